What follows belongs to an exercise in optimizing a design on an open flow for small area; a production flow would make more cautious choices. Only simulation tests tie the RTL to the original design; equivalence was not proved. Order is by start time. A run may have started before the one above it ended, and the first run may already hold edits. Some runs may be left out. An edit can pass the tests and still lose a function that they never use. Power is estimated from default activity; no workload was simulated.

File: flow/run.sh
#!/bin/bash
# synth_recipe.tcl (not shown) runs the flow's synth.tcl, then flattens the netlist and writes it again
# the make line also repeats each setting of config.mk as NAME=value (left out here)
make -C /OpenROAD-flow-scripts/flow DESIGN_CONFIG=/design/flow/config.mk WORK_HOME=/design/flow/orfs CLKGATE_MAP_FILE= SYNTH_SCRIPT=/design/flow/synth_recipe.tcl finish
File: flow/config.mk
export PLATFORM = sky130hd
export DESIGN_NAME = Main
export DESIGN_NICKNAME = Main
export VERILOG_FILES = /design/flow/design.v
export SDC_FILE = /design/flow/constraint.sdc
export NUM_CORES = 4
export LEC_CHECK = 0
export CAP_MARGIN = 20
export CORE_MARGIN = 2
export CORE_UTILIZATION = 40
export SLEW_MARGIN = 20
File: flow/constraint.sdc
create_clock -name core_clock -period 10.0 [get_ports {CLOCK_SIGNAL_IN}]
set_input_delay 2.0000 -clock core_clock [delete_from_list [all_inputs] [get_ports {CLOCK_SIGNAL_IN}]]
set_output_delay 2.0000 -clock core_clock [all_outputs]
set_load 0.01 [all_outputs]
File: flow/design.v
`timescale 1ns / 1ps
module CRC(
  input [63:0] data_in,
  input crc_en,
  output [14:0] crc_out,
  input rst,
  input clk);
  reg [14:0] lfsr_q ,lfsr_c ;
  assign crc_out[14:0] = lfsr_q[14:0];
  always @(*) begin
     lfsr_c[0] = lfsr_q[0] ^ lfsr_q[2] ^ lfsr_q[3] ^ lfsr_q[8] ^ lfsr_q[9] ^ lfsr_q[12] ^ lfsr_q[13] ^ lfsr_q[14] ^ data_in[0] ^ data_in[1] ^ data_in[2] ^ data_in[3] ^ data_in[4] ^ data_in[6] ^ data_in[7] ^ data_in[9] ^ data_in[10] ^ data_in[11] ^ data_in[12] ^ data_in[14] ^ data_in[17] ^ data_in[19] ^ data_in[20] ^ data_in[21] ^ data_in[27] ^ data_in[29] ^ data_in[33] ^ data_in[37] ^ data_in[38] ^ data_in[43] ^ data_in[45] ^ data_in[48] ^ data_in[49] ^ data_in[51] ^ data_in[52] ^ data_in[57] ^ data_in[58] ^ data_in[61] ^ data_in[62] ^ data_in[63];
    lfsr_c[1] = lfsr_q[0] ^ lfsr_q[1] ^ lfsr_q[3] ^ lfsr_q[4] ^ lfsr_q[9] ^ lfsr_q[10] ^ lfsr_q[13] ^ lfsr_q[14] ^ data_in[1] ^ data_in[2] ^ data_in[3] ^ data_in[4] ^ data_in[5] ^ data_in[7] ^ data_in[8] ^ data_in[10] ^ data_in[11] ^ data_in[12] ^ data_in[13] ^ data_in[15] ^ data_in[18] ^ data_in[20] ^ data_in[21] ^ data_in[22] ^ data_in[28] ^ data_in[30] ^ data_in[34] ^ data_in[38] ^ data_in[39] ^ data_in[44] ^ data_in[46] ^ data_in[49] ^ data_in[50] ^ data_in[52] ^ data_in[53] ^ data_in[58] ^ data_in[59] ^ data_in[62] ^ data_in[63];
    lfsr_c[2] = lfsr_q[1] ^ lfsr_q[2] ^ lfsr_q[4] ^ lfsr_q[5] ^ lfsr_q[10] ^ lfsr_q[11] ^ lfsr_q[14] ^ data_in[2] ^ data_in[3] ^ data_in[4] ^ data_in[5] ^ data_in[6] ^ data_in[8] ^ data_in[9] ^ data_in[11] ^ data_in[12] ^ data_in[13] ^ data_in[14] ^ data_in[16] ^ data_in[19] ^ data_in[21] ^ data_in[22] ^ data_in[23] ^ data_in[29] ^ data_in[31] ^ data_in[35] ^ data_in[39] ^ data_in[40] ^ data_in[45] ^ data_in[47] ^ data_in[50] ^ data_in[51] ^ data_in[53] ^ data_in[54] ^ data_in[59] ^ data_in[60] ^ data_in[63];
    lfsr_c[3] = lfsr_q[0] ^ lfsr_q[5] ^ lfsr_q[6] ^ lfsr_q[8] ^ lfsr_q[9] ^ lfsr_q[11] ^ lfsr_q[13] ^ lfsr_q[14] ^ data_in[0] ^ data_in[1] ^ data_in[2] ^ data_in[5] ^ data_in[11] ^ data_in[13] ^ data_in[15] ^ data_in[19] ^ data_in[21] ^ data_in[22] ^ data_in[23] ^ data_in[24] ^ data_in[27] ^ data_in[29] ^ data_in[30] ^ data_in[32] ^ data_in[33] ^ data_in[36] ^ data_in[37] ^ data_in[38] ^ data_in[40] ^ data_in[41] ^ data_in[43] ^ data_in[45] ^ data_in[46] ^ data_in[49] ^ data_in[54] ^ data_in[55] ^ data_in[57] ^ data_in[58] ^ data_in[60] ^ data_in[62] ^ data_in[63];
    lfsr_c[4] = lfsr_q[0] ^ lfsr_q[1] ^ lfsr_q[2] ^ lfsr_q[3] ^ lfsr_q[6] ^ lfsr_q[7] ^ lfsr_q[8] ^ lfsr_q[10] ^ lfsr_q[13] ^ data_in[0] ^ data_in[4] ^ data_in[7] ^ data_in[9] ^ data_in[10] ^ data_in[11] ^ data_in[16] ^ data_in[17] ^ data_in[19] ^ data_in[21] ^ data_in[22] ^ data_in[23] ^ data_in[24] ^ data_in[25] ^ data_in[27] ^ data_in[28] ^ data_in[29] ^ data_in[30] ^ data_in[31] ^ data_in[34] ^ data_in[39] ^ data_in[41] ^ data_in[42] ^ data_in[43] ^ data_in[44] ^ data_in[45] ^ data_in[46] ^ data_in[47] ^ data_in[48] ^ data_in[49] ^ data_in[50] ^ data_in[51] ^ data_in[52] ^ data_in[55] ^ data_in[56] ^ data_in[57] ^ data_in[59] ^ data_in[62];
    lfsr_c[5] = lfsr_q[0] ^ lfsr_q[1] ^ lfsr_q[2] ^ lfsr_q[3] ^ lfsr_q[4] ^ lfsr_q[7] ^ lfsr_q[8] ^ lfsr_q[9] ^ lfsr_q[11] ^ lfsr_q[14] ^ data_in[1] ^ data_in[5] ^ data_in[8] ^ data_in[10] ^ data_in[11] ^ data_in[12] ^ data_in[17] ^ data_in[18] ^ data_in[20] ^ data_in[22] ^ data_in[23] ^ data_in[24] ^ data_in[25] ^ data_in[26] ^ data_in[28] ^ data_in[29] ^ data_in[30] ^ data_in[31] ^ data_in[32] ^ data_in[35] ^ data_in[40] ^ data_in[42] ^ data_in[43] ^ data_in[44] ^ data_in[45] ^ data_in[46] ^ data_in[47] ^ data_in[48] ^ data_in[49] ^ data_in[50] ^ data_in[51] ^ data_in[52] ^ data_in[53] ^ data_in[56] ^ data_in[57] ^ data_in[58] ^ data_in[60] ^ data_in[63];
    lfsr_c[6] = lfsr_q[0] ^ lfsr_q[1] ^ lfsr_q[2] ^ lfsr_q[3] ^ lfsr_q[4] ^ lfsr_q[5] ^ lfsr_q[8] ^ lfsr_q[9] ^ lfsr_q[10] ^ lfsr_q[12] ^ data_in[2] ^ data_in[6] ^ data_in[9] ^ data_in[11] ^ data_in[12] ^ data_in[13] ^ data_in[18] ^ data_in[19] ^ data_in[21] ^ data_in[23] ^ data_in[24] ^ data_in[25] ^ data_in[26] ^ data_in[27] ^ data_in[29] ^ data_in[30] ^ data_in[31] ^ data_in[32] ^ data_in[33] ^ data_in[36] ^ data_in[41] ^ data_in[43] ^ data_in[44] ^ data_in[45] ^ data_in[46] ^ data_in[47] ^ data_in[48] ^ data_in[49] ^ data_in[50] ^ data_in[51] ^ data_in[52] ^ data_in[53] ^ data_in[54] ^ data_in[57] ^ data_in[58] ^ data_in[59] ^ data_in[61];
    lfsr_c[7] = lfsr_q[1] ^ lfsr_q[4] ^ lfsr_q[5] ^ lfsr_q[6] ^ lfsr_q[8] ^ lfsr_q[10] ^ lfsr_q[11] ^ lfsr_q[12] ^ lfsr_q[14] ^ data_in[0] ^ data_in[1] ^ data_in[2] ^ data_in[4] ^ data_in[6] ^ data_in[9] ^ data_in[11] ^ data_in[13] ^ data_in[17] ^ data_in[21] ^ data_in[22] ^ data_in[24] ^ data_in[25] ^ data_in[26] ^ data_in[28] ^ data_in[29] ^ data_in[30] ^ data_in[31] ^ data_in[32] ^ data_in[34] ^ data_in[38] ^ data_in[42] ^ data_in[43] ^ data_in[44] ^ data_in[46] ^ data_in[47] ^ data_in[50] ^ data_in[53] ^ data_in[54] ^ data_in[55] ^ data_in[57] ^ data_in[59] ^ data_in[60] ^ data_in[61] ^ data_in[63];
    lfsr_c[8] = lfsr_q[0] ^ lfsr_q[3] ^ lfsr_q[5] ^ lfsr_q[6] ^ lfsr_q[7] ^ lfsr_q[8] ^ lfsr_q[11] ^ lfsr_q[14] ^ data_in[0] ^ data_in[4] ^ data_in[5] ^ data_in[6] ^ data_in[9] ^ data_in[11] ^ data_in[17] ^ data_in[18] ^ data_in[19] ^ data_in[20] ^ data_in[21] ^ data_in[22] ^ data_in[23] ^ data_in[25] ^ data_in[26] ^ data_in[30] ^ data_in[31] ^ data_in[32] ^ data_in[35] ^ data_in[37] ^ data_in[38] ^ data_in[39] ^ data_in[44] ^ data_in[47] ^ data_in[49] ^ data_in[52] ^ data_in[54] ^ data_in[55] ^ data_in[56] ^ data_in[57] ^ data_in[60] ^ data_in[63];
    lfsr_c[9] = lfsr_q[1] ^ lfsr_q[4] ^ lfsr_q[6] ^ lfsr_q[7] ^ lfsr_q[8] ^ lfsr_q[9] ^ lfsr_q[12] ^ data_in[1] ^ data_in[5] ^ data_in[6] ^ data_in[7] ^ data_in[10] ^ data_in[12] ^ data_in[18] ^ data_in[19] ^ data_in[20] ^ data_in[21] ^ data_in[22] ^ data_in[23] ^ data_in[24] ^ data_in[26] ^ data_in[27] ^ data_in[31] ^ data_in[32] ^ data_in[33] ^ data_in[36] ^ data_in[38] ^ data_in[39] ^ data_in[40] ^ data_in[45] ^ data_in[48] ^ data_in[50] ^ data_in[53] ^ data_in[55] ^ data_in[56] ^ data_in[57] ^ data_in[58] ^ data_in[61];
    lfsr_c[10] = lfsr_q[3] ^ lfsr_q[5] ^ lfsr_q[7] ^ lfsr_q[10] ^ lfsr_q[12] ^ lfsr_q[14] ^ data_in[0] ^ data_in[1] ^ data_in[3] ^ data_in[4] ^ data_in[8] ^ data_in[9] ^ data_in[10] ^ data_in[12] ^ data_in[13] ^ data_in[14] ^ data_in[17] ^ data_in[22] ^ data_in[23] ^ data_in[24] ^ data_in[25] ^ data_in[28] ^ data_in[29] ^ data_in[32] ^ data_in[34] ^ data_in[38] ^ data_in[39] ^ data_in[40] ^ data_in[41] ^ data_in[43] ^ data_in[45] ^ data_in[46] ^ data_in[48] ^ data_in[52] ^ data_in[54] ^ data_in[56] ^ data_in[59] ^ data_in[61] ^ data_in[63];
    lfsr_c[11] = lfsr_q[0] ^ lfsr_q[4] ^ lfsr_q[6] ^ lfsr_q[8] ^ lfsr_q[11] ^ lfsr_q[13] ^ data_in[1] ^ data_in[2] ^ data_in[4] ^ data_in[5] ^ data_in[9] ^ data_in[10] ^ data_in[11] ^ data_in[13] ^ data_in[14] ^ data_in[15] ^ data_in[18] ^ data_in[23] ^ data_in[24] ^ data_in[25] ^ data_in[26] ^ data_in[29] ^ data_in[30] ^ data_in[33] ^ data_in[35] ^ data_in[39] ^ data_in[40] ^ data_in[41] ^ data_in[42] ^ data_in[44] ^ data_in[46] ^ data_in[47] ^ data_in[49] ^ data_in[53] ^ data_in[55] ^ data_in[57] ^ data_in[60] ^ data_in[62];
    lfsr_c[12] = lfsr_q[1] ^ lfsr_q[5] ^ lfsr_q[7] ^ lfsr_q[9] ^ lfsr_q[12] ^ lfsr_q[14] ^ data_in[2] ^ data_in[3] ^ data_in[5] ^ data_in[6] ^ data_in[10] ^ data_in[11] ^ data_in[12] ^ data_in[14] ^ data_in[15] ^ data_in[16] ^ data_in[19] ^ data_in[24] ^ data_in[25] ^ data_in[26] ^ data_in[27] ^ data_in[30] ^ data_in[31] ^ data_in[34] ^ data_in[36] ^ data_in[40] ^ data_in[41] ^ data_in[42] ^ data_in[43] ^ data_in[45] ^ data_in[47] ^ data_in[48] ^ data_in[50] ^ data_in[54] ^ data_in[56] ^ data_in[58] ^ data_in[61] ^ data_in[63];
    lfsr_c[13] = lfsr_q[0] ^ lfsr_q[2] ^ lfsr_q[6] ^ lfsr_q[8] ^ lfsr_q[10] ^ lfsr_q[13] ^ data_in[3] ^ data_in[4] ^ data_in[6] ^ data_in[7] ^ data_in[11] ^ data_in[12] ^ data_in[13] ^ data_in[15] ^ data_in[16] ^ data_in[17] ^ data_in[20] ^ data_in[25] ^ data_in[26] ^ data_in[27] ^ data_in[28] ^ data_in[31] ^ data_in[32] ^ data_in[35] ^ data_in[37] ^ data_in[41] ^ data_in[42] ^ data_in[43] ^ data_in[44] ^ data_in[46] ^ data_in[48] ^ data_in[49] ^ data_in[51] ^ data_in[55] ^ data_in[57] ^ data_in[59] ^ data_in[62];
    lfsr_c[14] = lfsr_q[1] ^ lfsr_q[2] ^ lfsr_q[7] ^ lfsr_q[8] ^ lfsr_q[11] ^ lfsr_q[12] ^ lfsr_q[13] ^ data_in[0] ^ data_in[1] ^ data_in[2] ^ data_in[3] ^ data_in[5] ^ data_in[6] ^ data_in[8] ^ data_in[9] ^ data_in[10] ^ data_in[11] ^ data_in[13] ^ data_in[16] ^ data_in[18] ^ data_in[19] ^ data_in[20] ^ data_in[26] ^ data_in[28] ^ data_in[32] ^ data_in[36] ^ data_in[37] ^ data_in[42] ^ data_in[44] ^ data_in[47] ^ data_in[48] ^ data_in[50] ^ data_in[51] ^ data_in[56] ^ data_in[57] ^ data_in[60] ^ data_in[61] ^ data_in[62];
  end  
  always @(posedge clk or posedge rst) begin
    if(rst) begin
      lfsr_q <= {15{1'b1}};
    end
    else begin
       lfsr_q[14:0] <= crc_en ? lfsr_c[14:0] : lfsr_q[14:0];
    end
  end  
endmodule  
`timescale 1ns / 1ps
module OneShot(
    input pulse,
    input clk,
    input rst,
    output reg out
    );
parameter waiting_l = 2'b00, on = 2'b01, waiting_h = 2'b10;
reg[1:0] next_state, current_state;
always @ (posedge clk or posedge rst) begin
	if(rst) begin
		current_state <= waiting_l;
	end
	else begin
		current_state <= next_state;
	end
end
always @ (current_state or pulse) begin
	if(current_state == on) begin
		next_state <= waiting_h;
	end
	else if(current_state == waiting_h) begin
		if(pulse) begin
			next_state <= waiting_h;
		end
		else begin
			next_state <= waiting_l;
		end
	end
	else if(pulse) begin
		next_state<= on;
	end
	else begin
		next_state<= waiting_l;
	end
end
always @(current_state or rst) begin
	if(rst)
		out <= 1'b0;
	else if(current_state == on)
		out <= 1'b1;
	else 
		out <= 1'b0;
end
endmodule
`timescale 1ns / 1ps
module can_tx(
	output reg tx,
	output reg can_bitstuff,
	output reg txing,
	input rx,
	input[10:0] address,
	input clk,
	input baud_tick,
	input rst,
	input [63:0] data,
	input send_data,
	input bitstuffed_output,
	input clear_to_tx
	);
	wire rx_buf;
	assign rx_buf = rx;
	parameter all_ones = 15'b111111111111111;
	parameter idle = 8'h0,  start_of_frame = 8'h1, addressing =8'h2 ,rtr = 8'h3 ,ide = 8'h4, reserve_bit = 8'h5, num_of_bytes = 8'h6,
			data_out = 8'h7, crc_out = 8'h8, crc_delimiter = 8'h9 , ack = 8'hA, ack_delimiter =  8'hB, end_of_frame = 8'hC, waiting = 8'hD;
	parameter bytes = 5'd8;
	reg[10:0] address_count, crc_count, eof_count, data_bit_count, data_byte_count;
	reg[7:0] c_state, n_state;
	reg[14:0] crc_output, crc_holder;
	wire one_shotted_send;
	wire[14:0] crc_buff;
	CRC cyclic_red_check(data, one_shotted_send, crc_buff,rst,clk);
	OneShot os(send_data, clk, rst, one_shotted_send);
	always @(crc_buff or crc_holder) begin
		if(crc_buff != all_ones) 
			crc_output <= crc_buff;
		else
			crc_output <= crc_holder;
	end
	always @ (posedge clk or posedge rst) begin
		if(rst == 1) begin
			crc_holder <= 15'd0;
		end
		else begin
			crc_holder <= crc_output;
		end
	end
	always @ (posedge clk or posedge rst) begin
		if(rst == 1) begin
			c_state <= 32'd0;
		end
		else if(baud_tick) begin
			c_state <= n_state;
		end
	end
	always @ (posedge clk) begin
		if(baud_tick)
		case(c_state) 
			idle: begin
				address_count <= 11'd0;
				data_bit_count<= 11'd0;
				data_byte_count<= 11'd0;
				crc_count <= 11'd0; 
				eof_count <= 11'd0;
			end
			waiting: begin
				address_count <= 11'd0;
				data_bit_count<= 11'd0;
				data_byte_count<= 11'd0;
				crc_count <= 11'd0; 
				eof_count <= 11'd0;
			end
			start_of_frame:begin
				address_count <= 11'd0;
				data_bit_count<= 11'd0;
				data_byte_count<= 11'd0;
				crc_count <= 11'd0; 
				eof_count <= 11'd0;
			end
			addressing: begin
				address_count <= address_count + 1'b1;
				data_bit_count<= 11'd0;
				data_byte_count<= 11'd0;
				crc_count <= 11'd0; 
				eof_count <= 11'd0;
			end
			rtr: begin
				address_count <= 11'd0;
				data_bit_count<= 11'd0;
				data_byte_count<= 11'd0;
				crc_count <= 11'd0; 
				eof_count <= 11'd0;
			end
			ide: begin
				address_count <= 11'd0;
				data_bit_count<= 11'd0;
				data_byte_count<= 11'd0;
				crc_count <= 11'd0; 
				eof_count <= 11'd0;
			end
			reserve_bit: begin
				address_count <= 11'd0;
				data_bit_count<= 11'd0;
				data_byte_count<= 11'd0;
				crc_count <= 11'd0; 
				eof_count <= 11'd0;
			end
			num_of_bytes: begin
				address_count <= 11'd0;
				data_bit_count<= 11'd0;
				data_byte_count<= data_byte_count +1'b1;
				crc_count <= 11'd0; 
				eof_count <= 11'd0;
			end
			data_out: begin
				address_count <= 11'd0;
				data_bit_count<= data_bit_count +1'b1;
				data_byte_count<= 11'd0;
				crc_count <= 11'd0; 
				eof_count <= 11'd0;
			end
			crc_out: begin
				address_count <= 11'd0;
				data_bit_count<= 11'd0;
				data_byte_count<= 11'd0;
				crc_count <= crc_count + 1'b1; 
				eof_count <= 11'd0;
			end
			crc_delimiter: begin
				address_count <= 11'd0;
				data_bit_count<= 11'd0;
				data_byte_count<= 11'd0;
				crc_count <= 11'd0; 
				eof_count <= 11'd0;
			end
			ack: begin
				address_count <= 11'd0;
				data_bit_count<= 11'd0;
				data_byte_count<= 11'd0;
				crc_count <= 11'd0; 
				eof_count <= 11'd0;
			end
			ack_delimiter:begin
				address_count <= 11'd0;
				data_bit_count<= 11'd0;
				data_byte_count<= 11'd0;
				crc_count <= 11'd0; 
				eof_count <= 11'd0;
			end
			end_of_frame: begin
				address_count <= 11'd0;
				data_bit_count<= 11'd0;
				data_byte_count<= 11'd0;
				crc_count <= 11'd0; 
				eof_count <= eof_count +1'b1;
			end
			default: begin
				address_count <= 11'd0;
				data_bit_count<= 11'd0;
				data_byte_count<= 11'd0;
				crc_count <= 11'd0; 
				eof_count <= 11'd0;
			end
		endcase
	end
	always @ (c_state or rx_buf or data or send_data or address_count or bitstuffed_output or data_byte_count
		or data_bit_count or crc_count or eof_count or clear_to_tx or crc_output) begin
		case(c_state)
			idle: begin
				if(send_data && clear_to_tx) begin
					n_state <= start_of_frame;
				end
				else begin
					n_state <= idle;
				end
			end
			start_of_frame: begin
				if(!rx_buf) begin
					n_state <= addressing;
				end
				else begin
					n_state <= waiting;
				end
			end
			waiting: begin
				if(send_data && clear_to_tx) begin
					n_state <= start_of_frame;
				end
				else begin
					n_state <= waiting;
				end
			end
			addressing: begin
				if(rx_buf != bitstuffed_output) begin
					n_state <= waiting;  
				end
				else if(address_count == 11'd10) begin
					n_state <= rtr;
				end
				else begin
					n_state <= addressing;
				end
			end
			rtr: begin
				n_state <= ide;
			end
			ide: begin
				n_state <= reserve_bit;
			end
			reserve_bit: begin
				n_state <= num_of_bytes;
			end
			num_of_bytes: begin
				if(data_byte_count == 11'd3) begin
					n_state <= data_out;
				end
				else begin
					n_state <= num_of_bytes;
				end
			end
			data_out: begin
				if(data_bit_count == 11'd63) begin
					n_state <= crc_out;
				end
				else begin
					n_state <= data_out;
				end
			end
			crc_out: begin
				if(crc_count == 11'd14) begin
					n_state <= crc_delimiter;
				end
				else begin
					n_state <= crc_out;
				end
			end
			crc_delimiter: begin
				n_state <= ack;
			end
			ack: begin
				n_state <= ack_delimiter;
			end
			ack_delimiter: begin
				n_state <= end_of_frame;
			end
			end_of_frame: begin
				if(eof_count == 11'd6) begin
					n_state <= idle;
				end
				else begin
					n_state <= end_of_frame;
				end
			end
			default:
			begin
				n_state <= idle;
			end
		endcase
	end
	always @(c_state or address or data or crc_output or crc_count or data_byte_count or data_bit_count or address_count) begin
		case(c_state) 
			idle: begin
				tx <= 1;
				can_bitstuff <= 0;
				txing <= 1'b0;
			end
			addressing: begin
				tx <= address[11'd10-address_count];
				can_bitstuff <= 1;
				txing <= 1'b1;
			end
			start_of_frame: begin
				tx<= 0;
				can_bitstuff <= 1'b0;
				txing <= 1'b1;
			end
			rtr: begin
				tx <= 0;
				can_bitstuff <= 1;
				txing <= 1'b1;
			end
			ide: begin
				tx <= 0;
				can_bitstuff <= 1;
				txing <= 1'b1;
			end
			reserve_bit: begin
				tx <= 0;
				can_bitstuff <= 1;
				txing <= 1'b1;
			end
			num_of_bytes: begin
				tx <= bytes[11'd3-data_byte_count];
				can_bitstuff <= 1;
				txing <= 1'b1;
			end
			data_out: begin
				tx <= data[11'd63-data_bit_count];
				can_bitstuff <= 1;
				txing <= 1'b1;
			end
			crc_out: begin
				tx <= crc_output[11'd14-crc_count];
				can_bitstuff <= 1;
				txing <= 1'b1;
			end
			crc_delimiter: begin
				tx <= 1;
				can_bitstuff <= 0;
				txing <= 1'b1;
			end
			ack: begin
				tx <= 1;
				can_bitstuff <= 0;
				txing <= 1'b1;
			end
			ack_delimiter:begin
				tx <= 1;
				can_bitstuff <= 0;
				txing <= 1'b1;
			end
			end_of_frame: begin
				tx <= 1;
				can_bitstuff <= 0;
				txing <= 1'b1;
			end
			waiting: begin
				tx <= 1;
				can_bitstuff <= 0;
				txing <= 1'b0;
			end
			default: begin
				tx <= 1;
				can_bitstuff <= 0;
				txing <= 1'b1;
			end
		endcase
	end
endmodule
`timescale 1ns / 1ps
module tx_container(
	output reg tx,
	output txing,
	input rx,
	input rxing,
	input[10:0] address,
	input clk,
	input baud_tick,
	input rst,
	input [63:0] data,
	input send_data
    );
	parameter  init = 2'h0,  ones = 2'h1, zeros = 2'h2;
	wire clear_to_tx;
	wire tx_buf;
	assign clear_to_tx =1;
	reg bit_stuffing;
	reg[1:0] c_state, n_state;
	reg[31:0] bit_stuffing_count;
	wire can_bitstuff;
	can_tx tx_block(tx_buf,can_bitstuff,txing,rx,address,clk,baud_tick,rst,data,send_data,tx,clear_to_tx);
	always @ (posedge clk or posedge rst) begin
		if(rst) begin
			bit_stuffing_count<= 0;
			bit_stuffing <= 0;
		end
		else begin
			if(n_state != c_state) begin
				bit_stuffing_count<= 0;
				bit_stuffing <= 0;
			end
			else if(!can_bitstuff) begin
				bit_stuffing_count <= 0;
				bit_stuffing <= 0;
			end 
			else if(bit_stuffing_count >= 5000)begin
				bit_stuffing_count <= 0;
				bit_stuffing <= 0;
			end
			else if(bit_stuffing_count >= 4000)begin
				bit_stuffing_count <= bit_stuffing_count + 1;
				bit_stuffing <= 1;
			end
			else begin
				bit_stuffing_count <= bit_stuffing_count +1;
				bit_stuffing <= 0;
			end
		end
	end
	always @ (posedge clk) begin
		c_state <= n_state;
	end
	always @ (tx_buf) begin
		if(tx_buf == 1) begin
			n_state<= ones;
		end
		else begin
			n_state <= zeros;
		end
	end
	always @ (bit_stuffing or tx_buf) begin
		if(bit_stuffing) begin
			tx <= ~tx_buf;
		end
		else begin
			tx <= tx_buf;
		end
	end
endmodule
`timescale 1ns / 1ps
module BaudGen(clk,rst,baud_clk,baud_tick);
input clk,rst;
output reg baud_clk;
output baud_tick;
parameter EndCount = 10'd800;
reg[9:0] count;
assign baud_tick = !rst && (count == EndCount) && !baud_clk;
always@(posedge clk)begin
	if(rst == 1) begin
		count <=10'd0;
		baud_clk <= 10'd0;
	end
	else if(count == EndCount) begin
		count <= 10'd0; 
		baud_clk <= ~baud_clk;
		end
	else begin
		count <= count + 10'd1;
		baud_clk <= baud_clk;
		end
	end
endmodule
`timescale 1ns / 1ps
module Main(
	output CAN_TX,
	output txing,
	input CAN_RX,
	input RESET,
	input CLOCK_SIGNAL_IN,
	input send_data,
	input[10:0] address,
	input[63:0] transmit_data
	);
	wire[63:0] tx_data;
	wire clk;
	wire baud_clk, baud_tick;
	assign tx_data = transmit_data;
	parameter rxing = 1'b1;
	assign clk = CLOCK_SIGNAL_IN;
	BaudGen baud_calc(clk,RESET,baud_clk,baud_tick);
	tx_container tx_can(CAN_TX,txing,CAN_RX,rxing,address,clk,baud_tick,RESET,tx_data,send_data);
endmodule
==> results.ini, run 1 <==
[sta]
relSlewSlack = 0.3939
tightest_slew_ps = 909.1
fin_hold_ws_ps = 471.9
finalCriticalPeriod_ps = 7331
rsz0062_at_grt = false
fin_setup_tns_ps = 0
finalCritPeriodShare = 0.7331
max_freq_mhz = 136.4
layout_setup_ws_ps = 2669
finalClockSkew_ps = 6.588
hold_violations = 0
drv_slew = 0
setup-violations-final = 0

[clocking]
numCtsBuffers = 17
clk_path_buf_depth = 2
clkTransAtPathRegs_ps = 50
htree_levels = 4
cts_sinks = 137
clk_latency_ps = 410
cts-root-buf = clkbuf_16
ctsResizeCount = 0
post_cts_buffers = 0
cts_tree = done
holdBufCountCts = 0

[worst_setup_path]
arrival_ps = 5330
start_kind = primary input
critical_path_class = primary input to output pin
crit_path_end_kind = output pin
cp_data_required_time_ps = 8000
cp_max_fo = 5

[synth]
avgSynthCellArea_um2 = 9.961
synthCells = 977
synth_ff_type = edfxtp_1
synth.most_common_cell = xnor2_1
synthTopCellsByArea = xnor2_1 (23%), edfxtp_1 (17%), dfrtp_1 (14%)
synth-seq-cells = 137
synth_edf_count = 55
async_reset_ff_frac = 0.5036
post-synth-top-area-cell = xnor2_1
yosys.cell_types.count = 64
yosysSeqAreaShare = 0.3758
synth_area_mm2 = 0.009732
synth_common_cells = xnor2_1 (254), nor2_1 (98), xor2_1 (83)
synth_top_cell_area_share = 0.2286
ys_warn_count = 5

[job]
maxCapViolCount = 0

[run_status]
status = timing/DRC/antenna clean

[power_and_ir_drop]
power.leakage_nw = 3.988
p_per_area_mw_per_mm2 = 256.7
ir_worst_vdd_mv = 0.3761
p_clk_frac = 0.229
comb_power_share = 0.521
p_switching_mw = 1.065
internal_power_mw = 1.883
total_power_mw = 2.947
pwr-share-seq = 0.250
switching_share = 0.3612

[floorplan]
die_h_um = 160.0
rows = 57
start_util = 0.4037
die_area_mm2 = 0.02559
die_w_um = 160.0
coreArea_mm2 = 0.02411
ios = 81

[route]
via_count = 7109
final_antenna_net_count = 0
routed_wl_um = 23790
via_per_inst = 5.103
drt_iter0_drc = 500
wl_per_cell_um = 17.07
dr.pass1.iters = 5
drc = 0

[global_routing]
overflow = 0
antenna_found_initial = 0
grt_max_degree = 71
grtUsageTotal = 0.1906
grt_pass1_vias = 7155
grt_pass1_wl_um = 38520

[finish]
multi_input_area_mm2 = 0.005873
drive_above_1_share = 0.06922
fillers = 2352
area_growth_pct = 18.00
final_nets = 1150
final_core_util = 0.4764
antennaDiodeCount = 0
final-seq-area_mm2 = 0.003657

[worst_hold_path]
hold_path.class = register to register

[placed_design]
port_buffers = 80
dp_hpwl_um = 18110
gp_congestion = 0.9480
dpl_worst_slack_ps = 2670

-- path summary, 6_finish.rpt --
| kind | from | to | slack [ps] | cells past startpoint |
|---|---|---|---|---|
| worst min-delay path | baud_calc.count[0] | baud_calc.count[0] | 470 | 1 |
| min in group asynchronous | RESET | tx_can.bit_stuffing_count[16] | 2340 | 3 |
| worst max register to register | tx_can.tx_block.cyclic_red_check.lfsr_q[1] | tx_can.bit_stuffing_count[12] | 6160 | 10 |
| max in group asynchronous | RESET | tx_can.tx_block.crc_holder[7] | 7080 | 3 |
| worst min register to register | baud_calc.count[0] | baud_calc.count[0] | 470 | 1 |
| worst max-delay path | transmit_data[27] | CAN_TX | 2670 | 10 |
-- cell families after synthesis --
group | share of synthesized area
compound gates | 0.05683
xor+xnor | 0.3057
fa+ha+maj | 0.01929
buf+inv | 0.02816
flops | 0.3758
mux | 0.06210
other cells | 0.0003853
simple gates | 0.1517
-- layout make-up --
type,count,area share
multi-input combinational,793,0.5114
sequential,137,0.3185
tap,324,0.03530
clock inverter,13,0.01754
clock buffer,19,0.03770
timing repair buffer,83,0.07169
inverter,24,0.007845
-- metal layers --
metal	vias up	global-route usage	share of wire
met5	-	0	0
met3	31	0.04338	0.053
met4	0	0.05979	0.022
li1	3465	-	-
met2	179	0.3013	0.46
met1	3434	0.2605	0.47
-- worst max-delay path, stage by stage --
cell and delay, ps:
clkdlybuf4s50_1 530, mux4_1 590, mux4_2 500, nand3_1 100
o21ai_1 70, a311o_1 420, or2_2 310, inv_1 80
xnor2_1 150, clkdlybuf4s50_1 580
-- power groups by stage --
stage / Sequential, mW / Clock, mW / Combinational (mW)
floorplan: 0.714 / 0 / 1.23
global placement: 0.746 / 0 / 1.53
detailed placement: 0.747 / 0 / 1.53
CTS: 0.737 / 0.687 / 1.54
global route: 0.745 / 0.711 / 1.66
finish: 0.736 / 0.675 / 1.54
-- stage by stage --
step / instance area [um2] / std cells
detailed placement: 10850 / 1361
floorplan: 9799 / 995
CTS: 11480 / 1393
global route: 11480 / 1393
global placement: 10850 / 1361
finish: 11480 / 1393
-- sequential cells by signal, indices dropped and copies added (netlist names), 10 cells and up --
name                                     cells
tx_can.tx_block.crc_count                   11
tx_can.tx_block.data_bit_count              11
tx_can.tx_block.data_byte_count             11
tx_can.tx_block.cyclic_red_check.lfsr_q     15
tx_can.tx_block.eof_count                   11
tx_can.tx_block.address_count               11
baud_calc.count                             10
tx_can.bit_stuffing_count                   32
tx_can.tx_block.crc_holder                  15
-- layout by cell type (no fill, tap or decap), types with 10 or more instances in the layout --
master	netlist	final
a21oi_1	12	12
and3_1	16	16
clkbuf_16	0	17
clkdlybuf4s50_1	0	80
conb_1	1	19
dfrtp_1	54	54
dfstp_2	15	15
dfxtp_1	13	13
edfxtp_1	55	55
ha_1	15	15
inv_1	23	22
mux2_2	10	10
mux2i_1	12	12
nand2_1	59	59
nand3_1	44	44
nor2_1	98	98
nor3_1	13	13
nor4_1	13	13
o21ai_0	29	29
xnor2_1	254	254
xor2_1	83	83
==> run 2: changes to the inputs <==
==> flow/design.v (replaced) <==
module CRC(input [14:0] q, input [63:0] d, output [14:0] c);
  wire x0 = q[8] ^ d[57];
  wire x1 = d[11] ^ x0;
  wire x2 = q[1] ^ d[50];
  wire x3 = q[0] ^ d[49];
  wire x4 = q[14] ^ d[63];
  wire x5 = x1 ^ x3;
  wire x6 = d[30] ^ d[47];
  wire x7 = d[29] ^ d[43];
  wire x8 = d[6] ^ d[26];
  wire x9 = d[19] ^ d[45];
  wire x10 = q[13] ^ d[62];
  wire x11 = q[9] ^ d[58];
  wire x12 = d[31] ^ x2;
  wire x13 = d[12] ^ d[48];
  wire x14 = d[21] ^ d[22];
  wire x15 = q[2] ^ d[51];
  wire x16 = d[24] ^ d[46];
  wire x17 = d[1] ^ d[10];
  wire x18 = d[25] ^ d[44];
  wire x19 = q[7] ^ d[56];
  wire x20 = q[3] ^ d[52];
  wire x21 = d[2] ^ d[13];
  wire x22 = q[6] ^ d[55];
  wire x23 = d[4] ^ d[9];
  wire x24 = q[12] ^ d[61];
  wire x25 = q[5] ^ d[54];
  wire x26 = q[10] ^ d[59];
  wire x27 = q[11] ^ d[60];
  wire x28 = q[4] ^ d[53];
  wire x29 = d[23] ^ d[40];
  wire x30 = x4 ^ x25;
  wire x31 = d[32] ^ x8;
  wire x32 = d[5] ^ d[18];
  wire x33 = x6 ^ x18;
  wire x34 = x7 ^ x16;
  wire x35 = d[27] ^ x9;
  wire x36 = d[20] ^ x32;
  wire x37 = x5 ^ x22;
  wire x38 = d[39] ^ x14;
  wire x39 = x12 ^ x28;
  wire x40 = d[0] ^ d[38];
  wire x41 = d[28] ^ x26;
  wire x42 = x13 ^ x24;
  wire x43 = x11 ^ x35;
  wire x44 = x21 ^ x27;
  wire x45 = d[17] ^ x23;
  wire x46 = x20 ^ x33;
  wire x47 = x10 ^ x17;
  wire x48 = d[16] ^ d[42];
  wire x49 = d[41] ^ x37;
  wire x50 = d[36] ^ x43;
  wire x51 = d[34] ^ x41;
  wire x52 = d[3] ^ x15;
  wire x53 = x30 ^ x40;
  wire x54 = x19 ^ x36;
  wire x55 = d[32] ^ x34;
  wire x56 = x45 ^ x51;
  wire x57 = d[33] ^ x50;
  wire x58 = d[15] ^ x49;
  wire x59 = x17 ^ x29;
  wire x60 = x31 ^ x39;
  wire x61 = d[23] ^ x46;
  wire x62 = d[41] ^ x42;
  wire x63 = x29 ^ x44;
  wire x64 = d[7] ^ x38;
  wire x65 = d[37] ^ x52;
  wire x66 = d[14] ^ x19;
  wire x67 = x34 ^ x61;
  wire x68 = d[44] ^ x47;
  wire x69 = d[26] ^ d[35];
  wire x70 = d[8] ^ d[47];
  wire x71 = d[5] ^ x30;
  wire x72 = d[8] ^ d[22];
  wire x73 = d[38] ^ x64;
  wire x74 = x4 ^ x20;
  wire x75 = x53 ^ x56;
  wire x76 = d[3] ^ x62;
  wire x77 = d[0] ^ d[48];
  wire x78 = d[6] ^ d[14];
  wire x79 = d[35] ^ x31;
  wire x80 = d[45] ^ x59;
  wire x81 = d[20] ^ x65;
  wire x82 = x58 ^ x63;
  wire x83 = d[1] ^ x14;
  wire x84 = d[31] ^ x79;
  wire x85 = x22 ^ x60;
  wire x86 = d[17] ^ x13;
  wire x87 = d[10] ^ x12;
  wire x88 = x1 ^ x44;
  wire x89 = x48 ^ x87;
  wire x90 = x66 ^ x76;
  wire x91 = d[29] ^ x23;
  wire x92 = d[42] ^ x69;
  wire x93 = x2 ^ x68;
  wire x94 = x27 ^ x54;
  wire x95 = x15 ^ x67;
  wire x96 = x24 ^ x88;
  wire x97 = x72 ^ x80;
  wire x98 = d[33] ^ x47;
  wire x99 = d[11] ^ d[12];
  wire x100 = d[25] ^ x90;
  wire x101 = d[37] ^ x53;
  wire x102 = d[21] ^ x5;
  wire x103 = x55 ^ x97;
  wire x104 = d[7] ^ x81;
  wire x105 = d[4] ^ d[46];
  wire x106 = d[18] ^ x25;
  wire x107 = x6 ^ x100;
  wire x108 = d[43] ^ x71;
  wire x109 = x46 ^ x94;
  wire x110 = x9 ^ x52;
  wire x111 = x4 ^ x39;
  wire x112 = x38 ^ x110;
  wire x113 = d[16] ^ x99;
  wire x114 = x10 ^ x86;
  wire x115 = x3 ^ x105;
  wire x116 = x19 ^ x64;
  wire x117 = x63 ^ x71;
  wire x118 = d[8] ^ x11;
  wire x119 = d[2] ^ x8;
  wire x120 = d[36] ^ x77;
  wire x121 = d[28] ^ x65;
  wire x122 = x43 ^ x104;
  wire x123 = d[34] ^ x89;
  wire x124 = x42 ^ x59;
  wire x125 = x28 ^ x118;
  wire x126 = x96 ^ x121;
  wire x127 = d[2] ^ x45;
  wire x128 = x78 ^ x112;
  wire x129 = x54 ^ x57;
  wire x130 = d[30] ^ x93;
  wire x131 = x103 ^ x109;
  wire x132 = x35 ^ x49;
  wire x133 = x31 ^ x70;
  wire x134 = x55 ^ x57;
  wire x135 = d[13] ^ d[39];
  wire x136 = d[14] ^ x91;
  wire x137 = d[40] ^ x107;
  wire x138 = d[3] ^ x51;
  wire x139 = d[19] ^ x84;
  wire x140 = x73 ^ x124;
  wire x141 = x21 ^ x26;
  wire x142 = x42 ^ x102;
  wire x143 = x7 ^ x78;
  wire x144 = x111 ^ x131;
  wire x145 = x60 ^ x95;
  wire x146 = x39 ^ x70;
  wire x147 = x32 ^ x33;
  wire x148 = x119 ^ x123;
  wire x149 = d[24] ^ x50;
  wire x150 = d[11] ^ x148;
  wire x151 = x16 ^ x92;
  wire x152 = x56 ^ x77;
  wire x153 = x83 ^ x134;
  wire x154 = x62 ^ x141;
  wire x155 = x122 ^ x142;
  wire x156 = d[24] ^ x140;
  wire x157 = d[43] ^ x41;
  wire x158 = x128 ^ x146;
  wire x159 = x117 ^ x158;
  wire x160 = x102 ^ x154;
  wire x161 = x137 ^ x149;
  wire x162 = x5 ^ x144;
  wire x163 = x33 ^ x75;
  wire x164 = d[27] ^ x104;
  wire x165 = x57 ^ x145;
  wire x166 = x28 ^ x147;
  wire x167 = d[42] ^ x163;
  wire x168 = x101 ^ x139;
  wire x169 = d[5] ^ x101;
  wire x170 = x92 ^ x162;
  wire x171 = x99 ^ x130;
  wire x172 = d[13] ^ x18;
  wire x173 = d[28] ^ x170;
  wire x174 = x37 ^ x38;
  wire x175 = x98 ^ x127;
  wire x176 = x11 ^ x15;
  wire x177 = x45 ^ x94;
  wire x178 = x75 ^ x103;
  wire x179 = x21 ^ x125;
  wire x180 = x36 ^ x73;
  wire x181 = d[15] ^ x115;
  wire x182 = d[19] ^ x48;
  wire x183 = x40 ^ x143;
  wire x184 = x168 ^ x174;
  wire x185 = x89 ^ x132;
  wire x186 = x58 ^ x114;
  wire x187 = x157 ^ x186;
  wire x188 = x133 ^ x182;
  wire x189 = x151 ^ x166;
  wire x190 = d[39] ^ x82;
  wire x191 = x74 ^ x171;
  wire x192 = x10 ^ x116;
  wire x193 = x85 ^ x129;
  wire x194 = x83 ^ x85;
  wire x195 = d[35] ^ x91;
  wire x196 = x26 ^ x195;
  wire x197 = x138 ^ x179;
  wire x198 = x159 ^ x196;
  wire x199 = x0 ^ x156;
  wire x200 = x82 ^ x153;
  wire x201 = x173 ^ x176;
  wire x202 = x61 ^ x184;
  wire x203 = x177 ^ x202;
  wire x204 = x54 ^ x93;
  wire x205 = x136 ^ x190;
  wire x206 = x167 ^ x194;
  wire x207 = x155 ^ x183;
  wire x208 = d[15] ^ x161;
  wire x209 = x95 ^ x152;
  wire x210 = d[30] ^ x200;
  wire x211 = x84 ^ x172;
  wire x212 = x100 ^ x178;
  wire x213 = x20 ^ x212;
  wire x214 = x48 ^ x211;
  wire x215 = x164 ^ x187;
  wire x216 = x135 ^ x213;
  wire x217 = x175 ^ x207;
  wire x218 = x34 ^ x206;
  wire x219 = d[9] ^ x188;
  wire x220 = x106 ^ x160;
  wire x221 = x10 ^ x169;
  wire x222 = x180 ^ x197;
  wire x223 = d[9] ^ x165;
  wire x224 = x210 ^ x221;
  wire x225 = x150 ^ x208;
  wire x226 = x126 ^ x219;
  wire x227 = x113 ^ x198;
  wire x228 = x74 ^ x217;
  wire x229 = x220 ^ x223;
  wire x230 = x185 ^ x209;
  wire x231 = x191 ^ x222;
  wire x232 = x189 ^ x205;
  wire x233 = x98 ^ x232;
  wire x234 = x192 ^ x230;
  wire x235 = x105 ^ x214;
  wire x236 = x108 ^ x225;
  wire x237 = x193 ^ x199;
  wire x238 = x181 ^ x231;
  wire x239 = x204 ^ x226;
  wire x240 = x96 ^ x218;
  wire x241 = x120 ^ x239;
  wire x242 = x86 ^ x201;
  wire x243 = x215 ^ x235;
  assign c[0] = x228;
  assign c[1] = x238;
  assign c[2] = x227;
  assign c[3] = x224;
  assign c[4] = x234;
  assign c[5] = x242;
  assign c[6] = x229;
  assign c[7] = x240;
  assign c[8] = x203;
  assign c[9] = x237;
  assign c[10] = x216;
  assign c[11] = x233;
  assign c[12] = x236;
  assign c[13] = x243;
  assign c[14] = x241;
endmodule
module OneShot(input pulse, input clk, input rst, output out);
	reg on, hi;
	always @(posedge clk or posedge rst) begin
		if (rst) begin
			on <= 1'b0;
			hi <= 1'b0;
		end else begin
			on <= pulse & ~on & ~hi;
			hi <= on | (hi & pulse);
		end
	end
	assign out = on;
endmodule
module can_tx(
	output tx_buf,
	output can_bitstuff,
	output txing,
	input rx,
	input tx,
	input [10:0] address,
	input [63:0] data,
	input send_data,
	input baud_tick,
	input clk,
	input rst
	);
	localparam IDLE = 7'd44;
	reg [6:0] p;
	reg f;
	reg [14:0] d;
	wire upd;
	wire [14:0] n;
	OneShot os(send_data, clk, rst, upd);
	CRC crc(d | {15{f}}, data, n);
	wire ones = &n;
	always @(posedge clk or posedge rst) begin
		if (rst) begin
			f <= 1'b1;
			d <= 15'd0;
		end else if (upd) begin
			f <= ones;
			if (!ones) d <= n;
		end
	end
	wire idle = ~p[6] & p[5] & ~p[4] & ~p[1] & ~p[0];
	wire sof_addr = ~p[6] & p[5] & ((~p[4] & (p[1] | p[0])) | (p[4] & (~p[3] | ~(p[2] | p[1] | p[0]))));
	wire eof_last = ~p[6] & ~p[5] & p[4] & p[3];
	assign txing = ~idle;
	assign can_bitstuff = p[6] | (~p[5] & ~p[4] & ~(&p[3:0])) | (p[5] & (p[4] | p[1]));
	reg amux, cmux;
	always @(*) begin
		case (p[3:0])
			4'd0: amux = address[8];
			4'd1: amux = address[7];
			4'd2: amux = address[6];
			4'd3: amux = address[5];
			4'd4: amux = address[4];
			4'd5: amux = address[3];
			4'd6: amux = address[2];
			4'd7: amux = address[1];
			4'd8: amux = address[0];
			4'd12: amux = 1'b1;
			4'd14: amux = address[10] & ~p[4];
			4'd15: amux = address[9] & ~p[4];
			default: amux = 1'b0;
		endcase
		case (p[3:0])
			4'd15: cmux = 1'b1;
			default: cmux = d[4'd14 - p[3:0]];
		endcase
	end
	wire dmux = data[6'd63 - p[5:0]];
	assign tx_buf = p[6] ? dmux : p[5] ? amux : p[4] | cmux;
	wire load = (sof_addr & (rx ^ tx)) | eof_last;
	always @(posedge clk or posedge rst) begin
		if (rst) p <= IDLE;
		else if (baud_tick) begin
			if (load) p <= IDLE;
			else if (~idle | send_data) p <= p + 7'd1;
		end
	end
endmodule
module tx_container(output tx, input tx_buf, input can_bitstuff, input clk);
	reg prev;
	reg [12:0] t;
	reg w;
	wire keep = can_bitstuff & (tx_buf == prev);
	wire m4000 = t[0] & t[1] & t[2] & ~t[3] & ~t[4] & t[5] & ~t[7] & ~t[9] & ~t[11] & ~t[12];
	wire m5000 = t[2] & t[3] & t[4] & t[5] & t[6] & t[7];
	wire clr = ~keep | (w & m5000);
	always @(posedge clk) begin
		prev <= tx_buf;
		if (clr) begin
			t <= 13'd34;
			w <= 1'b0;
		end else begin
			t <= {t[11:0], ~(t[12] ^ t[0])};
			w <= w | m4000;
		end
	end
	assign tx = tx_buf ^ w;
endmodule
module BaudGen(input clk, input rst, output baud_tick);
	reg [9:0] s;
	reg half;
	wire last = s[0] & ~s[1] & ~s[3] & s[4] & ~s[5] & ~s[7] & s[8];
	assign baud_tick = last & ~half;
	always @(posedge clk) begin
		if (rst | last) s <= 10'd95;
		else s <= {s[8:0], ~(s[9] ^ s[2])};
		if (rst) half <= 1'b0;
		else if (last) half <= ~half;
	end
endmodule
module Main(
	output CAN_TX,
	output txing,
	input CAN_RX,
	input RESET,
	input CLOCK_SIGNAL_IN,
	input send_data,
	input [10:0] address,
	input [63:0] transmit_data
	);
	wire baud_tick, tx_buf, can_bitstuff;
	BaudGen baud_calc(CLOCK_SIGNAL_IN, RESET, baud_tick);
	can_tx tx_block(tx_buf, can_bitstuff, txing, CAN_RX, CAN_TX, address,
		transmit_data, send_data, baud_tick, CLOCK_SIGNAL_IN, RESET);
	tx_container stuffer(CAN_TX, tx_buf, can_bitstuff, CLOCK_SIGNAL_IN);
endmodule
==> results.ini, run 2 <==
[run_status]
status = timing/DRC/antenna clean

[finish]
antennaDiodeCount = 0  ; unchanged
fillers = 1232  ; -48%
final_cell_mix = xnor2_1 (126), clkdlybuf4s50_1 (80), xnor3_1 (54)
final_nets = 659  ; -43%
final_cells = 757  ; -46%
largest-register = tx_block.d
top_regs = tx_block.d: 15 flops, stuffer.t: 13 flops, baud_calc.s: 10 flops
drive_above_1_share = 0.07799  ; +0.008766
largest_reg_flops = 15  ; -53%
final_common_cell = xnor2_1
area_growth_pct = 20.34

[global_routing]
overflow = 0  ; unchanged
grt_pass1_vias = 4222  ; -41%
grt_max_degree = 26  ; -63%
antenna_found_initial = 0  ; unchanged
grtUsageTotal = 0.2331  ; +0.04254
grt_pass1_wl_um = 25590  ; -34%

[worst_setup_path]
critPathTopFamily = buffers and inverters
cp_slowest_cell = clkdlybuf4s50_1
cp_data_required_time_ps = 8000  ; about the same
crit_path_max_incr_delay_ps = 570  ; -20 ps
start_kind = primary input
cp_num_buf_inv = 2  ; -1
critical_path_class = primary input to output pin
crit_path_end_kind = output pin
critPathMostFrequentCell = clkdlybuf4s50_1
path_cells = clkdlybuf4s50_1 -> mux4_2 -> a22o_1 -> o21ai_0 -> a21oi_1 -> o311ai_2 -> xnor2_1 -> clkdlybuf4s50_1
arrival_ps = 4850  ; -480 ps
cp_max_fo = 4  ; -1

[job]
maxCapViolCount = 0  ; unchanged

[synth]
synth_ff_type = dfxtp_1
synth_xor_area_frac = 0.5003  ; +0.1946
synth_common_cells = xnor2_1 (126), xnor3_1 (54), nor2_1 (36)
synth-simple-area-share = 0.09218  ; -0.05953
synth-seq-cells = 51  ; -63%
synth_edf_count = 0  ; -100%
post-synth-top-area-cell = xnor3_1
avgSynthCellArea_um2 = 11.23  ; +13%
yosysSeqAreaShare = 0.2039  ; -0.1719
synth_compound_area_frac = 0.07091  ; +0.01408
synth_top_cell_area_share = 0.2154  ; -0.01322
synth_area_mm2 = 0.005647  ; -42%
synth_top_family_by_area = XOR/XNOR gates
yosys.cell_types.count = 58  ; -9.4%
synth-adder-area-share = 0.008863  ; -0.01042
synth.most_common_cell = xnor2_1
synthTopCellsByArea = xnor3_1 (22%), xnor2_1 (20%), dfrtp_1 (9.3%)
synthCells = 503  ; -49%
ys_warn_count = 4  ; -1
async_reset_ff_frac = 0.4902  ; -0.01345
synth_mux_area_frac = 0.09683  ; +0.03473

[floorplan]
die_w_um = 122.8  ; -23%
die_h_um = 122.8  ; -23%
start_util = 0.4084  ; +0.004663
die_area_mm2 = 0.01508  ; -41%
ios = 81  ; unchanged
coreArea_mm2 = 0.01383  ; -43%
rows = 43  ; -25%

[sta]
fin_setup_tns_ps = 0  ; unchanged
max_freq_mhz = 146.1  ; +7.1%
fin_hold_ws_ps = 427.6  ; -44.33 ps
hold_violations = 0  ; unchanged
rsz0062_at_grt = false
drv_slew = 0  ; unchanged
finalClockSkew_ps = 8.881  ; +2.293 ps
tightest_slew_ps = 963.0  ; +53.90 ps
finalCritPeriodShare = 0.6846  ; -0.04853
relSlewSlack = 0.3573  ; -0.03664
setup-violations-final = 0  ; unchanged
finalCriticalPeriod_ps = 6846  ; -485.3 ps

[route]
via_count = 4154  ; -42%
top_layer = met4
met3WireLength_um = 1725  ; +36%
wl_met1_um = 7039  ; -37%
final_antenna_net_count = 0  ; unchanged
drt_iter0_drc = 430  ; -14%
met2RoutedLength_um = 8003  ; -26%
via_per_inst = 5.487  ; +7.5%
wl_per_cell_um = 22.39  ; +31%
routed_wl_um = 16950  ; -29%
dr.pass1.iters = 5  ; unchanged
drc = 0  ; unchanged

[worst_hold_path]
hold_path.class = register to register

[placed_design]
dp_hpwl_um = 14100  ; -22%
gp_congestion = 0.9490  ; +0.11%
place_inst = 749  ; -45%
port_buffers = 80  ; unchanged

[clocking]
htree_levels = 2  ; -2
cts_tree = done
cts-root-buf = clkbuf_16
holdBufCountCts = 0  ; unchanged
numCtsBuffers = 5  ; -12
cts_sinks = 51  ; -63%
post_cts_buffers = 0  ; unchanged
ctsResizeCount = 0  ; unchanged
clkTransAtPathRegs_ps = 70  ; +20 ps
clk_latency_ps = 290  ; -120 ps
clk_path_buf_depth = 2  ; unchanged

[power_and_ir_drop]
ir_worst_vdd_mv = 0.2757  ; -27%
p_per_area_mw_per_mm2 = 367.6  ; +43%
power.leakage_nw = 2.962  ; -26%

[run 2: cell types whose count changed after synthesis, moves of 41 or more]
cell,change
nor2_1,-62
xnor2_1,-128
xnor3_1,+54
xor2_1,-48
nand2_1,-49
nand3_1,-41
edfxtp_1,-55
[run 2: path summary, 6_finish.rpt]
kind,from,to,slack [ps],cells after the start
max,transmit_data[51],CAN_TX,3150,8
min,tx_block.os.hi,tx_block.os.on,430,1
max reg2reg,tx_block.f,tx_block.d[9],5960,9
min reg2reg,tx_block.os.hi,tx_block.os.on,430,1
max in group asynchronous,RESET,tx_block.os.on,7050,2
min in group asynchronous,RESET,tx_block.p[0],2360,2
[run 2: area by class of cell]
| type | count | area (um2) | area share |
|---|---|---|---|
| clock inverter | 1 | 6.256 | 0.0009206 |
| sequential | 51 | 1151 | 0.1694 |
| tap | 180 | 225.2 | 0.03314 |
| inverter | 21 | 78.83 | 0.01160 |
| multi-input combinational | 415 | 4343 | 0.6391 |
| timing repair buffer | 82 | 815.8 | 0.1201 |
| clock buffer | 7 | 175.2 | 0.02578 |
[run 2: cell families (layout without fill, tap and decap cells)]
| kind of cell | Yosys count | in the layout |
|---|---|---|
| xor gates and xnor gates | 224 | 224 |
| muxes | 30 | 30 |
| AOI/OAI and AO/OA | 57 | 57 |
| DFF | 51 | 51 |
| adders and majority gates | 4 | 4 |
| and+or+nand+nor | 100 | 100 |
| buffers and inverters | 37 | 111 |
[run 2: routing by layer]
layer,vias up,GRT usage
met5,-,0
met4,0,0.03233
met3,17,0.09201
met2,169,0.3788
met1,2066,0.3008
li1,1902,-
[run 2: metrics by stage]
stage	worst slack [ps]	util	cell area [um2]	total power, mW
after detailed placement	3161	0.4783	6614	2.288
final	3154	0.4914	6795	2.498
after CTS	3149	0.4914	6795	2.503
after floorplan	4399	-	5647	1.868
after global placement	3149	0.4783	6614	2.279
after global routing	3033	0.4914	6795	2.655
[run 2: where the power goes]
| group | leakage (nW) | switching (mW) | internal [mW] |
|---|---|---|---|
| Clock | 0.0907 | 0.0758 | 0.123 |
| Combinational | 2.37 | 0.876 | 1.08 |
| Sequential | 0.496 | 0.0726 | 0.271 |
==> run 3: changes to the inputs <==
==> flow/design.v (replaced) <==
module CRC(input [14:0] q, input [63:0] d, output [14:0] c);
  wire [243:0] x;
  XOR2 g0(q[8], d[57], x[0]);
  XOR2 g1(d[11], x[0], x[1]);
  XOR2 g2(q[1], d[50], x[2]);
  XOR2 g3(q[0], d[49], x[3]);
  XOR2 g4(q[14], d[63], x[4]);
  XOR2 g5(x[1], x[3], x[5]);
  XOR2 g6(d[30], d[47], x[6]);
  XOR2 g7(d[29], d[43], x[7]);
  XOR2 g8(d[6], d[26], x[8]);
  XOR2 g9(d[19], d[45], x[9]);
  XOR2 g10(q[13], d[62], x[10]);
  XOR2 g11(q[9], d[58], x[11]);
  XOR2 g12(d[31], x[2], x[12]);
  XOR2 g13(d[12], d[48], x[13]);
  XOR2 g14(d[21], d[22], x[14]);
  XOR2 g15(q[2], d[51], x[15]);
  XOR2 g16(d[24], d[46], x[16]);
  XOR2 g17(d[1], d[10], x[17]);
  XOR2 g18(d[25], d[44], x[18]);
  XOR2 g19(q[7], d[56], x[19]);
  XOR2 g20(q[3], d[52], x[20]);
  XOR2 g21(d[2], d[13], x[21]);
  XOR2 g22(q[6], d[55], x[22]);
  XOR2 g23(d[4], d[9], x[23]);
  XOR2 g24(q[12], d[61], x[24]);
  XOR2 g25(q[5], d[54], x[25]);
  XOR2 g26(q[10], d[59], x[26]);
  XOR2 g27(q[11], d[60], x[27]);
  XOR2 g28(q[4], d[53], x[28]);
  XOR2 g29(d[23], d[40], x[29]);
  XOR2 g30(x[4], x[25], x[30]);
  XOR2 g31(d[32], x[8], x[31]);
  XOR2 g32(d[5], d[18], x[32]);
  XOR2 g33(x[6], x[18], x[33]);
  XOR2 g34(x[7], x[16], x[34]);
  XOR2 g35(d[27], x[9], x[35]);
  XOR2 g36(d[20], x[32], x[36]);
  XOR2 g37(x[5], x[22], x[37]);
  XOR2 g38(d[39], x[14], x[38]);
  XOR2 g39(x[12], x[28], x[39]);
  XOR2 g40(d[0], d[38], x[40]);
  XOR2 g41(d[28], x[26], x[41]);
  XOR2 g42(x[13], x[24], x[42]);
  XOR2 g43(x[11], x[35], x[43]);
  XOR2 g44(x[21], x[27], x[44]);
  XOR2 g45(d[17], x[23], x[45]);
  XOR2 g46(x[20], x[33], x[46]);
  XOR2 g47(x[10], x[17], x[47]);
  XOR2 g48(d[16], d[42], x[48]);
  XOR2 g49(d[41], x[37], x[49]);
  XOR2 g50(d[36], x[43], x[50]);
  XOR2 g51(d[34], x[41], x[51]);
  XOR2 g52(d[3], x[15], x[52]);
  XOR2 g53(x[30], x[40], x[53]);
  XOR2 g54(x[19], x[36], x[54]);
  XOR2 g55(d[32], x[34], x[55]);
  XOR2 g56(x[45], x[51], x[56]);
  XOR2 g57(d[33], x[50], x[57]);
  XOR2 g58(d[15], x[49], x[58]);
  XOR2 g59(x[17], x[29], x[59]);
  XOR2 g60(x[31], x[39], x[60]);
  XOR2 g61(d[23], x[46], x[61]);
  XOR2 g62(d[41], x[42], x[62]);
  XOR2 g63(x[29], x[44], x[63]);
  XOR2 g64(d[7], x[38], x[64]);
  XOR2 g65(d[37], x[52], x[65]);
  XOR2 g66(d[14], x[19], x[66]);
  XOR2 g67(x[34], x[61], x[67]);
  XOR2 g68(d[44], x[47], x[68]);
  XOR2 g69(d[26], d[35], x[69]);
  XOR2 g70(d[8], d[47], x[70]);
  XOR2 g71(d[5], x[30], x[71]);
  XOR2 g72(d[8], d[22], x[72]);
  XOR2 g73(d[38], x[64], x[73]);
  XOR2 g74(x[4], x[20], x[74]);
  XOR2 g75(x[53], x[56], x[75]);
  XOR2 g76(d[3], x[62], x[76]);
  XOR2 g77(d[0], d[48], x[77]);
  XOR2 g78(d[6], d[14], x[78]);
  XOR2 g79(d[35], x[31], x[79]);
  XOR2 g80(d[45], x[59], x[80]);
  XOR2 g81(d[20], x[65], x[81]);
  XOR2 g82(x[58], x[63], x[82]);
  XOR2 g83(d[1], x[14], x[83]);
  XOR2 g84(d[31], x[79], x[84]);
  XOR2 g85(x[22], x[60], x[85]);
  XOR2 g86(d[17], x[13], x[86]);
  XOR2 g87(d[10], x[12], x[87]);
  XOR2 g88(x[1], x[44], x[88]);
  XOR2 g89(x[48], x[87], x[89]);
  XOR2 g90(x[66], x[76], x[90]);
  XOR2 g91(d[29], x[23], x[91]);
  XOR2 g92(d[42], x[69], x[92]);
  XOR2 g93(x[2], x[68], x[93]);
  XOR2 g94(x[27], x[54], x[94]);
  XOR2 g95(x[15], x[67], x[95]);
  XOR2 g96(x[24], x[88], x[96]);
  XOR2 g97(x[72], x[80], x[97]);
  XOR2 g98(d[33], x[47], x[98]);
  XOR2 g99(d[11], d[12], x[99]);
  XOR2 g100(d[25], x[90], x[100]);
  XOR2 g101(d[37], x[53], x[101]);
  XOR2 g102(d[21], x[5], x[102]);
  XOR2 g103(x[55], x[97], x[103]);
  XOR2 g104(d[7], x[81], x[104]);
  XOR2 g105(d[4], d[46], x[105]);
  XOR2 g106(d[18], x[25], x[106]);
  XOR2 g107(x[6], x[100], x[107]);
  XOR2 g108(d[43], x[71], x[108]);
  XOR2 g109(x[46], x[94], x[109]);
  XOR2 g110(x[9], x[52], x[110]);
  XOR2 g111(x[4], x[39], x[111]);
  XOR2 g112(x[38], x[110], x[112]);
  XOR2 g113(d[16], x[99], x[113]);
  XOR2 g114(x[10], x[86], x[114]);
  XOR2 g115(x[3], x[105], x[115]);
  XOR2 g116(x[19], x[64], x[116]);
  XOR2 g117(x[63], x[71], x[117]);
  XOR2 g118(d[8], x[11], x[118]);
  XOR2 g119(d[2], x[8], x[119]);
  XOR2 g120(d[36], x[77], x[120]);
  XOR2 g121(d[28], x[65], x[121]);
  XOR2 g122(x[43], x[104], x[122]);
  XOR2 g123(d[34], x[89], x[123]);
  XOR2 g124(x[42], x[59], x[124]);
  XOR2 g125(x[28], x[118], x[125]);
  XOR2 g126(x[96], x[121], x[126]);
  XOR2 g127(d[2], x[45], x[127]);
  XOR2 g128(x[78], x[112], x[128]);
  XOR2 g129(x[54], x[57], x[129]);
  XOR2 g130(d[30], x[93], x[130]);
  XOR2 g131(x[103], x[109], x[131]);
  XOR2 g132(x[35], x[49], x[132]);
  XOR2 g133(x[31], x[70], x[133]);
  XOR2 g134(x[55], x[57], x[134]);
  XOR2 g135(d[13], d[39], x[135]);
  XOR2 g136(d[14], x[91], x[136]);
  XOR2 g137(d[40], x[107], x[137]);
  XOR2 g138(d[3], x[51], x[138]);
  XOR2 g139(d[19], x[84], x[139]);
  XOR2 g140(x[73], x[124], x[140]);
  XOR2 g141(x[21], x[26], x[141]);
  XOR2 g142(x[42], x[102], x[142]);
  XOR2 g143(x[7], x[78], x[143]);
  XOR2 g144(x[111], x[131], x[144]);
  XOR2 g145(x[60], x[95], x[145]);
  XOR2 g146(x[39], x[70], x[146]);
  XOR2 g147(x[32], x[33], x[147]);
  XOR2 g148(x[119], x[123], x[148]);
  XOR2 g149(d[24], x[50], x[149]);
  XOR2 g150(d[11], x[148], x[150]);
  XOR2 g151(x[16], x[92], x[151]);
  XOR2 g152(x[56], x[77], x[152]);
  XOR2 g153(x[83], x[134], x[153]);
  XOR2 g154(x[62], x[141], x[154]);
  XOR2 g155(x[122], x[142], x[155]);
  XOR2 g156(d[24], x[140], x[156]);
  XOR2 g157(d[43], x[41], x[157]);
  XOR2 g158(x[128], x[146], x[158]);
  XOR2 g159(x[117], x[158], x[159]);
  XOR2 g160(x[102], x[154], x[160]);
  XOR2 g161(x[137], x[149], x[161]);
  XOR2 g162(x[5], x[144], x[162]);
  XOR2 g163(x[33], x[75], x[163]);
  XOR2 g164(d[27], x[104], x[164]);
  XOR2 g165(x[57], x[145], x[165]);
  XOR2 g166(x[28], x[147], x[166]);
  XOR2 g167(d[42], x[163], x[167]);
  XOR2 g168(x[101], x[139], x[168]);
  XOR2 g169(d[5], x[101], x[169]);
  XOR2 g170(x[92], x[162], x[170]);
  XOR2 g171(x[99], x[130], x[171]);
  XOR2 g172(d[13], x[18], x[172]);
  XOR2 g173(d[28], x[170], x[173]);
  XOR2 g174(x[37], x[38], x[174]);
  XOR2 g175(x[98], x[127], x[175]);
  XOR2 g176(x[11], x[15], x[176]);
  XOR2 g177(x[45], x[94], x[177]);
  XOR2 g178(x[75], x[103], x[178]);
  XOR2 g179(x[21], x[125], x[179]);
  XOR2 g180(x[36], x[73], x[180]);
  XOR2 g181(d[15], x[115], x[181]);
  XOR2 g182(d[19], x[48], x[182]);
  XOR2 g183(x[40], x[143], x[183]);
  XOR2 g184(x[168], x[174], x[184]);
  XOR2 g185(x[89], x[132], x[185]);
  XOR2 g186(x[58], x[114], x[186]);
  XOR2 g187(x[157], x[186], x[187]);
  XOR2 g188(x[133], x[182], x[188]);
  XOR2 g189(x[151], x[166], x[189]);
  XOR2 g190(d[39], x[82], x[190]);
  XOR2 g191(x[74], x[171], x[191]);
  XOR2 g192(x[10], x[116], x[192]);
  XOR2 g193(x[85], x[129], x[193]);
  XOR2 g194(x[83], x[85], x[194]);
  XOR2 g195(d[35], x[91], x[195]);
  XOR2 g196(x[26], x[195], x[196]);
  XOR2 g197(x[138], x[179], x[197]);
  XOR2 g198(x[159], x[196], x[198]);
  XOR2 g199(x[0], x[156], x[199]);
  XOR2 g200(x[82], x[153], x[200]);
  XOR2 g201(x[173], x[176], x[201]);
  XOR2 g202(x[61], x[184], x[202]);
  XOR2 g203(x[177], x[202], x[203]);
  XOR2 g204(x[54], x[93], x[204]);
  XOR2 g205(x[136], x[190], x[205]);
  XOR2 g206(x[167], x[194], x[206]);
  XOR2 g207(x[155], x[183], x[207]);
  XOR2 g208(d[15], x[161], x[208]);
  XOR2 g209(x[95], x[152], x[209]);
  XOR2 g210(d[30], x[200], x[210]);
  XOR2 g211(x[84], x[172], x[211]);
  XOR2 g212(x[100], x[178], x[212]);
  XOR2 g213(x[20], x[212], x[213]);
  XOR2 g214(x[48], x[211], x[214]);
  XOR2 g215(x[164], x[187], x[215]);
  XOR2 g216(x[135], x[213], x[216]);
  XOR2 g217(x[175], x[207], x[217]);
  XOR2 g218(x[34], x[206], x[218]);
  XOR2 g219(d[9], x[188], x[219]);
  XOR2 g220(x[106], x[160], x[220]);
  XOR2 g221(x[10], x[169], x[221]);
  XOR2 g222(x[180], x[197], x[222]);
  XOR2 g223(d[9], x[165], x[223]);
  XOR2 g224(x[210], x[221], x[224]);
  XOR2 g225(x[150], x[208], x[225]);
  XOR2 g226(x[126], x[219], x[226]);
  XOR2 g227(x[113], x[198], x[227]);
  XOR2 g228(x[74], x[217], x[228]);
  XOR2 g229(x[220], x[223], x[229]);
  XOR2 g230(x[185], x[209], x[230]);
  XOR2 g231(x[191], x[222], x[231]);
  XOR2 g232(x[189], x[205], x[232]);
  XOR2 g233(x[98], x[232], x[233]);
  XOR2 g234(x[192], x[230], x[234]);
  XOR2 g235(x[105], x[214], x[235]);
  XOR2 g236(x[108], x[225], x[236]);
  XOR2 g237(x[193], x[199], x[237]);
  XOR2 g238(x[181], x[231], x[238]);
  XOR2 g239(x[204], x[226], x[239]);
  XOR2 g240(x[96], x[218], x[240]);
  XOR2 g241(x[120], x[239], x[241]);
  XOR2 g242(x[86], x[201], x[242]);
  XOR2 g243(x[215], x[235], x[243]);
  assign c[0] = x[228];
  assign c[1] = x[238];
  assign c[2] = x[227];
  assign c[3] = x[224];
  assign c[4] = x[234];
  assign c[5] = x[242];
  assign c[6] = x[229];
  assign c[7] = x[240];
  assign c[8] = x[203];
  assign c[9] = x[237];
  assign c[10] = x[216];
  assign c[11] = x[233];
  assign c[12] = x[236];
  assign c[13] = x[243];
  assign c[14] = x[241];
endmodule
module XOR2(input a, input b, output y);
  assign y = a ^ b;
endmodule
module OneShot(input pulse, input clk, input rst, output out);
	reg on, hi;
	always @(posedge clk or posedge rst) begin
		if (rst) begin
			on <= 1'b0;
			hi <= 1'b0;
		end else begin
			on <= pulse & ~on & ~hi;
			hi <= on | (hi & pulse);
		end
	end
	assign out = on;
endmodule
module can_tx(
	output tx_buf,
	output can_bitstuff,
	output txing,
	input rx,
	input tx,
	input [10:0] address,
	input [63:0] data,
	input send_data,
	input baud_tick,
	input clk,
	input rst
	);
	localparam IDLE = 7'd44;
	reg [6:0] p;
	reg f;
	reg [14:0] d;
	wire upd;
	wire [14:0] n;
	OneShot os(send_data, clk, rst, upd);
	CRC crc(d | {15{f}}, data, n);
	wire ones = &n;
	always @(posedge clk or posedge rst) begin
		if (rst) begin
			f <= 1'b1;
			d <= 15'd0;
		end else if (upd) begin
			f <= ones;
			if (!ones) d <= n;
		end
	end
	wire idle = ~p[6] & p[5] & ~p[4] & ~p[1] & ~p[0];
	wire sof_addr = ~p[6] & p[5] & ((~p[4] & (p[1] | p[0])) | (p[4] & (~p[3] | ~(p[2] | p[1] | p[0]))));
	wire eof_last = ~p[6] & ~p[5] & p[4] & p[3];
	assign txing = ~idle;
	assign can_bitstuff = p[6] | (~p[5] & ~p[4] & ~(&p[3:0])) | (p[5] & (p[4] | p[1]));
	reg amux, cmux;
	always @(*) begin
		case (p[3:0])
			4'd0: amux = address[8];
			4'd1: amux = address[7];
			4'd2: amux = address[6];
			4'd3: amux = address[5];
			4'd4: amux = address[4];
			4'd5: amux = address[3];
			4'd6: amux = address[2];
			4'd7: amux = address[1];
			4'd8: amux = address[0];
			4'd12: amux = 1'b1;
			4'd14: amux = address[10] & ~p[4];
			4'd15: amux = address[9] & ~p[4];
			default: amux = 1'b0;
		endcase
		case (p[3:0])
			4'd15: cmux = 1'b1;
			default: cmux = d[4'd14 - p[3:0]];
		endcase
	end
	wire dmux = data[6'd63 - p[5:0]];
	assign tx_buf = p[6] ? dmux : p[5] ? amux : p[4] | cmux;
	wire load = (sof_addr & (rx ^ tx)) | eof_last;
	always @(posedge clk or posedge rst) begin
		if (rst) p <= IDLE;
		else if (baud_tick) begin
			if (load) p <= IDLE;
			else if (~idle | send_data) p <= p + 7'd1;
		end
	end
endmodule
module tx_container(output tx, input tx_buf, input can_bitstuff, input clk);
	reg prev;
	reg [12:0] t;
	reg w;
	wire keep = can_bitstuff & (tx_buf == prev);
	wire m4000 = t[0] & t[1] & t[2] & ~t[3] & ~t[4] & t[5] & ~t[7] & ~t[9] & ~t[11] & ~t[12];
	wire m5000 = t[2] & t[3] & t[4] & t[5] & t[6] & t[7];
	wire clr = ~keep | (w & m5000);
	always @(posedge clk) begin
		prev <= tx_buf;
		if (clr) begin
			t <= 13'd34;
			w <= 1'b0;
		end else begin
			t <= {t[11:0], ~(t[12] ^ t[0])};
			w <= w | m4000;
		end
	end
	assign tx = tx_buf ^ w;
endmodule
module BaudGen(input clk, input rst, output baud_tick);
	reg [9:0] s;
	reg half;
	wire last = s[0] & ~s[1] & ~s[3] & s[4] & ~s[5] & ~s[7] & s[8];
	assign baud_tick = last & ~half;
	always @(posedge clk) begin
		if (rst | last) s <= 10'd95;
		else s <= {s[8:0], ~(s[9] ^ s[2])};
		if (rst) half <= 1'b0;
		else if (last) half <= ~half;
	end
endmodule
module Main(
	output CAN_TX,
	output txing,
	input CAN_RX,
	input RESET,
	input CLOCK_SIGNAL_IN,
	input send_data,
	input [10:0] address,
	input [63:0] transmit_data
	);
	wire baud_tick, tx_buf, can_bitstuff;
	BaudGen baud_calc(CLOCK_SIGNAL_IN, RESET, baud_tick);
	can_tx tx_block(tx_buf, can_bitstuff, txing, CAN_RX, CAN_TX, address,
		transmit_data, send_data, baud_tick, CLOCK_SIGNAL_IN, RESET);
	tx_container stuffer(CAN_TX, tx_buf, can_bitstuff, CLOCK_SIGNAL_IN);
endmodule
--- a/flow/config.mk
+++ b/flow/config.mk
@@ -10,2 +10,4 @@
 export CORE_UTILIZATION = 40
 export SLEW_MARGIN = 20
+export SYNTH_HIERARCHICAL = 1
+export SYNTH_MINIMUM_KEEP_SIZE = 0
==> results.ini, run 3 <==
[run_status]
status = timing/DRC/antenna clean

[synth]
synth.most_common_cell = xor2_1
async_reset_ff_frac = 0.4902  ; unchanged
synth_top_cell_area_share = 0.4043  ; +0.1889
post-synth-top-area-cell = xor2_1
avgSynthCellArea_um2 = 10.21  ; -9.0%
synthTopCellsByArea = xor2_1 (40%), dfrtp_1 (9.8%), dfxtp_1 (9.7%)
yosysSeqAreaShare = 0.2151  ; +0.01125
synth-seq-cells = 51  ; unchanged
synth_edf_count = 0  ; unchanged
synth_ff_type = dfxtp_1
synth_common_cells = xor2_1 (247), dfxtp_1 (26), dfrtp_1 (21)
synth_area_mm2 = 0.005351  ; -5.2%
ys_warn_count = 10  ; +6
synthCells = 524  ; +4.2%
yosys.cell_types.count = 65  ; +12%

[clocking]
cts-root-buf = clkbuf_16
cts_tree = done
clkTransAtPathRegs_ps = 70  ; about the same
cts_sinks = 51  ; unchanged
clk_path_buf_depth = 2  ; unchanged
post_cts_buffers = 0  ; unchanged
numCtsBuffers = 5  ; unchanged
clk_latency_ps = 290  ; about the same
htree_levels = 2  ; unchanged
ctsResizeCount = 0  ; unchanged
holdBufCountCts = 0  ; unchanged

[placed_design]
place_area_mm2 = 0.006166  ; -6.8%
dp_hpwl_um = 13800  ; -2.1%
port_buffers = 80  ; unchanged
gp_congestion = 0.9725  ; +2.5%

[sta]
finalClockSkew_ps = 12.50  ; +3.621 ps
hold_violations = 0  ; unchanged
finalCritPeriodShare = 0.7287  ; +0.04411
finalCriticalPeriod_ps = 7287  ; +441.1 ps
tightest_slew_ps = 1019  ; +55.95 ps
relSlewSlack = 0.3184  ; -0.03891
rsz0062_at_grt = false
max_freq_mhz = 137.2  ; -6.1%
drv_slew = 0  ; unchanged
fin_setup_tns_ps = 0  ; unchanged
setup-violations-final = 0  ; unchanged

[worst_setup_path]
critPathMostFrequentCell = xor2_1
cp_slowest_cell = o41ai_4
cp_data_required_time_ps = 10170  ; +2170 ps
cp_max_fo = 16  ; +12
path_cells = clkdlybuf4s50_1 -> xor2_1 -> xor2_1 -> xor2_1 -> xor2_1 -> xor2_1 -> xor2_1 -> xor2_1 -> xor2_1 -> xor2_1 -> xor2_1 -> xor2_1 -> xor2_1 -> nand4_1 -> o41ai_4 -> mux2_2
arrival_ps = 7450  ; +2600 ps
crit_path_max_incr_delay_ps = 970  ; +400 ps
start_kind = primary input
critical_path_class = primary input to register
reg2reg_depth = 15  ; +6
crit_path_end_kind = register

[global_routing]
grt_pass1_wl_um = 25900  ; +1.2%
antenna_found_initial = 0  ; unchanged
overflow = 0  ; unchanged
grt_pass1_vias = 4278  ; +1.3%
grt_max_degree = 25  ; -3.8%
grtUsageTotal = 0.2423  ; +0.009143

[finish]
drive_above_1_share = 0.1492  ; +0.07124
fillers = 1270  ; +3.1%
final_common_cell = xor2_1
largest-register = tx_block.d
antennaDiodeCount = 0  ; unchanged
design_area_mm2 = 0.006330  ; -6.8%
final_nets = 666  ; +1.1%
top_regs = tx_block.d: 15 flops, stuffer.t: 13 flops, baud_calc.s: 10 flops
area_growth_pct = 18.28
largest_reg_flops = 15  ; unchanged
final_cell_mix = xor2_1 (247), clkdlybuf4s50_1 (80), dfxtp_1 (26)

[floorplan]
rows = 42  ; -2.3%
start_util = 0.4073  ; -0.001046
die_area_mm2 = 0.01432  ; -5.1%
die_w_um = 119.7  ; -2.6%
coreArea_mm2 = 0.01314  ; -5.0%
die_h_um = 119.7  ; -2.6%
ios = 81  ; unchanged

[route]
final_antenna_net_count = 0  ; unchanged
drt_iter0_drc = 292  ; -32%
drc = 0  ; unchanged
via_per_inst = 5.350  ; -2.5%
dr.pass1.iters = 5  ; unchanged
wl_per_cell_um = 22.50  ; +0.46%
routed_wl_um = 17080  ; +0.73%
via_count = 4061  ; -2.2%

[worst_hold_path]
hold_path_depth = 1  ; unchanged
hold_path.class = register to register

[job]
maxCapViolCount = 0  ; unchanged

[run 3: cell types whose count changed in the layout (fill, tap and decap cells not counted), sizes merged, moves of 9 or more]
cell,before,now
xor2,36,248
xnor3,56,0
inv,22,7
mux2,4,16
nor3b,2,12
a21oi,15,6
a22oi,12,1
nor2,36,7
and2,15,4
or2,2,18
xnor2,127,4
[run 3: logic make-up (layout without fill, tap and decap cells)]
group                      after synthesis  in the layout  synth area share
DFF                                     51             51            0.2151
muxes                                   46             46            0.1316
adders and majority gates                5              5           0.01169
AOI/OAI and AO/OA                       37             37           0.05542
and+or+nand+nor                         93             93            0.1211
buffers and inverters                   40             99           0.04770
xor gates and xnor gates               252            252            0.4174
[run 3: worst paths after layout]
| path | startpoint | end | slack (ps) |
|---|---|---|---|
| hold / removal | baud_calc.s[0] | baud_calc.s[1] | 440 |
| hold reg to reg | baud_calc.s[0] | baud_calc.s[1] | 440 |
| setup reg to reg | tx_block.f | tx_block.d[10] | 4140 |
| min in group asynchronous | RESET | tx_block.os.on | 2020 |
| setup / recovery | transmit_data[12] | tx_block.d[10] | 2710 |
| max in group asynchronous | RESET | tx_block.d[10] | 7000 |
[run 3: routing by layer]
layer | vias up | part of all wire | track usage
li1 | 1873 | - | -
met1 | 2029 | 0.44 | 0.3286
met2 | 135 | 0.48 | 0.4011
met3 | 24 | 0.050 | 0.02567
met4 | 0 | 0.029 | 0.08603
met5 | - | 0 | 0
[run 3: modules after synthesis (local to each module, per instance), excerpt]
module | cells inside | copies in the design | cell area, um2 | flops+latches
CRC | 15 | 1 | 112.6 | 0
OneShot | 5 | 1 | 73.82 | 2
can_tx | 189 | 1 | 2115 | 23
tx_container | 41 | 1 | 566.8 | 15
XOR2 | 1 | 244 | 8.758 | 0
BaudGen | 30 | 1 | 346.6 | 11
[run 3: through the flow]
| step | instances | hold slack, ps | utilization | setup slack (ps) |
|---|---|---|---|---|
| floorplan | 524 | 402.7 | - | 4119 |
| global placement | 751 | 414.5 | 0.4693 | 2548 |
| detailed placement | 751 | 424.3 | 0.4693 | 2559 |
| CTS | 759 | 442.6 | 0.4818 | 2828 |
| global route | 759 | 461.6 | 0.4818 | 2512 |
| finish | 759 | 436.9 | 0.4818 | 2713 |
[run 3: cell type report]
class / count / area [um2] / share of cell area
inverter: 9 / 33.78 / 0.005337
clock inverter: 2 / 13.76 / 0.002174
clock buffer: 6 / 150.1 / 0.02372
tap: 176 / 220.2 / 0.03479
sequential: 51 / 1151 / 0.1819
timing repair buffer: 82 / 815.8 / 0.1289
multi-input combinational: 433 / 3945 / 0.6232
[run 3: critical path: cells and delay by family]
family	cells	cell delay (ps)
xor gates and xnor gates	12	3210
AOI/OAI and AO/OA	1	970
muxes	1	430
buffers and inverters	1	630
and+or+nand+nor	1	210
Power of run 3 is not shown: the default activity estimate is doubtful for this run.
==> run 4: changes to the inputs <==
==> flow/design.v (replaced) <==
module CRC(input [14:0] q, input f, input [63:0] d, output [14:0] c);
  wire [14:0] m = ~(q | {15{f}});
  wire [237:0] x;
  XOR2 g0(m[8], d[57], x[0]);
  XOR2 g1(d[11], x[0], x[1]);
  XOR2 g2(m[0], d[49], x[2]);
  XOR2 g3(m[14], d[63], x[3]);
  XOR2 g4(m[1], d[50], x[4]);
  XOR2 g5(d[44], x[1], x[5]);
  XOR2 g6(d[30], d[47], x[6]);
  XOR2 g7(d[25], x[5], x[7]);
  XOR2 g8(d[12], d[48], x[8]);
  XOR2 g9(m[11], d[60], x[9]);
  XOR2 g10(m[6], d[55], x[10]);
  XOR2 g11(d[24], d[29], x[11]);
  XOR2 g12(m[3], d[52], x[12]);
  XOR2 g13(d[21], d[22], x[13]);
  XOR2 g14(d[6], d[26], x[14]);
  XOR2 g15(d[31], x[4], x[15]);
  XOR2 g16(m[5], d[54], x[16]);
  XOR2 g17(m[2], d[51], x[17]);
  XOR2 g18(d[43], d[46], x[18]);
  XOR2 g19(d[4], d[9], x[19]);
  XOR2 g20(m[9], d[58], x[20]);
  XOR2 g21(d[2], d[13], x[21]);
  XOR2 g22(m[13], d[62], x[22]);
  XOR2 g23(m[10], d[59], x[23]);
  XOR2 g24(m[12], d[61], x[24]);
  XOR2 g25(d[1], d[10], x[25]);
  XOR2 g26(m[4], d[53], x[26]);
  XOR2 g27(d[19], d[45], x[27]);
  XOR2 g28(m[7], d[56], x[28]);
  XOR2 g29(d[23], x[2], x[29]);
  XOR2 g30(d[5], d[18], x[30]);
  XOR2 g31(d[32], x[14], x[31]);
  XOR2 g32(x[3], x[16], x[32]);
  XOR2 g33(d[27], x[27], x[33]);
  XOR2 g34(x[11], x[18], x[34]);
  XOR2 g35(x[6], x[7], x[35]);
  XOR2 g36(x[8], x[24], x[36]);
  XOR2 g37(x[20], x[33], x[37]);
  XOR2 g38(d[38], x[13], x[38]);
  XOR2 g39(x[29], x[35], x[39]);
  XOR2 g40(d[28], d[42], x[40]);
  XOR2 g41(x[25], x[30], x[41]);
  XOR2 g42(x[15], x[26], x[42]);
  XOR2 g43(x[9], x[21], x[43]);
  XOR2 g44(d[0], d[17], x[44]);
  XOR2 g45(x[19], x[44], x[45]);
  XOR2 g46(x[12], x[45], x[46]);
  XOR2 g47(d[3], d[14], x[47]);
  XOR2 g48(d[41], x[34], x[48]);
  XOR2 g49(d[20], x[31], x[49]);
  XOR2 g50(d[7], x[22], x[50]);
  XOR2 g51(d[40], x[28], x[51]);
  XOR2 g52(x[17], x[23], x[52]);
  XOR2 g53(d[33], x[37], x[53]);
  XOR2 g54(x[10], x[38], x[54]);
  XOR2 g55(d[39], x[39], x[55]);
  XOR2 g56(d[36], x[36], x[56]);
  XOR2 g57(d[8], d[39], x[57]);
  XOR2 g58(d[40], x[43], x[58]);
  XOR2 g59(x[32], x[47], x[59]);
  XOR2 g60(d[37], x[49], x[60]);
  XOR2 g61(x[32], x[54], x[61]);
  XOR2 g62(d[16], x[52], x[62]);
  XOR2 g63(x[2], x[50], x[63]);
  XOR2 g64(d[20], x[3], x[64]);
  XOR2 g65(d[34], x[23], x[65]);
  XOR2 g66(d[15], d[41], x[66]);
  XOR2 g67(d[32], d[45], x[67]);
  XOR2 g68(x[34], x[40], x[68]);
  XOR2 g69(x[42], x[53], x[69]);
  XOR2 g70(x[25], x[36], x[70]);
  XOR2 g71(x[51], x[67], x[71]);
  XOR2 g72(d[0], d[36], x[72]);
  XOR2 g73(d[46], x[41], x[73]);
  XOR2 g74(d[35], x[19], x[74]);
  XOR2 g75(x[24], x[43], x[75]);
  XOR2 g76(x[10], x[40], x[76]);
  XOR2 g77(x[28], x[46], x[77]);
  XOR2 g78(d[6], d[29], x[78]);
  XOR2 g79(d[5], d[11], x[79]);
  XOR2 g80(d[35], x[60], x[80]);
  XOR2 g81(d[42], x[66], x[81]);
  XOR2 g82(x[1], x[53], x[82]);
  XOR2 g83(d[2], d[43], x[83]);
  XOR2 g84(x[12], x[21], x[84]);
  XOR2 g85(x[51], x[56], x[85]);
  XOR2 g86(d[23], x[57], x[86]);
  XOR2 g87(x[22], x[72], x[87]);
  XOR2 g88(x[42], x[68], x[88]);
  XOR2 g89(x[62], x[76], x[89]);
  XOR2 g90(d[10], d[34], x[90]);
  XOR2 g91(x[55], x[77], x[91]);
  XOR2 g92(x[20], x[64], x[92]);
  XOR2 g93(d[3], x[63], x[93]);
  XOR2 g94(x[46], x[70], x[94]);
  XOR2 g95(d[37], x[82], x[95]);
  XOR2 g96(d[25], x[59], x[96]);
  XOR2 g97(x[26], x[73], x[97]);
  XOR2 g98(d[38], x[94], x[98]);
  XOR2 g99(d[17], x[8], x[99]);
  XOR2 g100(d[15], d[30], x[100]);
  XOR2 g101(d[1], x[61], x[101]);
  XOR2 g102(x[17], x[41], x[102]);
  XOR2 g103(d[24], x[85], x[103]);
  XOR2 g104(x[15], x[90], x[104]);
  XOR2 g105(d[28], x[65], x[105]);
  XOR2 g106(d[31], x[80], x[106]);
  XOR2 g107(d[8], x[102], x[107]);
  XOR2 g108(x[58], x[74], x[108]);
  XOR2 g109(d[22], x[71], x[109]);
  XOR2 g110(d[4], x[93], x[110]);
  XOR2 g111(d[19], x[106], x[111]);
  XOR2 g112(d[19], x[60], x[112]);
  XOR2 g113(x[47], x[83], x[113]);
  XOR2 g114(x[4], x[75], x[114]);
  XOR2 g115(d[26], x[39], x[115]);
  XOR2 g116(d[9], x[28], x[116]);
  XOR2 g117(d[44], x[92], x[117]);
  XOR2 g118(d[11], x[117], x[118]);
  XOR2 g119(x[39], x[56], x[119]);
  XOR2 g120(x[5], x[114], x[120]);
  XOR2 g121(d[14], x[108], x[121]);
  XOR2 g122(d[3], x[120], x[122]);
  XOR2 g123(x[22], x[97], x[123]);
  XOR2 g124(x[27], x[62], x[124]);
  XOR2 g125(x[38], x[118], x[125]);
  XOR2 g126(x[66], x[106], x[126]);
  XOR2 g127(x[57], x[125], x[127]);
  XOR2 g128(x[6], x[83], x[128]);
  XOR2 g129(d[21], x[98], x[129]);
  XOR2 g130(d[27], x[18], x[130]);
  XOR2 g131(x[99], x[115], x[131]);
  XOR2 g132(x[63], x[64], x[132]);
  XOR2 g133(d[47], x[42], x[133]);
  XOR2 g134(x[103], x[104], x[134]);
  XOR2 g135(x[78], x[133], x[135]);
  XOR2 g136(x[45], x[88], x[136]);
  XOR2 g137(x[31], x[84], x[137]);
  XOR2 g138(x[108], x[135], x[138]);
  XOR2 g139(x[16], x[119], x[139]);
  XOR2 g140(d[18], x[52], x[140]);
  XOR2 g141(d[16], x[40], x[141]);
  XOR2 g142(x[48], x[58], x[142]);
  XOR2 g143(x[89], x[130], x[143]);
  XOR2 g144(x[88], x[131], x[144]);
  XOR2 g145(d[48], x[122], x[145]);
  XOR2 g146(x[9], x[111], x[146]);
  XOR2 g147(x[89], x[104], x[147]);
  XOR2 g148(x[79], x[86], x[148]);
  XOR2 g149(d[47], x[87], x[149]);
  XOR2 g150(x[107], x[144], x[150]);
  XOR2 g151(x[84], x[127], x[151]);
  XOR2 g152(d[48], x[33], x[152]);
  XOR2 g153(x[145], x[149], x[153]);
  XOR2 g154(d[35], x[109], x[154]);
  XOR2 g155(x[13], x[152], x[155]);
  XOR2 g156(x[95], x[142], x[156]);
  XOR2 g157(d[12], x[59], x[157]);
  XOR2 g158(x[65], x[101], x[158]);
  XOR2 g159(d[13], x[99], x[159]);
  XOR2 g160(x[96], x[105], x[160]);
  XOR2 g161(x[12], x[92], x[161]);
  XOR2 g162(x[37], x[81], x[162]);
  XOR2 g163(x[48], x[109], x[163]);
  XOR2 g164(x[61], x[146], x[164]);
  XOR2 g165(x[112], x[116], x[165]);
  XOR2 g166(x[29], x[156], x[166]);
  XOR2 g167(x[98], x[160], x[167]);
  XOR2 g168(x[107], x[141], x[168]);
  XOR2 g169(x[14], x[134], x[169]);
  XOR2 g170(d[16], x[79], x[170]);
  XOR2 g171(x[163], x[167], x[171]);
  XOR2 g172(x[113], x[129], x[172]);
  XOR2 g173(x[0], x[103], x[173]);
  XOR2 g174(x[10], x[55], x[174]);
  XOR2 g175(d[32], x[100], x[175]);
  XOR2 g176(d[12], x[151], x[176]);
  XOR2 g177(x[137], x[140], x[177]);
  XOR2 g178(x[4], x[97], x[178]);
  XOR2 g179(x[169], x[170], x[179]);
  XOR2 g180(d[9], x[69], x[180]);
  XOR2 g181(x[35], x[75], x[181]);
  XOR2 g182(x[139], x[177], x[182]);
  XOR2 g183(d[21], x[182], x[183]);
  XOR2 g184(d[33], x[174], x[184]);
  XOR2 g185(x[143], x[159], x[185]);
  XOR2 g186(x[110], x[126], x[186]);
  XOR2 g187(x[100], x[176], x[187]);
  XOR2 g188(x[96], x[179], x[188]);
  XOR2 g189(x[78], x[172], x[189]);
  XOR2 g190(x[158], x[181], x[190]);
  XOR2 g191(x[147], x[155], x[191]);
  XOR2 g192(x[81], x[184], x[192]);
  XOR2 g193(x[50], x[91], x[193]);
  XOR2 g194(d[7], x[49], x[194]);
  XOR2 g195(x[150], x[161], x[195]);
  XOR2 g196(x[95], x[189], x[196]);
  XOR2 g197(d[39], x[69], x[197]);
  XOR2 g198(x[87], x[175], x[198]);
  XOR2 g199(x[178], x[187], x[199]);
  XOR2 g200(x[162], x[188], x[200]);
  XOR2 g201(x[30], x[164], x[201]);
  XOR2 g202(x[48], x[193], x[202]);
  XOR2 g203(x[180], x[183], x[203]);
  XOR2 g204(x[54], x[173], x[204]);
  XOR2 g205(x[31], x[136], x[205]);
  XOR2 g206(x[13], x[138], x[206]);
  XOR2 g207(x[148], x[157], x[207]);
  XOR2 g208(x[9], x[195], x[208]);
  XOR2 g209(x[41], x[204], x[209]);
  XOR2 g210(x[124], x[207], x[210]);
  XOR2 g211(x[101], x[198], x[211]);
  XOR2 g212(x[194], x[209], x[212]);
  XOR2 g213(d[5], x[166], x[213]);
  XOR2 g214(d[26], x[11], x[214]);
  XNOR2 g215(x[191], x[202], x[215]);
  XOR2 g216(x[192], x[214], x[216]);
  XOR2 g217(x[211], x[213], x[217]);
  XOR2 g218(x[86], x[171], x[218]);
  XNOR2 g219(x[190], x[205], x[219]);
  XOR2 g220(x[153], x[168], x[220]);
  XOR2 g221(x[185], x[186], x[221]);
  XOR2 g222(x[17], x[132], x[222]);
  XOR2 g223(x[128], x[200], x[223]);
  XNOR2 g224(x[206], x[210], x[224]);
  XOR2 g225(x[110], x[199], x[225]);
  XOR2 g226(x[121], x[216], x[226]);
  XOR2 g227(x[105], x[225], x[227]);
  XOR2 g228(d[23], x[197], x[228]);
  XOR2 g229(x[154], x[208], x[229]);
  XOR2 g230(d[13], x[218], x[230]);
  XOR2 g231(x[7], x[221], x[231]);
  XOR2 g232(x[196], x[222], x[232]);
  XOR2 g233(x[91], x[201], x[233]);
  XOR2 g234(x[48], x[203], x[234]);
  XNOR2 g235(x[165], x[220], x[235]);
  XNOR2 g236(x[212], x[228], x[236]);
  XOR2 g237(x[123], x[226], x[237]);
  assign c[0] = x[232];
  assign c[1] = x[227];
  assign c[2] = x[224];
  assign c[3] = x[217];
  assign c[4] = x[215];
  assign c[5] = x[229];
  assign c[6] = x[234];
  assign c[7] = x[219];
  assign c[8] = x[233];
  assign c[9] = x[236];
  assign c[10] = x[230];
  assign c[11] = x[237];
  assign c[12] = x[223];
  assign c[13] = x[231];
  assign c[14] = x[235];
endmodule
module XOR2(input a, input b, output y);
  assign y = a ^ b;
endmodule
module XNOR2(input a, input b, output y);
  assign y = ~(a ^ b);
endmodule
module OneShot(input pulse, input clk, input rst, output out);
	reg on, hi;
	always @(posedge clk or posedge rst) begin
		if (rst) begin
			on <= 1'b0;
			hi <= 1'b0;
		end else begin
			on <= pulse & ~on & ~hi;
			hi <= on | (hi & pulse);
		end
	end
	assign out = on;
endmodule
module can_tx(
	output tx_buf,
	output can_bitstuff,
	output txing,
	input rx,
	input tx,
	input [10:0] address,
	input [63:0] data,
	input send_data,
	input baud_tick,
	input clk,
	input rst
	);
	localparam IDLE = 7'd44;
	reg [6:0] p;
	reg f;
	reg [14:0] d;
	wire upd;
	wire [14:0] n;
	OneShot os(send_data, clk, rst, upd);
	CRC crc(d, f, data, n);
	wire ones = &n;
	always @(posedge clk or posedge rst) begin
		if (rst) begin
			f <= 1'b1;
			d <= 15'd0;
		end else if (upd) begin
			f <= ones;
			if (!ones) d <= n;
		end
	end
	wire idle = ~p[6] & p[5] & ~p[4] & ~p[1] & ~p[0];
	wire sof_addr = ~p[6] & p[5] & ((~p[4] & (p[1] | p[0])) | (p[4] & (~p[3] | ~(p[2] | p[1] | p[0]))));
	wire eof_last = ~p[6] & ~p[5] & p[4] & p[3];
	assign txing = ~idle;
	assign can_bitstuff = p[6] | (~p[5] & ~p[4] & ~(&p[3:0])) | (p[5] & (p[4] | p[1]));
	wire [7:0] s;
	DEC8 dec(p[2:0], s);
	wire [7:0] dg;
	genvar g, k;
	generate
		for (g = 0; g < 8; g = g + 1) begin : dgrp
			wire [7:0] din;
			for (k = 0; k < 8; k = k + 1) begin : bit_
				assign din[k] = data[63 - 8*g - k];
			end
			SEL8 sel(din, s, dg[g]);
		end
	endgenerate
	wire g0, g1, g6;
	SEL8 sel_c0({d[7], d[8], d[9], d[10], d[11], d[12], d[13], d[14]}, s, g0);
	SEL8 sel_c1({1'b1, d[0], d[1], d[2], d[3], d[4], d[5], d[6]}, s, g1);
	SEL8 sel_a1({address[1], address[2], address[3], address[4],
		address[5], address[6], address[7], address[8]}, s, g6);
	wire g5 = s[4] | (address[10] & s[6]) | (address[9] & s[7]);
	wire g7 = (address[0] & s[0]) | s[4];
	wire nd = p[5] ? (p[4] ? (p[3] ? g7 : g6) : g5) : (p[4] | (p[3] ? g1 : g0));
	assign tx_buf = p[6] ? dg[p[5:3]] : nd;
	wire inc = baud_tick & (~idle | send_data);
	wire load = baud_tick & ((sof_addr & (rx ^ tx)) | eof_last);
	always @(posedge clk or posedge rst) begin
		if (rst) p <= IDLE;
		else p <= load ? IDLE : p + {6'd0, inc};
	end
endmodule
module DEC8(input [2:0] a, output [7:0] s);
	assign s[0] = a == 3'd0;
	assign s[1] = a == 3'd1;
	assign s[2] = a == 3'd2;
	assign s[3] = a == 3'd3;
	assign s[4] = a == 3'd4;
	assign s[5] = a == 3'd5;
	assign s[6] = a == 3'd6;
	assign s[7] = a == 3'd7;
endmodule
module SEL8(input [7:0] a, input [7:0] s, output y);
	assign y = |(a & s);
endmodule
module tx_container(output tx, input tx_buf, input can_bitstuff, input clk);
	reg prev;
	reg [12:0] t;
	reg w;
	wire keep = can_bitstuff & (tx_buf == prev);
	wire m4000 = t[0] & t[1] & t[2] & ~t[3] & ~t[4] & t[5] & ~t[7] & ~t[9] & ~t[11] & ~t[12];
	wire m5000 = t[2] & t[3] & t[4] & t[5] & t[6] & t[7];
	wire clr = ~keep | (w & m5000);
	always @(posedge clk) begin
		prev <= tx_buf;
		if (clr) begin
			t <= 13'd34;
			w <= 1'b0;
		end else begin
			t <= {t[11:0], ~(t[12] ^ t[0])};
			w <= w | m4000;
		end
	end
	assign tx = tx_buf ^ w;
endmodule
module BaudGen(input clk, input rst, output baud_tick);
	reg [9:0] s;
	reg half;
	wire last = s[0] & ~s[1] & ~s[3] & s[4] & ~s[5] & ~s[7] & s[8];
	assign baud_tick = last & ~half;
	always @(posedge clk) begin
		if (rst | last) s <= 10'd95;
		else s <= {s[8:0], ~(s[9] ^ s[2])};
		if (rst) half <= 1'b0;
		else if (last) half <= ~half;
	end
endmodule
module Main(
	output CAN_TX,
	output txing,
	input CAN_RX,
	input RESET,
	input CLOCK_SIGNAL_IN,
	input send_data,
	input [10:0] address,
	input [63:0] transmit_data
	);
	wire baud_tick, tx_buf, can_bitstuff;
	BaudGen baud_calc(CLOCK_SIGNAL_IN, RESET, baud_tick);
	can_tx tx_block(tx_buf, can_bitstuff, txing, CAN_RX, CAN_TX, address,
		transmit_data, send_data, baud_tick, CLOCK_SIGNAL_IN, RESET);
	tx_container stuffer(CAN_TX, tx_buf, can_bitstuff, CLOCK_SIGNAL_IN);
endmodule
--- a/flow/config.mk
+++ b/flow/config.mk
@@ -9,4 +9,5 @@
 export CORE_MARGIN = 2
 export CORE_UTILIZATION = 40
+export CTS_BUF_LIST = sky130_fd_sc_hd__clkbuf_8
 export SLEW_MARGIN = 20
 export SYNTH_HIERARCHICAL = 1
==> results.ini, run 4 <==
[placed_design]
gp_congestion = 1.007  ; +3.5%
place_area_mm2 = 0.005761  ; -6.6%
port_buffers = 80  ; unchanged
dp_hpwl_um = 13650  ; -1.1%

[route]
final_antenna_net_count = 0  ; unchanged
wl_per_cell_um = 23.61  ; +4.9%
drc = 0  ; unchanged
routed_wl_um = 17050  ; -0.17%
via_count = 4052  ; -0.22%
drt_iter0_drc = 329  ; +13%
via_per_inst = 5.612  ; +4.9%
dr.pass1.iters = 6  ; +1

[sta]
finalCriticalPeriod_ps = 7435  ; +147.6 ps
rsz0062_at_grt = false
drv_slew = 0  ; unchanged
fin_setup_tns_ps = 0  ; unchanged
max_freq_mhz = 134.5  ; -2.0%
hold_violations = 0  ; unchanged
tightest_slew_ps = 1033  ; +14.03 ps
finalClockSkew_ps = 15.10  ; +2.594 ps
setup-violations-final = 0  ; unchanged
finalCritPeriodShare = 0.7435  ; +0.01476
relSlewSlack = 0.3090  ; -0.009382

[worst_setup_path]
ff2ff_setup_slack_ps = 3940  ; -200 ps
start_kind = primary input
critical_path_class = primary input to register
cp_max_fo = 16  ; unchanged
timing.rr.start = tx_block.f
cp_data_required_time_ps = 10180  ; about the same
arrival_ps = 7610  ; +160 ps
crit_path_end_kind = register
reg2reg_depth = 17  ; +2
r2r-end = tx_block.d[4]

[worst_hold_path]
hold_path.class = register to register
min_from = baud_calc.s[6]
holdPathEnd = baud_calc.s[7]
hold_path_depth = 1  ; unchanged

[finish]
largest_reg_flops = 15  ; unchanged
design_area_mm2 = 0.005862  ; -7.4%
drive_above_1_share = 0.1043  ; -0.04488
largest-register = tx_block.d
top_regs = tx_block.d: 15 flops, stuffer.t: 13 flops, baud_calc.s: 10 flops
final_common_cell = xor2_1
final_nets = 654  ; -1.8%
area_growth_pct = 19.09
final_cell_mix = xor2_1 (240), clkdlybuf4s50_1 (80), a22oi_1 (44)
antennaDiodeCount = 0  ; unchanged

[synth]
post-synth-top-area-cell = xor2_1
synthTopCellsByArea = xor2_1 (43%), dfrtp_1 (11%), dfxtp_1 (11%)
synth.most_common_cell = xor2_1
synth-seq-cells = 51  ; unchanged
synth_common_cells = xor2_1 (240), a22oi_1 (44), dfxtp_1 (26)
synth-simple-area-share = 0.1324  ; +0.01132
synth_edf_count = 0  ; unchanged
synth_ff_type = dfxtp_1
synth_area_mm2 = 0.004922  ; -8.0%
synth_xor_area_frac = 0.4428  ; +0.02546
synth-adder-area-share = 0.002542  ; -0.009148
synthCells = 507  ; -3.2%
ys_warn_count = 10  ; unchanged
yosys.cell_types.count = 53  ; -18%
synth_top_cell_area_share = 0.4270  ; +0.02279
synth_top_family_by_area = XOR/XNOR gates
synth_mux_area_frac = 0.05008  ; -0.08156
synth_compound_area_frac = 0.09990  ; +0.04449
avgSynthCellArea_um2 = 9.709  ; -4.9%
async_reset_ff_frac = 0.4902  ; unchanged
yosysSeqAreaShare = 0.2339  ; +0.01875

[global_routing]
antenna_found_initial = 0  ; unchanged
overflow = 0  ; unchanged
grt_max_degree = 24  ; -4.0%
grt_pass1_vias = 4208  ; -1.6%
grtUsageTotal = 0.2528  ; +0.01053
grt_pass1_wl_um = 24590  ; -5.0%

[clocking]
cts_sinks = 51  ; unchanged
clk_path_buf_depth = 2  ; unchanged
numCtsBuffers = 5  ; unchanged
cts_tree = done
htree_levels = 2  ; unchanged
ctsResizeCount = 0  ; unchanged
clkTransAtPathRegs_ps = 80  ; about the same
cts-root-buf = clkbuf_8
clk_latency_ps = 300  ; about the same
holdBufCountCts = 0  ; unchanged
post_cts_buffers = 0  ; unchanged

[run_status]
status = timing/DRC/antenna clean

[floorplan]
die_area_mm2 = 0.01321  ; -7.8%
rows = 40  ; -4.8%
die_w_um = 114.9  ; -4.0%
start_util = 0.4098  ; +0.002458
ios = 81  ; unchanged
die_h_um = 114.9  ; -4.0%
coreArea_mm2 = 0.01201  ; -8.6%

[job]
maxCapViolCount = 0  ; unchanged

[run 4: cell count changes after synthesis, sizes merged, moves of 5 or more]
cell,change
mux2i,-12
buf,-5
nor2,+15
xor2,-8
mux4,-15
a22oi,+43
or2,-15
nand4,+9
[run 4: kinds of logic after synthesis]
kind of cell,count (synthesis)
AOI/OAI and AO/OA,64
xor gates and xnor gates,248
adders and majority gates,1
buffers and inverters,26
DFF,51
muxes,20
other,1
and+or+nand+nor,96
[run 4: cell type report]
class,count,area (um2)
Inverter,3,11.26
Clock inverter,2,12.51
Sequential cell,51,1151
Multi-Input combinational cell,430,3597
Fill cell,1177,6150
Clock buffer,6,82.58
Timing Repair Buffer,83,823.3
Tap cell,147,183.9
[run 4: per-layer routing]
layer,vias up,GRT usage,part of all wire
met2,190,0.4424,0.48
li1,1858,-,-
met4,0,0.1414,0.058
met1,1948,0.2987,0.40
met5,-,0,0
met3,56,0.03268,0.061
[run 4: worst max-delay path, stage by stage]
cell and delay, ps:
clkdlybuf4s50_1 500, xor2_1 250, xor2_1 280, xor2_1 280
xor2_1 280, xor2_1 260, xor2_1 370, xor2_1 240
xor2_1 200, xor2_1 370, xor2_1 230, xor2_1 200
xor2_1 210, xor2_1 350, nand4_1 220, o41ai_4 950
mux2_2 420
[run 4: per-module statistics from Yosys, one instance, submodules excluded, a selection]
module | times used | area (um2)
BaudGen | 1 | 346.6
tx_container | 1 | 566.8
XOR2 | 233 | 8.758
SEL8 | 11 | 36.28
OneShot | 1 | 73.82
DEC8 | 1 | 65.06
can_tx | 1 | 1206
CRC | 1 | 180.2
XNOR2 | 5 | 8.758
[run 4: worst max path at each step]
stage	slack [ps]	end	depth (start not counted)	from
after floorplan	3750	tx_block.d[0]	18	transmit_data[57]
after global placement	2430	tx_block.d[4]	17	transmit_data[57]
after detailed placement	2350	tx_block.d[14]	17	transmit_data[57]
after CTS	2650	tx_block.d[4]	17	transmit_data[57]
after global routing	2240	tx_block.d[4]	17	transmit_data[57]
final	2570	tx_block.d[4]	17	transmit_data[57]
[run 4: metrics by stage]
stage / util / cells / worst slack (ps) / hold slack [ps]
after floorplan: - / 507 / 3748 / 402.7
after global placement: 0.4796 / 714 / 2426 / 408.7
after detailed placement: 0.4796 / 714 / 2346 / 420.1
after CTS: 0.4875 / 722 / 2648 / 438.6
after global routing: 0.4880 / 722 / 2240 / 478.1
final: 0.4880 / 722 / 2565 / 436.5
Power of run 4 is not shown: the default activity estimate is doubtful for this run.
==> run 5: changes to the inputs <==
==> flow/flow/run.sh (new file) <==
#!/bin/bash
# Layout: the standard flow (standard.sh, standard synthesis unchanged) with
#  - buf_1 as the cell that buffers each input and output port,
#  - power recovery (downsizing of cells with slack) after global routing,
#  - CTS without dummy loads.
# make's full output goes to flow_make.log in the work folder; ORFS's per-step
# logs are under orfs/logs/.
set -euo pipefail
bash standard.sh \
  BUFFER_PORTS_ARGS="-buffer_cell sky130_fd_sc_hd__buf_1" \
  RECOVER_POWER=100 \
  CTS_ARGS="-sink_clustering_enable -repair_clock_nets -buf_list sky130_fd_sc_hd__clkbuf_8 -dont_use_dummy_load" \
  finish > flow_make.log 2>&1
==> flow/standard.sh (new file) <==
#!/bin/bash
# synth_recipe.tcl (not shown) runs the flow's synth.tcl, then flattens the netlist and writes it again
# the make line also repeats each setting of config.mk as NAME=value (left out here)
make -C /OpenROAD-flow-scripts/flow DESIGN_CONFIG=/design/flow/config.mk WORK_HOME=/design/flow/orfs CLKGATE_MAP_FILE= SYNTH_SCRIPT=/design/flow/synth_recipe.tcl "${@:-finish}"
removed: flow/run.sh
==> results.ini, run 5 <==
[worst_setup_path]
critical_path_class = primary input to register
ff2ff_setup_slack_ps = 3970  ; +30 ps
cp_data_required_time_ps = 10170  ; about the same
cp_max_fo = 16  ; unchanged
crit_path_max_incr_delay_ps = 920  ; -30 ps
cp_num_buf_inv = 1  ; unchanged
cp_slowest_cell = o41ai_4
critPathMostFrequentCell = xor2_1
crit_path_end_kind = register
arrival_ps = 7220  ; -390 ps
start_kind = primary input
path_cells = buf_1 -> xor2_1 -> xor2_1 -> xor2_1 -> xor2_1 -> xor2_1 -> xor2_1 -> xor2_1 -> xor2_1 -> xor2_1 -> xor2_1 -> xor2_1 -> xor2_1 -> xor2_1 -> nand4_1 -> o41ai_4 -> mux2_2
critPathTopFamily = XOR/XNOR gates

[synth]
synth-seq-cells = 51  ; unchanged
ys_warn_count = 10  ; unchanged
avgSynthCellArea_um2 = 9.709  ; unchanged
synth_common_cells = xor2_1 (240), a22oi_1 (44), dfxtp_1 (26)
async_reset_ff_frac = 0.4902  ; unchanged
yosysSeqAreaShare = 0.2339  ; unchanged
synthCells = 507  ; unchanged
synthTopCellsByArea = xor2_1 (43%), dfrtp_1 (11%), dfxtp_1 (11%)
synth_edf_count = 0  ; unchanged
post-synth-top-area-cell = xor2_1
synth.most_common_cell = xor2_1
synth_area_mm2 = 0.004922  ; unchanged
yosys.cell_types.count = 53  ; unchanged
synth_top_cell_area_share = 0.4270  ; unchanged
synth_ff_type = dfxtp_1

[global_routing]
antenna_found_initial = 0  ; unchanged
grt_max_degree = 24  ; unchanged
overflow = 0  ; unchanged
grt_pass1_vias = 4132  ; -1.8%
grt_pass1_wl_um = 24270  ; -1.3%
grtUsageTotal = 0.2468  ; -0.006000

[route]
dr.pass1.iters = 5  ; -1
via_count = 4070  ; +0.44%
wl_per_cell_um = 22.49  ; -4.7%
routed_wl_um = 16170  ; -5.1%
final_antenna_net_count = 0  ; unchanged
via_per_inst = 5.661  ; +0.86%
drt_iter0_drc = 282  ; -14%
drc = 0  ; unchanged

[floorplan]
die_area_mm2 = 0.01321  ; unchanged
die_w_um = 114.9  ; unchanged
start_util = 0.4098  ; unchanged
coreArea_mm2 = 0.01201  ; unchanged
rows = 40  ; unchanged
die_h_um = 114.9  ; unchanged
ios = 81  ; unchanged

[placed_design]
gp_congestion = 1.017  ; +1.0%
dp_hpwl_um = 12990  ; -4.8%
dpl_worst_slack_ps = 2716  ; +370.1 ps
port_buffers = 80  ; unchanged
place_inst = 714  ; unchanged

[finish]
area_growth_pct = 7.422
final_cell_mix = xor2_1 (240), buf_1 (78), a22oi_1 (44)
final_nets = 654  ; unchanged
drive_above_1_share = 0.08217  ; -0.02218
final_common_cell = xor2_1
antennaDiodeCount = 0  ; unchanged
largest-register = tx_block.d
final_cells = 719  ; -0.42%
fillers = 1242  ; +5.5%
final_core_util = 0.4402  ; -0.04781
largest_reg_flops = 15  ; unchanged
top_regs = tx_block.d: 15 flops, stuffer.t: 13 flops, baud_calc.s: 10 flops

[sta]
layout_setup_ws_ps = 2948  ; +382.3 ps
setup-violations-final = 0  ; unchanged
relSlewSlack = 0.2706  ; -0.03838
drv_slew = 0  ; unchanged
finalCriticalPeriod_ps = 7052  ; -382.3 ps
finalClockSkew_ps = 23.26  ; +8.161 ps
fin_setup_tns_ps = 0  ; unchanged
hold_violations = 0  ; unchanged
max_freq_mhz = 141.8  ; +5.4%
tightest_slew_ps = 1092  ; +58.74 ps
finalCritPeriodShare = 0.7052  ; -0.03823
rsz0062_at_grt = false

[clocking]
numCtsBuffers = 5  ; unchanged
ctsResizeCount = 0  ; unchanged
cts-root-buf = clkbuf_8
cts_tree = done
cts_sinks = 51  ; unchanged
clkTransAtPathRegs_ps = 90  ; about the same
holdBufCountCts = 0  ; unchanged
clk_path_buf_depth = 2  ; unchanged
htree_levels = 2  ; unchanged
clk_latency_ps = 300  ; about the same
post_cts_buffers = 0  ; unchanged

[run_status]
status = timing/DRC/antenna clean

[worst_hold_path]
hold_path.class = register to register

[job]
maxCapViolCount = 0  ; unchanged

==> run 5: changes by cell type in the layout (fill, tap and decap cells not counted), moves of 2 or more <==
cell	change
clkdlybuf4s50_1	-80
and2_0	+5
clkbuf_1	+2
nor3b_1	+9
nor3b_2	-9
buf_1	+78
and2_1	-5
==> run 5: cell type report <==
cell class / count / area (um2) / area share
Clock buffer: 5 / 68.82 / 0.01301
Inverter: 3 / 11.26 / 0.002130
Multi-Input combinational cell: 430 / 3550 / 0.6713
Sequential cell: 51 / 1151 / 0.2177
Tap cell: 147 / 183.9 / 0.03478
Timing Repair Buffer: 83 / 322.8 / 0.06105
==> run 5: layer usage <==
metal | routed length, um | part of all wire | up-vias | global-route usage
met1 | 6925 | 0.43 | 1948 | 0.3235
met2 | 7424 | 0.46 | 219 | 0.4059
met5 | 0 | 0 | - | 0
li1 | - | - | 1856 | -
met3 | 1060 | 0.066 | 47 | 0.02794
met4 | 760 | 0.047 | 0 | 0.1181
==> run 5: worst register-to-register path, delay by kind of cell, from the launching register on <==
kind | cells | cell delay (ps)
DFF | 1 | 710
and+or+nand+nor | 2 | 330
AOI/OAI and AO/OA | 1 | 920
muxes | 1 | 420
xor gates and xnor gates | 13 | 3520
==> run 5: modules after synthesis, one instance, submodules excluded, excerpt <==
module        flip-flops and latches  copies in the design
can_tx                            23                     1
tx_container                      15                     1
BaudGen                           11                     1
CRC                                0                     1
OneShot                            2                     1
DEC8                               0                     1
SEL8                               0                    11
XNOR2                              0                     5
XOR2                               0                   233
==> run 5: cells by family (layout without fill, tap and decap cells) <==
kind of cell             count (synthesis)  in the layout  share of synthesized area
AO/OA/AOI/OAI                           64             64                    0.09990
XOR/XNOR                               248            248                     0.4428
adder cells (fa/ha/maj)                  1              1                   0.002542
buffers and inverters                   26             91                    0.03762
flip-flops                              51             51                     0.2339
multiplexers                            20             20                    0.05007
other                                    1              1                  0.0007619
AND/OR/NAND/NOR                         96             96                     0.1324
==> run 5: stage by stage <==
| step | area, um2 | hold WS [ps] |
|---|---|---|
| finish | 5288 | 407.7 |
| global route | 5288 | 456.0 |
| CTS | 5329 | 418.9 |
| detailed placement | 5260 | 428.6 |
| global placement | 5260 | 417.6 |
| floorplan | 4922 | 402.7 |
==> run 5: path summary, 6_finish.rpt <==
check,start,endpoint,cells past startpoint
min in group asynchronous,RESET,tx_block.os.on,2
setup / recovery,transmit_data[57],tx_block.d[0],17
hold reg to reg,baud_calc.s[6],baud_calc.s[7],1
setup reg to reg,tx_block.f,tx_block.d[0],17
max in group asynchronous,RESET,tx_block.d[0],2
hold / removal,baud_calc.s[6],baud_calc.s[7],1
Power of run 5 is not shown: the default activity estimate is doubtful for this run.
==> run 6: changes to the inputs <==
--- a/flow/design.v
+++ b/flow/design.v
@@ -264,12 +264,7 @@
 module OneShot(input pulse, input clk, input rst, output out);
 	reg on, hi;
-	always @(posedge clk or posedge rst) begin
-		if (rst) begin
-			on <= 1'b0;
-			hi <= 1'b0;
-		end else begin
-			on <= pulse & ~on & ~hi;
-			hi <= on | (hi & pulse);
-		end
+	always @(posedge clk) begin
+		on <= ~rst & pulse & ~on & ~hi;
+		hi <= ~rst & (on | (hi & pulse));
 	end
 	assign out = on;
@@ -335,7 +330,6 @@
 	wire inc = baud_tick & (~idle | send_data);
 	wire load = baud_tick & ((sof_addr & (rx ^ tx)) | eof_last);
-	always @(posedge clk or posedge rst) begin
-		if (rst) p <= IDLE;
-		else p <= load ? IDLE : p + {6'd0, inc};
+	always @(posedge clk) begin
+		p <= (load | rst) ? IDLE : p + {6'd0, inc};
 	end
 endmodule
@@ -351,5 +345,18 @@
 endmodule
 module SEL8(input [7:0] a, input [7:0] s, output y);
-	assign y = |(a & s);
+	wire n0, n1, n2;
+	AOI222 u0(a[0], s[0], a[1], s[1], a[2], s[2], n0);
+	AOI222 u1(a[3], s[3], a[4], s[4], a[5], s[5], n1);
+	AOI22 u2(a[6], s[6], a[7], s[7], n2);
+	NAND3 u3(n0, n1, n2, y);
+endmodule
+module AOI222(input a0, input b0, input a1, input b1, input a2, input b2, output y);
+	assign y = ~((a0 & b0) | (a1 & b1) | (a2 & b2));
+endmodule
+module AOI22(input a0, input b0, input a1, input b1, output y);
+	assign y = ~((a0 & b0) | (a1 & b1));
+endmodule
+module NAND3(input a, input b, input c, output y);
+	assign y = ~(a & b & c);
 endmodule
 module tx_container(output tx, input tx_buf, input can_bitstuff, input clk);
==> results.ini, run 6 <==
[worst_setup_path]
crit_path_end_kind = register
arrival_ps = 7990  ; +770 ps
timing.rr.start = tx_block.f
reg2reg_depth = 17  ; unchanged
start_kind = primary input
critical_path_class = primary input to register
cp_data_required_time_ps = 10180  ; about the same
r2r-end = tx_block.d[3]
cp_max_fo = 16  ; unchanged
endpoint = tx_block.d[3]
critPathLaunch = transmit_data[57]
ff2ff_setup_slack_ps = 3290  ; -680 ps

[clocking]
clk_latency_ps = 300  ; about the same
cts-root-buf = clkbuf_8
ctsResizeCount = 0  ; unchanged
clkTransAtPathRegs_ps = 90  ; about the same
cts_tree = done
cts_sinks = 51  ; unchanged
post_cts_buffers = 0  ; unchanged
numCtsBuffers = 5  ; unchanged
holdBufCountCts = 0  ; unchanged
htree_levels = 2  ; unchanged
clk_path_buf_depth = 2  ; unchanged

[route]
via_per_inst = 5.671  ; +0.19%
dr.pass1.iters = 7  ; +2
via_count = 4038  ; -0.79%
wl_per_cell_um = 21.86  ; -2.8%
drc = 0  ; unchanged
routed_wl_um = 15570  ; -3.7%
final_antenna_net_count = 0  ; unchanged
drt_iter0_drc = 601  ; +110%

[placed_design]
gp_congestion = 0.9905  ; -2.6%
dp_hpwl_um = 12580  ; -3.2%
port_buffers = 80  ; unchanged

[global_routing]
grt_pass1_vias = 4150  ; +0.44%
overflow = 0  ; unchanged
antenna_found_initial = 0  ; unchanged
grt_pass1_wl_um = 23400  ; -3.6%
grt_max_degree = 18  ; -25%
grtUsageTotal = 0.2385  ; -0.008280

[finish]
largest-register = tx_block.d
final_nets = 647  ; -1.1%
largest_reg_flops = 15  ; unchanged
drive_above_1_share = 0.09381  ; +0.01164
final_common_cell = xor2_1
fillers = 1187  ; -4.4%
antennaDiodeCount = 0  ; unchanged
area_growth_pct = 7.265
final_cell_mix = xor2_1 (240), buf_1 (78), dfxtp_1 (35)
top_regs = tx_block.d: 15 flops, stuffer.t: 13 flops, baud_calc.s: 10 flops

[floorplan]
die_w_um = 114.6  ; -0.31%
start_util = 0.4089  ; -0.0009005
rows = 40  ; unchanged
die_h_um = 114.6  ; -0.31%
coreArea_mm2 = 0.01196  ; -0.42%
die_area_mm2 = 0.01313  ; -0.62%
ios = 81  ; unchanged

[sta]
max_freq_mhz = 128.1  ; -9.7%
finalCritPeriodShare = 0.7809  ; +0.07569
drv_slew = 0  ; unchanged
setup-violations-final = 0  ; unchanged
tightest_slew_ps = 1042  ; -49.90 ps
finalCriticalPeriod_ps = 7809  ; +756.9 ps
relSlewSlack = 0.3031  ; +0.03247
rsz0062_at_grt = false
finalClockSkew_ps = 15.70  ; -7.559 ps
hold_violations = 0  ; unchanged
fin_setup_tns_ps = 0  ; unchanged

[synth]
yosys.cell_types.count = 56  ; +5.7%
synthCells = 499  ; -1.6%
synth_top_cell_area_share = 0.4298  ; +0.002731
synth_ff_type = dfxtp_1
synth_edf_count = 0  ; unchanged
synthTopCellsByArea = xor2_1 (43%), dfxtp_1 (14%), dfrtp_1 (7.7%)
yosysSeqAreaShare = 0.2254  ; -0.008481
post-synth-top-area-cell = xor2_1
synth-seq-cells = 51  ; unchanged
ys_warn_count = 10  ; unchanged
synth_common_cells = xor2_1 (240), dfxtp_1 (35), a222oi_1 (22), nor2_1 (22), mux2_2 (18)
avgSynthCellArea_um2 = 9.801  ; +0.96%
async_reset_ff_frac = 0.3137  ; -0.1765
synth_area_mm2 = 0.004891  ; -0.64%
synth.most_common_cell = xor2_1

[job]
maxCapViolCount = 0  ; unchanged

[run_status]
status = timing/DRC/antenna clean

[worst_hold_path]
hold_path.class = register to register

[run 6: changes by cell type in the layout (fill, tap and decap cells not counted), sizes merged, moves of 3 or more]
cell	before	now
a21o	3	0
a21oi	5	2
a222oi	0	22
a22oi	44	11
dfrtp	21	15
dfstp	4	1
dfxtp	26	35
nand3	4	15
nand4	15	5
[run 6: layer usage]
layer / vias up / wire [um] / global-route usage
met5: - / 0 / 0
met4: 0 / 550 / 0.09106
met3: 47 / 1524 / 0.05082
met2: 219 / 6753 / 0.3669
met1: 1914 / 6739 / 0.3266
li1: 1858 / - / -
[run 6: stage by stage]
step | cells | utilization | hold slack, ps | worst slack [ps] | cell area (um2)
3_5_place_dp | 707 | 0.4373 | 412.4 | 2145 | 5231
4_1_cts | 712 | 0.4431 | 436.7 | 2385 | 5300
3_3_place_gp | 707 | 0.4373 | 413.6 | 1922 | 5231
5_1_grt | 712 | 0.4386 | 456.8 | 2022 | 5246
6_report | 712 | 0.4386 | 432.6 | 2191 | 5246
2_1_floorplan | 499 | - | 402.7 | 3729 | 4891
[run 6: layout make-up]
cell class / count / area [um2] / share of cell area
multi-input combinational: 423 / 3553 / 0.6773
sequential: 51 / 1102 / 0.2101
timing repair buffer: 84 / 330.3 / 0.06296
tap: 147 / 183.9 / 0.03506
clock buffer: 5 / 68.82 / 0.01312
inverter: 2 / 7.507 / 0.001431
[run 6: kinds of logic after synthesis]
family	synth area share
xor gates and xnor gates	0.4456
and+or+nand+nor	0.1394
DFF	0.2254
AOI/OAI and AO/OA	0.1011
buffers and inverters	0.03709
muxes	0.04809
adders and majority gates	0.002558
other	0.0007667
[run 6: worst min-delay path by stage]
stage                                end  cells after the start            from
after floorplan           baud_calc.s[2]                      1  baud_calc.s[1]
after global placement    baud_calc.s[2]                      1  baud_calc.s[1]
after detailed placement  baud_calc.s[2]                      1  baud_calc.s[1]
after CTS                 baud_calc.s[2]                      1  baud_calc.s[1]
after global routing      baud_calc.s[2]                      1  baud_calc.s[1]
final                     baud_calc.s[2]                      1  baud_calc.s[1]
[run 6: per-module statistics from Yosys (local to each module, per instance), excerpt]
module | cells | cell area [um2]
tx_container | 41 | 566.8
can_tx | 102 | 1171
CRC | 31 | 180.2
XNOR2 | 1 | 8.758
DEC8 | 8 | 65.06
AOI22 | 1 | 12.51
[run 6: worst max-delay path, cell delays in order]
cell and delay (ps):
buf_1 180, xor2_1 330, xor2_1 350, xor2_1 320
xor2_1 340, xor2_1 390, xor2_1 450, xor2_1 370
xor2_1 220, xor2_1 200, xor2_1 270, xor2_1 210
xor2_1 370, xor2_1 340, nand4_1 210, o41ai_4 1010
mux2_2 430
Power of run 6 is not shown: the default activity estimate is doubtful for this run.
==> run 7: changes to the inputs <==
--- a/flow/design.v
+++ b/flow/design.v
@@ -361,33 +361,63 @@
 endmodule
 module tx_container(output tx, input tx_buf, input can_bitstuff, input clk);
+	localparam [12:0] POL = 13'h0aaa;
+	localparam [12:0] SEED = 13'd34;
+	localparam [12:0] C = SEED ^ POL;	 
 	reg prev;
 	reg [12:0] t;
 	reg w;
+	wire [12:0] l = t ^ POL;
 	wire keep = can_bitstuff & (tx_buf == prev);
-	wire m4000 = t[0] & t[1] & t[2] & ~t[3] & ~t[4] & t[5] & ~t[7] & ~t[9] & ~t[11] & ~t[12];
-	wire m5000 = t[2] & t[3] & t[4] & t[5] & t[6] & t[7];
-	wire clr = ~keep | (w & m5000);
+	wire m4000 = l[0] & l[1] & l[2] & ~l[3] & ~l[4] & l[5] & ~l[7] & ~l[9] & ~l[11] & ~l[12];
+	wire m5000 = l[2] & l[3] & l[4] & l[5] & l[6] & l[7];
+	wire clr, clr_n;
+	CLR2 cg(~keep | (w & m5000), clr, clr_n);
+	wire [12:0] tn;
+	wire fb = ~(l[12] ^ l[0]) ^ POL[0];
+	assign tn[0] = clr ? C[0] : fb;
+	genvar i;
+	generate
+		for (i = 1; i < 13; i = i + 1) begin : stage
+			if (C[i]) begin : one
+				NAND2 g(clr_n, t[i-1], tn[i]);
+			end else begin : zero
+				NOR2 g(clr, t[i-1], tn[i]);
+			end
+		end
+	endgenerate
 	always @(posedge clk) begin
 		prev <= tx_buf;
-		if (clr) begin
-			t <= 13'd34;
-			w <= 1'b0;
-		end else begin
-			t <= {t[11:0], ~(t[12] ^ t[0])};
-			w <= w | m4000;
-		end
+		t <= tn;
+		w <= ~clr & (w | m4000);
 	end
 	assign tx = tx_buf ^ w;
 endmodule
 module BaudGen(input clk, input rst, output baud_tick);
+	localparam [9:0] POL = 10'h2aa;
+	localparam [9:0] SEED = 10'd95;
+	localparam [9:0] C = SEED ^ POL;
 	reg [9:0] s;
 	reg half;
-	wire last = s[0] & ~s[1] & ~s[3] & s[4] & ~s[5] & ~s[7] & s[8];
+	wire [9:0] l = s ^ POL;
+	wire last = l[0] & ~l[1] & ~l[3] & l[4] & ~l[5] & ~l[7] & l[8];
 	assign baud_tick = last & ~half;
+	wire clr, clr_n;
+	CLR2 cg(rst | last, clr, clr_n);
+	wire [9:0] sn;
+	wire fb = ~(l[9] ^ l[2]) ^ POL[0];
+	assign sn[0] = clr ? C[0] : fb;
+	genvar i;
+	generate
+		for (i = 1; i < 10; i = i + 1) begin : stage
+			if (C[i]) begin : one
+				NAND2 g(clr_n, s[i-1], sn[i]);
+			end else begin : zero
+				NOR2 g(clr, s[i-1], sn[i]);
+			end
+		end
+	endgenerate
 	always @(posedge clk) begin
-		if (rst | last) s <= 10'd95;
-		else s <= {s[8:0], ~(s[9] ^ s[2])};
-		if (rst) half <= 1'b0;
-		else if (last) half <= ~half;
+		s <= sn;
+		half <= ~rst & (half ^ last);
 	end
 endmodule
@@ -408,2 +438,12 @@
 	tx_container stuffer(CAN_TX, tx_buf, can_bitstuff, CLOCK_SIGNAL_IN);
 endmodule
+module NOR2(input a, input b, output y);
+	assign y = ~(a | b);
+endmodule
+module NAND2(input a, input b, output y);
+	assign y = ~(a & b);
+endmodule
+module CLR2(input a, output y, output y_n);
+	assign y = a;
+	assign y_n = ~a;
+endmodule
==> results.ini, run 7 <==
[run_status]
status = timing/DRC/antenna clean

[placed_design]
place_inst = 705  ; -0.28%
gp_congestion = 1.014  ; +2.4%
port_buffers = 80  ; unchanged
dp_hpwl_um = 12230  ; -2.8%

[finish]
fillers = 1142  ; -3.8%
final_common_cell = xor2_1
drive_above_1_share = 0.07760  ; -0.01620
final_cells = 710  ; -0.28%
largest-register = tx_block.d
final_cell_mix = xor2_1 (239), buf_1 (78), dfxtp_1 (35)
area_growth_pct = 8.438
largest_reg_flops = 15  ; unchanged
top_regs = tx_block.d: 15 flops, stuffer.t: 13 flops, baud_calc.s: 10 flops
final_nets = 650  ; +0.46%
antennaDiodeCount = 0  ; unchanged

[floorplan]
start_util = 0.4133  ; +0.004407
coreArea_mm2 = 0.01152  ; -3.7%
rows = 39  ; -2.5%
die_h_um = 113.1  ; -1.3%
die_area_mm2 = 0.01279  ; -2.6%
ios = 81  ; unchanged
die_w_um = 113.1  ; -1.3%

[sta]
finalCriticalPeriod_ps = 7051  ; -757.7 ps
max_freq_mhz = 141.8  ; +11%
finalClockSkew_ps = 27.01  ; +11.31 ps
setup-violations-final = 0  ; unchanged
hold_violations = 0  ; unchanged
tightest_slew_ps = 1066  ; +24.37 ps
fin_setup_tns_ps = 0  ; unchanged
rsz0062_at_grt = false
finalCritPeriodShare = 0.7051  ; -0.07577
relSlewSlack = 0.2868  ; -0.01630
drv_slew = 0  ; unchanged

[clocking]
clk_latency_ps = 310  ; about the same
post_cts_buffers = 0  ; unchanged
ctsResizeCount = 0  ; unchanged
clkTransAtPathRegs_ps = 100  ; about the same
cts_sinks = 51  ; unchanged
cts_tree = done
holdBufCountCts = 0  ; unchanged
clk_path_buf_depth = 2  ; unchanged
numCtsBuffers = 5  ; unchanged
cts-root-buf = clkbuf_8
htree_levels = 2  ; unchanged

[worst_setup_path]
reg2reg_depth = 17  ; unchanged
critPathMostFrequentCell = xor2_1
r2r-end = tx_block.d[6]
cp_slowest_cell = o41ai_4
cp_num_buf_inv = 1  ; unchanged
cp_data_required_time_ps = 10180  ; about the same
critical_path_class = primary input to register
critPathTopFamily = XOR/XNOR gates
path_cells = buf_1 -> xor2_1 -> xor2_1 -> xor2_1 -> xor2_1 -> xor2_1 -> xor2_1 -> xor2_1 -> xor2_1 -> xor2_1 -> xor2_1 -> xor2_1 -> xor2_1 -> xor2_1 -> nand4_1 -> o41ai_4 -> mux2_2
start_kind = primary input
crit_path_end_kind = register
timing.rr.start = tx_block.f
crit_path_max_incr_delay_ps = 1020  ; about the same
cp_max_fo = 16  ; unchanged
ff2ff_setup_slack_ps = 3980  ; +690 ps
arrival_ps = 7230  ; -760 ps

[synth]
synth-seq-cells = 51  ; unchanged
ys_warn_count = 10  ; unchanged
yosysSeqAreaShare = 0.2316  ; +0.006221
post-synth-top-area-cell = xor2_1
synth_area_mm2 = 0.004760  ; -2.7%
synth_top_cell_area_share = 0.4398  ; +0.01002
synthTopCellsByArea = xor2_1 (44%), dfxtp_1 (15%), dfrtp_1 (7.9%)
synth_ff_type = dfxtp_1
synth_common_cells = xor2_1 (239), dfxtp_1 (35), nor2_1 (34)
synthCells = 500  ; +0.20%
avgSynthCellArea_um2 = 9.519  ; -2.9%
synth.most_common_cell = xor2_1
async_reset_ff_frac = 0.3137  ; unchanged
yosys.cell_types.count = 52  ; -7.1%
synth_edf_count = 0  ; unchanged

[job]
maxCapViolCount = 0  ; unchanged

[route]
routed_wl_um = 14890  ; -4.4%
via_per_inst = 5.618  ; -0.94%
via_count = 3989  ; -1.2%
drc = 0  ; unchanged
drt_iter0_drc = 448  ; -25%
met3WireLength_um = 1540  ; +1.0%
wl_per_cell_um = 20.97  ; -4.1%
met2RoutedLength_um = 6693  ; -0.89%
wl_met1_um = 6287  ; -6.7%
dr.pass1.iters = 19  ; +12
final_antenna_net_count = 0  ; unchanged
top_layer = met4

[global_routing]
grt_pass1_wl_um = 22540  ; -3.7%
overflow = 0  ; unchanged
grtUsageTotal = 0.2317  ; -0.006817
grt_max_degree = 19  ; +1
antenna_found_initial = 0  ; unchanged
grt_pass1_vias = 3946  ; -4.9%

[worst_hold_path]
min_from = stuffer.t[8]
holdPathEnd = stuffer.t[9]
hold_path.class = register to register
hold_path_depth = 1  ; unchanged

## run 7: worst max path at each step
stage	start	to	slack [ps]	depth (start not counted)
2_1_floorplan	transmit_data[57]	tx_block.d[0]	3730	18
3_3_place_gp	transmit_data[57]	tx_block.d[13]	2880	17
3_5_place_dp	transmit_data[57]	tx_block.d[8]	2770	17
4_1_cts	transmit_data[57]	tx_block.d[8]	3040	17
5_1_grt	transmit_data[57]	tx_block.d[10]	2690	17
6_report	transmit_data[57]	tx_block.d[6]	2950	17
## run 7: cell type report
| cell class | count | area (um2) | share of cell area |
|---|---|---|---|
| clock buffers | 5 | 68.82 | 0.01333 |
| repair buffers | 85 | 334.1 | 0.06473 |
| multi-input cells | 420 | 3455 | 0.6693 |
| flip-flops and latches | 51 | 1102 | 0.2136 |
| inverters | 6 | 22.52 | 0.004364 |
| well taps | 143 | 178.9 | 0.03467 |
## run 7: Yosys stat by module, one instance, submodules excluded, a selection
module / cells / flip-flops and latches / copies in the design / area (um2)
XNOR2: 1 / 0 / 5 / 8.758
DEC8: 8 / 0 / 1 / 65.06
NOR2: 1 / 0 / 11 / 3.754
CRC: 31 / 0 / 1 / 180.2
tx_container: 27 / 15 / 1 / 402.9
NAND3: 1 / 0 / 11 / 5.005
## run 7: cell families (layout without fill, tap and decap cells)
family,count (synthesis),in the layout,synth area share
other,1,1,0.0007879
buffers and inverters,29,96,0.03969
AOI/OAI and AO/OA,49,49,0.1078
and+or+nand+nor,101,101,0.1115
adders and majority gates,2,2,0.005257
muxes,19,19,0.04705
DFF,51,51,0.2316
xor gates and xnor gates,248,248,0.4564
## run 7: layer usage
metal | track usage | vias up
met5 | 0 | -
met3 | 0.05838 | 32
met1 | 0.3188 | 1899
li1 | - | 1844
met4 | 0.07073 | 0
met2 | 0.3585 | 214
## run 7: per-stage QoR
stage / cell area [um2] / setup slack (ps) / hold WS, ps / util
2_1_floorplan: 4760 / 3729 / 343.4 / -
3_3_place_gp: 5110 / 2876 / 346.9 / 0.4437
3_5_place_dp: 5110 / 2775 / 350.2 / 0.4437
4_1_cts: 5179 / 3044 / 375.8 / 0.4497
5_1_grt: 5161 / 2693 / 387.7 / 0.4482
6_report: 5161 / 2949 / 374.3 / 0.4482
Power of run 7 is not shown: the default activity estimate is doubtful for this run.
==> run 8: changes to the inputs <==
--- a/flow/design.v
+++ b/flow/design.v
@@ -330,7 +330,22 @@
 	wire inc = baud_tick & (~idle | send_data);
 	wire load = baud_tick & ((sof_addr & (rx ^ tx)) | eof_last);
-	always @(posedge clk) begin
-		p <= (load | rst) ? IDLE : p + {6'd0, inc};
-	end
+	wire ld, ld_n;
+	CLR2 ldg(load | rst, ld, ld_n);
+	wire [7:0] c;
+	wire [6:0] sn, pn;
+	assign c[0] = inc;
+	genvar j;
+	generate
+		for (j = 0; j < 7; j = j + 1) begin : cnt
+			XNOR2 sx(p[j], c[j], sn[j]);		 
+			AND2 cx(p[j], c[j], c[j+1]);
+			if (IDLE[j]) begin : one
+				NAND2 g(ld_n, sn[j], pn[j]);
+			end else begin : zero
+				NOR2 g(ld, sn[j], pn[j]);
+			end
+		end
+	endgenerate
+	always @(posedge clk) p <= pn;
 endmodule
 module DEC8(input [2:0] a, output [7:0] s);
@@ -448,2 +463,5 @@
 	assign y_n = ~a;
 endmodule
+module AND2(input a, input b, output y);
+	assign y = a & b;
+endmodule
--- a/flow/flow/run.sh
+++ b/flow/flow/run.sh
@@ -1,11 +1,14 @@
 #!/bin/bash
 # Layout: the standard flow (standard.sh, standard synthesis unchanged) with
+#  - each combinational gate downsized to its smallest-area variant after floorplan
+#    (flow/downsize.tcl; later repair steps still fix slew, capacitance and timing),
 #  - buf_1 as the cell that buffers each input and output port,
 #  - power recovery (downsizing of cells with slack) after global routing,
-#  - CTS without dummy loads.
+#  - CTS with clkbuf_8 and without dummy loads.
 # make's full output goes to flow_make.log in the work folder; ORFS's per-step
 # logs are under orfs/logs/.
 set -euo pipefail
 bash standard.sh \
+  POST_FLOORPLAN_TCL="$PWD/flow/downsize.tcl" \
   BUFFER_PORTS_ARGS="-buffer_cell sky130_fd_sc_hd__buf_1" \
   RECOVER_POWER=100 \
==> flow/flow/downsize.tcl (new file) <==
set n 0
set saved 0.0
foreach inst [get_cells *] {
  set master [get_property $inst ref_name]
  if {![regexp {^(sky130_fd_sc_hd__)([a-z0-9]+)_([0-9]+)$} $master -> pfx base drive]} { continue }
  if {[regexp {^(df|edf|sdf|sedf|dl|buf|clk|conb|tap|fill|decap|diode|ebuf|einv|lpflow|probe|dlygate|dlymetal)} $base]} { continue }
  # leave gates that drive many pins at their size
  set fo 0
  foreach opin [get_pins -of_objects $inst -filter "direction==output"] {
    set net [get_nets -of_objects $opin]
    if {$net ne ""} { set fo [expr {$fo + [llength [get_pins -of_objects $net -filter "direction==input"]]}] }
  }
  if {$fo > 6} { continue }
  set best ""
  set best_area 1e9
  foreach lc [get_lib_cells "*/${pfx}${base}_*"] {
    set lname [get_property $lc name]
    if {![regexp "^${pfx}${base}_\[0-9\]+\$" $lname]} { continue }
    if {[get_property $lc dont_use]} { continue }
    set a [get_property $lc area]
    if {$a < $best_area} { set best_area $a; set best $lname }
  }
  set cur_area [get_property [get_lib_cells "*/$master"] area]
  if {$best ne "" && $best ne $master && $best_area < $cur_area} {
    replace_cell $inst [get_lib_cells "*/$best"]
    incr n
    set saved [expr {$saved + $cur_area - $best_area}]
  }
}
puts "downsize.tcl: resized $n instances, saved [format %.1f $saved] um^2"
==> results.ini, run 8 <==
[run_status]
status = timing/DRC/antenna clean

[global_routing]
grtUsageTotal = 0.2373  ; +0.005567
grt_pass1_wl_um = 23010  ; +2.1%
antenna_found_initial = 0  ; unchanged
grt_max_degree = 18  ; -1
grt_pass1_vias = 4061  ; +2.9%
overflow = 0  ; unchanged

[worst_setup_path]
cp_max_fo = 16  ; unchanged
cp_slowest_cell = o41ai_4
timing.rr.start = tx_block.f
r2r-end = tx_block.d[7]
crit_path_max_incr_delay_ps = 830  ; -190 ps
start_kind = primary input
path_cells = buf_1 -> xor2_1 -> xor2_1 -> xor2_1 -> xor2_1 -> xor2_1 -> xor2_1 -> xor2_1 -> xor2_1 -> xor2_1 -> xor2_1 -> xor2_1 -> xor2_1 -> xor2_1 -> nand3_1 -> o41ai_4 -> mux2_2
critical_path_class = primary input to register
reg2reg_depth = 17  ; unchanged
critPathMostFrequentCell = xor2_1
cp_data_required_time_ps = 10160  ; -20 ps
crit_path_end_kind = register
ff2ff_setup_slack_ps = 3880  ; -100 ps
arrival_ps = 7370  ; +140 ps

[synth]
avgSynthCellArea_um2 = 9.550  ; +0.33%
synth_common_cells = xor2_1 (236), dfxtp_1 (35), nor2_1 (35)
synth_ff_type = dfxtp_1
synth_area_mm2 = 0.004737  ; -0.47%
ys_warn_count = 10  ; unchanged
synth_edf_count = 0  ; unchanged
synth-seq-cells = 51  ; unchanged
synth.most_common_cell = xor2_1
async_reset_ff_frac = 0.3137  ; unchanged
yosys.cell_types.count = 45  ; -13%
synthTopCellsByArea = xor2_1 (44%), dfxtp_1 (15%), dfrtp_1 (7.9%)
synth_top_cell_area_share = 0.4363  ; -0.003456
synthCells = 496  ; -0.80%
yosysSeqAreaShare = 0.2327  ; +0.001101
post-synth-top-area-cell = xor2_1

[route]
routed_wl_um = 15400  ; +3.4%
drc = 0  ; unchanged
via_count = 4033  ; +1.1%
via_per_inst = 5.704  ; +1.5%
wl_per_cell_um = 21.78  ; +3.9%
dr.pass1.iters = 6  ; -13
final_antenna_net_count = 0  ; unchanged
drt_iter0_drc = 487  ; +8.7%

[clocking]
cts-root-buf = clkbuf_8
holdBufCountCts = 0  ; unchanged
htree_levels = 2  ; unchanged
clkTransAtPathRegs_ps = 70  ; -30 ps
cts_tree = done
clk_latency_ps = 300  ; about the same
ctsResizeCount = 0  ; unchanged
clk_path_buf_depth = 2  ; unchanged
post_cts_buffers = 0  ; unchanged
cts_sinks = 51  ; unchanged
numCtsBuffers = 5  ; unchanged

[finish]
design_area_mm2 = 0.005085  ; -1.5%
largest_reg_flops = 15  ; unchanged
final_cell_mix = xor2_1 (236), buf_1 (79), nor2_1 (35), dfxtp_1 (35), a222oi_1 (22)
largest-register = tx_block.d
top_regs = tx_block.d: 15 flops, stuffer.t: 13 flops, baud_calc.s: 10 flops
final_nets = 646  ; -0.62%
antennaDiodeCount = 0  ; unchanged
drive_above_1_share = 0.05674  ; -0.02086
final_common_cell = xor2_1
fillers = 1141  ; -0.088%
area_growth_pct = 7.343

[worst_hold_path]
hold_path_depth = 1  ; unchanged
min_from = baud_calc.s[6]
hold_path.class = register to register
holdPathEnd = baud_calc.s[7]

[sta]
finalCritPeriodShare = 0.7203  ; +0.01516
tightest_slew_ps = 981.8  ; -84.39 ps
drv_slew = 0  ; unchanged
finalCriticalPeriod_ps = 7203  ; +151.6 ps
max_freq_mhz = 138.8  ; -2.1%
finalClockSkew_ps = 25.69  ; -1.314 ps
hold_violations = 0  ; unchanged
setup-violations-final = 0  ; unchanged
fin_hold_ws_ps = 379.7  ; +5.440 ps
rsz0062_at_grt = false
fin_setup_tns_ps = 0  ; unchanged
relSlewSlack = 0.3432  ; +0.05645

[job]
maxCapViolCount = 0  ; unchanged

[placed_design]
port_buffers = 80  ; unchanged
dp_hpwl_um = 12470  ; +2.0%
gp_congestion = 1.072  ; +5.7%
place_area_mm2 = 0.005020  ; -1.8%

[floorplan]
start_util = 0.4131  ; about the same
die_area_mm2 = 0.01273  ; -0.45%
rows = 39  ; unchanged
die_h_um = 112.8  ; -0.23%
die_w_um = 112.8  ; -0.23%
ios = 81  ; unchanged
coreArea_mm2 = 0.01147  ; -0.42%

[run 8: changes by cell type in the layout (fill, tap and decap cells not counted), sizes merged, moves of 2 or more]
cell / before / now
a21oi: 1 / 4
mux2: 17 / 15
and2: 4 / 6
nor3: 3 / 1
nor4: 2 / 0
xor2: 239 / 236
xnor2: 9 / 14
o31ai: 0 / 2
nand3: 15 / 13
[run 8: Yosys stat by module, one instance, submodules excluded, excerpt]
module	flops+latches	times used	cells	cell area, um2
OneShot	2	1	5	63.81
BaudGen	11	1	20	277.8
CLR2	0	3	2	11.26
can_tx	23	1	76	1012
CRC	0	1	31	180.2
tx_container	15	1	27	402.9
NAND2	0	13	1	3.754
AOI22	0	11	1	12.51
NOR2	0	15	1	3.754
XNOR2	0	12	1	8.758
XOR2	0	233	1	8.758
AOI222	0	22	1	10.01
AND2	0	6	1	6.256
NAND3	0	11	1	5.005
[run 8: stage by stage]
step,utilization,setup WS (ps),cells
final,0.4434,2797,707
after global routing,0.4434,2601,707
after CTS,0.4438,2946,707
after floorplan,-,3831,496
after global placement,0.4378,2695,702
after detailed placement,0.4378,2675,702
[run 8: cells by family after synthesis]
| family | count (synthesis) | synth area share |
|---|---|---|
| adder cells (fa/ha/maj) | 1 | 0.002641 |
| buffers and inverters | 29 | 0.04041 |
| AO/OA/AOI/OAI | 52 | 0.1104 |
| flip-flops | 51 | 0.2327 |
| multiplexers | 17 | 0.04517 |
| XOR/XNOR | 250 | 0.4622 |
| other | 1 | 0.0007916 |
| AND/OR/NAND/NOR | 95 | 0.1057 |
[run 8: worst max path at each step]
| stage | from | endpoint | slack [ps] | cells after the start |
|---|---|---|---|---|
| floorplan | transmit_data[57] | tx_block.d[14] | 3830 | 18 |
| global placement | transmit_data[57] | tx_block.d[8] | 2700 | 17 |
| detailed placement | transmit_data[57] | tx_block.d[11] | 2680 | 17 |
| CTS | transmit_data[57] | tx_block.d[5] | 2950 | 17 |
| global route | transmit_data[57] | tx_block.d[1] | 2600 | 17 |
| finish | transmit_data[57] | tx_block.d[7] | 2800 | 17 |
[run 8: worst max-delay path, delay by kind of cell]
kind / cells / cell delay (ps)
and+or+nand+nor: 1 / 180
muxes: 1 / 420
xor gates and xnor gates: 13 / 3760
buffers and inverters: 1 / 140
AOI/OAI and AO/OA: 1 / 830
[run 8: area by class of cell]
class / instances / area (um2) / share of cell area
Multi-Input combinational cell: 416 / 3374 / 0.6636
Sequential cell: 51 / 1102 / 0.2168
Timing Repair Buffer: 85 / 334.1 / 0.06570
Tap cell: 143 / 178.9 / 0.03519
Clock buffer: 5 / 68.82 / 0.01353
Inverter: 7 / 26.28 / 0.005167
[run 8: per-layer routing]
layer  vias to the layer above  share of wire  global-route usage  wire, um
met1                      1909           0.42              0.3108      6464
met4                         0          0.042              0.1122       644
met3                        50          0.091             0.03589      1406
met2                       257           0.45              0.3844      6882
met5                         -              0                   0         0
li1                       1817              -                   -         -
Power of run 8 is not shown: the default activity estimate is doubtful for this run.
==> run 9: changes to the inputs <==
--- a/flow/design.v
+++ b/flow/design.v
@@ -292,12 +292,16 @@
 	CRC crc(d, f, data, n);
 	wire ones = &n;
-	always @(posedge clk or posedge rst) begin
-		if (rst) begin
-			f <= 1'b1;
-			d <= 15'd0;
-		end else if (upd) begin
-			f <= ones;
-			if (!ones) d <= n;
+	wire en = upd & ~ones;
+	wire [14:0] dm_n, dn;
+	genvar b;
+	generate
+		for (b = 0; b < 15; b = b + 1) begin : dreg
+			MUX2I m(en, d[b], n[b], dm_n[b]);	 
+			NOR2 r(rst, dm_n[b], dn[b]);
 		end
+	endgenerate
+	always @(posedge clk) begin
+		d <= dn;
+		f <= rst | (upd ? ones : f);
 	end
 	wire idle = ~p[6] & p[5] & ~p[4] & ~p[1] & ~p[0];
@@ -466,2 +470,5 @@
 	assign y = a & b;
 endmodule
+module MUX2I(input s, input a, input b, output y);
+	assign y = ~(s ? b : a);
+endmodule
==> results.ini, run 9 <==
[global_routing]
grtUsageTotal = 0.2254  ; -0.01190
antenna_found_initial = 0  ; unchanged
overflow = 0  ; unchanged
grt_pass1_wl_um = 21840  ; -5.1%
grt_max_degree = 22  ; +4
grt_pass1_vias = 3847  ; -5.3%

[route]
final_antenna_net_count = 0  ; unchanged
via_count = 4015  ; -0.45%
routed_wl_um = 14630  ; -5.0%
dr.pass1.iters = 9  ; +3
drt_iter0_drc = 510  ; +4.7%
drc = 0  ; unchanged
via_per_inst = 5.530  ; -3.1%
wl_per_cell_um = 20.15  ; -7.5%

[placed_design]
dp_hpwl_um = 11990  ; -3.9%
place_inst = 721  ; +2.7%
gp_congestion = 1.027  ; -4.2%
place_area_mm2 = 0.004970  ; -1.0%
port_buffers = 80  ; unchanged
dpl_worst_slack_ps = 3180  ; +504.8 ps

[worst_setup_path]
arrival_ps = 6780  ; -590 ps
critPathLaunch = transmit_data[57]
cp_max_fo = 16  ; unchanged
path_cells = buf_1 -> xor2_1 -> xor2_1 -> xor2_1 -> xor2_1 -> xor2_1 -> xor2_1 -> xor2_1 -> xor2_1 -> xor2_1 -> xor2_1 -> xor2_1 -> xor2_1 -> xor2_1 -> nand4_1 -> o41a_1 -> mux2i_1 -> nor2_1
crit_path_end_kind = register
crit_path_max_incr_delay_ps = 790  ; -40 ps
start_kind = primary input
critPathTopFamily = XOR/XNOR gates
reg2reg_depth = 18  ; +1
critPathMostFrequentCell = xor2_1
cp_num_buf_inv = 1  ; unchanged
timing.rr.start = tx_block.f
ff2ff_setup_slack_ps = 4410  ; +530 ps
cp_data_required_time_ps = 10150  ; about the same
cp_slowest_cell = o41a_1
critical_path_class = primary input to register
r2r-end = tx_block.d[4]

[finish]
final_core_util = 0.4409  ; -0.002488
drive_above_1_share = 0.03087  ; -0.02586
final_nets = 665  ; +2.9%
final_cells = 726  ; +2.7%
top_regs = tx_block.d: 15 flops, stuffer.t: 13 flops, baud_calc.s: 10 flops
design_area_mm2 = 0.005035  ; -0.98%
antennaDiodeCount = 0  ; unchanged
area_growth_pct = 7.307  ; about the same
largest-register = tx_block.d
final_cell_mix = xor2_1 (235), buf_1 (78), nor2_1 (56)
final_common_cell = xor2_1
fillers = 1178  ; +3.2%
largest_reg_flops = 15  ; unchanged

[synth]
yosysSeqAreaShare = 0.2176  ; -0.01510
synth_compound_area_frac = 0.1067  ; -0.003740
synth_edf_count = 0  ; unchanged
synth_area_mm2 = 0.004692  ; -0.95%
synth-adder-area-share = 0.002667  ; +0.00002536
synth_common_cells = xor2_1 (235), nor2_1 (56), dfxtp_1 (51)
yosys.cell_types.count = 43  ; -4.4%
synth-seq-cells = 51  ; unchanged
synthCells = 515  ; +3.8%
async_reset_ff_frac = 0  ; -0.3137
synth-simple-area-share = 0.1197  ; +0.01408
synth_top_family_by_area = XOR/XNOR gates
ys_warn_count = 10  ; unchanged
post-synth-top-area-cell = xor2_1
synth_ff_type = dfxtp_1
synth_xor_area_frac = 0.4667  ; +0.004437
synthTopCellsByArea = xor2_1 (44%), dfxtp_1 (22%), a222oi_1 (4.7%)
avgSynthCellArea_um2 = 9.111  ; -4.6%
synth_mux_area_frac = 0.04560  ; +0.0004336
synth_top_cell_area_share = 0.4387  ; +0.002322
synth.most_common_cell = xor2_1

[power_and_ir_drop]
ir_worst_vdd_mv = 0.1820
power.leakage_nw = 2.061
internal_power_uw = 625.7
p_per_area_mw_per_mm2 = 256.9
switching_share = 0.5163
p_clk_frac = 0.080
p_switching_uw = 667.8
pwr-share-seq = 0.200
comb_power_share = 0.720

[sta]
relSlewSlack = 0.3556  ; +0.01235
max_freq_mhz = 150.7  ; +8.5%
finalCriticalPeriod_ps = 6638  ; -565.4 ps
finalClockSkew_ps = 27.17  ; +1.477 ps
drv_slew = 0  ; unchanged
rsz0062_at_grt = false
tightest_slew_ps = 966.6  ; -15.17 ps
layout_setup_ws_ps = 3362  ; +565.4 ps
setup-violations-final = 0  ; unchanged
fin_setup_tns_ps = 0  ; unchanged
hold_violations = 0  ; unchanged
finalCritPeriodShare = 0.6638  ; -0.05654

[floorplan]
coreArea_mm2 = 0.01142  ; -0.42%
start_util = 0.4109  ; -0.002179
die_h_um = 112.3  ; -0.46%
rows = 39  ; unchanged
ios = 81  ; unchanged
die_area_mm2 = 0.01261  ; -0.92%
die_w_um = 112.3  ; -0.46%

[clocking]
clkTransAtPathRegs_ps = 90  ; +20 ps
ctsResizeCount = 0  ; unchanged
cts-root-buf = clkbuf_8
clk_latency_ps = 300  ; about the same
clk_path_buf_depth = 2  ; unchanged
post_cts_buffers = 0  ; unchanged
numCtsBuffers = 5  ; unchanged
holdBufCountCts = 0  ; unchanged
htree_levels = 2  ; unchanged
cts_sinks = 51  ; unchanged
cts_tree = done

[run_status]
status = timing/DRC/antenna clean

[worst_hold_path]
holdPathEnd = baud_calc.s[4]
hold_path_depth = 1  ; unchanged
hold_path.class = register to register
min_from = baud_calc.s[3]

[job]
maxCapViolCount = 0  ; unchanged

==> run 9: changes by cell type in the layout (fill, tap and decap cells not counted), moves of 14 or more <==
cell / change
mux2_2: -14
mux2i_1: +15
dfrtp_1: -15
dfxtp_1: +16
nor2_1: +21
==> run 9: per-module statistics from Yosys, one instance, submodules excluded, a selection <==
module | cells inside | area (um2) | copies in the design
AOI22 | 1 | 12.51 | 11
CLR2 | 2 | 11.26 | 3
NAND2 | 1 | 3.754 | 13
can_tx | 65 | 760.7 | 1
NOR2 | 1 | 3.754 | 30
AOI222 | 1 | 10.01 | 22
BaudGen | 20 | 277.8 | 1
OneShot | 5 | 63.81 | 1
tx_container | 27 | 402.9 | 1
NAND3 | 1 | 5.005 | 11
XNOR2 | 1 | 8.758 | 12
==> run 9: kinds of logic (layout without fill, tap and decap cells) <==
family          count (synthesis)  in the layout
compound gates                 51             51
xor+xnor                      250            250
fa+ha+maj                       1              1
buf+inv                        28             96
flops                          51             51
mux                            18             18
other cells                     1              1
simple gates                  115            115
==> run 9: layer usage <==
| layer | track usage | up-vias | wire length, um |
|---|---|---|---|
| li1 | - | 1881 | - |
| met1 | 0.3087 | 1867 | 6073 |
| met2 | 0.3590 | 237 | 6511 |
| met3 | 0.05022 | 28 | 1649 |
| met4 | 0.05447 | 2 | 343 |
| met5 | 0.03529 | - | 54 |
==> run 9: final cells by class <==
cell class                      count  area, um2  area share
Tap cell                          143      178.9     0.03554
Timing Repair Buffer               85      334.1     0.06635
Multi-Input combinational cell    436       3410      0.6772
Inverter                            6      22.52    0.004473
Clock buffer                        5      68.82     0.01367
Sequential cell                    51       1021      0.2028
==> run 9: per-stage QoR <==
stage	power [mW]	hold WS (ps)
after floorplan	1.142	343.4
after global placement	1.169	345.3
after detailed placement	1.169	355.4
after CTS	1.277	364.5
after global routing	1.367	381.1
final	1.293	360.7
==> run 9: power by group through the flow <==
stage	registers (mW)	logic (mW)	clock network (mW)
final	0.259	0.931	0.104
after floorplan	0.255	0.887	0
after detailed placement	0.262	0.906	0
after CTS	0.258	0.913	0.106
after global routing	0.263	0.990	0.114
after global placement	0.262	0.907	0
==> run 9: worst max-delay path by stage <==
stage	end	slack (ps)	cells past startpoint
after detailed placement	tx_block.d[4]	3180	18
final	tx_block.d[4]	3360	18
after CTS	tx_block.d[4]	3440	18
after global routing	tx_block.d[4]	3010	18
after floorplan	tx_block.d[0]	3860	18
after global placement	tx_block.d[11]	3220	18
==> run 10: changes to the inputs <==
--- a/flow/config.mk
+++ b/flow/config.mk
@@ -8,5 +8,5 @@
 export CAP_MARGIN = 20
 export CORE_MARGIN = 2
-export CORE_UTILIZATION = 40
+export CORE_UTILIZATION = 60
 export CTS_BUF_LIST = sky130_fd_sc_hd__clkbuf_8
 export SLEW_MARGIN = 20
==> results.ini, run 10 <==
[route]
wl_per_cell_um = 20.32  ; +0.84%
drt_iter0_drc = 423  ; -17%
dr.pass1.iters = 6  ; -3
drc = 0  ; unchanged
routed_wl_um = 13900  ; -5.0%
via_count = 3984  ; -0.77%
final_antenna_net_count = 0  ; unchanged
via_per_inst = 5.825  ; +5.3%

[finish]
largest-register = tx_block.d
drive_above_1_share = 0.02921  ; -0.001665
fillers = 716  ; -39%
area_growth_pct = 6.053
final_common_cell = xor2_1
final_cells = 684  ; -5.8%
final_core_util = 0.6507  ; +0.2097
final_cell_mix = xor2_1 (235), buf_1 (78), nor2_1 (56)
largest_reg_flops = 15  ; unchanged
top_regs = tx_block.d: 15 flops, stuffer.t: 13 flops, baud_calc.s: 10 flops
final_nets = 664  ; -0.15%
antennaDiodeCount = 0  ; unchanged

[floorplan]
die_w_um = 92.43  ; -18%
ios = 81  ; unchanged
die_area_mm2 = 0.008543  ; -32%
start_util = 0.6135  ; +0.2026
coreArea_mm2 = 0.007647  ; -33%
rows = 32  ; -18%
die_h_um = 92.43  ; -18%

[synth]
post-synth-top-area-cell = xor2_1
synth-seq-cells = 51  ; unchanged
synth_edf_count = 0  ; unchanged
avgSynthCellArea_um2 = 9.111  ; unchanged
synthCells = 515  ; unchanged
yosysSeqAreaShare = 0.2176  ; unchanged
ys_warn_count = 10  ; unchanged
synth_compound_area_frac = 0.1067  ; unchanged
synth.most_common_cell = xor2_1
synth_top_family_by_area = XOR/XNOR gates
synth_common_cells = xor2_1 (235), nor2_1 (56), dfxtp_1 (51)
synth_area_mm2 = 0.004692  ; unchanged
synth_ff_type = dfxtp_1
synth_xor_area_frac = 0.4667  ; unchanged
yosys.cell_types.count = 43  ; unchanged
synth_mux_area_frac = 0.04560  ; unchanged
synth-simple-area-share = 0.1197  ; unchanged
async_reset_ff_frac = 0  ; unchanged
synth-adder-area-share = 0.002667  ; unchanged
synth_top_cell_area_share = 0.4387  ; unchanged
synthTopCellsByArea = xor2_1 (44%), dfxtp_1 (22%), a222oi_1 (4.7%)

[sta]
fin_hold_ws_ps = 365.7  ; +4.959 ps
drv_slew = 0  ; unchanged
setup-violations-final = 0  ; unchanged
fin_setup_tns_ps = 0  ; unchanged
tightest_slew_ps = 1075  ; +108.3 ps
finalCritPeriodShare = 0.6605  ; -0.003229
rsz0062_at_grt = false
relSlewSlack = 0.2803  ; -0.07534
finalCriticalPeriod_ps = 6605  ; -32.29 ps
hold_violations = 0  ; unchanged
finalClockSkew_ps = 31.30  ; +4.134 ps
max_freq_mhz = 151.4  ; +0.49%

[worst_setup_path]
crit_path_end_kind = register
cp_slowest_cell = o41a_1
critical_path_class = primary input to register
cp_max_fo = 16  ; unchanged
arrival_ps = 6760  ; -20 ps
crit_path_max_incr_delay_ps = 800  ; about the same
start_kind = primary input
cp_data_required_time_ps = 10150  ; about the same
critPathMostFrequentCell = xor2_1
path_cells = buf_1 -> xor2_1 -> xor2_1 -> xor2_1 -> xor2_1 -> xor2_1 -> xor2_1 -> xor2_1 -> xor2_1 -> xor2_1 -> xor2_1 -> xor2_1 -> xor2_1 -> xor2_1 -> nand4_1 -> o41a_1 -> mux2i_1 -> nor2_1

[clocking]
cts_sinks = 51  ; unchanged
clk_path_buf_depth = 2  ; unchanged
cts_tree = done
cts-root-buf = clkbuf_8
clkTransAtPathRegs_ps = 80  ; about the same
ctsResizeCount = 0  ; unchanged
clk_latency_ps = 300  ; about the same
holdBufCountCts = 0  ; unchanged
numCtsBuffers = 5  ; unchanged
post_cts_buffers = 0  ; unchanged
htree_levels = 2  ; unchanged

[run_status]
status = timing/DRC/antenna clean

[global_routing]
grt_pass1_wl_um = 20740  ; -5.0%
grt_max_degree = 22  ; unchanged
grtUsageTotal = 0.3236  ; +0.09821
grt_pass1_vias = 3841  ; -0.16%
antenna_found_initial = 0  ; unchanged
overflow = 0  ; unchanged

[power_and_ir_drop]
p_per_area_mw_per_mm2 = 256.8  ; about the same
ir_worst_vdd_mv = 0.08591  ; -53%
power.leakage_nw = 2.057  ; -0.20%

[placed_design]
port_buffers = 80  ; unchanged
place_inst = 679  ; -5.8%
gp_congestion = 1.035  ; +0.77%
dp_hpwl_um = 11320  ; -5.6%

[job]
maxCapViolCount = 0  ; unchanged

[worst_hold_path]
hold_path.class = register to register

[run 10: cell counts after synthesis]
Identical to the previous run, type by type.
[run 10: metrics by stage]
| step | setup WS, ps | instance area (um2) | power [mW] |
|---|---|---|---|
| 3_5_place_dp | 3211 | 4911 | 1.150 |
| 3_3_place_gp | 3365 | 4911 | 1.150 |
| 2_1_floorplan | 3861 | 4692 | 1.142 |
| 6_report | 3395 | 4976 | 1.278 |
| 5_1_grt | 3024 | 4976 | 1.342 |
| 4_1_cts | 3494 | 4980 | 1.261 |
[run 10: kinds of logic (layout without fill, tap and decap cells)]
| kind of cell | Yosys count | in the layout |
|---|---|---|
| compound gates | 51 | 51 |
| fa+ha+maj | 1 | 1 |
| other cells | 1 | 1 |
| mux | 18 | 18 |
| simple gates | 115 | 115 |
| flops | 51 | 51 |
| buf+inv | 28 | 95 |
| xor+xnor | 250 | 250 |
[run 10: final timing paths]
kind                            cells past startpoint               from  slack (ps)       endpoint
worst max-delay path                               18  transmit_data[57]        3390  tx_block.d[4]
worst min-delay path                                1      stuffer.t[10]         370  stuffer.t[11]
worst max register to register                     18         tx_block.f        4420  tx_block.d[4]
worst min register to register                      1      stuffer.t[10]         370  stuffer.t[11]
[run 10: modules after synthesis (local to each module, per instance), a selection]
module | times used | area (um2) | cells
can_tx | 1 | 760.7 | 65
tx_container | 1 | 402.9 | 27
BaudGen | 1 | 277.8 | 20
DEC8 | 1 | 65.06 | 8
OneShot | 1 | 63.81 | 5
AOI22 | 11 | 12.51 | 1
CLR2 | 3 | 11.26 | 2
MUX2I | 15 | 10.01 | 1
AOI222 | 22 | 10.01 | 1
XOR2 | 233 | 8.758 | 1
XNOR2 | 12 | 8.758 | 1
AND2 | 6 | 6.256 | 1
NAND3 | 11 | 5.005 | 1
NAND2 | 13 | 3.754 | 1
[run 10: area by class of cell]
cell class              instances  area (um2)  share of cell area
repair buffers                 84       326.6             0.06563
inverters                       6       22.52            0.004526
flip-flops and latches         51        1021              0.2052
well taps                     102       127.6             0.02565
clock buffers                   5       68.82             0.01383
multi-input cells             436        3410              0.6852
[run 10: worst max-delay path, delay by kind of cell]
kind	cells	cell delay, ps
simple gates	2	190
xor+xnor	13	3320
buf+inv	1	130
compound gates	1	800
mux	1	310
[run 10: report_power, final]
group / internal, mW / switching, mW / total (mW)
Sequential: 0.233 / 0.0248 / 0.258
Combinational: 0.347 / 0.568 / 0.915
Clock: 0.0453 / 0.0596 / 0.105
[run 10: layer usage]
layer | GRT usage | share of wire
met1 | 0.3987 | 0.40
met2 | 0.5481 | 0.49
met3 | 0.06428 | 0.079
met4 | 0.1393 | 0.037
met5 | 0 | 0
==> run 11: changes to the inputs <==
==> flow/design.v (replaced) <==
module CRC(input [14:0] q, input f, input [63:0] d, output [14:0] c);
  wire [14:0] m = ~(q | {15{f}});
  wire [232:0] x;
  XOR2 g0(d[22], d[39], x[0]);
  XOR2 g1(m[5], d[54], x[1]);
  XOR2 g2(m[1], d[50], x[2]);
  XOR2 g3(d[2], d[13], x[3]);
  XOR2 g4(m[14], d[63], x[4]);
  XOR2 g5(m[10], d[5], x[5]);
  XOR2 g6(d[10], x[1], x[6]);
  XOR2 g7(m[7], d[56], x[7]);
  XOR2 g8(d[36], d[42], x[8]);
  XOR2 g9(m[3], d[52], x[9]);
  XOR2 g10(d[59], x[5], x[10]);
  XOR2 g11(m[12], d[61], x[11]);
  XOR2 g12(x[3], x[10], x[12]);
  XOR2 g13(d[18], d[28], x[13]);
  XOR2 g14(d[9], d[47], x[14]);
  XOR2 g15(m[9], d[58], x[15]);
  XOR2 g16(d[19], x[8], x[16]);
  XOR2 g17(d[21], x[4], x[17]);
  XOR2 g18(d[0], d[32], x[18]);
  XOR2 g19(d[6], x[2], x[19]);
  XOR2 g20(m[4], d[53], x[20]);
  XOR2 g21(d[38], x[0], x[21]);
  XOR2 g22(d[15], d[30], x[22]);
  XOR2 g23(d[1], d[20], x[23]);
  XOR2 g24(d[23], x[9], x[24]);
  XOR2 g25(d[40], x[6], x[25]);
  XOR2 g26(d[11], d[16], x[26]);
  XOR2 g27(d[4], x[15], x[27]);
  XOR2 g28(m[6], d[55], x[28]);
  XOR2 g29(m[2], d[51], x[29]);
  XOR2 g30(m[11], d[60], x[30]);
  XOR2 g31(d[3], d[12], x[31]);
  XOR2 g32(m[0], d[49], x[32]);
  XOR2 g33(d[41], x[25], x[33]);
  XOR2 g34(d[34], x[13], x[34]);
  XOR2 g35(d[27], x[16], x[35]);
  XOR2 g36(x[7], x[11], x[36]);
  XOR2 g37(d[26], x[18], x[37]);
  XOR2 g38(d[31], x[19], x[38]);
  XOR2 g39(d[7], x[28], x[39]);
  XOR2 g40(x[12], x[23], x[40]);
  XOR2 g41(x[29], x[30], x[41]);
  XOR2 g42(d[35], x[17], x[42]);
  XOR2 g43(d[29], x[14], x[43]);
  XOR2 g44(x[22], x[31], x[44]);
  XOR2 g45(m[13], d[62], x[45]);
  XOR2 g46(d[25], d[43], x[46]);
  XOR2 g47(x[32], x[34], x[47]);
  XOR2 g48(d[17], d[33], x[48]);
  XOR2 g49(x[20], x[27], x[49]);
  XOR2 g50(d[14], x[42], x[50]);
  XOR2 g51(d[48], x[41], x[51]);
  XOR2 g52(d[37], x[37], x[52]);
  XOR2 g53(d[44], x[21], x[53]);
  XOR2 g54(d[24], x[44], x[54]);
  XOR2 g55(d[46], x[40], x[55]);
  XOR2 g56(x[26], x[38], x[56]);
  XOR2 g57(d[45], x[35], x[57]);
  XOR2 g58(d[23], x[20], x[58]);
  XOR2 g59(x[0], x[43], x[59]);
  XOR2 g60(d[2], d[47], x[60]);
  XOR2 g61(d[14], d[32], x[61]);
  XOR2 g62(x[23], x[26], x[62]);
  XOR2 g63(x[47], x[55], x[63]);
  XOR2 g64(x[36], x[48], x[64]);
  XOR2 g65(x[39], x[61], x[65]);
  XOR2 g66(x[2], x[63], x[66]);
  XOR2 g67(d[5], x[51], x[67]);
  XOR2 g68(x[12], x[56], x[68]);
  XOR2 g69(x[24], x[54], x[69]);
  XOR2 g70(d[10], x[19], x[70]);
  XOR2 g71(d[34], x[46], x[71]);
  XOR2 g72(d[13], x[69], x[72]);
  XOR2 g73(d[9], d[22], x[73]);
  XOR2 g74(d[11], x[53], x[74]);
  XOR2 g75(d[19], d[35], x[75]);
  XOR2 g76(x[52], x[70], x[76]);
  XOR2 g77(x[9], x[74], x[77]);
  XOR2 g78(x[6], x[49], x[78]);
  XOR2 g79(d[17], d[46], x[79]);
  XOR2 g80(x[33], x[73], x[80]);
  XOR2 g81(d[8], x[45], x[81]);
  XOR2 g82(d[6], x[64], x[82]);
  XOR2 g83(x[1], x[58], x[83]);
  XOR2 g84(x[24], x[27], x[84]);
  XOR2 g85(m[8], d[3], x[85]);
  XOR2 g86(d[57], x[62], x[86]);
  XOR2 g87(d[28], x[35], x[87]);
  XOR2 g88(d[20], x[72], x[88]);
  XOR2 g89(d[8], x[87], x[89]);
  XOR2 g90(x[47], x[48], x[90]);
  XOR2 g91(x[85], x[86], x[91]);
  XOR2 g92(x[4], x[57], x[92]);
  XOR2 g93(x[60], x[71], x[93]);
  XOR2 g94(d[1], x[84], x[94]);
  XOR2 g95(x[21], x[22], x[95]);
  XOR2 g96(d[45], x[59], x[96]);
  XOR2 g97(x[44], x[49], x[97]);
  XOR2 g98(x[52], x[57], x[98]);
  XOR2 g99(x[17], x[95], x[99]);
  XOR2 g100(x[39], x[77], x[100]);
  XOR2 g101(x[78], x[82], x[101]);
  XOR2 g102(d[18], d[41], x[102]);
  XOR2 g103(x[3], x[37], x[103]);
  XOR2 g104(d[12], x[94], x[104]);
  XOR2 g105(x[37], x[68], x[105]);
  XOR2 g106(x[29], x[55], x[106]);
  XOR2 g107(d[14], d[48], x[107]);
  XOR2 g108(d[8], x[68], x[108]);
  XOR2 g109(d[5], d[26], x[109]);
  XOR2 g110(x[83], x[108], x[110]);
  XOR2 g111(x[30], x[42], x[111]);
  XOR2 g112(x[0], x[34], x[112]);
  XOR2 g113(x[79], x[88], x[113]);
  XOR2 g114(d[4], x[41], x[114]);
  XOR2 g115(d[18], x[50], x[115]);
  XOR2 g116(x[38], x[90], x[116]);
  XOR2 g117(d[10], x[17], x[117]);
  XOR2 g118(x[65], x[80], x[118]);
  XOR2 g119(d[15], x[21], x[119]);
  XOR2 g120(d[7], x[77], x[120]);
  XOR2 g121(x[7], x[46], x[121]);
  XOR2 g122(x[28], x[92], x[122]);
  XOR2 g123(x[107], x[109], x[123]);
  XOR2 g124(x[75], x[96], x[124]);
  XOR2 g125(x[33], x[93], x[125]);
  XOR2 g126(x[18], x[50], x[126]);
  XOR2 g127(x[14], x[16], x[127]);
  XOR2 g128(d[23], x[119], x[128]);
  XOR2 g129(d[34], x[76], x[129]);
  XOR2 g130(d[43], x[66], x[130]);
  XOR2 g131(d[33], x[83], x[131]);
  XOR2 g132(d[38], x[122], x[132]);
  XOR2 g133(d[6], x[113], x[133]);
  XOR2 g134(x[10], x[128], x[134]);
  XOR2 g135(d[21], x[129], x[135]);
  XOR2 g136(x[67], x[81], x[136]);
  XOR2 g137(x[79], x[95], x[137]);
  XOR2 g138(x[7], x[135], x[138]);
  XOR2 g139(x[20], x[24], x[139]);
  XOR2 g140(x[33], x[45], x[140]);
  XOR2 g141(x[124], x[138], x[141]);
  XOR2 g142(d[4], x[133], x[142]);
  XOR2 g143(x[67], x[118], x[143]);
  XOR2 g144(d[0], d[22], x[144]);
  XOR2 g145(x[104], x[132], x[145]);
  XOR2 g146(d[42], x[131], x[146]);
  XOR2 g147(d[37], d[39], x[147]);
  XOR2 g148(x[116], x[126], x[148]);
  XOR2 g149(d[43], x[134], x[149]);
  XOR2 g150(x[36], x[139], x[150]);
  XOR2 g151(d[30], x[106], x[151]);
  XOR2 g152(x[56], x[125], x[152]);
  XOR2 g153(x[14], x[53], x[153]);
  XOR2 g154(x[8], x[101], x[154]);
  XOR2 g155(x[39], x[103], x[155]);
  XOR2 g156(x[97], x[117], x[156]);
  XOR2 g157(x[66], x[81], x[157]);
  XOR2 g158(x[82], x[89], x[158]);
  XOR2 g159(d[36], x[143], x[159]);
  XOR2 g160(x[78], x[98], x[160]);
  XOR2 g161(x[91], x[146], x[161]);
  XOR2 g162(x[50], x[96], x[162]);
  XOR2 g163(x[3], x[36], x[163]);
  XOR2 g164(x[33], x[151], x[164]);
  XOR2 g165(x[31], x[162], x[165]);
  XOR2 g166(x[43], x[100], x[166]);
  XOR2 g167(x[75], x[130], x[167]);
  XOR2 g168(d[40], x[165], x[168]);
  XOR2 g169(d[44], x[163], x[169]);
  XOR2 g170(x[94], x[105], x[170]);
  XOR2 g171(x[51], x[145], x[171]);
  XOR2 g172(x[45], x[112], x[172]);
  XOR2 g173(x[93], x[102], x[173]);
  XOR2 g174(x[120], x[157], x[174]);
  XOR2 g175(x[13], x[91], x[175]);
  XOR2 g176(d[19], x[168], x[176]);
  XOR2 g177(x[89], x[137], x[177]);
  XOR2 g178(x[46], x[153], x[178]);
  XOR2 g179(x[32], x[164], x[179]);
  XOR2 g180(x[65], x[99], x[180]);
  XOR2 g181(x[15], x[36], x[181]);
  XOR2 g182(x[110], x[114], x[182]);
  XOR2 g183(x[147], x[150], x[183]);
  XOR2 g184(d[41], x[90], x[184]);
  XOR2 g185(x[92], x[152], x[185]);
  XOR2 g186(x[123], x[181], x[186]);
  XOR2 g187(d[42], x[183], x[187]);
  XOR2 g188(x[140], x[149], x[188]);
  XOR2 g189(x[185], x[186], x[189]);
  XOR2 g190(x[173], x[180], x[190]);
  XOR2 g191(x[148], x[188], x[191]);
  XOR2 g192(d[29], x[187], x[192]);
  XOR2 g193(x[11], x[191], x[193]);
  XOR2 g194(x[76], x[169], x[194]);
  XOR2 g195(x[170], x[177], x[195]);
  XOR2 g196(d[12], x[172], x[196]);
  XOR2 g197(x[127], x[194], x[197]);
  XOR2 g198(x[155], x[196], x[198]);
  XOR2 g199(x[171], x[184], x[199]);
  XOR2 g200(x[156], x[174], x[200]);
  XOR2 g201(x[175], x[197], x[201]);
  XOR2 g202(x[115], x[178], x[202]);
  XOR2 g203(x[54], x[189], x[203]);
  XOR2 g204(x[160], x[202], x[204]);
  XOR2 g205(d[24], x[192], x[205]);
  XNOR2 g206(x[136], x[201], x[206]);
  XOR2 g207(d[16], x[154], x[207]);
  XOR2 g208(x[166], x[179], x[208]);
  XOR2 g209(x[198], x[207], x[209]);
  XOR2 g210(x[121], x[208], x[210]);
  XOR2 g211(x[80], x[158], x[211]);
  XOR2 g212(x[43], x[195], x[212]);
  XOR2 g213(x[11], x[142], x[213]);
  XOR2 g214(x[161], x[190], x[214]);
  XOR2 g215(x[159], x[213], x[215]);
  XOR2 g216(x[111], x[211], x[216]);
  XOR2 g217(x[88], x[141], x[217]);
  XOR2 g218(x[167], x[205], x[218]);
  XOR2 g219(x[40], x[216], x[219]);
  XOR2 g220(x[144], x[199], x[220]);
  XNOR2 g221(x[176], x[182], x[221]);
  XNOR2 g222(x[203], x[214], x[222]);
  XNOR2 g223(x[222], x[210], x[223]);
  XNOR2 g224(x[223], x[209], x[224]);
  XNOR2 g225(x[224], x[217], x[225]);
  XOR2 g226(x[223], x[219], x[226]);
  XNOR2 g227(x[223], x[220], x[227]);
  XNOR2 g228(x[227], x[218], x[228]);
  XNOR2 g229(x[227], x[193], x[229]);
  XOR2 g230(x[229], x[204], x[230]);
  XOR2 g231(x[203], x[212], x[231]);
  XOR2 g232(x[230], x[215], x[232]);
  assign c[0] = x[232];
  assign c[1] = x[200];
  assign c[2] = x[221];
  assign c[3] = x[230];
  assign c[4] = x[224];
  assign c[5] = x[226];
  assign c[6] = x[223];
  assign c[7] = x[227];
  assign c[8] = x[228];
  assign c[9] = x[222];
  assign c[10] = x[231];
  assign c[11] = x[229];
  assign c[12] = x[203];
  assign c[13] = x[225];
  assign c[14] = x[206];
endmodule
module XOR2(input a, input b, output y);
  assign y = a ^ b;
endmodule
module XNOR2(input a, input b, output y);
  assign y = ~(a ^ b);
endmodule
module OneShot(input pulse, input clk, input rst, output out);
	reg on, hi;
	always @(posedge clk) begin
		on <= ~rst & pulse & ~on & ~hi;
		hi <= ~rst & (on | (hi & pulse));
	end
	assign out = on;
endmodule
module can_tx(
	output tx_buf,
	output can_bitstuff,
	output txing,
	input rx,
	input tx,
	input [10:0] address,
	input [63:0] data,
	input send_data,
	input baud_tick,
	input clk,
	input rst
	);
	localparam IDLE = 7'd44;
	reg [6:0] p;
	reg f;
	reg [14:0] d;
	wire upd;
	wire [14:0] n;
	OneShot os(send_data, clk, rst, upd);
	CRC crc(d, f, data, n);
	wire ones = &n;
	wire en = upd & ~ones;
	wire [14:0] dm_n, dn;
	genvar b;
	generate
		for (b = 0; b < 15; b = b + 1) begin : dreg
			MUX2I m(en, d[b], n[b], dm_n[b]);	 
			NOR2 r(rst, dm_n[b], dn[b]);
		end
	endgenerate
	always @(posedge clk) begin
		d <= dn;
		f <= rst | (upd ? ones : f);
	end
	wire idle = ~p[6] & p[5] & ~p[4] & ~p[1] & ~p[0];
	wire sof_addr = ~p[6] & p[5] & ((~p[4] & (p[1] | p[0])) | (p[4] & (~p[3] | ~(p[2] | p[1] | p[0]))));
	wire eof_last = ~p[6] & ~p[5] & p[4] & p[3];
	assign txing = ~idle;
	assign can_bitstuff = p[6] | (~p[5] & ~p[4] & ~(&p[3:0])) | (p[5] & (p[4] | p[1]));
	wire [7:0] s;
	DEC8 dec(p[2:0], s);
	wire [7:0] dg;
	genvar g, k;
	generate
		for (g = 0; g < 8; g = g + 1) begin : dgrp
			wire [7:0] din;
			for (k = 0; k < 8; k = k + 1) begin : bit_
				assign din[k] = data[63 - 8*g - k];
			end
			SEL8 sel(din, s, dg[g]);
		end
	endgenerate
	wire g0, g1, g6;
	SEL8 sel_c0({d[7], d[8], d[9], d[10], d[11], d[12], d[13], d[14]}, s, g0);
	SEL8 sel_c1({1'b1, d[0], d[1], d[2], d[3], d[4], d[5], d[6]}, s, g1);
	SEL8 sel_a1({address[1], address[2], address[3], address[4],
		address[5], address[6], address[7], address[8]}, s, g6);
	wire g5 = s[4] | (address[10] & s[6]) | (address[9] & s[7]);
	wire g7 = (address[0] & s[0]) | s[4];
	wire nd = p[5] ? (p[4] ? (p[3] ? g7 : g6) : g5) : (p[4] | (p[3] ? g1 : g0));
	assign tx_buf = p[6] ? dg[p[5:3]] : nd;
	wire inc = baud_tick & (~idle | send_data);
	wire load = baud_tick & ((sof_addr & (rx ^ tx)) | eof_last);
	wire ld, ld_n;
	CLR2 ldg(load | rst, ld, ld_n);
	wire [7:0] c;
	wire [6:0] sn, pn;
	assign c[0] = inc;
	genvar j;
	generate
		for (j = 0; j < 7; j = j + 1) begin : cnt
			XNOR2 sx(p[j], c[j], sn[j]);		 
			AND2 cx(p[j], c[j], c[j+1]);
			if (IDLE[j]) begin : one
				NAND2 g(ld_n, sn[j], pn[j]);
			end else begin : zero
				NOR2 g(ld, sn[j], pn[j]);
			end
		end
	endgenerate
	always @(posedge clk) p <= pn;
endmodule
module DEC8(input [2:0] a, output [7:0] s);
	assign s[0] = a == 3'd0;
	assign s[1] = a == 3'd1;
	assign s[2] = a == 3'd2;
	assign s[3] = a == 3'd3;
	assign s[4] = a == 3'd4;
	assign s[5] = a == 3'd5;
	assign s[6] = a == 3'd6;
	assign s[7] = a == 3'd7;
endmodule
module SEL8(input [7:0] a, input [7:0] s, output y);
	wire n0, n1, n2;
	AOI222 u0(a[0], s[0], a[1], s[1], a[2], s[2], n0);
	AOI222 u1(a[3], s[3], a[4], s[4], a[5], s[5], n1);
	AOI22 u2(a[6], s[6], a[7], s[7], n2);
	NAND3 u3(n0, n1, n2, y);
endmodule
module AOI222(input a0, input b0, input a1, input b1, input a2, input b2, output y);
	assign y = ~((a0 & b0) | (a1 & b1) | (a2 & b2));
endmodule
module AOI22(input a0, input b0, input a1, input b1, output y);
	assign y = ~((a0 & b0) | (a1 & b1));
endmodule
module NAND3(input a, input b, input c, output y);
	assign y = ~(a & b & c);
endmodule
module tx_container(output tx, input tx_buf, input can_bitstuff, input clk);
	localparam [12:0] POL = 13'h0aaa;
	localparam [12:0] SEED = 13'd34;
	localparam [12:0] C = SEED ^ POL;	 
	reg prev;
	reg [12:0] t;
	reg w;
	wire [12:0] l = t ^ POL;
	wire keep = can_bitstuff & (tx_buf == prev);
	wire m4000 = l[0] & l[1] & l[2] & ~l[3] & ~l[4] & l[5] & ~l[7] & ~l[9] & ~l[11] & ~l[12];
	wire m5000 = l[2] & l[3] & l[4] & l[5] & l[6] & l[7];
	wire clr, clr_n;
	CLR2 cg(~keep | (w & m5000), clr, clr_n);
	wire [12:0] tn;
	wire fb = ~(l[12] ^ l[0]) ^ POL[0];
	assign tn[0] = clr ? C[0] : fb;
	genvar i;
	generate
		for (i = 1; i < 13; i = i + 1) begin : stage
			if (C[i]) begin : one
				NAND2 g(clr_n, t[i-1], tn[i]);
			end else begin : zero
				NOR2 g(clr, t[i-1], tn[i]);
			end
		end
	endgenerate
	always @(posedge clk) begin
		prev <= tx_buf;
		t <= tn;
		w <= ~clr & (w | m4000);
	end
	assign tx = tx_buf ^ w;
endmodule
module BaudGen(input clk, input rst, output baud_tick);
	localparam [9:0] POL = 10'h2aa;
	localparam [9:0] SEED = 10'd95;
	localparam [9:0] C = SEED ^ POL;
	reg [9:0] s;
	reg half;
	wire [9:0] l = s ^ POL;
	wire last = l[0] & ~l[1] & ~l[3] & l[4] & ~l[5] & ~l[7] & l[8];
	assign baud_tick = last & ~half;
	wire clr, clr_n;
	CLR2 cg(rst | last, clr, clr_n);
	wire [9:0] sn;
	wire fb = ~(l[9] ^ l[2]) ^ POL[0];
	assign sn[0] = clr ? C[0] : fb;
	genvar i;
	generate
		for (i = 1; i < 10; i = i + 1) begin : stage
			if (C[i]) begin : one
				NAND2 g(clr_n, s[i-1], sn[i]);
			end else begin : zero
				NOR2 g(clr, s[i-1], sn[i]);
			end
		end
	endgenerate
	always @(posedge clk) begin
		s <= sn;
		half <= ~rst & (half ^ last);
	end
endmodule
module Main(
	output CAN_TX,
	output txing,
	input CAN_RX,
	input RESET,
	input CLOCK_SIGNAL_IN,
	input send_data,
	input [10:0] address,
	input [63:0] transmit_data
	);
	wire baud_tick, tx_buf, can_bitstuff;
	BaudGen baud_calc(CLOCK_SIGNAL_IN, RESET, baud_tick);
	can_tx tx_block(tx_buf, can_bitstuff, txing, CAN_RX, CAN_TX, address,
		transmit_data, send_data, baud_tick, CLOCK_SIGNAL_IN, RESET);
	tx_container stuffer(CAN_TX, tx_buf, can_bitstuff, CLOCK_SIGNAL_IN);
endmodule
module NOR2(input a, input b, output y);
	assign y = ~(a | b);
endmodule
module NAND2(input a, input b, output y);
	assign y = ~(a & b);
endmodule
module CLR2(input a, output y, output y_n);
	assign y = a;
	assign y_n = ~a;
endmodule
module AND2(input a, input b, output y);
	assign y = a & b;
endmodule
module MUX2I(input s, input a, input b, output y);
	assign y = ~(s ? b : a);
endmodule
==> results.ini, run 11 <==
[finish]
final_common_cell = xor2_1
final_cell_mix = xor2_1 (226), buf_1 (79), nor2_1 (56)
drive_above_1_share = 0.03109  ; +0.001878
largest_reg_flops = 15  ; unchanged
final_nets = 661  ; -0.45%
antennaDiodeCount = 0  ; unchanged
area_growth_pct = 6.353
fillers = 721  ; +0.70%
largest-register = tx_block.d
top_regs = tx_block.d: 15 flops, stuffer.t: 13 flops, baud_calc.s: 10 flops
design_area_mm2 = 0.004943  ; -0.65%

[global_routing]
grtUsageTotal = 0.3369  ; +0.01334
antenna_found_initial = 1  ; +1
grt_pass1_vias = 4002  ; +4.2%
overflow = 0  ; unchanged
grt_max_degree = 22  ; unchanged
grt_pass1_wl_um = 21380  ; +3.1%

[route]
drt_iter0_drc = 477  ; +13%
wl_per_cell_um = 20.75  ; +2.1%
dr.pass1.iters = 7  ; +1
routed_wl_um = 14130  ; +1.6%
via_count = 4011  ; +0.68%
final_antenna_net_count = 0  ; unchanged
via_per_inst = 5.890  ; +1.1%
drc = 0  ; unchanged

[sta]
max_freq_mhz = 132.0  ; -13%
setup-violations-final = 0  ; unchanged
rsz0062_at_grt = false
hold_violations = 0  ; unchanged
finalCritPeriodShare = 0.7575  ; +0.09701
tightest_slew_ps = 1268  ; +193.1 ps
finalClockSkew_ps = 20.99  ; -10.31 ps
drv_slew = 0  ; unchanged
fin_hold_ws_ps = 355.4  ; -10.29 ps
finalCriticalPeriod_ps = 7575  ; +970.1 ps
fin_setup_tns_ps = 0  ; unchanged
relSlewSlack = 0.1509  ; -0.1293
layout_setup_ws_ps = 2425  ; -970.1 ps

[worst_hold_path]
hold_path.class = register to register

[placed_design]
gp_congestion = 1.037  ; +0.17%
dpl_worst_slack_ps = 2309  ; -901.9 ps
port_buffers = 80  ; unchanged
place_area_mm2 = 0.004882  ; -0.59%
dp_hpwl_um = 11400  ; +0.69%

[power_and_ir_drop]
p_per_area_mw_per_mm2 = 344.1  ; +34%
power.leakage_nw = 2.033  ; -1.1%
ir_worst_vdd_mv = 0.2838  ; +230%

[floorplan]
start_util = 0.6110  ; -0.002527
coreArea_mm2 = 0.007607  ; -0.52%
die_area_mm2 = 0.008467  ; -0.90%
ios = 81  ; unchanged
die_h_um = 92.02  ; -0.45%
rows = 32  ; unchanged
die_w_um = 92.02  ; -0.45%

[synth]
synth_compound_area_frac = 0.1077  ; +0.001005
synth-adder-area-share = 0.002692  ; +0.00002512
synth_edf_count = 0  ; unchanged
synth_mux_area_frac = 0.04603  ; +0.0004296
synth_common_cells = xor2_1 (226), nor2_1 (56), dfxtp_1 (51)
yosysSeqAreaShare = 0.2197  ; +0.002050
synth-seq-cells = 51  ; unchanged
synth_area_mm2 = 0.004648  ; -0.93%
avgSynthCellArea_um2 = 9.114  ; about the same
synth_xor_area_frac = 0.4616  ; -0.005025
synth_ff_type = dfxtp_1
synthTopCellsByArea = xor2_1 (43%), dfxtp_1 (22%), a222oi_1 (4.7%)
async_reset_ff_frac = 0  ; unchanged
synth_top_cell_area_share = 0.4258  ; -0.01283
post-synth-top-area-cell = xor2_1
yosys.cell_types.count = 43  ; unchanged
synthCells = 510  ; -0.97%
synth-simple-area-share = 0.1209  ; +0.001128
synth_top_family_by_area = XOR/XNOR gates
synth.most_common_cell = xor2_1
ys_warn_count = 10  ; unchanged

[worst_setup_path]
critical_path_class = primary input to register
cp_data_required_time_ps = 10150  ; about the same
cp_max_fo = 16  ; unchanged
start_kind = primary input
crit_path_end_kind = register
arrival_ps = 7730  ; +970 ps

[clocking]
clk_latency_ps = 300  ; about the same
numCtsBuffers = 5  ; unchanged
holdBufCountCts = 0  ; unchanged
cts_tree = done
clkTransAtPathRegs_ps = 90  ; about the same
cts-root-buf = clkbuf_8
clk_path_buf_depth = 2  ; unchanged
post_cts_buffers = 0  ; unchanged
htree_levels = 2  ; unchanged
ctsResizeCount = 0  ; unchanged
cts_sinks = 51  ; unchanged

[run_status]
status = timing/DRC/antenna clean

[job]
maxCapViolCount = 0  ; unchanged

## run 11: changes by cell type after synthesis
cell     change
xor2_1       -9
xnor2_1      +4
## run 11: metrics by stage
stage	util	total power, mW	std cells
finish	0.6498	1.701	681
CTS	0.6508	1.676	681
floorplan	-	1.843	510
global placement	0.6418	1.542	676
detailed placement	0.6418	1.565	676
global route	0.6498	1.813	681
## run 11: cells by family (layout without fill, tap and decap cells)
| family | Yosys count | after routing |
|---|---|---|
| xor+xnor | 245 | 245 |
| simple gates | 115 | 115 |
| compound gates | 51 | 51 |
| flops | 51 | 51 |
| buf+inv | 28 | 97 |
| mux | 18 | 18 |
| fa+ha+maj | 1 | 1 |
| other cells | 1 | 1 |
## run 11: final timing paths
kind	slack, ps	cells after the start	from	end
min reg2reg	360	1	stuffer.t[10]	stuffer.t[11]
max	2420	20	transmit_data[54]	tx_block.d[7]
max reg2reg	3400	20	tx_block.f	tx_block.d[7]
min	360	1	stuffer.t[10]	stuffer.t[11]
## run 11: report_power, final
group | total, mW | leakage, nW | switching, mW | internal [mW]
clock | 0.105 | 0.0359 | 0.0600 | 0.0453
sequential | 0.242 | 0.416 | 0.0164 | 0.226
combinational | 1.35 | 1.58 | 0.846 | 0.508
## run 11: metal layers
layer / wire (um) / GRT usage / vias to the layer above
met5: 18 / 0 / -
met1: 5487 / 0.3967 / 1869
met3: 1361 / 0.08463 / 56
li1: - / - / 1858
met2: 6587 / 0.5735 / 226
met4: 673 / 0.1580 / 2
## run 11: cell type report
class / count / area (um2) / share of cell area
Inverter: 6 / 22.52 / 0.004556
Timing Repair Buffer: 86 / 337.8 / 0.06834
Sequential cell: 51 / 1021 / 0.2065
Multi-Input combinational cell: 431 / 3366 / 0.6808
Clock buffer: 5 / 68.82 / 0.01392
Tap cell: 102 / 127.6 / 0.02582
## run 11: critical path: stages
cell	delay (ps)
buf_1	110
xor2_1	350
xor2_1	290
xor2_1	210
xor2_1	560
xor2_1	220
xor2_1	190
xor2_1	270
xor2_1	220
xor2_1	350
xnor2_1	210
xnor2_1	460
xnor2_1	260
xnor2_1	340
xor2_1	300
xor2_1	140
nand3_1	110
o41a_1	790
mux2i_1	280
nor2_1	70
## run 11: per-module statistics from Yosys, one instance, submodules excluded, a selection
module / cells / flops+latches
BaudGen: 20 / 11
CLR2: 2 / 0
MUX2I: 1 / 0
OneShot: 5 / 2
XNOR2: 1 / 0
can_tx: 65 / 23
tx_container: 27 / 15
==> run 12: changes to the inputs <==
--- a/flow/flow/run.sh
+++ b/flow/flow/run.sh
@@ -13,4 +13,4 @@
   BUFFER_PORTS_ARGS="-buffer_cell sky130_fd_sc_hd__buf_1" \
   RECOVER_POWER=100 \
-  CTS_ARGS="-sink_clustering_enable -repair_clock_nets -buf_list sky130_fd_sc_hd__clkbuf_8 -dont_use_dummy_load" \
+  CTS_ARGS="-sink_clustering_enable -repair_clock_nets -buf_list sky130_fd_sc_hd__clkbuf_8 -sink_clustering_size 20 -sink_clustering_max_diameter 200 -dont_use_dummy_load" \
   finish > flow_make.log 2>&1
==> results.ini, run 12 <==
[sta]
layout_setup_ws_ps = 2425  ; unchanged
max_freq_mhz = 132.0  ; unchanged
finalCritPeriodShare = 0.7575  ; unchanged
finalCriticalPeriod_ps = 7575  ; unchanged
hold_violations = 0  ; unchanged
relSlewSlack = 0.1509  ; unchanged
setup-violations-final = 0  ; unchanged
rsz0062_at_grt = false
finalClockSkew_ps = 20.99  ; unchanged
drv_slew = 0  ; unchanged
fin_setup_tns_ps = 0  ; unchanged
tightest_slew_ps = 1268  ; unchanged

[power_and_ir_drop]
ir_worst_vdd_mv = 0.2838  ; unchanged
power.leakage_nw = 2.033  ; unchanged
total_power_mw = 1.701  ; unchanged
p_per_area_mw_per_mm2 = 344.1  ; unchanged

[route]
routed_wl_um = 14130  ; unchanged
final_antenna_net_count = 0  ; unchanged
wl_per_cell_um = 20.75  ; unchanged
drt_iter0_drc = 477  ; unchanged
via_count = 4011  ; unchanged
dr.pass1.iters = 7  ; unchanged
drc = 0  ; unchanged
via_per_inst = 5.890  ; unchanged

[clocking]
numCtsBuffers = 5  ; unchanged
clk_latency_ps = 300  ; about the same
cts-root-buf = clkbuf_8
clk_path_buf_depth = 2  ; unchanged
ctsResizeCount = 0  ; unchanged
clkTransAtPathRegs_ps = 90  ; about the same
cts_sinks = 51  ; unchanged
post_cts_buffers = 0  ; unchanged
htree_levels = 2  ; unchanged
holdBufCountCts = 0  ; unchanged
cts_tree = done

[finish]
final_nets = 661  ; unchanged
largest_reg_flops = 15  ; unchanged
final_common_cell = xor2_1
final_cells = 681  ; unchanged
largest-register = tx_block.d
drive_above_1_share = 0.03109  ; unchanged
top_regs = tx_block.d: 15 flops, stuffer.t: 13 flops, baud_calc.s: 10 flops
area_growth_pct = 6.353  ; unchanged
antennaDiodeCount = 0  ; unchanged
final_cell_mix = xor2_1 (226), buf_1 (79), nor2_1 (56)
design_area_mm2 = 0.004943  ; unchanged

[synth]
synth_edf_count = 0  ; unchanged
synth-simple-area-share = 0.1209  ; unchanged
synth-adder-area-share = 0.002692  ; unchanged
post-synth-top-area-cell = xor2_1
synth.most_common_cell = xor2_1
synthCells = 510  ; unchanged
yosysSeqAreaShare = 0.2197  ; unchanged
synth_compound_area_frac = 0.1077  ; unchanged
synth_ff_type = dfxtp_1
synth_top_cell_area_share = 0.4258  ; unchanged
synthTopCellsByArea = xor2_1 (43%), dfxtp_1 (22%), a222oi_1 (4.7%)
synth_area_mm2 = 0.004648  ; unchanged
synth_mux_area_frac = 0.04603  ; unchanged
synth-seq-cells = 51  ; unchanged
synth_xor_area_frac = 0.4616  ; unchanged
synth_common_cells = xor2_1 (226), nor2_1 (56), dfxtp_1 (51)
avgSynthCellArea_um2 = 9.114  ; unchanged
async_reset_ff_frac = 0  ; unchanged
synth_top_family_by_area = XOR/XNOR gates
yosys.cell_types.count = 43  ; unchanged
ys_warn_count = 10  ; unchanged

[worst_setup_path]
r2r-end = tx_block.d[7]
start_kind = primary input
critical_path_class = primary input to register
crit_path_end_kind = register
timing.rr.start = tx_block.f
reg2reg_depth = 20  ; unchanged
cp_max_fo = 16  ; unchanged
cp_data_required_time_ps = 10150  ; about the same
ff2ff_setup_slack_ps = 3400  ; about the same
arrival_ps = 7730  ; about the same

[placed_design]
dp_hpwl_um = 11400  ; unchanged
gp_congestion = 1.037  ; unchanged
dpl_worst_slack_ps = 2309  ; unchanged
port_buffers = 80  ; unchanged
place_inst = 676  ; unchanged
place_area_mm2 = 0.004882  ; unchanged

[floorplan]
rows = 32  ; unchanged
die_area_mm2 = 0.008467  ; unchanged
die_w_um = 92.02  ; unchanged
die_h_um = 92.02  ; unchanged
ios = 81  ; unchanged
start_util = 0.6110  ; unchanged
coreArea_mm2 = 0.007607  ; unchanged

[worst_hold_path]
hold_path.class = register to register
min_from = stuffer.t[10]
holdPathEnd = stuffer.t[11]
hold_path_depth = 1  ; unchanged

[global_routing]
grt_max_degree = 22  ; unchanged
grt_pass1_wl_um = 21380  ; unchanged
grt_pass1_vias = 4002  ; unchanged
grtUsageTotal = 0.3369  ; unchanged
antenna_found_initial = 1  ; unchanged
overflow = 0  ; unchanged

[job]
maxCapViolCount = 0  ; unchanged

[run_status]
status = timing/DRC/antenna clean

## run 12: worst max-delay path, stage by stage
cell	delay (ps)
buf_1	110
xor2_1	350
xor2_1	290
xor2_1	210
xor2_1	560
xor2_1	220
xor2_1	190
xor2_1	270
xor2_1	220
xor2_1	350
xnor2_1	210
xnor2_1	460
xnor2_1	260
xnor2_1	340
xor2_1	300
xor2_1	140
nand3_1	110
o41a_1	790
mux2i_1	280
nor2_1	70
## run 12: layout make-up
cell class              instances  area, um2
multi-input cells             431       3366
fillers                       721       2664
flip-flops and latches         51       1021
repair buffers                 86      337.8
well taps                     102      127.6
clock buffers                   5      68.82
inverters                       6      22.52
## run 12: per-stage QoR
step | hold WS, ps | utilization
2_1_floorplan | 343.4 | -
3_3_place_gp | 345.9 | 0.6418
5_1_grt | 380.0 | 0.6498
4_1_cts | 356.9 | 0.6508
6_report | 355.4 | 0.6498
3_5_place_dp | 350.3 | 0.6418
## run 12: cells by family after synthesis
group,Yosys count
other,1
DFF,51
and+or+nand+nor,115
adders and majority gates,1
buffers and inverters,28
AOI/OAI and AO/OA,51
muxes,18
xor gates and xnor gates,245
## run 12: worst max path at each step
stage                     endpoint              start  slack (ps)  depth (start not counted)
floorplan            tx_block.d[0]  transmit_data[54]        3520                         20
global placement     tx_block.d[7]   transmit_data[5]        2460                         21
detailed placement  tx_block.d[12]  transmit_data[54]        2310                         20
CTS                  tx_block.d[1]  transmit_data[54]        2610                         20
global route        tx_block.d[11]   transmit_data[5]        2090                         21
finish               tx_block.d[7]  transmit_data[54]        2420                         20
## run 12: modules after synthesis, one instance, submodules excluded, excerpt
module / cells inside / cell area, um2 / flip-flops and latches
AND2: 1 / 6.256 / 0
AOI22: 1 / 12.51 / 0
AOI222: 1 / 10.01 / 0
CLR2: 2 / 11.26 / 0
CRC: 31 / 180.2 / 0
DEC8: 8 / 65.06 / 0
MUX2I: 1 / 10.01 / 0
NAND3: 1 / 5.005 / 0
NOR2: 1 / 3.754 / 0
XOR2: 1 / 8.758 / 0
can_tx: 65 / 760.7 / 23
tx_container: 27 / 402.9 / 15
## run 12: report_power, final
part / switching [mW] / internal [mW] / leakage [nW]
logic: 0.846 / 0.508 / 1.58
registers: 0.0164 / 0.226 / 0.416
clock network: 0.0600 / 0.0453 / 0.0359
## run 12: metal layers
layer | wire [um] | GRT usage
met1 | 5487 | 0.3967
met2 | 6587 | 0.5735
met3 | 1361 | 0.08463
met4 | 673 | 0.1580
met5 | 18 | 0
==> run 13: changes to the inputs <==
--- a/flow/flow/run.sh
+++ b/flow/flow/run.sh
@@ -13,4 +13,4 @@
   BUFFER_PORTS_ARGS="-buffer_cell sky130_fd_sc_hd__buf_1" \
   RECOVER_POWER=100 \
-  CTS_ARGS="-sink_clustering_enable -repair_clock_nets -buf_list sky130_fd_sc_hd__clkbuf_8 -sink_clustering_size 20 -sink_clustering_max_diameter 200 -dont_use_dummy_load" \
+  CTS_ARGS="-sink_clustering_enable -repair_clock_nets -buf_list sky130_fd_sc_hd__clkbuf_8 -dont_use_dummy_load" \
   finish > flow_make.log 2>&1
--- a/flow/config.mk
+++ b/flow/config.mk
@@ -8,5 +8,5 @@
 export CAP_MARGIN = 20
 export CORE_MARGIN = 2
-export CORE_UTILIZATION = 60
+export CORE_UTILIZATION = 70
 export CTS_BUF_LIST = sky130_fd_sc_hd__clkbuf_8
 export SLEW_MARGIN = 20
==> results.ini, run 13 <==
[run_status]
status = finished with violations
so_faults = capacitance limit, slew limit

[synth]
async_reset_ff_frac = 0  ; unchanged
synth_ff_type = dfxtp_1
synth_common_cells = xor2_1 (226), nor2_1 (56), dfxtp_1 (51)
synth.most_common_cell = xor2_1
synthTopCellsByArea = xor2_1 (43%), dfxtp_1 (22%), a222oi_1 (4.7%)
synthCells = 510  ; unchanged
synth_edf_count = 0  ; unchanged
ys_warn_count = 10  ; unchanged
post-synth-top-area-cell = xor2_1
synth_area_mm2 = 0.004648  ; unchanged
synth_top_cell_area_share = 0.4258  ; unchanged
yosys.cell_types.count = 43  ; unchanged
synth-seq-cells = 51  ; unchanged
avgSynthCellArea_um2 = 9.114  ; unchanged
yosysSeqAreaShare = 0.2197  ; unchanged

[worst_setup_path]
cp_max_fo = 16  ; unchanged
critical_path_class = primary input to register
cp_data_required_time_ps = 10140  ; about the same
start_kind = primary input
crit_path_end_kind = register
arrival_ps = 7850  ; +120 ps

[sta]
tightest_slew_ps = 1946  ; +678.3 ps
hold_violations = 0  ; unchanged
fin_setup_tns_ps = 0  ; unchanged
setup-violations-final = 0  ; unchanged
finalCriticalPeriod_ps = 7713  ; +137.8 ps
relSlewSlack = -0.3140  ; -0.4650
finalClockSkew_ps = 31.62  ; +10.63 ps
max_freq_mhz = 129.6  ; -1.8%
rsz0062_at_grt = false
drv_slew = 13  ; +13
finalCritPeriodShare = 0.7713  ; +0.01378

[route]
via_count = 4120  ; +2.7%
drt_iter0_drc = 605  ; +27%
routed_wl_um = 14650  ; +3.7%
dr.pass1.iters = 9  ; +2
final_antenna_net_count = 0  ; unchanged
wl_per_cell_um = 22.33  ; +7.6%
drc = 0  ; unchanged
via_per_inst = 6.280  ; +6.6%

[finish]
multi_input_area_mm2 = 0.003361  ; -0.15%
fillers = 470  ; -35%
top_regs = tx_block.d: 15 flops, stuffer.t: 13 flops, baud_calc.s: 10 flops
final-seq-area_mm2 = 0.001021  ; unchanged
largest-register = tx_block.d
largest_reg_flops = 15  ; unchanged
final_nets = 660  ; -0.15%
final_cell_mix = xor2_1 (226), buf_1 (80), nor2_1 (56)
final_cells = 656  ; -3.7%
drive_above_1_share = 0.02941  ; -0.001676
area_growth_pct = 5.545
final_common_cell = xor2_1

[clocking]
cts-root-buf = clkbuf_8
htree_levels = 2  ; unchanged
clk_path_buf_depth = 2  ; unchanged
holdBufCountCts = 0  ; unchanged
cts_tree = done
numCtsBuffers = 5  ; unchanged
clk_latency_ps = 310  ; about the same
post_cts_buffers = 0  ; unchanged
cts_sinks = 51  ; unchanged
clkTransAtPathRegs_ps = 100  ; about the same
ctsResizeCount = 0  ; unchanged

[floorplan]
rows = 29  ; -9.4%
ios = 81  ; unchanged
die_w_um = 85.49  ; -7.1%
die_h_um = 85.49  ; -7.1%
start_util = 0.7279  ; +0.1168
die_area_mm2 = 0.007309  ; -14%
coreArea_mm2 = 0.006386  ; -16%

[placed_design]
port_buffers = 80  ; unchanged
place_inst = 650  ; -3.8%
dp_hpwl_um = 11660  ; +2.3%
gp_congestion = 1.023  ; -1.4%

[global_routing]
grt_pass1_vias = 4205  ; +5.1%
grt_pass1_wl_um = 22160  ; +3.6%
antenna_found_initial = 1  ; unchanged
grtUsageTotal = 0.4032  ; +0.06628
overflow = 0  ; unchanged
grt_max_degree = 22  ; unchanged

[job]
maxCapViolCount = 1  ; +1

[worst_hold_path]
hold_path.class = register to register

[power_and_ir_drop]
power.leakage_nw = 2.028  ; -0.24%
p_per_area_mw_per_mm2 = 348.1  ; +1.2%
ir_worst_vdd_mv = 0.5180  ; +83%

[run 13: cell counts after synthesis]
Identical to the previous run, type by type.
[run 13: per-module statistics from Yosys (local to each module, per instance), excerpt]
module / times used / cell area (um2)
CRC: 1 / 180.2
can_tx: 1 / 760.7
AOI222: 22 / 10.01
XOR2: 224 / 8.758
MUX2I: 15 / 10.01
BaudGen: 1 / 277.8
AND2: 6 / 6.256
[run 13: final timing paths]
path	start	endpoint	slack, ps	depth (start not counted)
setup / recovery	transmit_data[54]	tx_block.d[4]	2290	20
hold / removal	stuffer.t[10]	stuffer.t[11]	390	1
setup reg to reg	tx_block.f	tx_block.d[4]	3250	20
hold reg to reg	stuffer.t[10]	stuffer.t[11]	390	1
[run 13: cell families (layout without fill, tap and decap cells)]
logic type | after synthesis | in the layout | share of synthesized area
adders and majority gates | 1 | 1 | 0.002691
muxes | 18 | 18 | 0.04603
DFF | 51 | 51 | 0.2197
other | 1 | 2 | 0.0008068
and+or+nand+nor | 115 | 115 | 0.1209
xor gates and xnor gates | 245 | 245 | 0.4616
AOI/OAI and AO/OA | 51 | 51 | 0.1077
buffers and inverters | 28 | 96 | 0.04064
[run 13: stage by stage]
stage / setup WS, ps / area [um2] / hold WS, ps / util / power (mW)
detailed placement: 2205 / 4846 / 360.8 / 0.7588 / 1.560
global route: 1887 / 4903 / 390.4 / 0.7678 / 1.814
floorplan: 3519 / 4648 / 343.4 / - / 1.843
finish: 2287 / 4906 / 386.3 / 0.7682 / 1.708
global placement: 2459 / 4838 / 346.4 / 0.7576 / 1.522
CTS: 2508 / 4915 / 384.5 / 0.7696 / 1.668
[run 13: critical path, stage by stage]
cell,delay (ps)
buf_1,110
xor2_1,390
xor2_1,290
xor2_1,200
xor2_1,530
xor2_1,230
xor2_1,240
xor2_1,230
xor2_1,190
xor2_1,440
xnor2_1,230
xnor2_1,460
xnor2_1,250
xnor2_1,330
xor2_1,300
xor2_1,250
nand3_1,100
o41a_1,680
mux2i_1,300
nor2_1,90
[run 13: routing by layer]
layer	global-route usage	routed length [um]
met1	0.4711	5513
met2	0.6946	6925
met3	0.09143	1512
met4	0.1991	695
met5	0	0
[run 13: cell type report]
type,instances,share of cell area
Antenna cell,1,0.0005101
Clock buffer,5,0.01403
Inverter,6,0.004591
Multi-Input combinational cell,431,0.6850
Sequential cell,51,0.2081
Tap cell,77,0.01964
Timing Repair Buffer,85,0.06809
[run 13: power by group]
part           total [mW]  leakage, nW  internal (mW)  switching, mW
clock network       0.107       0.0360         0.0453         0.0618
registers           0.244        0.416          0.226         0.0187
logic                1.36         1.58          0.508          0.848
total                1.71         2.03          0.779          0.929
==> run 14: changes to the inputs <==
==> flow/design.v (replaced) <==
module CRC(input [14:0] q, input f, input [63:0] d, output [14:0] c);
  wire [14:0] m = ~(q | {15{f}});
  wire [231:0] x;
  XOR2 g0(d[39], d[47], x[0]);
  XOR2 g1(m[4], d[53], x[1]);
  XOR2 g2(d[2], x[0], x[2]);
  XOR2 g3(d[21], d[45], x[3]);
  XOR2 g4(m[6], d[55], x[4]);
  XOR2 g5(d[40], x[2], x[5]);
  XOR2 g6(m[2], d[51], x[6]);
  XOR2 g7(d[13], d[35], x[7]);
  XOR2 g8(d[6], d[12], x[8]);
  XOR2 g9(d[42], x[4], x[9]);
  XOR2 g10(m[7], d[56], x[10]);
  XOR2 g11(d[3], d[23], x[11]);
  XOR2 g12(m[10], d[59], x[12]);
  XOR2 g13(d[9], d[29], x[13]);
  XOR2 g14(d[25], d[43], x[14]);
  XOR2 g15(m[5], d[54], x[15]);
  XOR2 g16(m[9], d[58], x[16]);
  XOR2 g17(d[26], d[32], x[17]);
  XOR2 g18(d[31], x[5], x[18]);
  XOR2 g19(m[3], d[52], x[19]);
  XOR2 g20(x[6], x[12], x[20]);
  XOR2 g21(d[0], x[16], x[21]);
  XOR2 g22(d[10], x[3], x[22]);
  XOR2 g23(d[28], d[37], x[23]);
  XOR2 g24(d[1], d[46], x[24]);
  XOR2 g25(x[10], x[19], x[25]);
  XOR2 g26(d[60], x[18], x[26]);
  XOR2 g27(d[7], d[16], x[27]);
  XOR2 g28(d[15], x[7], x[28]);
  XOR2 g29(m[1], d[50], x[29]);
  XOR2 g30(d[18], x[1], x[30]);
  XOR2 g31(m[13], d[62], x[31]);
  XOR2 g32(d[22], x[15], x[32]);
  XOR2 g33(m[11], x[11], x[33]);
  XOR2 g34(d[41], d[44], x[34]);
  XOR2 g35(x[26], x[33], x[35]);
  XOR2 g36(d[20], d[30], x[36]);
  XOR2 g37(m[14], d[14], x[37]);
  XOR2 g38(x[9], x[21], x[38]);
  XOR2 g39(d[48], x[8], x[39]);
  XOR2 g40(d[17], x[31], x[40]);
  XOR2 g41(x[13], x[24], x[41]);
  XOR2 g42(d[19], x[29], x[42]);
  XOR2 g43(m[8], d[57], x[43]);
  XOR2 g44(x[17], x[28], x[44]);
  XOR2 g45(d[8], x[1], x[45]);
  XOR2 g46(d[4], x[40], x[46]);
  XOR2 g47(d[63], x[37], x[47]);
  XOR2 g48(d[33], x[27], x[48]);
  XOR2 g49(d[24], x[23], x[49]);
  XOR2 g50(d[38], x[14], x[50]);
  XOR2 g51(d[43], x[49], x[51]);
  XOR2 g52(x[35], x[45], x[52]);
  XOR2 g53(d[11], x[43], x[53]);
  XOR2 g54(x[30], x[48], x[54]);
  XOR2 g55(m[12], d[2], x[55]);
  XOR2 g56(d[5], x[20], x[56]);
  XOR2 g57(x[9], x[53], x[57]);
  XOR2 g58(x[32], x[50], x[58]);
  XOR2 g59(d[61], x[55], x[59]);
  XOR2 g60(x[34], x[41], x[60]);
  XOR2 g61(m[0], d[49], x[61]);
  XOR2 g62(d[38], x[38], x[62]);
  XOR2 g63(d[10], x[56], x[63]);
  XOR2 g64(x[11], x[36], x[64]);
  XOR2 g65(x[22], x[44], x[65]);
  XOR2 g66(d[27], x[46], x[66]);
  XOR2 g67(d[34], x[64], x[67]);
  XOR2 g68(d[24], x[25], x[68]);
  XOR2 g69(d[29], d[34], x[69]);
  XOR2 g70(d[1], x[54], x[70]);
  XOR2 g71(x[25], x[61], x[71]);
  XOR2 g72(d[28], x[59], x[72]);
  XOR2 g73(d[42], x[30], x[73]);
  XOR2 g74(x[6], x[62], x[74]);
  XOR2 g75(x[39], x[57], x[75]);
  XOR2 g76(x[34], x[75], x[76]);
  XOR2 g77(d[20], x[66], x[77]);
  XOR2 g78(x[39], x[51], x[78]);
  XOR2 g79(d[4], x[22], x[79]);
  XOR2 g80(d[39], x[42], x[80]);
  XOR2 g81(d[37], x[0], x[81]);
  XOR2 g82(x[20], x[44], x[82]);
  XOR2 g83(x[8], x[32], x[83]);
  XOR2 g84(d[33], x[60], x[84]);
  XOR2 g85(d[9], d[27], x[85]);
  XOR2 g86(d[36], x[17], x[86]);
  XOR2 g87(d[32], x[70], x[87]);
  XOR2 g88(d[44], x[85], x[88]);
  XOR2 g89(x[3], x[52], x[89]);
  XOR2 g90(x[14], x[77], x[90]);
  XOR2 g91(d[16], x[47], x[91]);
  XOR2 g92(x[36], x[63], x[92]);
  XOR2 g93(x[10], x[46], x[93]);
  XOR2 g94(x[13], x[42], x[94]);
  XOR2 g95(d[11], d[13], x[95]);
  XOR2 g96(x[47], x[58], x[96]);
  XOR2 g97(x[56], x[94], x[97]);
  XOR2 g98(d[34], x[72], x[98]);
  XOR2 g99(x[19], x[91], x[99]);
  XOR2 g100(x[35], x[82], x[100]);
  XOR2 g101(x[23], x[76], x[101]);
  XOR2 g102(d[31], d[46], x[102]);
  XOR2 g103(d[35], x[73], x[103]);
  XOR2 g104(d[18], d[45], x[104]);
  XOR2 g105(x[71], x[73], x[105]);
  XOR2 g106(d[25], x[99], x[106]);
  XOR2 g107(x[79], x[86], x[107]);
  XOR2 g108(x[13], x[78], x[108]);
  XOR2 g109(d[30], x[29], x[109]);
  XOR2 g110(x[4], x[60], x[110]);
  XOR2 g111(x[49], x[95], x[111]);
  XOR2 g112(d[26], x[68], x[112]);
  XOR2 g113(d[7], x[92], x[113]);
  XOR2 g114(d[6], x[16], x[114]);
  XOR2 g115(x[45], x[79], x[115]);
  XOR2 g116(d[0], x[67], x[116]);
  XOR2 g117(x[21], x[103], x[117]);
  XOR2 g118(d[42], x[50], x[118]);
  XOR2 g119(d[27], x[92], x[119]);
  XOR2 g120(x[90], x[114], x[120]);
  XOR2 g121(d[13], x[98], x[121]);
  XOR2 g122(x[61], x[82], x[122]);
  XOR2 g123(d[23], x[24], x[123]);
  XOR2 g124(d[3], x[102], x[124]);
  XOR2 g125(x[12], x[69], x[125]);
  XOR2 g126(d[26], x[76], x[126]);
  XOR2 g127(d[4], x[7], x[127]);
  XOR2 g128(x[74], x[80], x[128]);
  XOR2 g129(x[31], x[88], x[129]);
  XOR2 g130(d[40], x[78], x[130]);
  XOR2 g131(x[28], x[120], x[131]);
  XOR2 g132(x[65], x[106], x[132]);
  XOR2 g133(x[25], x[109], x[133]);
  XOR2 g134(x[84], x[131], x[134]);
  XOR2 g135(x[58], x[110], x[135]);
  XOR2 g136(d[22], x[68], x[136]);
  XOR2 g137(d[19], x[62], x[137]);
  XOR2 g138(d[14], x[119], x[138]);
  XOR2 g139(x[97], x[127], x[139]);
  XOR2 g140(x[15], x[130], x[140]);
  XOR2 g141(x[69], x[100], x[141]);
  XOR2 g142(x[128], x[140], x[142]);
  XOR2 g143(d[24], x[141], x[143]);
  XOR2 g144(d[11], x[89], x[144]);
  XOR2 g145(x[94], x[116], x[145]);
  XOR2 g146(x[3], x[143], x[146]);
  XOR2 g147(d[7], x[146], x[147]);
  XOR2 g148(d[20], x[51], x[148]);
  XOR2 g149(x[57], x[96], x[149]);
  XOR2 g150(x[88], x[96], x[150]);
  XOR2 g151(d[22], x[89], x[151]);
  XOR2 g152(x[65], x[136], x[152]);
  XOR2 g153(d[15], x[149], x[153]);
  XOR2 g154(x[59], x[148], x[154]);
  XOR2 g155(x[7], x[154], x[155]);
  XOR2 g156(x[43], x[147], x[156]);
  XOR2 g157(d[39], x[93], x[157]);
  XOR2 g158(x[81], x[145], x[158]);
  XOR2 g159(d[31], x[137], x[159]);
  XOR2 g160(x[48], x[74], x[160]);
  XOR2 g161(x[91], x[144], x[161]);
  XOR2 g162(d[36], x[134], x[162]);
  XOR2 g163(x[123], x[125], x[163]);
  XOR2 g164(d[19], x[117], x[164]);
  XOR2 g165(x[27], x[124], x[165]);
  XOR2 g166(x[67], x[153], x[166]);
  XOR2 g167(d[10], x[157], x[167]);
  XOR2 g168(x[126], x[133], x[168]);
  XOR2 g169(d[12], x[160], x[169]);
  XOR2 g170(x[107], x[150], x[170]);
  XOR2 g171(x[83], x[121], x[171]);
  XOR2 g172(x[72], x[159], x[172]);
  XOR2 g173(x[22], x[168], x[173]);
  XOR2 g174(x[38], x[54], x[174]);
  XOR2 g175(d[41], x[2], x[175]);
  XOR2 g176(x[84], x[132], x[176]);
  XOR2 g177(d[5], x[163], x[177]);
  XOR2 g178(x[8], x[152], x[178]);
  XOR2 g179(x[18], x[162], x[179]);
  XOR2 g180(d[17], x[108], x[180]);
  XOR2 g181(x[12], x[176], x[181]);
  XOR2 g182(x[122], x[165], x[182]);
  XOR2 g183(x[87], x[166], x[183]);
  XOR2 g184(x[5], x[135], x[184]);
  XOR2 g185(x[105], x[155], x[185]);
  XOR2 g186(x[151], x[169], x[186]);
  XOR2 g187(x[139], x[161], x[187]);
  XOR2 g188(x[104], x[179], x[188]);
  XOR2 g189(x[113], x[184], x[189]);
  XOR2 g190(d[21], x[175], x[190]);
  XOR2 g191(x[171], x[174], x[191]);
  XOR2 g192(d[48], x[156], x[192]);
  XOR2 g193(x[90], x[101], x[193]);
  XOR2 g194(x[35], x[138], x[194]);
  XOR2 g195(x[164], x[170], x[195]);
  XOR2 g196(x[41], x[142], x[196]);
  XNOR2 g197(x[83], x[187], x[197]);
  XOR2 g198(x[111], x[186], x[198]);
  XOR2 g199(x[118], x[192], x[199]);
  XOR2 g200(x[81], x[195], x[200]);
  XOR2 g201(x[115], x[196], x[201]);
  XOR2 g202(x[180], x[194], x[202]);
  XOR2 g203(x[182], x[193], x[203]);
  XOR2 g204(x[71], x[95], x[204]);
  XOR2 g205(x[172], x[181], x[205]);
  XOR2 g206(x[52], x[173], x[206]);
  XOR2 g207(x[86], x[191], x[207]);
  XOR2 g208(x[80], x[177], x[208]);
  XOR2 g209(x[87], x[202], x[209]);
  XOR2 g210(x[185], x[208], x[210]);
  XOR2 g211(x[112], x[188], x[211]);
  XOR2 g212(x[93], x[199], x[212]);
  XOR2 g213(x[129], x[198], x[213]);
  XOR2 g214(x[189], x[204], x[214]);
  XOR2 g215(x[183], x[190], x[215]);
  XOR2 g216(x[167], x[207], x[216]);
  XOR2 g217(x[158], x[178], x[217]);
  XOR2 g218(d[14], x[206], x[218]);
  XNOR2 g219(x[203], x[217], x[219]);
  XOR2 g220(x[203], x[209], x[220]);
  XOR2 g221(x[220], x[200], x[221]);
  XOR2 g222(x[221], x[211], x[222]);
  XOR2 g223(x[222], x[201], x[223]);
  XNOR2 g224(x[222], x[210], x[224]);
  XNOR2 g225(x[219], x[216], x[225]);
  XNOR2 g226(x[225], x[214], x[226]);
  XNOR2 g227(x[226], x[215], x[227]);
  XNOR2 g228(x[224], x[218], x[228]);
  XOR2 g229(x[226], x[213], x[229]);
  XOR2 g230(x[203], x[205], x[230]);
  XOR2 g231(x[223], x[212], x[231]);
  assign c[0] = x[230];
  assign c[1] = x[231];
  assign c[2] = x[197];
  assign c[3] = x[221];
  assign c[4] = x[219];
  assign c[5] = x[223];
  assign c[6] = x[225];
  assign c[7] = x[224];
  assign c[8] = x[222];
  assign c[9] = x[226];
  assign c[10] = x[228];
  assign c[11] = x[220];
  assign c[12] = x[227];
  assign c[13] = x[203];
  assign c[14] = x[229];
endmodule
module XOR2(input a, input b, output y);
  assign y = a ^ b;
endmodule
module XNOR2(input a, input b, output y);
  assign y = ~(a ^ b);
endmodule
module OneShot(input pulse, input clk, input rst, output out);
	reg on, hi;
	always @(posedge clk) begin
		on <= ~rst & pulse & ~on & ~hi;
		hi <= ~rst & (on | (hi & pulse));
	end
	assign out = on;
endmodule
module can_tx(
	output tx_buf,
	output can_bitstuff,
	output txing,
	input rx,
	input tx,
	input [10:0] address,
	input [63:0] data,
	input send_data,
	input baud_tick,
	input clk,
	input rst
	);
	localparam IDLE = 7'd44;
	reg [6:0] p;
	reg f;
	reg [14:0] d;
	wire upd;
	wire [14:0] n;
	OneShot os(send_data, clk, rst, upd);
	CRC crc(d, f, data, n);
	wire ones = &n;
	wire en = upd & ~ones;
	wire [14:0] dm_n, dn;
	genvar b;
	generate
		for (b = 0; b < 15; b = b + 1) begin : dreg
			MUX2I m(en, d[b], n[b], dm_n[b]);	 
			NOR2 r(rst, dm_n[b], dn[b]);
		end
	endgenerate
	always @(posedge clk) begin
		d <= dn;
		f <= rst | (upd ? ones : f);
	end
	wire idle = ~p[6] & p[5] & ~p[4] & ~p[1] & ~p[0];
	wire sof_addr = ~p[6] & p[5] & ((~p[4] & (p[1] | p[0])) | (p[4] & (~p[3] | ~(p[2] | p[1] | p[0]))));
	wire eof_last = ~p[6] & ~p[5] & p[4] & p[3];
	assign txing = ~idle;
	assign can_bitstuff = p[6] | (~p[5] & ~p[4] & ~(&p[3:0])) | (p[5] & (p[4] | p[1]));
	wire [7:0] s;
	DEC8 dec(p[2:0], s);
	wire [7:0] dg;
	genvar g, k;
	generate
		for (g = 0; g < 8; g = g + 1) begin : dgrp
			wire [7:0] din;
			for (k = 0; k < 8; k = k + 1) begin : bit_
				assign din[k] = data[63 - 8*g - k];
			end
			SEL8 sel(din, s, dg[g]);
		end
	endgenerate
	wire g0, g1, g6;
	SEL8 sel_c0({d[7], d[8], d[9], d[10], d[11], d[12], d[13], d[14]}, s, g0);
	SEL8 sel_c1({1'b1, d[0], d[1], d[2], d[3], d[4], d[5], d[6]}, s, g1);
	SEL8 sel_a1({address[1], address[2], address[3], address[4],
		address[5], address[6], address[7], address[8]}, s, g6);
	wire g5 = s[4] | (address[10] & s[6]) | (address[9] & s[7]);
	wire g7 = (address[0] & s[0]) | s[4];
	wire nd = p[5] ? (p[4] ? (p[3] ? g7 : g6) : g5) : (p[4] | (p[3] ? g1 : g0));
	assign tx_buf = p[6] ? dg[p[5:3]] : nd;
	wire inc = baud_tick & (~idle | send_data);
	wire load = baud_tick & ((sof_addr & (rx ^ tx)) | eof_last);
	wire ld, ld_n;
	CLR2 ldg(~(load | rst), ld, ld_n);
	wire [7:0] c;
	wire [6:0] sn, pn;
	assign c[0] = inc;
	genvar j;
	generate
		for (j = 0; j < 7; j = j + 1) begin : cnt
			XNOR2 sx(p[j], c[j], sn[j]);		 
			AND2 cx(p[j], c[j], c[j+1]);
			if (IDLE[j]) begin : one
				NAND2 g(ld_n, sn[j], pn[j]);
			end else begin : zero
				NOR2 g(ld, sn[j], pn[j]);
			end
		end
	endgenerate
	always @(posedge clk) p <= pn;
endmodule
module DEC8(input [2:0] a, output [7:0] s);
	assign s[0] = a == 3'd0;
	assign s[1] = a == 3'd1;
	assign s[2] = a == 3'd2;
	assign s[3] = a == 3'd3;
	assign s[4] = a == 3'd4;
	assign s[5] = a == 3'd5;
	assign s[6] = a == 3'd6;
	assign s[7] = a == 3'd7;
endmodule
module SEL8(input [7:0] a, input [7:0] s, output y);
	wire n0, n1, n2;
	AOI222 u0(a[0], s[0], a[1], s[1], a[2], s[2], n0);
	AOI222 u1(a[3], s[3], a[4], s[4], a[5], s[5], n1);
	AOI22 u2(a[6], s[6], a[7], s[7], n2);
	NAND3 u3(n0, n1, n2, y);
endmodule
module AOI222(input a0, input b0, input a1, input b1, input a2, input b2, output y);
	assign y = ~((a0 & b0) | (a1 & b1) | (a2 & b2));
endmodule
module AOI22(input a0, input b0, input a1, input b1, output y);
	assign y = ~((a0 & b0) | (a1 & b1));
endmodule
module NAND3(input a, input b, input c, output y);
	assign y = ~(a & b & c);
endmodule
module tx_container(output tx, input tx_buf, input can_bitstuff, input clk);
	localparam [12:0] POL = 13'h0aaa;
	localparam [12:0] SEED = 13'd34;
	localparam [12:0] C = SEED ^ POL;	 
	reg prev;
	reg [12:0] t;
	reg w;
	wire [12:0] l = t ^ POL;
	wire keep = can_bitstuff & (tx_buf == prev);
	wire m4000 = l[0] & l[1] & l[2] & ~l[3] & ~l[4] & l[5] & ~l[7] & ~l[9] & ~l[11] & ~l[12];
	wire m5000 = l[2] & l[3] & l[4] & l[5] & l[6] & l[7];
	wire clr, clr_n;
	CLR2 cg(keep & ~(w & m5000), clr, clr_n);
	wire [12:0] tn;
	wire fb = ~(l[12] ^ l[0]) ^ POL[0];
	assign tn[0] = clr ? C[0] : fb;
	genvar i;
	generate
		for (i = 1; i < 13; i = i + 1) begin : stage
			if (C[i]) begin : one
				NAND2 g(clr_n, t[i-1], tn[i]);
			end else begin : zero
				NOR2 g(clr, t[i-1], tn[i]);
			end
		end
	endgenerate
	always @(posedge clk) begin
		prev <= tx_buf;
		t <= tn;
		w <= ~clr & (w | m4000);
	end
	assign tx = tx_buf ^ w;
endmodule
module BaudGen(input clk, input rst, output baud_tick);
	localparam [9:0] POL = 10'h2aa;
	localparam [9:0] SEED = 10'd95;
	localparam [9:0] C = SEED ^ POL;
	reg [9:0] s;
	reg half;
	wire [9:0] l = s ^ POL;
	wire last = l[0] & ~l[1] & ~l[3] & l[4] & ~l[5] & ~l[7] & l[8];
	assign baud_tick = last & ~half;
	wire clr, clr_n;
	CLR2 cg(~(rst | last), clr, clr_n);
	wire [9:0] sn;
	wire fb = ~(l[9] ^ l[2]) ^ POL[0];
	assign sn[0] = clr ? C[0] : fb;
	genvar i;
	generate
		for (i = 1; i < 10; i = i + 1) begin : stage
			if (C[i]) begin : one
				NAND2 g(clr_n, s[i-1], sn[i]);
			end else begin : zero
				NOR2 g(clr, s[i-1], sn[i]);
			end
		end
	endgenerate
	always @(posedge clk) begin
		s <= sn;
		half <= ~rst & (half ^ last);
	end
endmodule
module Main(
	output CAN_TX,
	output txing,
	input CAN_RX,
	input RESET,
	input CLOCK_SIGNAL_IN,
	input send_data,
	input [10:0] address,
	input [63:0] transmit_data
	);
	wire baud_tick, tx_buf, can_bitstuff;
	BaudGen baud_calc(CLOCK_SIGNAL_IN, RESET, baud_tick);
	can_tx tx_block(tx_buf, can_bitstuff, txing, CAN_RX, CAN_TX, address,
		transmit_data, send_data, baud_tick, CLOCK_SIGNAL_IN, RESET);
	tx_container stuffer(CAN_TX, tx_buf, can_bitstuff, CLOCK_SIGNAL_IN);
endmodule
module NOR2(input a, input b, output y);
	assign y = ~(a | b);
endmodule
module NAND2(input a, input b, output y);
	assign y = ~(a & b);
endmodule
module CLR2(input a_n, output y, output y_n);
	assign y = ~a_n;
	assign y_n = a_n;
endmodule
module AND2(input a, input b, output y);
	assign y = a & b;
endmodule
module MUX2I(input s, input a, input b, output y);
	assign y = ~(s ? b : a);
endmodule
--- a/flow/config.mk
+++ b/flow/config.mk
@@ -8,5 +8,5 @@
 export CAP_MARGIN = 20
 export CORE_MARGIN = 2
-export CORE_UTILIZATION = 70
+export CORE_UTILIZATION = 60
 export CTS_BUF_LIST = sky130_fd_sc_hd__clkbuf_8
 export SLEW_MARGIN = 20
==> results.ini, run 14 <==
[run_status]
status = timing/DRC/antenna clean

[sta]
finalCriticalPeriod_ps = 7576  ; -136.9 ps
relSlewSlack = 0.3275  ; +0.6415
fin_setup_tns_ps = 0  ; unchanged
finalCritPeriodShare = 0.7576  ; -0.01369
tightest_slew_ps = 1009  ; -937.6 ps
finalClockSkew_ps = 36.32  ; +4.693 ps
rsz0062_at_grt = false
layout_setup_ws_ps = 2424  ; +136.9 ps
max_freq_mhz = 132.0  ; +1.8%
setup-violations-final = 0  ; unchanged
hold_violations = 0  ; unchanged
fin_hold_ws_ps = 359.1  ; -27.22 ps
drv_slew = 0  ; -13

[synth]
synth_ff_type = dfxtp_1
synthTopCellsByArea = xor2_1 (43%), dfxtp_1 (22%), a222oi_1 (4.7%)
synth_top_cell_area_share = 0.4303  ; +0.004463
ys_warn_count = 10  ; unchanged
avgSynthCellArea_um2 = 9.135  ; +0.23%
synth_common_cells = xor2_1 (228), nor2_1 (54), dfxtp_1 (51)
synth_edf_count = 0  ; unchanged
synth_area_mm2 = 0.004641  ; -0.16%
post-synth-top-area-cell = xor2_1
synthCells = 508  ; -0.39%
yosysSeqAreaShare = 0.2200  ; +0.0003553
synth.most_common_cell = xor2_1
yosys.cell_types.count = 47  ; +9.3%
synth-seq-cells = 51  ; unchanged
async_reset_ff_frac = 0  ; unchanged

[floorplan]
rows = 32  ; +10%
die_area_mm2 = 0.008454  ; +16%
die_h_um = 91.95  ; +7.6%
die_w_um = 91.95  ; +7.6%
coreArea_mm2 = 0.007607  ; +19%
start_util = 0.6100  ; -0.1178
ios = 81  ; unchanged

[finish]
top_regs = tx_block.d: 15 flops, stuffer.t: 13 flops, baud_calc.s: 10 flops
drive_above_1_share = 0.03120  ; +0.001784
final_nets = 659  ; -0.15%
largest_reg_flops = 15  ; unchanged
final_common_cell = xor2_1
antennaDiodeCount = 0  ; -1
fillers = 697  ; +48%
largest-register = tx_block.d
final_cells = 679  ; +3.5%
final_cell_mix = xor2_1 (228), buf_1 (78), nor2_1 (54)
area_growth_pct = 6.498

[worst_setup_path]
timing.rr.start = tx_block.f
cp_num_buf_inv = 1  ; unchanged
path_cells = clkbuf_1 -> xor2_1 -> xor2_1 -> xor2_1 -> xor2_1 -> xor2_1 -> xor2_1 -> xor2_1 -> xor2_1 -> xor2_1 -> xor2_1 -> xor2_1 -> xor2_1 -> xor2_1 -> xor2_1 -> xor2_1 -> xor2_1 -> nand3_1 -> o41a_1 -> mux2i_1 -> nor2_1
cp.depth = 21  ; +5.0%
critPathMostFrequentCell = xor2_1
crit_path_end_kind = register
critPathTopFamily = XOR/XNOR gates
start_kind = primary input
cp_max_fo = 16  ; unchanged
endpoint = tx_block.d[3]
cp_slowest_cell = o41a_1
r2r-end = tx_block.d[3]
critPathLaunch = transmit_data[39]
cp_data_required_time_ps = 10130  ; about the same
arrival_ps = 7700  ; -150 ps
crit_path_max_incr_delay_ps = 690  ; about the same
critical_path_class = primary input to register
reg2reg_depth = 20  ; unchanged
ff2ff_setup_slack_ps = 3650  ; +400 ps

[clocking]
ctsResizeCount = 0  ; unchanged
cts_tree = done
cts_sinks = 51  ; unchanged
numCtsBuffers = 5  ; unchanged
htree_levels = 2  ; unchanged
holdBufCountCts = 0  ; unchanged
cts-root-buf = clkbuf_8
clk_path_buf_depth = 2  ; unchanged
clk_latency_ps = 310  ; about the same
clkTransAtPathRegs_ps = 80  ; -20 ps
post_cts_buffers = 0  ; unchanged

[route]
via_count = 4010  ; -2.7%
wl_per_cell_um = 20.98  ; -6.1%
routed_wl_um = 14240  ; -2.8%
drc = 0  ; unchanged
drt_iter0_drc = 556  ; -8.1%
dr.pass1.iters = 8  ; -1
via_per_inst = 5.906  ; -6.0%
final_antenna_net_count = 0  ; unchanged

[worst_hold_path]
hold_path_depth = 1  ; unchanged
hold_path.class = register to register
min_from = baud_calc.s[6]

[power_and_ir_drop]
switching_share = 0.5520  ; +0.008053
p_per_area_mw_per_mm2 = 350.3  ; +0.65%
pwr-share-seq = 0.138  ; -0.005
power.leakage_nw = 2.068  ; +2.0%
p_switching_uw = 955.7  ; +2.9%
total_power_mw = 1.731  ; +1.4%
ir_worst_vdd_mv = 0.2360  ; -54%
comb_power_share = 0.799  ; +0.005
p_clk_frac = 0.063  ; about the same
internal_power_uw = 775.8  ; -0.39%

[placed_design]
port_buffers = 80  ; unchanged
place_inst = 674  ; +3.7%
gp_congestion = 1.040  ; +1.7%
dpl_worst_slack_ps = 2340  ; +134.9 ps
dp_hpwl_um = 11410  ; -2.1%

[global_routing]
grtUsageTotal = 0.3393  ; -0.06391
grt_max_degree = 22  ; unchanged
antenna_found_initial = 0  ; -1
grt_pass1_vias = 3941  ; -6.3%
grt_pass1_wl_um = 21890  ; -1.2%
overflow = 0  ; unchanged

[job]
maxCapViolCount = 0  ; -1

[run 14: metal layers]
metal	global-route usage	up-vias	part of all wire
met1	0.4363	1890	0.40
met3	0.07970	39	0.10
li1	-	1853	-
met2	0.5539	228	0.46
met4	0.1256	0	0.038
met5	0	-	0
[run 14: final cells by class]
cell class / count / area (um2) / area share
multi-input cells: 430 / 3368 / 0.6815
flip-flops and latches: 51 / 1021 / 0.2066
repair buffers: 85 / 334.1 / 0.06759
well taps: 102 / 127.6 / 0.02582
clock buffers: 5 / 68.82 / 0.01392
inverters: 6 / 22.52 / 0.004557
[run 14: worst min-delay path by stage]
| stage | to | slack (ps) |
|---|---|---|
| after floorplan | baud_calc.s[7] | 340 |
| after global placement | stuffer.t[11] | 350 |
| after detailed placement | baud_calc.s[7] | 350 |
| after CTS | baud_calc.s[7] | 360 |
| after global routing | baud_calc.s[7] | 390 |
| final | baud_calc.s[7] | 360 |
[run 14: kinds of logic after synthesis]
family | Yosys count | synth area share
AO/OA/AOI/OAI | 52 | 0.1089
XOR/XNOR | 244 | 0.4605
adder cells (fa/ha/maj) | 1 | 0.002696
buffers and inverters | 27 | 0.03963
flip-flops | 51 | 0.2200
multiplexers | 18 | 0.04610
other | 1 | 0.0008081
AND/OR/NAND/NOR | 114 | 0.1213
[run 14: modules after synthesis (local to each module, per instance), excerpt]
| module | flops+latches | cells | cell area [um2] |
|---|---|---|---|
| AND2 | 0 | 1 | 6.256 |
| AOI22 | 0 | 1 | 12.51 |
| AOI222 | 0 | 1 | 10.01 |
| BaudGen | 11 | 20 | 280.3 |
| DEC8 | 0 | 8 | 65.06 |
| MUX2I | 0 | 1 | 10.01 |
| NAND2 | 0 | 1 | 3.754 |
| NOR2 | 0 | 1 | 3.754 |
| XNOR2 | 0 | 1 | 8.758 |
| XOR2 | 0 | 1 | 8.758 |
| can_tx | 23 | 63 | 758.2 |
| tx_container | 15 | 28 | 404.1 |
[run 14: power groups by stage]
stage / clock network [mW] / logic (mW) / registers (mW)
4_1_cts: 0.112 / 1.35 / 0.238
6_report: 0.110 / 1.38 / 0.239
3_5_place_dp: 0 / 1.33 / 0.242
2_1_floorplan: 0 / 1.61 / 0.238
5_1_grt: 0.120 / 1.48 / 0.241
3_3_place_gp: 0 / 1.31 / 0.243
[run 14: worst register-to-register path: cells and delay by family, from the launching register on]
kind / cells / cell delay, ps
DFF: 1 / 700
xor gates and xnor gates: 15 / 4190
muxes: 1 / 280
and+or+nand+nor: 3 / 290
AOI/OAI and AO/OA: 1 / 690
[run 14: stage by stage]
| stage | util | area [um2] |
|---|---|---|
| final | 0.6497 | 4942 |
| after CTS | 0.6502 | 4946 |
| after global placement | 0.6411 | 4877 |
| after global routing | 0.6497 | 4942 |
| after floorplan | - | 4641 |
| after detailed placement | 0.6411 | 4877 |
==> run 15: changes to the inputs <==
--- a/flow/config.mk
+++ b/flow/config.mk
@@ -6,9 +6,9 @@
 export NUM_CORES = 4
 export LEC_CHECK = 0
-export CAP_MARGIN = 20
+export CAP_MARGIN = 10
 export CORE_MARGIN = 2
 export CORE_UTILIZATION = 60
 export CTS_BUF_LIST = sky130_fd_sc_hd__clkbuf_8
-export SLEW_MARGIN = 20
+export SLEW_MARGIN = 10
 export SYNTH_HIERARCHICAL = 1
 export SYNTH_MINIMUM_KEEP_SIZE = 0
==> results.ini, run 15 <==
[clocking]
cts_tree = done
clk_path_buf_depth = 2  ; unchanged
holdBufCountCts = 0  ; unchanged
cts_sinks = 51  ; unchanged
clk_latency_ps = 310  ; about the same
numCtsBuffers = 5  ; unchanged
htree_levels = 2  ; unchanged
clkTransAtPathRegs_ps = 80  ; about the same
ctsResizeCount = 0  ; unchanged
post_cts_buffers = 0  ; unchanged
cts-root-buf = clkbuf_8

[worst_setup_path]
crit_path_end_kind = register
ff2ff_setup_slack_ps = 3650  ; about the same
cp_data_required_time_ps = 10130  ; about the same
crit_path_max_incr_delay_ps = 690  ; about the same
start_kind = primary input
path_cells = clkbuf_1 -> xor2_1 -> xor2_1 -> xor2_1 -> xor2_1 -> xor2_1 -> xor2_1 -> xor2_1 -> xor2_1 -> xor2_1 -> xor2_1 -> xor2_1 -> xor2_1 -> xor2_1 -> xor2_1 -> xor2_1 -> xor2_1 -> nand3_1 -> o41a_1 -> mux2i_1 -> nor2_1
reg2reg_depth = 20  ; unchanged
endpoint = tx_block.d[3]
critPathTopFamily = XOR/XNOR gates
cp_max_fo = 16  ; unchanged
arrival_ps = 7700  ; about the same
cp_num_buf_inv = 1  ; unchanged
cp.depth = 21  ; unchanged
cp_slowest_cell = o41a_1
critPathMostFrequentCell = xor2_1
critPathLaunch = transmit_data[39]
r2r-end = tx_block.d[3]
critical_path_class = primary input to register
timing.rr.start = tx_block.f

[placed_design]
place_area_mm2 = 0.004877  ; unchanged
port_buffers = 80  ; unchanged
dp_hpwl_um = 11410  ; unchanged
gp_congestion = 1.040  ; unchanged

[synth]
async_reset_ff_frac = 0  ; unchanged
synthCells = 508  ; unchanged
ys_warn_count = 10  ; unchanged
synth_ff_type = dfxtp_1
synth.most_common_cell = xor2_1
synth_common_cells = xor2_1 (228), nor2_1 (54), dfxtp_1 (51)
synthTopCellsByArea = xor2_1 (43%), dfxtp_1 (22%), a222oi_1 (4.7%)
synth_area_mm2 = 0.004641  ; unchanged
synth_edf_count = 0  ; unchanged
synth_top_cell_area_share = 0.4303  ; unchanged
yosys.cell_types.count = 47  ; unchanged
synth-seq-cells = 51  ; unchanged
post-synth-top-area-cell = xor2_1
yosysSeqAreaShare = 0.2200  ; unchanged
avgSynthCellArea_um2 = 9.135  ; unchanged

[floorplan]
ios = 81  ; unchanged
die_w_um = 91.95  ; unchanged
die_h_um = 91.95  ; unchanged
die_area_mm2 = 0.008454  ; unchanged
coreArea_mm2 = 0.007607  ; unchanged
rows = 32  ; unchanged
start_util = 0.6100  ; unchanged

[global_routing]
grt_pass1_vias = 3941  ; unchanged
grt_max_degree = 22  ; unchanged
grtUsageTotal = 0.3393  ; unchanged
antenna_found_initial = 0  ; unchanged
overflow = 0  ; unchanged
grt_pass1_wl_um = 21890  ; unchanged

[route]
drt_iter0_drc = 556  ; unchanged
via_count = 4010  ; unchanged
wl_per_cell_um = 20.98  ; unchanged
drc = 0  ; unchanged
final_antenna_net_count = 0  ; unchanged
routed_wl_um = 14240  ; unchanged
dr.pass1.iters = 8  ; unchanged
via_per_inst = 5.906  ; unchanged

[finish]
fillers = 697  ; unchanged
multi_input_area_mm2 = 0.003368  ; unchanged
final-seq-area_mm2 = 0.001021  ; unchanged
final_common_cell = xor2_1
largest_reg_flops = 15  ; unchanged
final_nets = 659  ; unchanged
design_area_mm2 = 0.004942  ; unchanged
drive_above_1_share = 0.03120  ; unchanged
area_growth_pct = 6.498  ; unchanged
final_cell_mix = xor2_1 (228), buf_1 (78), nor2_1 (54)
top_regs = tx_block.d: 15 flops, stuffer.t: 13 flops, baud_calc.s: 10 flops
antennaDiodeCount = 0  ; unchanged
largest-register = tx_block.d

[power_and_ir_drop]
ir_worst_vdd_mv = 0.2360  ; unchanged
power.leakage_nw = 2.068  ; unchanged
p_per_area_mw_per_mm2 = 350.3  ; unchanged

[sta]
setup-violations-final = 0  ; unchanged
relSlewSlack = 0.3275  ; unchanged
max_freq_mhz = 132.0  ; unchanged
rsz0062_at_grt = false
fin_setup_tns_ps = 0  ; unchanged
finalClockSkew_ps = 36.32  ; unchanged
drv_slew = 0  ; unchanged
tightest_slew_ps = 1009  ; unchanged
finalCritPeriodShare = 0.7576  ; unchanged
finalCriticalPeriod_ps = 7576  ; unchanged
hold_violations = 0  ; unchanged

[run_status]
status = timing/DRC/antenna clean

[job]
maxCapViolCount = 0  ; unchanged

[worst_hold_path]
hold_path.class = register to register

run 15: layer usage:
layer,vias up,wire [um],global-route usage
li1,1853,-,-
met1,1890,5630,0.4363
met2,228,6574,0.5539
met3,39,1491,0.07970
met4,0,546,0.1256
met5,-,0,0
run 15: kinds of logic (layout without fill, tap and decap cells):
kind of cell,after synthesis,after routing,synth area share
flip-flops,51,51,0.2200
adder cells (fa/ha/maj),1,1,0.002696
AO/OA/AOI/OAI,52,52,0.1089
other,1,1,0.0008081
XOR/XNOR,244,244,0.4605
multiplexers,18,18,0.04610
AND/OR/NAND/NOR,114,114,0.1213
buffers and inverters,27,96,0.03963
run 15: how the worst min path moves through the flow:
| stage | from | end | slack (ps) | cells after the start |
|---|---|---|---|---|
| 2_1_floorplan | baud_calc.s[6] | baud_calc.s[7] | 340 | 1 |
| 3_3_place_gp | stuffer.t[10] | stuffer.t[11] | 350 | 1 |
| 3_5_place_dp | baud_calc.s[6] | baud_calc.s[7] | 350 | 1 |
| 4_1_cts | baud_calc.s[6] | baud_calc.s[7] | 360 | 1 |
| 5_1_grt | baud_calc.s[6] | baud_calc.s[7] | 390 | 1 |
| 6_report | baud_calc.s[6] | baud_calc.s[7] | 360 | 1 |
run 15: cell type report:
class	instances	area share
Sequential cell	51	0.2066
Tap cell	102	0.02582
Timing Repair Buffer	85	0.06759
Inverter	6	0.004557
Clock buffer	5	0.01392
Multi-Input combinational cell	430	0.6815
run 15: report_power, final:
part	switching (mW)	internal, mW	total, mW
clock	0.0644	0.0454	0.110
combinational	0.876	0.507	1.38
sequential	0.0155	0.223	0.239
total	0.956	0.776	1.73
run 15: Yosys stat by module, one instance, submodules excluded, a selection:
module        flops+latches  area [um2]
tx_container             15       404.1
NOR2                      0       3.754
AND2                      0       6.256
NAND3                     0       5.005
OneShot                   2       63.81
DEC8                      0       65.06
MUX2I                     0       10.01
can_tx                   23       758.2
NAND2                     0       3.754
XNOR2                     0       8.758
CLR2                      0       11.26
XOR2                      0       8.758
BaudGen                  11       280.3
AOI22                     0       12.51
run 15: stage by stage:
stage	worst slack (ps)	cells	util	total power [mW]	hold WS (ps)
global route	2186	679	0.6497	1.838	389.7
finish	2424	679	0.6497	1.731	359.1
CTS	2591	679	0.6502	1.701	356.7
global placement	2349	674	0.6411	1.550	345.9
floorplan	3618	508	-	1.851	343.4
detailed placement	2340	674	0.6411	1.576	352.0
==> run 16: changes to the inputs <==
--- a/flow/flow/downsize.tcl
+++ b/flow/flow/downsize.tcl
@@ -1,2 +1,3 @@
+remove_buffers
 set n 0
 set saved 0.0
--- a/flow/config.mk
+++ b/flow/config.mk
@@ -6,9 +6,10 @@
 export NUM_CORES = 4
 export LEC_CHECK = 0
-export CAP_MARGIN = 10
+export CAP_MARGIN = 20
 export CORE_MARGIN = 2
 export CORE_UTILIZATION = 60
 export CTS_BUF_LIST = sky130_fd_sc_hd__clkbuf_8
-export SLEW_MARGIN = 10
+export GPL_TIMING_DRIVEN = 0
+export SLEW_MARGIN = 20
 export SYNTH_HIERARCHICAL = 1
 export SYNTH_MINIMUM_KEEP_SIZE = 0
==> results.ini, run 16 <==
[synth]
synth_common_cells = xor2_1 (228), nor2_1 (54), dfxtp_1 (51)
ys_warn_count = 10  ; unchanged
avgSynthCellArea_um2 = 9.135  ; unchanged
synth_edf_count = 0  ; unchanged
synth_top_cell_area_share = 0.4303  ; unchanged
post-synth-top-area-cell = xor2_1
synth_ff_type = dfxtp_1
synth.most_common_cell = xor2_1
synthTopCellsByArea = xor2_1 (43%), dfxtp_1 (22%), a222oi_1 (4.7%)
synthCells = 508  ; unchanged
yosysSeqAreaShare = 0.2200  ; unchanged
synth_area_mm2 = 0.004641  ; unchanged
synth-seq-cells = 51  ; unchanged
yosys.cell_types.count = 47  ; unchanged
async_reset_ff_frac = 0  ; unchanged

[finish]
top_regs = tx_block.d: 15 flops, stuffer.t: 13 flops, baud_calc.s: 10 flops
drive_above_1_share = 0.03646  ; +0.005262
antennaDiodeCount = 0  ; unchanged
final_common_cell = xor2_1
largest_reg_flops = 15  ; unchanged
final_nets = 658  ; -0.15%
area_growth_pct = 6.821
final_cell_mix = xor2_1 (228), buf_1 (77), nor2_1 (54)
largest-register = tx_block.d

[placed_design]
gp_congestion = 1.050  ; +1.0%
port_buffers = 80  ; unchanged
dp_hpwl_um = 11330  ; -0.67%

[floorplan]
die_area_mm2 = 0.008454  ; unchanged
die_w_um = 91.95  ; unchanged
rows = 32  ; unchanged
ios = 81  ; unchanged
coreArea_mm2 = 0.007607  ; unchanged
die_h_um = 91.95  ; unchanged
start_util = 0.6100  ; unchanged

[route]
dr.pass1.iters = 8  ; unchanged
routed_wl_um = 13800  ; -3.1%
via_per_inst = 5.844  ; -1.1%
wl_per_cell_um = 20.35  ; -3.0%
drc = 0  ; unchanged
via_count = 3962  ; -1.2%
drt_iter0_drc = 427  ; -23%
final_antenna_net_count = 0  ; unchanged

[sta]
finalClockSkew_ps = 39.05  ; +2.730 ps
max_freq_mhz = 127.3  ; -3.6%
finalCritPeriodShare = 0.7858  ; +0.02819
fin_setup_tns_ps = 0  ; unchanged
drv_slew = 0  ; unchanged
rsz0062_at_grt = false
setup-violations-final = 0  ; unchanged
tightest_slew_ps = 1038  ; +29.32 ps
hold_violations = 0  ; unchanged
finalCriticalPeriod_ps = 7858  ; +281.9 ps
relSlewSlack = 0.3079  ; -0.01955

[worst_setup_path]
cp_max_fo = 16  ; unchanged
start_kind = primary input
ff2ff_setup_slack_ps = 3300  ; -350 ps
critical_path_class = primary input to register
arrival_ps = 7980  ; +280 ps
r2r-end = tx_block.d[3]
crit_path_max_incr_delay_ps = 790  ; +100 ps
crit_path_end_kind = register
timing.rr.start = tx_block.f
path_cells = clkbuf_1 -> xor2_1 -> xor2_1 -> xor2_1 -> xor2_1 -> xor2_1 -> xor2_1 -> xor2_1 -> xor2_1 -> xor2_1 -> xor2_1 -> xor2_1 -> xor2_1 -> xnor2_1 -> xnor2_1 -> nand4_1 -> o41a_1 -> mux2i_1 -> nor2_1
critPathMostFrequentCell = xor2_1
reg2reg_depth = 20  ; unchanged
cp_data_required_time_ps = 10120  ; about the same
cp_slowest_cell = o41a_1

[global_routing]
overflow = 0  ; unchanged
grt_pass1_vias = 3945  ; +0.10%
antenna_found_initial = 0  ; unchanged
grtUsageTotal = 0.3237  ; -0.01554
grt_max_degree = 22  ; unchanged
grt_pass1_wl_um = 20790  ; -5.0%

[clocking]
ctsResizeCount = 0  ; unchanged
cts_sinks = 51  ; unchanged
post_cts_buffers = 0  ; unchanged
numCtsBuffers = 5  ; unchanged
clkTransAtPathRegs_ps = 90  ; about the same
htree_levels = 2  ; unchanged
cts-root-buf = clkbuf_8
clk_path_buf_depth = 2  ; unchanged
clk_latency_ps = 310  ; about the same
cts_tree = done
holdBufCountCts = 0  ; unchanged

[worst_hold_path]
hold_path.class = register to register
hold_path_depth = 1  ; unchanged
holdPathEnd = baud_calc.s[4]
min_from = baud_calc.s[3]

[run_status]
status = timing/DRC/antenna clean

[job]
maxCapViolCount = 0  ; unchanged

[run 16: cell families after synthesis]
logic type | Yosys count | share of synthesized area
AOI/OAI and AO/OA | 52 | 0.1089
other | 1 | 0.0008081
muxes | 18 | 0.04610
xor gates and xnor gates | 244 | 0.4605
buffers and inverters | 27 | 0.03963
adders and majority gates | 1 | 0.002696
and+or+nand+nor | 114 | 0.1213
DFF | 51 | 0.2200
[run 16: critical path: cells and delay by family]
family | cells | cell delay [ps]
xor gates and xnor gates | 14 | 4400
muxes | 1 | 300
AOI/OAI and AO/OA | 1 | 790
and+or+nand+nor | 2 | 210
buffers and inverters | 1 | 270
[run 16: per-layer routing]
metal	up-vias	share of wire	global-route usage
met3	28	0.083	0.07395
met5	-	0	0
met4	0	0.024	0.09577
li1	1857	-	-
met1	1906	0.41	0.3988
met2	171	0.48	0.5631
[run 16: worst max path at each step]
| stage | endpoint | slack (ps) | from | cells after the start |
|---|---|---|---|---|
| detailed placement | tx_block.d[3] | 2100 | transmit_data[39] | 19 |
| finish | tx_block.d[3] | 2140 | transmit_data[39] | 19 |
| floorplan | tx_block.d[0] | 3620 | transmit_data[59] | 20 |
| global route | tx_block.d[12] | 1900 | transmit_data[39] | 19 |
| global placement | tx_block.d[4] | 2150 | transmit_data[39] | 19 |
| CTS | tx_block.d[3] | 2350 | transmit_data[39] | 19 |
[run 16: modules after synthesis, one instance, submodules excluded, a selection]
module | area [um2] | flops+latches
BaudGen | 280.3 | 11
AOI222 | 10.01 | 0
NOR2 | 3.754 | 0
CLR2 | 11.26 | 0
XOR2 | 8.758 | 0
OneShot | 63.81 | 2
XNOR2 | 8.758 | 0
MUX2I | 10.01 | 0
NAND2 | 3.754 | 0
[run 16: area by class of cell]
| class | count | area [um2] |
|---|---|---|
| multi-input cells | 430 | 3383 |
| clock buffers | 5 | 68.82 |
| inverters | 6 | 22.52 |
| repair buffers | 84 | 334.1 |
| well taps | 102 | 127.6 |
| flip-flops and latches | 51 | 1021 |
| fillers | 725 | 2650 |
[run 16: metrics by stage]
step / instance area, um2 / std cells / hold slack, ps / util / worst slack, ps
finish: 4957 / 678 / 368.5 / 0.6516 / 2142
global route: 4957 / 678 / 375.6 / 0.6516 / 1898
CTS: 4957 / 678 / 369.3 / 0.6516 / 2350
detailed placement: 4888 / 673 / 360.8 / 0.6426 / 2096
global placement: 4835 / 669 / 345.6 / 0.6355 / 2148
floorplan: 4641 / 508 / 343.4 / - / 3618
Power of run 16 is not shown: the default activity estimate is doubtful for this run.

==> port drivers added, routing unchanged <==
No port has a modelled driver above. Below, the same layouts with a new extraction and two added sets of constraints. Step 1 assumes that a clkbuf_16 drives the clock port and a buf_2 every other input. Step 2 adds t to the input delays and takes it off the output delays; t is the mean of the earliest and latest rising clock arrival at the registers after step 1. Input paths then give back, and output paths get back, about the clock's delay inside the block. Three values: no drivers, after step 1, after step 2; two values: the first two.
run	t, ns	setup slack, ns	worst setup path at the end	latest minus earliest clock arrival (ns)	worst register clock-pin slew, ns
run 1	0.456	2.669 / 2.649 / 2.649	input to output	0.007 / 0.007	0.06 / 0.06
run 2	0.325	3.154 / 3.128 / 3.128	input to output	0.009 / 0.009	0.07 / 0.07
run 3	0.325	2.713 / 2.725 / 2.401	input to register	0.012 / 0.013	0.08 / 0.08
run 4	0.325	2.565 / 2.556 / 2.231	input to register	0.015 / 0.015	0.10 / 0.10
run 5	0.319	2.948 / 2.951 / 2.632	input to register	0.024 / 0.024	0.09 / 0.09
run 6	0.323	2.191 / 2.186 / 1.863	input to register	0.016 / 0.016	0.09 / 0.09
run 7	0.329	2.949 / 2.949 / 2.620	input to register	0.027 / 0.027	0.10 / 0.10
run 8	0.318	2.797 / 2.789 / 2.472	input to register	0.026 / 0.025	0.10 / 0.10
run 9	0.314	3.362 / 3.358 / 3.044	input to register	0.028 / 0.027	0.09 / 0.09
run 10	0.323	3.395 / 3.404 / 3.081	input to register	0.031 / 0.032	0.10 / 0.10
run 11	0.319	2.425 / 2.423 / 2.104	input to register	0.022 / 0.022	0.09 / 0.09
run 12	0.319	2.425 / 2.423 / 2.104	input to register	0.022 / 0.022	0.09 / 0.09
run 13	0.325	2.287 / 2.285 / 1.960	input to register	0.032 / 0.032	0.10 / 0.10
run 14	0.328	2.424 / 2.431 / 2.103	input to register	0.037 / 0.036	0.11 / 0.11
run 15	0.328	2.424 / 2.431 / 2.103	input to register	0.037 / 0.036	0.11 / 0.11
run 16	0.324	2.142 / 2.144 / 1.820	input to register	0.039 / 0.039	0.11 / 0.11
For run 4, which loses most, drivers alone change the setup slack by -0.009 ns; drivers and shift together by -0.334 ns.
